This is an optimization exercise on Yosys and OpenROAD, whose aim is small area, not a production implementation. RTL that was checked went through simulation tests only; none was proved equivalent to the original. The runs stand in the order in which they began. Some may have run side by side, so a run need not build on the results above it, and the first need not be the original design. Not every run is shown, and edits may drop behaviour that the tests do not exercise. Function not checked in runs 3 to 15 and 19 to 22: the RTL went through the layout flow alone. Power and IR drop assume default switching activity.

===== flow/design.v =====
module debounce_fsm
    # (
        parameter DEBOUNCE_COUNTER_WIDTH    = 24
    )
    (
        input   logic i_clock,
        input   logic i_reset,
        input   logic [DEBOUNCE_COUNTER_WIDTH-1 : 0] i_debounce_counter,
        input   logic i_bouncing_signal,
        output  logic o_debounced_signal
    );
    logic bouncing_signal_meta;
    logic bouncing_signal_stable;
    always_ff @(posedge i_clock) begin
        bouncing_signal_meta <= i_bouncing_signal;
        bouncing_signal_stable <= bouncing_signal_meta;
    end  
    typedef enum logic [1:0] {  IDLE,
                                EDGE_DETECTED,
                                DEBOUNCED_HIGH,
                                DEBOUNCED_LOW } fsm_state_t;
    fsm_state_t fsm_state;
    logic [DEBOUNCE_COUNTER_WIDTH-1 : 0] debounce_counter;
    always_ff @(posedge i_clock) begin
        if (i_reset) begin
            o_debounced_signal <= 1'b0;
            fsm_state <= IDLE;
        end else begin
            case (fsm_state)
                IDLE : begin
                    o_debounced_signal <= 1'b0;
                    debounce_counter <= 'b0;
                    fsm_state <= EDGE_DETECTED;
                end
                EDGE_DETECTED : begin
                    debounce_counter <= debounce_counter + 1;
                    if (debounce_counter == i_debounce_counter) begin
                        debounce_counter <= 'b0;
                        if (bouncing_signal_stable == 1'b1) begin
                            fsm_state <= DEBOUNCED_HIGH;
                        end else begin
                            fsm_state <= DEBOUNCED_LOW;
                        end
                    end
                end
                DEBOUNCED_HIGH : begin
                    o_debounced_signal <= 1'b1;
                    if (bouncing_signal_stable == 1'b0) begin
                        fsm_state <= EDGE_DETECTED;
                    end
                end
                DEBOUNCED_LOW : begin
                    o_debounced_signal <= 1'b0;
                    if (bouncing_signal_stable == 1'b1) begin
                        fsm_state <= EDGE_DETECTED;
                    end
                end
            endcase
        end
    end  
endmodule
module zed_debouncer
    # (
        parameter SWITCH_COUNT              = 8,
        parameter BUTTON_COUNT              = 5,
        parameter DEBOUNCE_COUNTER_WIDTH    = 24
    )
    (
        input   logic i_clock,
        input   logic i_reset,
        input   logic [DEBOUNCE_COUNTER_WIDTH-1 : 0] i_switch_debounce_counter,
        input   logic [DEBOUNCE_COUNTER_WIDTH-1 : 0] i_button_debounce_counter,
        input   logic i_sw0,
        input   logic i_sw1,
        input   logic i_sw2,
        input   logic i_sw3,
        input   logic i_sw4,
        input   logic i_sw5,
        input   logic i_sw6,
        input   logic i_sw7,
        input   logic i_btnu,
        input   logic i_btnd,
        input   logic i_btnl,
        input   logic i_btnr,
        input   logic i_btnc,
        output  logic o_sw0,
        output  logic o_sw1,
        output  logic o_sw2,
        output  logic o_sw3,
        output  logic o_sw4,
        output  logic o_sw5,
        output  logic o_sw6,
        output  logic o_sw7,
        output  logic o_btnu,
        output  logic o_btnd,
        output  logic o_btnl,
        output  logic o_btnr,
        output  logic o_btnc
    );
    logic [SWITCH_COUNT-1 : 0] bouncing_switch_array;
    logic [SWITCH_COUNT-1 : 0] debounced_switch_array;
    logic [BUTTON_COUNT-1 : 0] bouncing_button_array;
    logic [BUTTON_COUNT-1 : 0] debounced_button_array;
    assign bouncing_switch_array    = {i_sw7, i_sw6, i_sw5, i_sw4, i_sw3, i_sw2, i_sw1, i_sw0};
    assign {o_sw7, o_sw6, o_sw5, o_sw4, o_sw3, o_sw2, o_sw1, o_sw0} = debounced_switch_array;
    assign bouncing_button_array    = {i_btnu, i_btnd, i_btnl, i_btnr, i_btnc};
    assign {o_btnu, o_btnd, o_btnl, o_btnr, o_btnc} = debounced_button_array;
    genvar i;
    generate
        for (i = 0; i < SWITCH_COUNT; i++) begin : switch_debounce_fsm_gen
            debounce_fsm 
            # (
                .DEBOUNCE_COUNTER_WIDTH (DEBOUNCE_COUNTER_WIDTH)
            )
            switch_debounce_fsm_inst (
                .i_clock            (i_clock),
                .i_reset            (i_reset),
                .i_debounce_counter (i_switch_debounce_counter),
                .i_bouncing_signal  (bouncing_switch_array[i]),
                .o_debounced_signal (debounced_switch_array[i])
            );
        end 
    endgenerate
    genvar j;
    generate
        for (j = 0; j < BUTTON_COUNT; j++) begin : button_debounce_fsm_gen
            debounce_fsm 
            # (
                .DEBOUNCE_COUNTER_WIDTH (DEBOUNCE_COUNTER_WIDTH)
            )
            button_debounce_fsm_inst (
                .i_clock            (i_clock),
                .i_reset            (i_reset),
                .i_debounce_counter (i_button_debounce_counter),
                .i_bouncing_signal  (bouncing_button_array[j]),
                .o_debounced_signal (debounced_button_array[j])
            );
        end 
    endgenerate
endmodule

===== flow/run.sh =====
#!/bin/bash
# synth_recipe.tcl (not shown) runs the flow's synth.tcl, then flattens the netlist and writes it again
# the make line also repeats each setting of config.mk as NAME=value (left out here)
make -C /OpenROAD-flow-scripts/flow DESIGN_CONFIG=/design/flow/config.mk WORK_HOME=/design/flow/orfs CLKGATE_MAP_FILE= SYNTH_SCRIPT=/design/flow/synth_recipe.tcl finish

===== flow/config.mk =====
export PLATFORM = sky130hd
export DESIGN_NAME = zed_debouncer
export DESIGN_NICKNAME = zed_debouncer
export VERILOG_FILES = /design/flow/design.v
export SDC_FILE = /design/flow/constraint.sdc
export NUM_CORES = 4
export LEC_CHECK = 0
export CAP_MARGIN = 20
export CORE_MARGIN = 2
export CORE_UTILIZATION = 40
export SLEW_MARGIN = 20

===== flow/constraint.sdc =====
create_clock -name core_clock -period 5.0 [get_ports {i_clock}]
set_input_delay 1.0000 -clock core_clock [delete_from_list [all_inputs] [get_ports {i_clock}]]
set_output_delay 1.0000 -clock core_clock [all_outputs]
set_load 0.01 [all_outputs]

==> results.cfg, run 1 <==
[timing]
hold_viol_final = 0
holdWs_ns = 0.326
period_needed_ns = 3.62
drv_slew = 0
worst_slack_ns = 1.38
setup_tns_ns = 0
finalClockSkew_ns = 0.0259
clock.fmax_mhz = 277
slew_headroom_pct = 31.4
rsz0062_at_grt = no
min_period_over_period_pct = 72.3
setup_viol = 0
worst-slew-pin-transition_ns = 1.03

[setup_path]
path_cells = clkdlybuf4s50_1 -> xnor2_1 -> nand4_1 -> nor4_1 -> nand3_1 -> nand2_1 -> nor2_1
worst-setup-path-type = primary input to flop
cp_num_buf_inv = 1
cpPeakStageDelay_ns = 0.96
critPathCaptureType = flop
cp.arrival_ns = 3.92
cp_max_fo = 23
start_kind = primary input
cpLargestDelayFamily = simple AND/OR/NAND/NOR gates
required_ns = 5.30
r2r_cells = 5
cp_slowest_cell = clkdlybuf4s50_1
r2r_slack_ns = 2.40

[synth]
synth-seq-area-share_pct = 46.6
synth_edf_count = 312
yosys-top-cells-area = edfxtp_1 41%, xnor2_1 13%, xor2_1 10%, nor2_1 7.0%, dfxtp_1 5.7%
ys.flop_type = edfxtp_1
yosysTopAreaCellShare_pct = 40.9
postSynthCellCount = 2277
synth-seq-cells = 377
synth_top_area_cell = edfxtp_1
synth_async_sr_flop_share_pct = 0
synth_area_per_cell_sq_um = 10.1
synth.distinct_cells = 53
yosys_warnings = 1
syn_area_sq_mm = 0.0229

[grt]
grt_max_degree = 53
grt_overflow_total = 0
antenna_found_initial = 0
grt_util_all_layers_pct = 18.8
grt_pass1_wl_mm = 88.2
grt_pass1_vias = 15800

[detailed_routing]
top_layer = met4
vias = 16300
wl_per_cell_um = 18.3
drt_iter0_drc = 1360
wl_met3_mm = 3.55
wl_met2_mm = 26.0
drc = 0
drt-met1-wl_mm = 25.3
dr.pass1.iters = 6
ant_nets = 0
wirelength_mm = 56.6
drt-vias-per-instance = 5.28

[placed_design]
port_buffers = 75
pre_cts_slack_ns = 0.821
place_hpwl_mm = 38.0
dpl_cell_area_sq_mm = 0.0242
dp.cells = 3007
gp_congestion = 0.861

[outcome]
outcome = complete, no violations

[cells_and_area]
num_antenna_cells = 0
fillers = 5226
stdcell_area_sq_mm = 0.0258
drive_gt1_share_pct = 5.22
mostFrequentLayoutCells = 416 x nor2_1, 331 x xnor2_1, 312 x edfxtp_1
nets = 2427
syn_to_final_growth_pct = 12.7
final_common_cell = nor2_1
stdcell_count = 3093

[worst_hold_path]
hold_path_depth = 0
min_path_type = flop to flop

[cts]
postCtsResizedCells = 0
cts_sinks = 377
cts_max_level = 2
clock_latency_ns = 0.59
root_buffer = clkbuf_16
cts_setup_buffers = 0
cts_buffers = 46
cts_tree = done
postCtsHoldBufs = 0
clk_pin_slew_ns = 0.06
cts_buffer_depth = 3

[die]
die-area_sq_mm = 0.0592
die-height_um = 243
coreArea_sq_mm = 0.0565
chipWidth_um = 243
initial_core_util_pct = 40.5
num_rows = 87
ioPinCount = 76

[job]
max-cap-violations = 0

[power]
vdd_drop_max_uv = 238
leakagePower_nw = 8.71
p_per_area_mw_per_mm2 = 351
[worst register-to-register path, stage by stage (launching register included)]
cell,delay (ns)
edfxtp_1,0.49
xor2_1,0.20
nor4_1,0.67
nand3_1,0.18
nand2_1,0.64
nor2_1,0.13
[cell type report]
class	instances	area, sq um	area share (%)
well taps	756	946	3.67
multi-input cells	1741	11600	45.1
flip-flops and latches	377	10700	41.4
inverters	53	199	0.771
repair buffers	80	796	3.08
clock buffers	72	1410	5.48
clock inverters	14	144	0.558
[synth_stat cells (3+ instances only)]
library cell,count
nor2_1,429
xnor2_1,331
edfxtp_1,312
xor2_1,267
nand2_1,125
nand3_1,118
nand4_1,104
and3_1,67
dfxtp_1,65
ha_1,65
buf_2,54
inv_1,53
clkbuf_1,47
nor4_1,40
nor3_1,37
mux2i_1,26
o21ai_0,18
and4_1,17
a311oi_1,13
o21a_1,13
a21o_1,9
and2_1,8
nor2b_1,7
nor2_2,5
nor3_2,4
clkbuf_2,3
[metal layers]
metal / track usage [%] / up-vias
met5: 0 / -
met4: 6.39 / 0
met3: 3.24 / 110
met2: 30.2 / 475
met1: 25.5 / 7910
li1: - / 7849
[where the power goes]
group	switching, W	total (W)	internal, W
clock network	0.00138	0.00343	0.00205
registers	0.000440	0.00427	0.00383
logic	0.000762	0.00135	0.000591
total	0.00258	0.00905	0.00647
[logic make-up after synthesis]
kind of cell             Yosys count  share of synthesized area, %
XOR/XNOR                         598                          22.9
multiplexers                      28                          1.24
AND/OR/NAND/NOR                  993                          21.0
adder cells (fa/ha/maj)           65                          3.55
flip-flops                       377                          46.6
buffers and inverters            159                          2.94
AO/OA/AOI/OAI                     57                          1.73
[through the flow]
step | total power, W | utilization, %
floorplan | 0.00523 | -
global placement | 0.00563 | 42.8
detailed placement | 0.00567 | 42.9
CTS | 0.00914 | 45.7
global route | 0.00945 | 45.7
finish | 0.00905 | 45.7
[worst max path at each step]
stage / cells past startpoint / slack [ns] / endpoint / start
final: 7 / 1.38 / flop / i_switch_debounce_counter[2]
after global routing: 7 / 1.19 / flop / i_switch_debounce_counter[2]
after CTS: 7 / 1.44 / flop / i_switch_debounce_counter[2]
after detailed placement: 7 / 0.82 / flop / i_switch_debounce_counter[2]
after global placement: 7 / 0.85 / flop / i_switch_debounce_counter[9]
after floorplan: 4 / 1.98 / flop / i_reset
==> run 2: changes to the inputs <==
--- a/flow/design.v
+++ b/flow/design.v
@@ -9,55 +9,36 @@
         input   logic i_bouncing_signal,
         output  logic o_debounced_signal
     );
-    logic bouncing_signal_meta;
-    logic bouncing_signal_stable;
+    localparam W = DEBOUNCE_COUNTER_WIDTH;
+    logic meta;
+    logic stable;
+    logic level;
+    logic waiting;
+    logic [W-1 : 0] count_n;
+    logic [W : 0]   carry;
+    logic [W-1 : 0] count_n_inc;
+    always_comb begin
+        carry[0] = 1'b1;
+        for (int i = 0; i < W; i++) begin
+            count_n_inc[i] = count_n[i] ^ carry[i];
+            carry[i+1]     = count_n[i] & carry[i];
+        end
+    end
     always_ff @(posedge i_clock) begin
-        bouncing_signal_meta <= i_bouncing_signal;
-        bouncing_signal_stable <= bouncing_signal_meta;
-    end  
-    typedef enum logic [1:0] {  IDLE,
-                                EDGE_DETECTED,
-                                DEBOUNCED_HIGH,
-                                DEBOUNCED_LOW } fsm_state_t;
-    fsm_state_t fsm_state;
-    logic [DEBOUNCE_COUNTER_WIDTH-1 : 0] debounce_counter;
-    always_ff @(posedge i_clock) begin
+        meta    <= i_bouncing_signal;
+        stable  <= meta | i_reset;
+        level   <= stable & ~i_reset;
+        count_n <= waiting ? count_n_inc : ~i_debounce_counter;
         if (i_reset) begin
+            waiting            <= 1'b0;
             o_debounced_signal <= 1'b0;
-            fsm_state <= IDLE;
+        end else if (waiting) begin
+            waiting            <= ~carry[W];
         end else begin
-            case (fsm_state)
-                IDLE : begin
-                    o_debounced_signal <= 1'b0;
-                    debounce_counter <= 'b0;
-                    fsm_state <= EDGE_DETECTED;
-                end
-                EDGE_DETECTED : begin
-                    debounce_counter <= debounce_counter + 1;
-                    if (debounce_counter == i_debounce_counter) begin
-                        debounce_counter <= 'b0;
-                        if (bouncing_signal_stable == 1'b1) begin
-                            fsm_state <= DEBOUNCED_HIGH;
-                        end else begin
-                            fsm_state <= DEBOUNCED_LOW;
-                        end
-                    end
-                end
-                DEBOUNCED_HIGH : begin
-                    o_debounced_signal <= 1'b1;
-                    if (bouncing_signal_stable == 1'b0) begin
-                        fsm_state <= EDGE_DETECTED;
-                    end
-                end
-                DEBOUNCED_LOW : begin
-                    o_debounced_signal <= 1'b0;
-                    if (bouncing_signal_stable == 1'b1) begin
-                        fsm_state <= EDGE_DETECTED;
-                    end
-                end
-            endcase
+            waiting            <= stable ^ level;
+            o_debounced_signal <= level;
         end
-    end  
+    end
 endmodule
 module zed_debouncer
     # (
==> results.cfg, run 2 <==
[die]
chipWidth_um = 201
initial_core_util_pct = 40.3
coreArea_sq_mm = 0.0384
num_rows = 72
ioPinCount = 76
die-height_um = 201
die-area_sq_mm = 0.0402

[setup_path]
start_kind = flop
worst-setup-path-type = flop to flop
required_ns = 5.49
cp_max_fo = 2
critPathCaptureType = flop
cp.arrival_ns = 5.35

[synth]
synth_common_cells = 377 x dfxtp_1, 299 x ha_1, 217 x nand2_1
synth_area_per_cell_sq_um = 10.7
yosys-top-cells-area = dfxtp_1 49%, ha_1 24%, mux2i_1 7.0%, o21ai_0 6.9%, nand2_1 5.3%
synthAdderAreaFrac_pct = 24.2
synth_xor_area_share_pct = 0.736
yosysTopAreaCellShare_pct = 48.8
postSynthCellCount = 1441
synth_async_sr_flop_share_pct = 0
synth.most_common_cell = dfxtp_1
synth_edf_count = 0
synth.distinct_cells = 17
synth_top_area_cell = dfxtp_1
yosys.area_share.simple_pct = 6.63
ys.flop_type = dfxtp_1
synth_mux_area_share_pct = 6.99
synth-seq-cells = 377
syn_area_sq_mm = 0.0155
synth-seq-area-share_pct = 48.8
synth_top_family_by_area = adder cells
synth_compound_area_share_pct = 8.08
yosys_warnings = 1

[cts]
cts_max_level = 2
clk_pin_slew_ns = 0.06
cts_buffer_depth = 3
clock_latency_ns = 0.55
postCtsHoldBufs = 0
cts_tree = done
cts_sinks = 377
cts_setup_buffers = 0
root_buffer = clkbuf_16
cts_buffers = 41

[grt]
grt_util_all_layers_pct = 13.9
grt_pass1_vias = 9144
antenna_found_initial = 0
grt_max_degree = 53
grt_overflow_total = 0
grt_pass1_wl_mm = 45.3

[outcome]
outcome = complete, no violations

[cells_and_area]
num_antenna_cells = 0
largestRegisters = switch_debounce_fsm_gen.switch_debounce_fsm_inst.count_n x192, button_debounce_fsm_gen.button_debounce_fsm_inst.count_n x120
largest_reg_flops = 192
final_common_cell = dfxtp_1
mostFrequentLayoutCells = 365 x dfxtp_1, 217 x nand2_1, 207 x o21ai_0
drive_gt1_share_pct = 16.0
nets = 1872
syn_to_final_growth_pct = 19.3
regMostFlops = switch_debounce_fsm_gen.switch_debounce_fsm_inst.count_n
fillers = 3569

[detailed_routing]
dr.pass1.iters = 4
ant_nets = 0
drt_iter0_drc = 313
wl_per_cell_um = 13.3
vias = 9496
drc = 0
wirelength_mm = 27.3
drt-vias-per-instance = 4.62

[power]
leakagePower_nw = 8.38
p_per_area_mw_per_mm2 = 398
vdd_drop_max_uv = 228
p_total_w = 0.00735

[placed_design]
port_buffers = 75
place_hpwl_mm = 18.4
gp_congestion = 0.701

[job]
max-cap-violations = 0

[timing]
holdWs_ns = 0.402
worst-slew-pin-transition_ns = 0.714
period_needed_ns = 4.86
drv_slew = 0
min_period_over_period_pct = 97.2
clock.fmax_mhz = 206
finalClockSkew_ns = 0.0219
hold_viol_final = 0
slew_headroom_pct = 52.4
setup_viol = 0

[worst_hold_path]
min_path_type = flop to flop
==> run 2: cell count changes after synthesis, moves of 118 or more <==
cell,change
dfxtp_1,+312
edfxtp_1,-312
ha_1,+234
nand3_1,-118
nor2_1,-416
o21ai_0,+196
xnor2_1,-331
xor2_1,-254
==> run 2: critical path, cell delays in order, from the launching register on <==
cell and delay (ns):
dfxtp_2 0.32, ha_1 0.20, ha_2 0.18, ha_1 0.19
ha_1 0.20, ha_2 0.18, ha_2 0.17, ha_2 0.18
ha_2 0.18, ha_1 0.19, ha_2 0.19, ha_4 0.17
ha_4 0.15, ha_2 0.17, ha_2 0.18, ha_2 0.18
ha_2 0.17, ha_1 0.19, ha_2 0.18, ha_2 0.18
ha_1 0.19, ha_1 0.20, ha_2 0.18, ha_2 0.19
a21oi_2 0.17, o21a_1 0.14
==> run 2: logic make-up (layout without fill, tap and decap cells) <==
logic type               count (synthesis)  in the layout
flip-flops                             377            377
adder cells (fa/ha/maj)                299            299
AND/OR/NAND/NOR                        256            256
AO/OA/AOI/OAI                          243            243
buffers and inverters                  145            240
multiplexers                           108            108
XOR/XNOR                                13             13
==> run 2: path summary, 6_finish.rpt <==
check                           from  cells past startpoint   end  slack, ns
worst max-delay path            flop                     25  flop       0.14
worst min register to register  flop                      1  flop       0.40
worst min-delay path            flop                      1  flop       0.40
worst max register to register  flop                     25  flop       0.14
==> run 2: where the power goes <==
group	internal [W]	switching, W
registers	0.00340	0.000144
logic	0.000381	0.000428
clock network	0.00183	0.00116
==> run 2: per-layer routing <==
layer / GRT usage (%) / up-vias / wire length, um
met3: 3.10 / 36 / 1290
met1: 18.1 / 4325 / 13300
met4: 4.58 / 0 / 520
met5: 0 / - / 0
li1: - / 5021 / -
met2: 22.9 / 114 / 12200
==> run 2: what timing repair did <==
| action | in CTS | in global routing |
|---|---|---|
| endpoints found under the setup margin | 29 | 27 |
| endpoints found under the hold margin | 0 | 0 |
| gates resized for setup | 86 | 100 |
| pin swaps | 7 | 14 |
==> run 2: per-stage QoR <==
step / std cells / setup TNS, ns / utilization, % / instance area [sq um] / worst slack, ns
detailed placement: 1985 / -3.53 / 43.2 / 16600 / -0.308
global placement: 1985 / -2.70 / 43.2 / 16600 / -0.246
finish: 2054 / 0 / 48.1 / 18500 / 0.138
floorplan: 1441 / 0 / - / 15500 / 0.0542
global route: 2054 / -0.0217 / 48.1 / 18500 / -0.0142
CTS: 2054 / 0 / 47.3 / 18200 / 0.00706
==> run 2: cell type report <==
type	count	area [sq um]	area share (%)
Multi-Input combinational cell	919	7730	41.9
Inverter	82	308	1.67
Timing Repair Buffer	89	851	4.61
Clock inverter	11	146	0.793
Clock buffer	58	1210	6.56
Tap cell	518	648	3.51
Sequential cell	377	7560	41.0
==> run 3: changes to the inputs <==
--- a/flow/design.v
+++ b/flow/design.v
@@ -17,11 +17,15 @@
     logic [W-1 : 0] count_n;
     logic [W : 0]   carry;
     logic [W-1 : 0] count_n_inc;
+    localparam H = W / 2;
     always_comb begin
         carry[0] = 1'b1;
         for (int i = 0; i < W; i++) begin
             count_n_inc[i] = count_n[i] ^ carry[i];
-            carry[i+1]     = count_n[i] & carry[i];
+            if (i == H - 1)
+                carry[i+1] = &count_n[H-1 : 0];
+            else
+                carry[i+1] = count_n[i] & carry[i];
         end
     end
     always_ff @(posedge i_clock) begin
==> results.cfg, run 3 <==
[detailed_routing]
drt-vias-per-instance = 4.74
drc = 0
wl_per_cell_um = 14.3
ant_nets = 0
wirelength_mm = 30.0
vias = 9935
drt_iter0_drc = 418
dr.pass1.iters = 5

[timing]
hold_viol_final = 0
clock.fmax_mhz = 292
drv_slew = 0
finalClockSkew_ns = 0.0262
worst_slack_ns = 1.58
period_needed_ns = 3.42
slew_headroom_pct = 56.8
worst-slew-pin-transition_ns = 0.649
rsz0062_at_grt = no
setup_tns_ns = 0
setup_viol = 0
min_period_over_period_pct = 68.5

[cts]
clock_latency_ns = 0.56
cts_max_level = 2
postCtsResizedCells = 0
root_buffer = clkbuf_16
postCtsHoldBufs = 0
cts_buffer_depth = 3
clk_pin_slew_ns = 0.06
cts_buffers = 42
cts_tree = done
cts_setup_buffers = 0
cts_sinks = 377

[grt]
grt_pass1_vias = 9864
grt_pass1_wl_mm = 49.8
antenna_found_initial = 1
grt_util_all_layers_pct = 15.2
grt_overflow_total = 0
grt_max_degree = 53

[synth]
synth_edf_count = 0
synth_area_per_cell_sq_um = 10.7
synth-seq-cells = 377
yosys_warnings = 1
synth-seq-area-share_pct = 47.8
syn_area_sq_mm = 0.0158
synth.distinct_cells = 23
postSynthCellCount = 1481
yosys-top-cells-area = dfxtp_1 48%, ha_1 23%, mux2i_1 7.8%, o21ai_0 6.2%, nand2_1 4.8%
yosysTopAreaCellShare_pct = 47.8
ys.flop_type = dfxtp_1
synth.most_common_cell = dfxtp_1
synth_async_sr_flop_share_pct = 0
synth_common_cells = 377 x dfxtp_1, 286 x ha_1, 202 x nand2_1
synth_top_area_cell = dfxtp_1

[power]
p_per_area_mw_per_mm2 = 409
leakagePower_nw = 8.68
vdd_drop_max_uv = 217

[setup_path]
required_ns = 5.39
cp.arrival_ns = 3.82
r2r_cells = 17
worst-setup-path-type = flop to flop
r2r_slack_ns = 1.58
start_kind = flop
cp_max_fo = 2
critPathCaptureType = flop

[placed_design]
place_hpwl_mm = 20.2
port_buffers = 75
gp_congestion = 0.705
pre_cts_slack_ns = 1.56

[cells_and_area]
drive_gt1_share_pct = 5.44
regMostFlops = switch_debounce_fsm_gen.switch_debounce_fsm_inst.count_n
num_antenna_cells = 0
nets = 1899
final_common_cell = dfxtp_1
largestRegisters = switch_debounce_fsm_gen.switch_debounce_fsm_inst.count_n x192, button_debounce_fsm_gen.button_debounce_fsm_inst.count_n x120
syn_to_final_growth_pct = 15.5
mostFrequentLayoutCells = 377 x dfxtp_1, 286 x ha_1, 202 x nand2_1
largest_reg_flops = 192

[worst_hold_path]
hold_path_depth = 1
min_path_type = flop to flop

[outcome]
outcome = complete, no violations

[die]
coreArea_sq_mm = 0.0388
chipWidth_um = 203
die-height_um = 203
die-area_sq_mm = 0.0411
num_rows = 72
initial_core_util_pct = 40.7
ioPinCount = 76

[job]
max-cap-violations = 0
## run 3: cell types whose count changed after synthesis, sizes merged, moves of 6 or more
| cell | before | now |
|---|---|---|
| nor3 | 0 | 13 |
| clkbuf | 2 | 8 |
| ha | 299 | 286 |
| nand4 | 0 | 26 |
| o21ai | 217 | 202 |
| nand3 | 0 | 13 |
| mux2i | 108 | 123 |
| nand2 | 217 | 202 |
| xnor2 | 0 | 13 |
## run 3: cell families after synthesis
logic type	synth area share, %
muxes	7.80
buffers and inverters	4.84
DFF	47.8
and+or+nand+nor	8.00
adders and majority gates	22.7
xor gates and xnor gates	1.44
AOI/OAI and AO/OA	7.46
## run 3: layout make-up
class	count	area [sq um]
inverters	84	315
clock inverters	15	138
clock buffers	59	1260
multi-input cells	956	7480
fillers	3580	20600
well taps	518	648
repair buffers	89	851
flip-flops and latches	377	7550
## run 3: critical path: stages, from the launching register on
cell and delay (ns):
dfxtp_1 0.31, ha_1 0.22, nand4_1 0.09, nor3_1 0.06, ha_1 0.20, ha_1 0.19
ha_1 0.19, ha_1 0.20, ha_1 0.20, ha_1 0.19, ha_1 0.20, ha_1 0.20
ha_1 0.20, ha_1 0.20, ha_1 0.20, ha_1 0.28, nand2_1 0.06, o21ai_0 0.07
## run 3: power by group
group | internal (W) | leakage [nW] | switching, W
clock network | 0.00185 | 0.693 | 0.00122
registers | 0.00339 | 3.17 | 0.000171
logic | 0.000377 | 4.81 | 0.000441
## run 3: per-stage QoR
step,cells,utilization (%),instance area (sq um),total power (W),hold WS [ns]
final,2098,47.0,18200,0.00745,0.404
after global routing,2098,47.0,18200,0.00787,0.418
after CTS,2098,47.0,18200,0.00757,0.406
after detailed placement,2024,43.4,16800,0.00446,0.392
after global placement,2024,43.4,16800,0.00441,0.386
after floorplan,1481,-,15800,0.00421,0.383
## run 3: layer usage
metal,routed length [um],up-vias,track usage [%],share of wire [%]
li1,-,5217,-,-
met1,14900,4531,19.9,50
met2,13100,134,24.9,44
met3,1210,53,3.27,4.0
met4,763,0,4.85,2.5
met5,0,-,0,0
## run 3: worst max-delay path by stage
stage                     startpoint    to  cells after the start
after global placement          flop  flop                     17
after global routing            flop  flop                     17
after detailed placement        flop  flop                     17
after floorplan                 flop  flop                     17
after CTS                       flop  flop                     17
final                           flop  flop                     17
==> run 4: changes to the inputs <==
--- a/flow/config.mk
+++ b/flow/config.mk
@@ -8,4 +8,8 @@
 export CAP_MARGIN = 20
 export CORE_MARGIN = 2
 export CORE_UTILIZATION = 40
+export CTS_BUF_LIST = sky130_fd_sc_hd__clkbuf_8 sky130_fd_sc_hd__clkbuf_16
+export CTS_CLUSTER_DIAMETER = 60
+export CTS_CLUSTER_SIZE = 20
 export SLEW_MARGIN = 20
+export SYNTH_HIERARCHICAL = 1
==> results.cfg, run 4 <==
[cts]
root_buffer = clkbuf_16
cts_sinks = 377
cts_buffer_depth = 3
cts_buffers = 30
postCtsResizedCells = 0
clock_latency_ns = 0.57
cts_max_level = 1
postCtsHoldBufs = 0
cts_setup_buffers = 0
clk_pin_slew_ns = 0.07
cts_tree = done

[setup_path]
required_ns = 5.44
cp_slowest_cell = dfxtp_1
cp_max_fo = 2
path_cells = ha_1 -> nand3_1 -> nor3_1 -> ha_1 -> ha_1 -> ha_1 -> ha_1 -> ha_1 -> ha_1 -> ha_1 -> ha_1 -> ha_1 -> ha_1 -> ha_1 -> ha_1 -> nand2_1 -> o21ai_0
cp_common_cell = ha_1
cpPeakStageDelay_ns = 0.31
r2r_cells = 17
cp.arrival_ns = 3.64
critPathCaptureType = flop
r2r_slack_ns = 1.80
worst-setup-path-type = flop to flop
start_kind = flop

[synth]
yosysTopAreaCellShare_pct = 47.7
syn_area_sq_mm = 0.0158
yosys-top-cells-area = dfxtp_1 48%, ha_1 23%, o21ai_0 7.8%, nand2_1 6.5%, buf_12 3.3%
synth.distinct_cells = 22
synth_area_per_cell_sq_um = 10.7
synth_common_cells = 377 x dfxtp_1, 286 x ha_1, 273 x nand2_1
ys.flop_type = dfxtp_1
synth.most_common_cell = dfxtp_1
postSynthCellCount = 1482
synth_async_sr_flop_share_pct = 0
synth-seq-cells = 377
synth-seq-area-share_pct = 47.7
yosys_warnings = 7
synth_top_area_cell = dfxtp_1
synth_edf_count = 0

[detailed_routing]
drc = 0
dr.pass1.iters = 4
wirelength_mm = 28.9
drt-vias-per-instance = 4.76
ant_nets = 0
drt_iter0_drc = 415
vias = 9904
wl_per_cell_um = 13.9

[die]
num_rows = 72
die-area_sq_mm = 0.0411
chipWidth_um = 203
coreArea_sq_mm = 0.0388
ioPinCount = 76
initial_core_util_pct = 40.7
die-height_um = 203

[cells_and_area]
fillers = 3644
largestRegisters = switch_debounce_fsm_gen.switch_debounce_fsm_inst.count_n x192, button_debounce_fsm_gen.button_debounce_fsm_inst.count_n x120
final_common_cell = dfxtp_1
syn_to_final_growth_pct = 11.2
regMostFlops = switch_debounce_fsm_gen.switch_debounce_fsm_inst.count_n
nets = 1887
drive_gt1_share_pct = 6.02
largest_reg_flops = 192
num_antenna_cells = 0
mostFrequentLayoutCells = 377 x dfxtp_1, 286 x ha_1, 273 x nand2_1

[grt]
grt_util_all_layers_pct = 14.4
grt_overflow_total = 0
grt_pass1_wl_mm = 47.9
grt_max_degree = 49
antenna_found_initial = 0
grt_pass1_vias = 9436

[timing]
rsz0062_at_grt = no
finalClockSkew_ns = 0.0141
worst_slack_ns = 1.80
worst-slew-pin-transition_ns = 0.801
clock.fmax_mhz = 312
setup_tns_ns = 0
period_needed_ns = 3.20
setup_viol = 0
slew_headroom_pct = 46.5
hold_viol_final = 0
drv_slew = 0
min_period_over_period_pct = 64.1

[outcome]
outcome = complete, no violations

[placed_design]
pre_cts_slack_ns = 1.78
gp_congestion = 0.743
place_hpwl_mm = 19.8
port_buffers = 75

[job]
max-cap-violations = 0

[power]
p_per_area_mw_per_mm2 = 388
vdd_drop_max_uv = 267
leakagePower_nw = 8.05

[worst_hold_path]
min_path_type = flop to flop
hold_path_depth = 1
run 4: worst max path at each step:
stage               cells after the start   end
floorplan                              17  flop
global placement                       17  flop
detailed placement                     17  flop
CTS                                    17  flop
global route                           17  flop
finish                                 17  flop
run 4: power by group:
part	switching [W]	internal [W]	total, W	leakage [nW]
Clock	0.00118	0.00133	0.00250	0.527
Combinational	0.000423	0.000343	0.000766	4.35
Sequential	0.000168	0.00338	0.00355	3.17
run 4: critical path, delay by kind of cell (launching register included):
kind            cells  cell delay, ns
fa+ha+maj          13            2.50
flops               1            0.31
simple gates        3            0.19
compound gates      1            0.08
run 4: layout make-up:
class                      instances  area, sq um  share of cell area, %
clock buffer                      34          817                   4.65
clock inverter                    21          235                   1.34
inverter                          13         48.8                  0.278
multi-input combinational       1027         7430                   42.3
sequential                       377         7550                   42.9
tap                              518          648                   3.69
timing repair buffer              89          851                   4.84
run 4: layer usage:
layer,part of all wire [%],GRT usage [%]
met1,50,19.4
met2,45,24.3
met3,3.6,2.46
met4,1.6,2.97
met5,0,0
run 4: logic make-up after synthesis:
family / after synthesis / share of synthesized area (%)
simple gates: 364 / 9.67
mux: 52 / 3.29
buf+inv: 78 / 5.25
flops: 377 / 47.7
compound gates: 299 / 9.98
fa+ha+maj: 286 / 22.6
xor+xnor: 26 / 1.44
run 4: stage by stage:
step	area, sq um	utilization [%]	cells	hold slack (ns)	total power (W)
floorplan	15800	-	1482	0.389	0.00422
global placement	16500	42.6	2024	0.396	0.00436
detailed placement	16500	42.6	2024	0.399	0.00440
CTS	17600	45.3	2079	0.403	0.00693
global route	17600	45.3	2079	0.407	0.00723
finish	17600	45.3	2079	0.402	0.00682
==> run 5: changes to the inputs <==
--- a/flow/config.mk
+++ b/flow/config.mk
@@ -8,8 +8,8 @@
 export CAP_MARGIN = 20
 export CORE_MARGIN = 2
 export CORE_UTILIZATION = 40
-export CTS_BUF_LIST = sky130_fd_sc_hd__clkbuf_8 sky130_fd_sc_hd__clkbuf_16
-export CTS_CLUSTER_DIAMETER = 60
-export CTS_CLUSTER_SIZE = 20
+export CTS_BUF_LIST = sky130_fd_sc_hd__clkbuf_4 sky130_fd_sc_hd__clkbuf_8
+export CTS_CLUSTER_DIAMETER = 50
+export CTS_CLUSTER_SIZE = 12
 export SLEW_MARGIN = 20
 export SYNTH_HIERARCHICAL = 1
==> results.cfg, run 5 <==
[outcome]
outcome = complete, no violations

[grt]
antenna_found_initial = 0
grt_pass1_vias = 9561
grt_overflow_total = 0
grt_util_all_layers_pct = 14.8
grt_max_degree = 49
grt_pass1_wl_mm = 48.4

[detailed_routing]
drc = 0
drt_iter0_drc = 346
drt-vias-per-instance = 4.76
dr.pass1.iters = 4
ant_nets = 0
wl_per_cell_um = 14.0
vias = 9980
wirelength_mm = 29.3

[cts]
cts_buffer_depth = 3
root_buffer = clkbuf_8
cts_tree = done
cts_buffers = 43
cts_setup_buffers = 0
clk_pin_slew_ns = 0.08
cts_max_level = 2
postCtsHoldBufs = 0
cts_sinks = 377
clock_latency_ns = 0.62
postCtsResizedCells = 0

[synth]
ys.flop_type = dfxtp_1
yosysTopAreaCellShare_pct = 47.7
synth-seq-cells = 377
synth_area_per_cell_sq_um = 10.7
synth.distinct_cells = 22
postSynthCellCount = 1482
yosys-top-cells-area = dfxtp_1 48%, ha_1 23%, o21ai_0 7.8%, nand2_1 6.5%, buf_12 3.3%
synth_async_sr_flop_share_pct = 0
synth_edf_count = 0
synth_common_cells = 377 x dfxtp_1, 286 x ha_1, 273 x nand2_1
synth_top_area_cell = dfxtp_1
synth-seq-area-share_pct = 47.7
synth.most_common_cell = dfxtp_1
yosys_warnings = 7
syn_area_sq_mm = 0.0158

[die]
initial_core_util_pct = 40.7
die-height_um = 203
coreArea_sq_mm = 0.0388
num_rows = 72
chipWidth_um = 203
ioPinCount = 76
die-area_sq_mm = 0.0411

[timing]
hold_viol_final = 0
clock.fmax_mhz = 310
finalClockSkew_ns = 0.0315
slew_headroom_pct = 46.1
setup_viol = 0
period_needed_ns = 3.23
setup_tns_ns = 0
rsz0062_at_grt = no
worst-slew-pin-transition_ns = 0.806
min_period_over_period_pct = 64.5
drv_slew = 0

[cells_and_area]
largest_reg_flops = 192
multi_input_area_sq_mm = 0.00743
largestRegisters = switch_debounce_fsm_gen.switch_debounce_fsm_inst.count_n x192, button_debounce_fsm_gen.button_debounce_fsm_inst.count_n x120
fillers = 3649
final_common_cell = dfxtp_1
syn_to_final_growth_pct = 10.9
seqCellArea_sq_mm = 0.00755
num_antenna_cells = 0
nets = 1900
mostFrequentLayoutCells = 377 x dfxtp_1, 286 x ha_1, 273 x nand2_1
regMostFlops = switch_debounce_fsm_gen.switch_debounce_fsm_inst.count_n
drive_gt1_share_pct = 7.16

[setup_path]
cp.arrival_ns = 3.70
cp_max_fo = 2
critPathCaptureType = flop
required_ns = 5.47
r2r_cells = 17
start_kind = flop
worst-setup-path-type = flop to flop

[job]
max-cap-violations = 0

[power]
leakagePower_nw = 8.03
p_total_w = 0.00675
vdd_drop_max_uv = 199
p_per_area_mw_per_mm2 = 385

[worst_hold_path]
hold_path_depth = 1
min_path_type = flop to flop

[placed_design]
place_hpwl_mm = 19.8
gp_congestion = 0.743
port_buffers = 75
-- run 5: where the power goes --
part,switching (W),total [W],internal (W)
logic,0.000422,0.000765,0.000343
registers,0.000168,0.00355,0.00338
clock network,0.00113,0.00243,0.00130
-- run 5: area by class of cell --
type | count | area share [%]
multi-input combinational | 1027 | 42.4
sequential | 377 | 43.1
clock inverter | 18 | 1.67
clock buffer | 54 | 4.03
timing repair buffer | 89 | 4.85
tap | 518 | 3.70
inverter | 13 | 0.278
-- run 5: cells by family (layout without fill, tap and decap cells) --
group | after synthesis | after routing | synth area share, %
flops | 377 | 377 | 47.7
simple gates | 364 | 364 | 9.67
compound gates | 299 | 299 | 9.98
fa+ha+maj | 286 | 286 | 22.6
buf+inv | 78 | 174 | 5.25
mux | 52 | 52 | 3.29
xor+xnor | 26 | 26 | 1.44
-- run 5: worst paths after layout --
check / from / end / slack (ns)
hold / removal: flop / flop / 0.40
hold reg to reg: flop / flop / 0.40
setup reg to reg: flop / flop / 1.77
setup / recovery: flop / flop / 1.77
-- run 5: layer usage --
metal	vias to the layer above	global-route usage (%)	wire, um	share of wire, %
met4	0	5.21	661	2.3
met2	122	24.2	13100	45
met1	4544	19.5	14400	49
met3	45	2.87	1130	3.8
li1	5269	-	-	-
met5	-	0	0	0
-- run 5: metrics by stage --
| step | util, % | hold WS, ns | area (sq um) | instances | worst slack, ns |
|---|---|---|---|---|---|
| after CTS | 45.1 | 0.399 | 17500 | 2096 | 1.74 |
| after detailed placement | 42.6 | 0.399 | 16500 | 2024 | 1.78 |
| after global routing | 45.1 | 0.408 | 17500 | 2096 | 1.57 |
| after global placement | 42.6 | 0.396 | 16500 | 2024 | 1.81 |
| after floorplan | - | 0.389 | 15800 | 1482 | 2.03 |
| final | 45.1 | 0.398 | 17500 | 2096 | 1.77 |
-- run 5: critical path: stages, from the launching register on --
cell	delay, ns
dfxtp_1	0.32
ha_1	0.19
nand3_1	0.09
nor3_1	0.08
ha_1	0.19
ha_1	0.18
ha_1	0.18
ha_1	0.19
ha_1	0.18
ha_1	0.18
ha_1	0.18
ha_1	0.18
ha_1	0.18
ha_1	0.18
ha_1	0.18
ha_1	0.27
nand2_1	0.06
o21ai_0	0.08
==> run 6: changes to the inputs <==
==> flow/config.mk (replaced) <==
export PLATFORM = sky130hd
export DESIGN_NAME = zed_debouncer
export DESIGN_NICKNAME = zed_debouncer
export VERILOG_FILES = /design/flow/design.v
export SDC_FILE = /design/flow/constraint.sdc
export NUM_CORES = 4
export LEC_CHECK = 0
export CAP_MARGIN = 20
export CORE_MARGIN = 2
export CORE_UTILIZATION = 65
export CTS_BUF_LIST = sky130_fd_sc_hd__clkbuf_8 sky130_fd_sc_hd__clkbuf_16
export CTS_CLUSTER_DIAMETER = 80
export CTS_CLUSTER_SIZE = 24
export PLACE_DENSITY = 0.75
export SLEW_MARGIN = 20
export SYNTH_HIERARCHICAL = 1
==> results.cfg, run 6 <==
[cts]
cts_tree = done
clk_pin_slew_ns = 0.09
postCtsHoldBufs = 0
cts_sinks = 377
cts_buffers = 19
postCtsResizedCells = 0
clock_latency_ns = 0.52
cts_max_level = 1
root_buffer = clkbuf_16
cts_buffer_depth = 3
cts_setup_buffers = 0

[synth]
synth_common_cells = 377 x dfxtp_1, 286 x ha_1, 273 x nand2_1
ys.flop_type = dfxtp_1
synth.distinct_cells = 22
synth_area_per_cell_sq_um = 10.7
yosys.area_share.simple_pct = 9.67
synth_top_area_cell = dfxtp_1
synth_mux_area_share_pct = 3.29
syn_area_sq_mm = 0.0158
yosys_warnings = 7
synth-seq-area-share_pct = 47.7
synth_edf_count = 0
postSynthCellCount = 1482
synth_async_sr_flop_share_pct = 0
yosys-top-cells-area = dfxtp_1 48%, ha_1 23%, o21ai_0 7.8%, nand2_1 6.5%, buf_12 3.3%
yosysTopAreaCellShare_pct = 47.7
synth_compound_area_share_pct = 9.98
synthAdderAreaFrac_pct = 22.6
synth-seq-cells = 377
synth_top_family_by_area = adder cells
synth.most_common_cell = dfxtp_1
synth_xor_area_share_pct = 1.44

[timing]
slew_headroom_pct = 59.2
worst_slack_ns = 1.77
setup_tns_ns = 0
min_period_over_period_pct = 64.7
drv_slew = 0
rsz0062_at_grt = no
finalClockSkew_ns = 0.0127
period_needed_ns = 3.23
worst-slew-pin-transition_ns = 0.610
setup_viol = 0
clock.fmax_mhz = 309
hold_viol_final = 0

[setup_path]
cp.arrival_ns = 3.70
critPathCaptureType = flop
start_kind = flop
r2r_slack_ns = 1.77
worst-setup-path-type = flop to flop
r2r_cells = 17
required_ns = 5.47
cp_max_fo = 2

[placed_design]
port_buffers = 75
dpl_cell_area_sq_mm = 0.0163
place_hpwl_mm = 18.9
pre_cts_slack_ns = 1.77
gp_congestion = 0.774

[power]
p_total_w = 0.00593
vdd_drop_max_uv = 257
leakagePower_nw = 7.76
p_per_area_mw_per_mm2 = 354

[detailed_routing]
vias = 9769
ant_nets = 0
drc = 0
drt_iter0_drc = 536
wl_per_cell_um = 14.6
dr.pass1.iters = 5
wirelength_mm = 27.0
drt-vias-per-instance = 5.28

[die]
num_rows = 57
initial_core_util_pct = 65.6
chipWidth_um = 160
ioPinCount = 76
coreArea_sq_mm = 0.0241
die-height_um = 160
die-area_sq_mm = 0.0256

[cells_and_area]
multi_input_area_sq_mm = 0.00743
num_antenna_cells = 0
mostFrequentLayoutCells = 377 x dfxtp_1, 286 x ha_1, 273 x nand2_1
regMostFlops = switch_debounce_fsm_gen.switch_debounce_fsm_inst.count_n
drive_gt1_share_pct = 4.06
stdcell_area_sq_mm = 0.0168
largestRegisters = switch_debounce_fsm_gen.switch_debounce_fsm_inst.count_n x192, button_debounce_fsm_gen.button_debounce_fsm_inst.count_n x120
fillers = 1954
syn_to_final_growth_pct = 6.13
seqCellArea_sq_mm = 0.00755
nets = 1876
final_common_cell = dfxtp_1
largest_reg_flops = 192

[outcome]
outcome = complete, no violations

[grt]
grt_util_all_layers_pct = 22.0
antenna_found_initial = 0
grt_pass1_vias = 9366
grt_overflow_total = 0
busiest_layer = met2
grt_use_met1_pct = 31.5
grt_pass1_wl_mm = 46.2
grtUsageMet3_pct = 2.60
grt_max_degree = 53
use_met2_pct = 36.2

[job]
max-cap-violations = 0

[worst_hold_path]
min_path_type = flop to flop
run 6: cell types whose count changed in the layout (fill, tap and decap cells not counted), moves of 2 or more:
cell / change
clkbuf_8: -48
bufinv_16: -7
clkbuf_16: +19
clkbuf_4: -6
clkinvlp_4: -2
clkinv_2: -5
run 6: metal layers:
layer	part of all wire [%]	up-vias	routed length, um
li1	-	5208	-
met1	51	4428	13700
met2	45	109	12100
met3	3.1	24	842
met4	1.4	0	374
met5	0	-	0
run 6: logic make-up after synthesis:
logic type      after synthesis
simple gates                364
buf+inv                      78
mux                          52
flops                       377
fa+ha+maj                   286
xor+xnor                     26
compound gates              299
run 6: final cells by class:
class	count	area share, %
flip-flops and latches	377	45.0
multi-input cells	1027	44.3
repair buffers	89	5.07
clock buffers	19	2.83
well taps	324	2.42
inverters	13	0.291
clock inverters	2	0.104
run 6: worst min path at each step:
stage,slack (ns),cells past startpoint,from,to
floorplan,0.39,1,flop,flop
global placement,0.39,1,flop,flop
detailed placement,0.39,1,flop,flop
CTS,0.42,1,flop,flop
global route,0.43,1,flop,flop
finish,0.41,1,flop,flop
run 6: metrics by stage:
step	utilization, %	std cells	hold slack (ns)
after CTS	69.6	1851	0.416
after detailed placement	67.6	1830	0.394
after global routing	69.6	1851	0.432
final	69.6	1851	0.414
after floorplan	-	1482	0.389
after global placement	67.6	1830	0.394
run 6: where the power goes:
group / total (W) / internal (W) / leakage, nW / switching (W)
sequential: 0.00356 / 0.00338 / 3.17 / 0.000175
combinational: 0.000764 / 0.000346 / 4.35 / 0.000418
clock: 0.00161 / 0.000692 / 0.243 / 0.000918
total: 0.00593 / 0.00442 / 7.76 / 0.00151
run 6: worst max-delay path, stage by stage, from the launching register on:
cell and delay, ns:
dfxtp_1 0.32, ha_1 0.20, nand3_1 0.08, nor3_1 0.08
ha_1 0.19, ha_1 0.18, ha_1 0.18, ha_1 0.20
ha_1 0.19, ha_1 0.18, ha_1 0.18, ha_1 0.18
ha_1 0.18, ha_1 0.18, ha_1 0.18, ha_1 0.18
a21oi_1 0.16, o21a_1 0.15
==> run 7: changes to the inputs <==
==> flow/config.mk (replaced) <==
export PLATFORM = sky130hd
export DESIGN_NAME = zed_debouncer
export DESIGN_NICKNAME = zed_debouncer
export VERILOG_FILES = /design/flow/design.v
export SDC_FILE = /design/flow/constraint.sdc
export NUM_CORES = 4
export LEC_CHECK = 0
export CAP_MARGIN = 20
export CORE_MARGIN = 2
export CORE_UTILIZATION = 40
export CTS_BUF_LIST = sky130_fd_sc_hd__clkbuf_16
export CTS_CLUSTER_DIAMETER = 80
export CTS_CLUSTER_SIZE = 30
export SLEW_MARGIN = 20
export SYNTH_HIERARCHICAL = 1
==> results.cfg, run 7 <==
[outcome]
outcome = complete, no violations

[cts]
postCtsHoldBufs = 0
clock_latency_ns = 0.55
root_buffer = clkbuf_16
cts_buffers = 22
clk_pin_slew_ns = 0.11
postCtsResizedCells = 0
cts_sinks = 377
cts_max_level = 1
cts_setup_buffers = 0
cts_buffer_depth = 3
cts_tree = done

[setup_path]
r2r_slack_ns = 1.79
cp_num_buf_inv = 0
path_cells = ha_1 -> nand3_1 -> nor3_1 -> ha_1 -> ha_1 -> ha_1 -> ha_1 -> ha_1 -> ha_1 -> ha_1 -> ha_1 -> ha_1 -> ha_1 -> ha_1 -> ha_1 -> nand2_1 -> o21ai_0
r2r_cells = 17
required_ns = 5.42
crit_cells = 17
cp_common_cell = ha_1
cp.arrival_ns = 3.64
cp_slowest_cell = dfxtp_1
critPathCaptureType = flop
worst-setup-path-type = flop to flop
cpLargestDelayFamily = adder cells
cp_max_fo = 2
start_kind = flop
cpPeakStageDelay_ns = 0.32

[synth]
postSynthCellCount = 1482
synth.most_common_cell = dfxtp_1
synth_area_per_cell_sq_um = 10.7
syn_area_sq_mm = 0.0158
synth_top_area_cell = dfxtp_1
synth_edf_count = 0
synth_async_sr_flop_share_pct = 0
synth-seq-area-share_pct = 47.7
synth-seq-cells = 377
yosysTopAreaCellShare_pct = 47.7
yosys-top-cells-area = dfxtp_1 48%, ha_1 23%, o21ai_0 7.8%, nand2_1 6.5%, buf_12 3.3%
ys.flop_type = dfxtp_1
yosys_warnings = 7
synth_common_cells = 377 x dfxtp_1, 286 x ha_1, 273 x nand2_1
synth.distinct_cells = 22

[detailed_routing]
drc = 0
drt-met1-wl_mm = 14.2
dr.pass1.iters = 5
wirelength_mm = 28.7
drt-vias-per-instance = 4.79
vias = 9874
ant_nets = 0
wl_per_cell_um = 13.9
drt_iter0_drc = 356
wl_met2_mm = 12.9
top_layer = met4
wl_met3_mm = 1.08

[worst_hold_path]
min_path_type = flop to flop

[job]
max-cap-violations = 0

[die]
initial_core_util_pct = 40.7
ioPinCount = 76
chipWidth_um = 203
die-height_um = 203
die-area_sq_mm = 0.0411
coreArea_sq_mm = 0.0388
num_rows = 72

[power]
vdd_drop_max_uv = 195
p_per_area_mw_per_mm2 = 371
leakagePower_nw = 7.91
p_total_w = 0.00642

[timing]
clock.fmax_mhz = 311
drv_slew = 0
finalClockSkew_ns = 0.0301
min_period_over_period_pct = 64.3
setup_viol = 0
worst-slew-pin-transition_ns = 0.796
hold_viol_final = 0
setup_tns_ns = 0
slew_headroom_pct = 46.7
period_needed_ns = 3.21
rsz0062_at_grt = no

[cells_and_area]
num_antenna_cells = 0
mostFrequentLayoutCells = 377 x dfxtp_1, 286 x ha_1, 273 x nand2_1
largest_reg_flops = 192
regMostFlops = switch_debounce_fsm_gen.switch_debounce_fsm_inst.count_n
drive_gt1_share_pct = 5.05
final_common_cell = dfxtp_1
syn_to_final_growth_pct = 9.61
stdcell_count = 2062
largestRegisters = switch_debounce_fsm_gen.switch_debounce_fsm_inst.count_n x192, button_debounce_fsm_gen.button_debounce_fsm_inst.count_n x120
nets = 1879

[grt]
grt_max_degree = 49
grt_util_all_layers_pct = 14.3
grt_overflow_total = 0
grt_pass1_wl_mm = 47.5
antenna_found_initial = 0
grt_pass1_vias = 9377

[placed_design]
port_buffers = 75
dp.cells = 2024
place_hpwl_mm = 19.8
gp_congestion = 0.743
[run 7: cell counts after synthesis]
No cell type changed its count.
[run 7: area by class of cell]
| type | count | area (sq um) |
|---|---|---|
| clock buffer | 23 | 576 |
| tap | 518 | 648 |
| clock inverter | 15 | 225 |
| timing repair buffer | 89 | 851 |
| inverter | 13 | 48.8 |
| multi-input combinational | 1027 | 7430 |
| sequential | 377 | 7550 |
| fill | 3653 | 21500 |
[run 7: worst register-to-register path, stage by stage (launching register included)]
cell	delay, ns
dfxtp_1	0.32
ha_1	0.21
nand3_1	0.08
nor3_1	0.05
ha_1	0.18
ha_1	0.18
ha_1	0.18
ha_1	0.18
ha_1	0.19
ha_1	0.18
ha_1	0.18
ha_1	0.18
ha_1	0.19
ha_1	0.19
ha_1	0.19
ha_1	0.27
nand2_1	0.06
o21ai_0	0.08
[run 7: kinds of logic after synthesis]
| family | after synthesis | share of synthesized area (%) |
|---|---|---|
| muxes | 52 | 3.29 |
| buffers and inverters | 78 | 5.25 |
| AOI/OAI and AO/OA | 299 | 9.98 |
| DFF | 377 | 47.7 |
| and+or+nand+nor | 364 | 9.67 |
| xor gates and xnor gates | 26 | 1.44 |
| adders and majority gates | 286 | 22.6 |
[run 7: layer usage]
| layer | global-route usage (%) | up-vias |
|---|---|---|
| met3 | 2.17 | 28 |
| met1 | 19.3 | 4520 |
| met4 | 2.84 | 0 |
| li1 | - | 5226 |
| met5 | 0 | - |
| met2 | 24.2 | 100 |
[run 7: worst min path at each step]
| stage | start | endpoint | slack (ns) | cells past startpoint |
|---|---|---|---|---|
| final | flop | flop | 0.38 | 1 |
| after detailed placement | flop | flop | 0.40 | 1 |
| after CTS | flop | flop | 0.38 | 1 |
| after global routing | flop | flop | 0.39 | 1 |
| after floorplan | flop | flop | 0.39 | 1 |
| after global placement | flop | flop | 0.40 | 1 |
[run 7: through the flow]
| stage | hold slack (ns) | setup WS (ns) | util, % | cell area (sq um) |
|---|---|---|---|---|
| after floorplan | 0.389 | 2.03 | - | 15800 |
| after global placement | 0.396 | 1.81 | 42.6 | 16500 |
| after detailed placement | 0.399 | 1.78 | 42.6 | 16500 |
| after CTS | 0.384 | 1.75 | 44.6 | 17300 |
| after global routing | 0.390 | 1.55 | 44.6 | 17300 |
| final | 0.382 | 1.79 | 44.6 | 17300 |
[run 7: report_power, final]
part | switching [W] | internal (W)
registers | 0.000168 | 0.00338
clock network | 0.00117 | 0.000938
logic | 0.000422 | 0.000343
==> run 8: changes to the inputs <==
--- a/flow/config.mk
+++ b/flow/config.mk
@@ -7,9 +7,10 @@
 export LEC_CHECK = 0
 export CAP_MARGIN = 20
 export CORE_MARGIN = 2
-export CORE_UTILIZATION = 40
-export CTS_BUF_LIST = sky130_fd_sc_hd__clkbuf_16
+export CORE_UTILIZATION = 80
+export CTS_BUF_LIST = sky130_fd_sc_hd__clkbuf_8 sky130_fd_sc_hd__clkbuf_16
 export CTS_CLUSTER_DIAMETER = 80
-export CTS_CLUSTER_SIZE = 30
+export CTS_CLUSTER_SIZE = 24
+export PLACE_DENSITY = 0.85
 export SLEW_MARGIN = 20
 export SYNTH_HIERARCHICAL = 1
==> results.cfg, run 8 <==
[grt]
grt_overflow_total = 0
grt_max_degree = 53
grt_pass1_wl_mm = 48.0
antenna_found_initial = 0
grt_pass1_vias = 9901
grt_util_all_layers_pct = 29.3

[cells_and_area]
multi_input_area_sq_mm = 0.00743
nets = 1875
largestRegisters = switch_debounce_fsm_gen.switch_debounce_fsm_inst.count_n x192, button_debounce_fsm_gen.button_debounce_fsm_inst.count_n x120
seqCellArea_sq_mm = 0.00755
fillers = 1096
post-route-util_pct = 86.0
final_common_cell = dfxtp_1
drive_gt1_share_pct = 3.93
num_antenna_cells = 0
largest_reg_flops = 192
syn_to_final_growth_pct = 5.56
regMostFlops = switch_debounce_fsm_gen.switch_debounce_fsm_inst.count_n
mostFrequentLayoutCells = 377 x dfxtp_1, 286 x ha_1, 273 x nand2_1

[die]
initial_core_util_pct = 81.5
coreArea_sq_mm = 0.0194
chipWidth_um = 145
ioPinCount = 76
die-height_um = 145
num_rows = 51
die-area_sq_mm = 0.0209

[cts]
clock_latency_ns = 0.52
postCtsResizedCells = 0
cts_sinks = 377
cts_setup_buffers = 0
cts_buffers = 19
cts_tree = done
cts_max_level = 1
root_buffer = clkbuf_16
cts_buffer_depth = 3
clk_pin_slew_ns = 0.09
postCtsHoldBufs = 0

[synth]
yosysTopAreaCellShare_pct = 47.7
synth.most_common_cell = dfxtp_1
synth-seq-area-share_pct = 47.7
synth_top_family_by_area = adder cells
synth_area_per_cell_sq_um = 10.7
syn_area_sq_mm = 0.0158
yosys.area_share.simple_pct = 9.67
synth_common_cells = 377 x dfxtp_1, 286 x ha_1, 273 x nand2_1
synthAdderAreaFrac_pct = 22.6
yosys-top-cells-area = dfxtp_1 48%, ha_1 23%, o21ai_0 7.8%, nand2_1 6.5%, buf_12 3.3%
synth.distinct_cells = 22
synth_mux_area_share_pct = 3.29
synth_top_area_cell = dfxtp_1
ys.flop_type = dfxtp_1
synth-seq-cells = 377
synth_xor_area_share_pct = 1.44
synth_edf_count = 0
yosys_warnings = 7
synth_compound_area_share_pct = 9.98
postSynthCellCount = 1482
synth_async_sr_flop_share_pct = 0

[power]
vdd_drop_max_uv = 374
p_total_w = 0.00596
p_per_area_mw_per_mm2 = 357
leakagePower_nw = 7.75

[timing]
setup_viol = 0
rsz0062_at_grt = no
min_period_over_period_pct = 66.3
worst-slew-pin-transition_ns = 1.05
slew_headroom_pct = 30.0
finalClockSkew_ns = 0.00987
drv_slew = 0
clock.fmax_mhz = 302
period_needed_ns = 3.31
hold_viol_final = 0
setup_tns_ns = 0

[job]
max-cap-violations = 0

[detailed_routing]
drt-vias-per-instance = 5.74
dr.pass1.iters = 5
wirelength_mm = 30.2
drt_iter0_drc = 565
drc = 0
wl_per_cell_um = 16.9
vias = 10300
ant_nets = 0

[placed_design]
port_buffers = 75
gp_congestion = 0.792
place_hpwl_mm = 20.4

[outcome]
outcome = complete, no violations

[setup_path]
cp_slowest_cell = dfxtp_1
worst-setup-path-type = flop to flop
cp.arrival_ns = 3.77
required_ns = 5.45
cp_common_cell = ha_1
start_kind = flop
cpLargestDelayFamily = adder cells
cp_num_buf_inv = 0
cp_max_fo = 2
critPathCaptureType = flop
cpPeakStageDelay_ns = 0.33
path_cells = ha_1 -> nand3_1 -> nor3_1 -> ha_1 -> ha_1 -> ha_1 -> ha_1 -> ha_1 -> ha_1 -> ha_1 -> ha_1 -> ha_1 -> ha_1 -> ha_1 -> ha_1 -> a21oi_1 -> o21a_1

[worst_hold_path]
min_path_type = flop to flop
[run 8: cell types whose count changed in the layout (fill, tap and decap cells not counted), sizes merged]
cell	change
inv	-10
clkbuf	-4
clkinv	-4
buf	-1
[run 8: cell type report]
| cell class | instances | share of cell area [%] |
|---|---|---|
| Multi-Input combinational cell | 1027 | 44.5 |
| Clock buffer | 19 | 2.85 |
| Tap cell | 265 | 1.99 |
| Inverter | 13 | 0.292 |
| Clock inverter | 1 | 0.0525 |
| Timing Repair Buffer | 88 | 5.05 |
| Sequential cell | 377 | 45.2 |
[run 8: final timing paths]
check	end	slack, ns	from	cells after the start
setup / recovery	flop	1.69	flop	17
hold / removal	flop	0.42	flop	1
setup reg to reg	flop	1.69	flop	17
hold reg to reg	flop	0.42	flop	1
[run 8: metrics by stage]
step / area (sq um) / worst slack (ns) / std cells / hold slack, ns
after detailed placement: 16200 / 1.74 / 1770 / 0.396
final: 16700 / 1.69 / 1790 / 0.416
after floorplan: 15800 / 2.03 / 1482 / 0.389
after global placement: 16200 / 1.83 / 1770 / 0.391
after global routing: 16700 / 1.49 / 1790 / 0.441
after CTS: 16700 / 1.66 / 1790 / 0.414
[run 8: per-layer routing]
layer	routed length, um	global-route usage [%]
met1	13400	37.2
met2	14900	52.2
met3	983	3.38
met4	845	9.40
met5	0	0
[run 8: cells by family after synthesis]
| logic type | count (synthesis) |
|---|---|
| compound gates | 299 |
| xor+xnor | 26 |
| fa+ha+maj | 286 |
| buf+inv | 78 |
| flops | 377 |
| mux | 52 |
| simple gates | 364 |
[run 8: report_power, final]
group / total [W] / switching (W) / internal (W) / leakage, nW
logic: 0.000807 / 0.000455 / 0.000352 / 4.34
clock network: 0.00159 / 0.000902 / 0.000688 / 0.239
registers: 0.00356 / 0.000178 / 0.00338 / 3.17
total: 0.00596 / 0.00154 / 0.00442 / 7.75
==> run 9: changes to the inputs <==
==> flow/flow/run.sh (new file) <==
#!/bin/bash
# Layout flow: the standard ORFS flow with smaller port buffers and a
# clock tree built without dummy loads. Each tool's output goes to its own
# log file in the work folder.
set -euo pipefail
cat >> config.mk <<'EOC'
export BUFFER_PORTS_ARGS = -buffer_cell sky130_fd_sc_hd__buf_1
export CTS_ARGS = -sink_clustering_enable -repair_clock_nets -sink_clustering_size 24 -sink_clustering_max_diameter 80 -buf_list {sky130_fd_sc_hd__clkbuf_8 sky130_fd_sc_hd__clkbuf_16} -dont_use_dummy_load
EOC
bash standard.sh synth > synth.log 2>&1
bash standard.sh floorplan > floorplan.log 2>&1
bash standard.sh place > place.log 2>&1
bash standard.sh cts > cts.log 2>&1
bash standard.sh route > route.log 2>&1
bash standard.sh finish > finish.log 2>&1
==> flow/standard.sh (new file) <==
#!/bin/bash
# synth_recipe.tcl (not shown) runs the flow's synth.tcl, then flattens the netlist and writes it again
# the make line also repeats each setting of config.mk as NAME=value (left out here)
make -C /OpenROAD-flow-scripts/flow DESIGN_CONFIG=/design/flow/config.mk WORK_HOME=/design/flow/orfs CLKGATE_MAP_FILE= SYNTH_SCRIPT=/design/flow/synth_recipe.tcl "${@:-finish}"
==> flow/config.mk (replaced) <==
export PLATFORM = sky130hd
export DESIGN_NAME = zed_debouncer
export DESIGN_NICKNAME = zed_debouncer
export VERILOG_FILES = /design/flow/design.v
export SDC_FILE = /design/flow/constraint.sdc
export NUM_CORES = 4
export LEC_CHECK = 0
export CAP_MARGIN = 20
export CORE_MARGIN = 2
export CORE_UTILIZATION = 65
export PLACE_DENSITY = 0.75
export SLEW_MARGIN = 20
export SYNTH_HIERARCHICAL = 1
export BUFFER_PORTS_ARGS = -buffer_cell sky130_fd_sc_hd__buf_1
export CTS_ARGS = -sink_clustering_enable -repair_clock_nets -sink_clustering_size 24 -sink_clustering_max_diameter 80 -buf_list {sky130_fd_sc_hd__clkbuf_8 sky130_fd_sc_hd__clkbuf_16} -dont_use_dummy_load
removed: flow/run.sh
==> results.cfg, run 9 <==
[outcome]
outcome = complete, no violations

[setup_path]
cp_slowest_cell = dfxtp_1
r2r_slack_ns = 1.75
r2r_cells = 17
cp.arrival_ns = 3.63
worst-setup-path-type = flop to flop
cp_max_fo = 2
required_ns = 5.38
cpPeakStageDelay_ns = 0.32
path_cells = ha_1 -> nand3_1 -> nor3_1 -> ha_1 -> ha_1 -> ha_1 -> ha_1 -> ha_1 -> ha_1 -> ha_1 -> ha_1 -> ha_1 -> ha_1 -> ha_1 -> ha_1 -> nand2_1 -> o21ai_0
start_kind = flop
critPathCaptureType = flop
cp_common_cell = ha_1

[cts]
cts_max_level = 1
postCtsResizedCells = 0
cts_setup_buffers = 0
cts_sinks = 377
clk_pin_slew_ns = 0.09
cts_buffers = 19
cts_buffer_depth = 3
cts_tree = done
clock_latency_ns = 0.51
postCtsHoldBufs = 0
root_buffer = clkbuf_16

[synth]
synth.distinct_cells = 22
synth_xor_area_share_pct = 1.44
synth_top_family_by_area = adder cells
postSynthCellCount = 1482
syn_area_sq_mm = 0.0158
synth-seq-cells = 377
ys.flop_type = dfxtp_1
synth.most_common_cell = dfxtp_1
synth_edf_count = 0
synth_mux_area_share_pct = 3.29
synthAdderAreaFrac_pct = 22.6
yosys_warnings = 7
synth_async_sr_flop_share_pct = 0
synth_common_cells = 377 x dfxtp_1, 286 x ha_1, 273 x nand2_1
yosys-top-cells-area = dfxtp_1 48%, ha_1 23%, o21ai_0 7.8%, nand2_1 6.5%, buf_12 3.3%
synth_top_area_cell = dfxtp_1
yosys.area_share.simple_pct = 9.67
synth-seq-area-share_pct = 47.7
synth_compound_area_share_pct = 9.98
yosysTopAreaCellShare_pct = 47.7
synth_area_per_cell_sq_um = 10.7

[die]
initial_core_util_pct = 65.6
ioPinCount = 76
num_rows = 57
chipWidth_um = 160
die-area_sq_mm = 0.0256
die-height_um = 160
coreArea_sq_mm = 0.0241

[cells_and_area]
mostFrequentLayoutCells = 377 x dfxtp_1, 286 x ha_1, 273 x nand2_1
syn_to_final_growth_pct = 3.09
stdcell_area_sq_mm = 0.0163
drive_gt1_share_pct = 3.93
largest_reg_flops = 192
final_common_cell = dfxtp_1
largestRegisters = switch_debounce_fsm_gen.switch_debounce_fsm_inst.count_n x192, button_debounce_fsm_gen.button_debounce_fsm_inst.count_n x120
stdcell_count = 1849
regMostFlops = switch_debounce_fsm_gen.switch_debounce_fsm_inst.count_n
num_antenna_cells = 0
fillers = 1919
nets = 1876

[timing]
period_needed_ns = 3.25
worst-slew-pin-transition_ns = 0.807
setup_viol = 0
clock.fmax_mhz = 307
worst_slack_ns = 1.75
hold_viol_final = 0
slew_headroom_pct = 46.2
rsz0062_at_grt = no
holdWs_ns = 0.413
setup_tns_ns = 0
finalClockSkew_ns = 0.0214
drv_slew = 0
min_period_over_period_pct = 65.1

[grt]
grt_pass1_wl_mm = 45.2
grtUsageMet3_pct = 2.49
busiest_layer = met2
grt_pass1_vias = 9137
grt_overflow_total = 0
grt_util_all_layers_pct = 21.7
antenna_found_initial = 0
grt_use_met1_pct = 30.5
grt_max_degree = 53
use_met2_pct = 36.3

[detailed_routing]
vias = 9823
wl_per_cell_um = 14.8
wirelength_mm = 27.4
ant_nets = 0
drt-vias-per-instance = 5.31
drt_iter0_drc = 618
drc = 0
dr.pass1.iters = 5

[power]
power.share.clock_pct = 26.9
swShare_pct = 25.4
pwr-share-comb_pct = 12.5
leakagePower_nw = 7.56
internal_power_w = 0.00437
p_per_area_mw_per_mm2 = 360
p_seq_share_pct = 60.7
vdd_drop_max_uv = 248
p_switching_w = 0.00149

[placed_design]
dpl_cell_area_sq_mm = 0.0158
dp.cells = 1830
gp_congestion = 0.777
place_hpwl_mm = 18.7
pre_cts_slack_ns = 1.77
port_buffers = 75

[job]
max-cap-violations = 0

[worst_hold_path]
hold_path_depth = 1
min_path_type = flop to flop
[run 9: critical path, delay by kind of cell, from the launching register on]
family / cells / cell delay [ns]
adders and majority gates: 13 / 2.46
DFF: 1 / 0.32
and+or+nand+nor: 3 / 0.25
AOI/OAI and AO/OA: 1 / 0.10
[run 9: layout make-up]
cell class / instances / area, sq um / share of cell area, %
repair buffers: 89 / 388 / 2.38
inverters: 13 / 48.8 / 0.299
multi-input cells: 1027 / 7430 / 45.6
well taps: 324 / 405 / 2.49
clock buffers: 19 / 475 / 2.92
flip-flops and latches: 377 / 7550 / 46.3
[run 9: metal layers]
metal / share of wire, % / up-vias
met5: 0 / -
met4: 1.2 / 0
met3: 3.3 / 27
met2: 45 / 111
met1: 50 / 4478
li1: - / 5207
[run 9: worst max path at each step]
stage / to / from / depth (start not counted) / slack (ns)
finish: flop / flop / 17 / 1.75
global route: flop / flop / 17 / 1.56
CTS: flop / flop / 17 / 1.74
detailed placement: flop / flop / 17 / 1.77
global placement: flop / flop / 17 / 1.80
floorplan: flop / flop / 17 / 2.03
[run 9: power by group through the flow]
stage	clock network [W]	registers, W	logic, W
2_1_floorplan	0	0.00358	0.000639
3_3_place_gp	0	0.00361	0.000690
3_5_place_dp	0	0.00363	0.000731
4_1_cts	0.00162	0.00356	0.000741
5_1_grt	0.00174	0.00360	0.000871
6_report	0.00158	0.00356	0.000730
[run 9: metrics by stage]
| stage | util [%] | total power, W |
|---|---|---|
| final | 67.6 | 0.00586 |
| after global routing | 67.6 | 0.00621 |
| after global placement | 65.6 | 0.00430 |
| after CTS | 67.6 | 0.00592 |
| after detailed placement | 65.6 | 0.00436 |
| after floorplan | - | 0.00422 |
[run 9: cells by family after synthesis]
| group | Yosys count |
|---|---|
| DFF | 377 |
| and+or+nand+nor | 364 |
| muxes | 52 |
| adders and majority gates | 286 |
| xor gates and xnor gates | 26 |
| AOI/OAI and AO/OA | 299 |
| buffers and inverters | 78 |
==> run 10: changes to the inputs <==
--- a/flow/flow/run.sh
+++ b/flow/flow/run.sh
@@ -5,7 +5,7 @@
 set -euo pipefail
 cat >> config.mk <<'EOC'
 export BUFFER_PORTS_ARGS = -buffer_cell sky130_fd_sc_hd__buf_1
-export CTS_ARGS = -sink_clustering_enable -repair_clock_nets -sink_clustering_size 24 -sink_clustering_max_diameter 80 -buf_list {sky130_fd_sc_hd__clkbuf_8 sky130_fd_sc_hd__clkbuf_16} -dont_use_dummy_load
+export CTS_ARGS = -sink_clustering_enable -repair_clock_nets -sink_clustering_size 20 -sink_clustering_max_diameter 60 -buf_list {sky130_fd_sc_hd__clkbuf_8} -dont_use_dummy_load
 EOC
 bash standard.sh synth > synth.log 2>&1
 bash standard.sh floorplan > floorplan.log 2>&1
--- a/flow/config.mk
+++ b/flow/config.mk
@@ -12,4 +12,4 @@
 export SLEW_MARGIN = 20
 export SYNTH_HIERARCHICAL = 1
 export BUFFER_PORTS_ARGS = -buffer_cell sky130_fd_sc_hd__buf_1
-export CTS_ARGS = -sink_clustering_enable -repair_clock_nets -sink_clustering_size 24 -sink_clustering_max_diameter 80 -buf_list {sky130_fd_sc_hd__clkbuf_8 sky130_fd_sc_hd__clkbuf_16} -dont_use_dummy_load
+export CTS_ARGS = -sink_clustering_enable -repair_clock_nets -sink_clustering_size 20 -sink_clustering_max_diameter 60 -buf_list {sky130_fd_sc_hd__clkbuf_8} -dont_use_dummy_load
==> results.cfg, run 10 <==
[die]
num_rows = 57
chipWidth_um = 160
ioPinCount = 76
coreArea_sq_mm = 0.0241
die-height_um = 160
initial_core_util_pct = 65.6
die-area_sq_mm = 0.0256

[cells_and_area]
mostFrequentLayoutCells = 377 x dfxtp_1, 286 x ha_1, 273 x nand2_1
num_antenna_cells = 0
largestRegisters = switch_debounce_fsm_gen.switch_debounce_fsm_inst.count_n x192, button_debounce_fsm_gen.button_debounce_fsm_inst.count_n x120
syn_to_final_growth_pct = 2.60
regMostFlops = switch_debounce_fsm_gen.switch_debounce_fsm_inst.count_n
stdcell_area_sq_mm = 0.0162
nets = 1886
post-route-util_pct = 67.3
largest_reg_flops = 192
final_common_cell = dfxtp_1
drive_gt1_share_pct = 4.56

[synth]
synth_common_cells = 377 x dfxtp_1, 286 x ha_1, 273 x nand2_1
synth_area_per_cell_sq_um = 10.7
syn_area_sq_mm = 0.0158
yosys-top-cells-area = dfxtp_1 48%, ha_1 23%, o21ai_0 7.8%, nand2_1 6.5%, buf_12 3.3%
synth-seq-area-share_pct = 47.7
synth.distinct_cells = 22
synth_edf_count = 0
ys.flop_type = dfxtp_1
synth_top_area_cell = dfxtp_1
postSynthCellCount = 1482
yosys_warnings = 7
yosysTopAreaCellShare_pct = 47.7
synth.most_common_cell = dfxtp_1
synth-seq-cells = 377
synth_async_sr_flop_share_pct = 0

[cts]
postCtsHoldBufs = 0
cts_tree = done
postCtsResizedCells = 0
cts_max_level = 1
cts_buffer_depth = 3
clock_latency_ns = 0.59
cts_buffers = 29
cts_setup_buffers = 0
root_buffer = clkbuf_8
clk_pin_slew_ns = 0.12
cts_sinks = 377

[worst_hold_path]
hold_path_depth = 1
min_path_type = flop to flop

[setup_path]
r2r_slack_ns = 1.74
start_kind = flop
required_ns = 5.44
r2r_cells = 17
cp_max_fo = 2
critPathCaptureType = flop
worst-setup-path-type = flop to flop
cp.arrival_ns = 3.70

[timing]
hold_viol_final = 0
holdWs_ns = 0.388
rsz0062_at_grt = no
setup_tns_ns = 0
setup_viol = 0
clock.fmax_mhz = 307
worst-slew-pin-transition_ns = 0.794
drv_slew = 0
slew_headroom_pct = 47.1
finalClockSkew_ns = 0.0519
min_period_over_period_pct = 65.1
period_needed_ns = 3.26

[detailed_routing]
drt_iter0_drc = 640
wirelength_mm = 27.2
drt-vias-per-instance = 5.28
dr.pass1.iters = 4
drc = 0
wl_per_cell_um = 14.6
drt-met1-wl_mm = 13.7
vias = 9814
wl_met3_um = 940
top_layer = met4
wl_met2_mm = 12.2
ant_nets = 0

[power]
vdd_drop_max_uv = 268
swShare_pct = 26.0
leakagePower_nw = 7.53
p_per_area_mw_per_mm2 = 351
power.share.clock_pct = 24.7
p_seq_share_pct = 62.5
internal_power_w = 0.00421
pwr-share-comb_pct = 12.8
p_switching_w = 0.00148

[grt]
grt_overflow_total = 0
grt_util_all_layers_pct = 21.5
antenna_found_initial = 0
grt_pass1_vias = 9096
grt_max_degree = 53
grt_pass1_wl_mm = 44.7

[placed_design]
dpl_cell_area_sq_mm = 0.0158
place_hpwl_mm = 18.7
port_buffers = 75
gp_congestion = 0.777

[job]
max-cap-violations = 0

[outcome]
outcome = complete, no violations
run 10: routing by layer:
| metal | vias up | GRT usage, % |
|---|---|---|
| li1 | 5220 | - |
| met1 | 4435 | 30.3 |
| met2 | 125 | 35.6 |
| met3 | 34 | 2.73 |
| met4 | 0 | 4.46 |
| met5 | - | 0 |
run 10: layout make-up:
type                       count  area, sq um
clock buffer                  29          399
timing repair buffer          89          388
inverter                      13         48.8
sequential                   377         7550
tap                          324          405
fill                        1942         7880
multi-input combinational   1027         7430
run 10: critical path, cell delays in order, from the launching register on:
cell	delay, ns
dfxtp_1	0.32
ha_1	0.21
nand3_1	0.09
nor3_1	0.08
ha_1	0.20
ha_1	0.20
ha_1	0.18
ha_1	0.18
ha_1	0.18
ha_1	0.18
ha_1	0.18
ha_1	0.18
ha_1	0.18
ha_1	0.18
ha_1	0.18
ha_1	0.26
nand2_1	0.06
o21ai_0	0.07
run 10: logic make-up after synthesis:
group,synth area share [%]
flops,47.7
buf+inv,5.25
compound gates,9.98
fa+ha+maj,22.6
simple gates,9.67
xor+xnor,1.44
mux,3.29
run 10: how the worst max path moves through the flow:
| stage | endpoint | depth (start not counted) | startpoint | slack (ns) |
|---|---|---|---|---|
| 3_5_place_dp | flop | 17 | flop | 1.77 |
| 5_1_grt | flop | 17 | flop | 1.50 |
| 6_report | flop | 17 | flop | 1.74 |
| 3_3_place_gp | flop | 17 | flop | 1.80 |
| 2_1_floorplan | flop | 17 | flop | 2.03 |
| 4_1_cts | flop | 17 | flop | 1.71 |
run 10: power by group through the flow:
stage / Sequential (W) / Combinational [W] / Clock [W]
floorplan: 0.00358 / 0.000639 / 0
global placement: 0.00361 / 0.000690 / 0
detailed placement: 0.00363 / 0.000731 / 0
CTS: 0.00356 / 0.000738 / 0.00146
global route: 0.00360 / 0.000868 / 0.00158
finish: 0.00355 / 0.000726 / 0.00141
run 10: metrics by stage:
step | worst slack (ns) | cells | power (W)
2_1_floorplan | 2.03 | 1482 | 0.00422
3_3_place_gp | 1.80 | 1830 | 0.00430
3_5_place_dp | 1.77 | 1830 | 0.00436
4_1_cts | 1.71 | 1859 | 0.00576
5_1_grt | 1.50 | 1859 | 0.00605
6_report | 1.74 | 1859 | 0.00569
==> run 11: changes to the inputs <==
--- a/flow/flow/run.sh
+++ b/flow/flow/run.sh
@@ -5,7 +5,7 @@
 set -euo pipefail
 cat >> config.mk <<'EOC'
 export BUFFER_PORTS_ARGS = -buffer_cell sky130_fd_sc_hd__buf_1
-export CTS_ARGS = -sink_clustering_enable -repair_clock_nets -sink_clustering_size 20 -sink_clustering_max_diameter 60 -buf_list {sky130_fd_sc_hd__clkbuf_8} -dont_use_dummy_load
+export CTS_ARGS = -sink_clustering_enable -repair_clock_nets -sink_clustering_size 30 -sink_clustering_max_diameter 80 -buf_list {sky130_fd_sc_hd__clkbuf_8 sky130_fd_sc_hd__clkbuf_16} -dont_use_dummy_load
 EOC
 bash standard.sh synth > synth.log 2>&1
 bash standard.sh floorplan > floorplan.log 2>&1
--- a/flow/config.mk
+++ b/flow/config.mk
@@ -12,4 +12,4 @@
 export SLEW_MARGIN = 20
 export SYNTH_HIERARCHICAL = 1
 export BUFFER_PORTS_ARGS = -buffer_cell sky130_fd_sc_hd__buf_1
-export CTS_ARGS = -sink_clustering_enable -repair_clock_nets -sink_clustering_size 20 -sink_clustering_max_diameter 60 -buf_list {sky130_fd_sc_hd__clkbuf_8} -dont_use_dummy_load
+export CTS_ARGS = -sink_clustering_enable -repair_clock_nets -sink_clustering_size 30 -sink_clustering_max_diameter 80 -buf_list {sky130_fd_sc_hd__clkbuf_8 sky130_fd_sc_hd__clkbuf_16} -dont_use_dummy_load
==> results.cfg, run 11 <==
[timing]
holdWs_ns = 0.419
slew_headroom_pct = 46.6
clock.fmax_mhz = 307
rsz0062_at_grt = no
hold_viol_final = 0
min_period_over_period_pct = 65.2
setup_tns_ns = 0
drv_slew = 0
setup_viol = 0
period_needed_ns = 3.26
finalClockSkew_ns = 0.0322
worst-slew-pin-transition_ns = 0.801

[synth]
syn_area_sq_mm = 0.0158
synth_common_cells = 377 x dfxtp_1, 286 x ha_1, 273 x nand2_1
synth_area_per_cell_sq_um = 10.7
synth.distinct_cells = 22
ys.flop_type = dfxtp_1
synth.most_common_cell = dfxtp_1
synth_edf_count = 0
synth_async_sr_flop_share_pct = 0
synth-seq-cells = 377
yosys-top-cells-area = dfxtp_1 48%, ha_1 23%, o21ai_0 7.8%, nand2_1 6.5%, buf_12 3.3%
yosysTopAreaCellShare_pct = 47.7
yosys_warnings = 7
postSynthCellCount = 1482
synth_top_area_cell = dfxtp_1
synth-seq-area-share_pct = 47.7

[cells_and_area]
num_antenna_cells = 0
syn_to_final_growth_pct = 2.61
largestRegisters = switch_debounce_fsm_gen.switch_debounce_fsm_inst.count_n x192, button_debounce_fsm_gen.button_debounce_fsm_inst.count_n x120
drive_gt1_share_pct = 3.75
largest_reg_flops = 192
regMostFlops = switch_debounce_fsm_gen.switch_debounce_fsm_inst.count_n
mostFrequentLayoutCells = 377 x dfxtp_1, 286 x ha_1, 273 x nand2_1
final_common_cell = dfxtp_1
nets = 1873

[detailed_routing]
dr.pass1.iters = 5
drt-vias-per-instance = 5.30
vias = 9793
drt_iter0_drc = 622
wirelength_mm = 27.3
wl_per_cell_um = 14.8
drc = 0
ant_nets = 0

[power]
p_seq_share_pct = 62.0
p_per_area_mw_per_mm2 = 353
p_switching_w = 0.00146
pwr-share-comb_pct = 12.7
power.share.clock_pct = 25.3
swShare_pct = 25.5
vdd_drop_max_uv = 198
internal_power_w = 0.00427
leakagePower_nw = 7.52

[cts]
cts_sinks = 377
cts_tree = done
clk_pin_slew_ns = 0.11
cts_max_level = 1
clock_latency_ns = 0.51
postCtsResizedCells = 0
postCtsHoldBufs = 0
cts_setup_buffers = 0
cts_buffer_depth = 3
root_buffer = clkbuf_16
cts_buffers = 16

[grt]
antenna_found_initial = 0
grt_util_all_layers_pct = 21.5
busiest_layer = met2
grt_pass1_wl_mm = 44.7
grtUsageMet3_pct = 2.29
grt_max_degree = 53
use_met2_pct = 36.0
grt_use_met1_pct = 30.3
grt_overflow_total = 0
grt_pass1_vias = 9066

[die]
die-area_sq_mm = 0.0256
ioPinCount = 76
coreArea_sq_mm = 0.0241
initial_core_util_pct = 65.6
num_rows = 57
chipWidth_um = 160
die-height_um = 160

[setup_path]
start_kind = flop
worst-setup-path-type = flop to flop
critPathCaptureType = flop
required_ns = 5.46
r2r_slack_ns = 1.74
cp.arrival_ns = 3.72
r2r_cells = 17
cp_max_fo = 2

[job]
max-cap-violations = 0

[placed_design]
gp_congestion = 0.777
port_buffers = 75
place_hpwl_mm = 18.7

[outcome]
outcome = complete, no violations

[worst_hold_path]
min_path_type = flop to flop
run 11: cell counts after synthesis:
No cell type changed its count.
run 11: critical path: stages, from the launching register on:
cell	delay, ns
dfxtp_1	0.33
ha_1	0.20
nand3_1	0.09
nor3_1	0.06
ha_1	0.19
ha_1	0.20
ha_1	0.19
ha_1	0.21
ha_1	0.19
ha_1	0.18
ha_1	0.18
ha_1	0.18
ha_1	0.18
ha_1	0.18
ha_1	0.18
ha_1	0.19
a21oi_1	0.16
o21a_1	0.13
run 11: cell families after synthesis:
logic type,synth area share (%)
buffers and inverters,5.25
DFF,47.7
AOI/OAI and AO/OA,9.98
xor gates and xnor gates,1.44
adders and majority gates,22.6
muxes,3.29
and+or+nand+nor,9.67
run 11: power by group through the flow:
stage	logic [W]	registers [W]	clock network, W
2_1_floorplan	0.000639	0.00358	0
3_3_place_gp	0.000690	0.00361	0
3_5_place_dp	0.000731	0.00363	0
4_1_cts	0.000740	0.00356	0.00149
5_1_grt	0.000871	0.00360	0.00160
6_report	0.000729	0.00356	0.00145
run 11: area by class of cell:
type / count / area (sq um)
clock buffer: 16 / 400
fill: 1934 / 7880
inverter: 13 / 48.8
multi-input combinational: 1027 / 7430
sequential: 377 / 7550
tap: 324 / 405
timing repair buffer: 89 / 388
run 11: worst min path at each step:
stage                     startpoint  slack, ns    to  depth (start not counted)
final                           flop       0.42  flop                          1
after global routing            flop       0.43  flop                          1
after CTS                       flop       0.42  flop                          1
after detailed placement        flop       0.39  flop                          1
after global placement          flop       0.39  flop                          1
after floorplan                 flop       0.39  flop                          1
run 11: layer usage:
| metal | vias to the layer above | share of wire (%) |
|---|---|---|
| met4 | 0 | 1.6 |
| met3 | 30 | 3.1 |
| met5 | - | 0 |
| met1 | 4451 | 50 |
| met2 | 118 | 45 |
| li1 | 5194 | - |
run 11: metrics by stage:
step	std cells	cell area [sq um]	power [W]	util, %	setup WS, ns
final	1846	16200	0.00573	67.3	1.74
after global routing	1846	16200	0.00607	67.3	1.53
after CTS	1846	16200	0.00579	67.3	1.73
after detailed placement	1830	15800	0.00436	65.6	1.77
after global placement	1830	15800	0.00430	65.6	1.80
after floorplan	1482	15800	0.00422	-	2.03
==> run 12: changes to the inputs <==
--- a/flow/flow/run.sh
+++ b/flow/flow/run.sh
@@ -5,7 +5,7 @@
 set -euo pipefail
 cat >> config.mk <<'EOC'
 export BUFFER_PORTS_ARGS = -buffer_cell sky130_fd_sc_hd__buf_1
-export CTS_ARGS = -sink_clustering_enable -repair_clock_nets -sink_clustering_size 30 -sink_clustering_max_diameter 80 -buf_list {sky130_fd_sc_hd__clkbuf_8 sky130_fd_sc_hd__clkbuf_16} -dont_use_dummy_load
+export CTS_ARGS = -sink_clustering_enable -repair_clock_nets -sink_clustering_size 16 -sink_clustering_max_diameter 50 -buf_list {sky130_fd_sc_hd__clkbuf_4 sky130_fd_sc_hd__clkbuf_8} -dont_use_dummy_load
 EOC
 bash standard.sh synth > synth.log 2>&1
 bash standard.sh floorplan > floorplan.log 2>&1
--- a/flow/config.mk
+++ b/flow/config.mk
@@ -12,4 +12,4 @@
 export SLEW_MARGIN = 20
 export SYNTH_HIERARCHICAL = 1
 export BUFFER_PORTS_ARGS = -buffer_cell sky130_fd_sc_hd__buf_1
-export CTS_ARGS = -sink_clustering_enable -repair_clock_nets -sink_clustering_size 30 -sink_clustering_max_diameter 80 -buf_list {sky130_fd_sc_hd__clkbuf_8 sky130_fd_sc_hd__clkbuf_16} -dont_use_dummy_load
+export CTS_ARGS = -sink_clustering_enable -repair_clock_nets -sink_clustering_size 16 -sink_clustering_max_diameter 50 -buf_list {sky130_fd_sc_hd__clkbuf_4 sky130_fd_sc_hd__clkbuf_8} -dont_use_dummy_load
==> results.cfg, run 12 <==
[detailed_routing]
wl_per_cell_um = 14.6
ant_nets = 0
wirelength_mm = 27.2
drt_iter0_drc = 615
drt-vias-per-instance = 5.28
vias = 9855
dr.pass1.iters = 4
drc = 0

[synth]
yosysTopAreaCellShare_pct = 47.7
synth.distinct_cells = 22
synth_common_cells = 377 x dfxtp_1, 286 x ha_1, 273 x nand2_1
synth_compound_area_share_pct = 9.98
yosys-top-cells-area = dfxtp_1 48%, ha_1 23%, o21ai_0 7.8%, nand2_1 6.5%, buf_12 3.3%
synth.most_common_cell = dfxtp_1
synth-seq-area-share_pct = 47.7
synth_edf_count = 0
synth_top_area_cell = dfxtp_1
ys.flop_type = dfxtp_1
synth_xor_area_share_pct = 1.44
synth_top_family_by_area = adder cells
yosys_warnings = 7
synth_mux_area_share_pct = 3.29
synth_async_sr_flop_share_pct = 0
synth-seq-cells = 377
synth_area_per_cell_sq_um = 10.7
syn_area_sq_mm = 0.0158
postSynthCellCount = 1482
synthAdderAreaFrac_pct = 22.6
yosys.area_share.simple_pct = 9.67

[timing]
clock.fmax_mhz = 309
hold_viol_final = 0
setup_tns_ns = 0
worst-slew-pin-transition_ns = 0.782
finalClockSkew_ns = 0.0561
setup_viol = 0
slew_headroom_pct = 47.8
holdWs_ns = 0.405
rsz0062_at_grt = no
worst_slack_ns = 1.76
drv_slew = 0
min_period_over_period_pct = 64.8
period_needed_ns = 3.24

[power]
vdd_drop_max_uv = 230
leakagePower_nw = 7.58
p_seq_share_pct = 60.8
p_switching_w = 0.00151
power.share.clock_pct = 26.7
internal_power_w = 0.00433
p_per_area_mw_per_mm2 = 358
p_total_w = 0.00584
pwr-share-comb_pct = 12.4
swShare_pct = 25.8

[setup_path]
cp_slowest_cell = dfxtp_1
path_cells = ha_1 -> nand3_1 -> nor3_1 -> ha_1 -> ha_1 -> ha_1 -> ha_1 -> ha_1 -> ha_1 -> ha_1 -> ha_1 -> ha_1 -> ha_1 -> ha_1 -> ha_1 -> nand2_1 -> o21ai_0
critPathCaptureType = flop
cp.arrival_ns = 3.61
worst-setup-path-type = flop to flop
cp_max_fo = 2
start_kind = flop
required_ns = 5.37
cpPeakStageDelay_ns = 0.31
r2r_slack_ns = 1.76
cp_common_cell = ha_1
r2r_cells = 17

[worst_hold_path]
hold_path_depth = 1
min_path_type = flop to flop

[cts]
postCtsResizedCells = 0
clk_pin_slew_ns = 0.09
postCtsHoldBufs = 0
clock_latency_ns = 0.53
cts_sinks = 377
cts_buffers = 36
cts_setup_buffers = 0
root_buffer = clkbuf_8
cts_buffer_depth = 3
cts_tree = done
cts_max_level = 2

[placed_design]
gp_congestion = 0.777
dp.cells = 1830
place_hpwl_mm = 18.7
pre_cts_slack_ns = 1.77
port_buffers = 75

[cells_and_area]
nets = 1893
regMostFlops = switch_debounce_fsm_gen.switch_debounce_fsm_inst.count_n
stdcell_count = 1866
drive_gt1_share_pct = 4.99
fillers = 1931
seqCellArea_sq_mm = 0.00755
final_common_cell = dfxtp_1
mostFrequentLayoutCells = 377 x dfxtp_1, 286 x ha_1, 273 x nand2_1
multi_input_area_sq_mm = 0.00743
syn_to_final_growth_pct = 3.21
num_antenna_cells = 0
largest_reg_flops = 192
largestRegisters = switch_debounce_fsm_gen.switch_debounce_fsm_inst.count_n x192, button_debounce_fsm_gen.button_debounce_fsm_inst.count_n x120

[die]
coreArea_sq_mm = 0.0241
die-height_um = 160
ioPinCount = 76
initial_core_util_pct = 65.6
die-area_sq_mm = 0.0256
num_rows = 57
chipWidth_um = 160

[job]
max-cap-violations = 0

[grt]
grt_util_all_layers_pct = 21.6
grt_pass1_vias = 9139
antenna_found_initial = 0
grt_overflow_total = 0
grt_pass1_wl_mm = 44.9
grt_max_degree = 53

[outcome]
outcome = complete, no violations
[run 12: cell count changes in the layout (fill, tap and decap cells not counted)]
cell and change:
clkbuf_8 +36, clkbuf_16 -16
[run 12: per-stage QoR]
stage	util (%)	area, sq um
5_1_grt	67.7	16300
4_1_cts	67.7	16300
2_1_floorplan	-	15800
6_report	67.7	16300
3_3_place_gp	65.6	15800
3_5_place_dp	65.6	15800
[run 12: cells by family after synthesis]
family,Yosys count
AOI/OAI and AO/OA,299
xor gates and xnor gates,26
adders and majority gates,286
buffers and inverters,78
DFF,377
muxes,52
and+or+nand+nor,364
[run 12: power by group through the flow]
stage	clock, W	combinational (W)	sequential [W]
after floorplan	0	0.000639	0.00358
after global placement	0	0.000690	0.00361
after detailed placement	0	0.000731	0.00363
after CTS	0.00162	0.000738	0.00356
after global routing	0.00173	0.000868	0.00360
final	0.00156	0.000727	0.00355
[run 12: cell type report]
class / count / area share [%]
flip-flops and latches: 377 / 46.3
clock buffers: 36 / 3.04
multi-input cells: 1027 / 45.6
inverters: 13 / 0.299
repair buffers: 89 / 2.38
well taps: 324 / 2.48
[run 12: worst max-delay path: cells and delay by family (launching register included)]
family,cells,cell delay (ns)
adders and majority gates,13,2.49
AOI/OAI and AO/OA,1,0.07
DFF,1,0.31
and+or+nand+nor,3,0.23
[run 12: how the worst max path moves through the flow]
stage	startpoint	to	slack, ns
floorplan	flop	flop	2.03
global placement	flop	flop	1.80
detailed placement	flop	flop	1.77
CTS	flop	flop	1.74
global route	flop	flop	1.53
finish	flop	flop	1.76
[run 12: routing by layer]
layer | wire length, um | part of all wire, % | up-vias | global-route usage, %
met1 | 13600 | 50 | 4457 | 30.1
li1 | - | - | 5233 | -
met3 | 998 | 3.7 | 32 | 2.88
met5 | 0 | 0 | - | 0
met4 | 400 | 1.5 | 0 | 5.32
met2 | 12200 | 45 | 133 | 35.6
==> run 13: changes to the inputs <==
--- a/flow/flow/run.sh
+++ b/flow/flow/run.sh
@@ -5,7 +5,7 @@
 set -euo pipefail
 cat >> config.mk <<'EOC'
 export BUFFER_PORTS_ARGS = -buffer_cell sky130_fd_sc_hd__buf_1
-export CTS_ARGS = -sink_clustering_enable -repair_clock_nets -sink_clustering_size 16 -sink_clustering_max_diameter 50 -buf_list {sky130_fd_sc_hd__clkbuf_4 sky130_fd_sc_hd__clkbuf_8} -dont_use_dummy_load
+export CTS_ARGS = -sink_clustering_enable -repair_clock_nets -sink_clustering_size 35 -sink_clustering_max_diameter 70 -buf_list {sky130_fd_sc_hd__clkbuf_16} -dont_use_dummy_load
 EOC
 bash standard.sh synth > synth.log 2>&1
 bash standard.sh floorplan > floorplan.log 2>&1
--- a/flow/config.mk
+++ b/flow/config.mk
@@ -12,4 +12,4 @@
 export SLEW_MARGIN = 20
 export SYNTH_HIERARCHICAL = 1
 export BUFFER_PORTS_ARGS = -buffer_cell sky130_fd_sc_hd__buf_1
-export CTS_ARGS = -sink_clustering_enable -repair_clock_nets -sink_clustering_size 16 -sink_clustering_max_diameter 50 -buf_list {sky130_fd_sc_hd__clkbuf_4 sky130_fd_sc_hd__clkbuf_8} -dont_use_dummy_load
+export CTS_ARGS = -sink_clustering_enable -repair_clock_nets -sink_clustering_size 35 -sink_clustering_max_diameter 70 -buf_list {sky130_fd_sc_hd__clkbuf_16} -dont_use_dummy_load
==> results.cfg, run 13 <==
[worst_hold_path]
hold_path_depth = 1
min_path_type = flop to flop

[power]
p_seq_share_pct = 61.0
p_total_w = 0.00582
p_switching_w = 0.00149
pwr-share-comb_pct = 12.5
power.share.clock_pct = 26.5
p_per_area_mw_per_mm2 = 358
swShare_pct = 25.5
leakagePower_nw = 7.54
vdd_drop_max_uv = 282
internal_power_w = 0.00434

[synth]
yosys_warnings = 7
synth.distinct_cells = 22
synth.most_common_cell = dfxtp_1
yosys-top-cells-area = dfxtp_1 48%, ha_1 23%, o21ai_0 7.8%, nand2_1 6.5%, buf_12 3.3%
ys.flop_type = dfxtp_1
synth_async_sr_flop_share_pct = 0
synth_top_area_cell = dfxtp_1
postSynthCellCount = 1482
yosysTopAreaCellShare_pct = 47.7
synth_area_per_cell_sq_um = 10.7
syn_area_sq_mm = 0.0158
synth-seq-cells = 377
synth_edf_count = 0
synth_common_cells = 377 x dfxtp_1, 286 x ha_1, 273 x nand2_1
synth-seq-area-share_pct = 47.7

[grt]
grt_pass1_wl_mm = 44.8
grt_overflow_total = 0
antenna_found_initial = 0
grt_pass1_vias = 9047
grt_util_all_layers_pct = 21.5
grt_max_degree = 53

[cells_and_area]
drive_gt1_share_pct = 3.87
largest_reg_flops = 192
nets = 1875
stdcell_count = 1848
num_antenna_cells = 0
fillers = 1930
regMostFlops = switch_debounce_fsm_gen.switch_debounce_fsm_inst.count_n
post-route-util_pct = 67.5
syn_to_final_growth_pct = 2.93
mostFrequentLayoutCells = 377 x dfxtp_1, 286 x ha_1, 273 x nand2_1
largestRegisters = switch_debounce_fsm_gen.switch_debounce_fsm_inst.count_n x192, button_debounce_fsm_gen.button_debounce_fsm_inst.count_n x120
final_common_cell = dfxtp_1

[setup_path]
r2r_cells = 17
cp_common_cell = ha_1
path_cells = ha_1 -> nand3_1 -> nor3_1 -> ha_1 -> ha_1 -> ha_1 -> ha_1 -> ha_1 -> ha_1 -> ha_1 -> ha_1 -> ha_1 -> ha_1 -> ha_1 -> ha_1 -> nand2_1 -> o21ai_0
start_kind = flop
cpPeakStageDelay_ns = 0.33
r2r_slack_ns = 1.71
worst-setup-path-type = flop to flop
cpLargestDelayFamily = adder cells
critPathCaptureType = flop
required_ns = 5.36
cp_max_fo = 2
cp_num_buf_inv = 0
cp.arrival_ns = 3.65
cp_slowest_cell = dfxtp_1

[cts]
cts_buffer_depth = 3
cts_max_level = 1
postCtsResizedCells = 0
cts_sinks = 377
cts_tree = done
postCtsHoldBufs = 0
root_buffer = clkbuf_16
clock_latency_ns = 0.54
cts_buffers = 18
cts_setup_buffers = 0
clk_pin_slew_ns = 0.13

[timing]
finalClockSkew_ns = 0.0857
worst-slew-pin-transition_ns = 0.791
drv_slew = 0
clock.fmax_mhz = 304
setup_tns_ns = 0
period_needed_ns = 3.29
slew_headroom_pct = 47.3
setup_viol = 0
hold_viol_final = 0
rsz0062_at_grt = no
min_period_over_period_pct = 65.7

[detailed_routing]
drt-vias-per-instance = 5.33
dr.pass1.iters = 4
wl_per_cell_um = 14.8
drt_iter0_drc = 702
wirelength_mm = 27.3
vias = 9857
ant_nets = 0
drc = 0

[placed_design]
place_hpwl_mm = 18.7
port_buffers = 75
dp.cells = 1830
gp_congestion = 0.777

[die]
chipWidth_um = 160
num_rows = 57
initial_core_util_pct = 65.6
die-area_sq_mm = 0.0256
coreArea_sq_mm = 0.0241
die-height_um = 160
ioPinCount = 76

[job]
max-cap-violations = 0

[outcome]
outcome = complete, no violations
run 13: logic make-up (layout without fill, tap and decap cells):
family	Yosys count	count (layout)	share of synthesized area, %
AOI/OAI and AO/OA	299	299	9.98
xor gates and xnor gates	26	26	1.44
adders and majority gates	286	286	22.6
buffers and inverters	78	120	5.25
DFF	377	377	47.7
muxes	52	52	3.29
and+or+nand+nor	364	364	9.67
run 13: per-layer routing:
metal	vias up	wire length [um]	track usage [%]
met4	0	383	4.38
met3	29	780	2.05
met1	4514	13900	30.5
met5	-	0	0
li1	5200	-	-
met2	114	12200	36.0
run 13: how the worst max path moves through the flow:
stage | startpoint | slack, ns | end | cells past startpoint
3_3_place_gp | flop | 1.80 | flop | 17
4_1_cts | flop | 1.70 | flop | 17
2_1_floorplan | flop | 2.03 | flop | 17
6_report | flop | 1.71 | flop | 17
5_1_grt | flop | 1.54 | flop | 17
3_5_place_dp | flop | 1.77 | flop | 17
run 13: final cells by class:
| type | count | area, sq um | share of cell area, % |
|---|---|---|---|
| well taps | 324 | 405 | 2.49 |
| clock buffers | 18 | 450 | 2.77 |
| flip-flops and latches | 377 | 7550 | 46.4 |
| repair buffers | 89 | 388 | 2.38 |
| inverters | 13 | 48.8 | 0.300 |
| multi-input cells | 1027 | 7430 | 45.7 |
run 13: power groups by stage:
| stage | Combinational [W] | Clock, W | Sequential [W] |
|---|---|---|---|
| CTS | 0.000741 | 0.00158 | 0.00356 |
| global placement | 0.000690 | 0 | 0.00361 |
| global route | 0.000870 | 0.00169 | 0.00360 |
| floorplan | 0.000639 | 0 | 0.00358 |
| finish | 0.000729 | 0.00154 | 0.00355 |
| detailed placement | 0.000731 | 0 | 0.00363 |
run 13: per-stage QoR:
stage	hold WS [ns]	cell area [sq um]	worst slack [ns]
after global routing	0.426	16300	1.54
final	0.409	16300	1.71
after floorplan	0.389	15800	2.03
after detailed placement	0.393	15800	1.77
after CTS	0.410	16300	1.70
after global placement	0.394	15800	1.80
==> run 14: changes to the inputs <==
--- a/flow/flow/run.sh
+++ b/flow/flow/run.sh
@@ -5,7 +5,7 @@
 set -euo pipefail
 cat >> config.mk <<'EOC'
 export BUFFER_PORTS_ARGS = -buffer_cell sky130_fd_sc_hd__buf_1
-export CTS_ARGS = -sink_clustering_enable -repair_clock_nets -sink_clustering_size 35 -sink_clustering_max_diameter 70 -buf_list {sky130_fd_sc_hd__clkbuf_16} -dont_use_dummy_load
+export CTS_ARGS = -sink_clustering_enable -repair_clock_nets -sink_clustering_size 26 -sink_clustering_max_diameter 50 -buf_list {sky130_fd_sc_hd__clkbuf_8} -dont_use_dummy_load
 EOC
 bash standard.sh synth > synth.log 2>&1
 bash standard.sh floorplan > floorplan.log 2>&1
--- a/flow/config.mk
+++ b/flow/config.mk
@@ -12,4 +12,4 @@
 export SLEW_MARGIN = 20
 export SYNTH_HIERARCHICAL = 1
 export BUFFER_PORTS_ARGS = -buffer_cell sky130_fd_sc_hd__buf_1
-export CTS_ARGS = -sink_clustering_enable -repair_clock_nets -sink_clustering_size 35 -sink_clustering_max_diameter 70 -buf_list {sky130_fd_sc_hd__clkbuf_16} -dont_use_dummy_load
+export CTS_ARGS = -sink_clustering_enable -repair_clock_nets -sink_clustering_size 26 -sink_clustering_max_diameter 50 -buf_list {sky130_fd_sc_hd__clkbuf_8} -dont_use_dummy_load
==> results.cfg, run 14 <==
[synth]
synth_common_cells = 377 x dfxtp_1, 286 x ha_1, 273 x nand2_1
yosys_warnings = 7
synth_async_sr_flop_share_pct = 0
yosys-top-cells-area = dfxtp_1 48%, ha_1 23%, o21ai_0 7.8%, nand2_1 6.5%, buf_12 3.3%
synth.distinct_cells = 22
ys.flop_type = dfxtp_1
postSynthCellCount = 1482
synth_edf_count = 0
yosysTopAreaCellShare_pct = 47.7
synth-seq-cells = 377
synth_area_per_cell_sq_um = 10.7
synth_top_area_cell = dfxtp_1
synth-seq-area-share_pct = 47.7
syn_area_sq_mm = 0.0158
synth.most_common_cell = dfxtp_1

[timing]
rsz0062_at_grt = no
period_needed_ns = 3.23
min_period_over_period_pct = 64.6
finalClockSkew_ns = 0.0421
holdWs_ns = 0.392
setup_viol = 0
worst-slew-pin-transition_ns = 0.790
setup_tns_ns = 0
hold_viol_final = 0
drv_slew = 0
slew_headroom_pct = 47.3
clock.fmax_mhz = 310

[cts]
postCtsHoldBufs = 0
cts_sinks = 377
cts_tree = done
cts_buffer_depth = 3
cts_buffers = 36
clk_pin_slew_ns = 0.11
postCtsResizedCells = 0
clock_latency_ns = 0.54
cts_max_level = 2
root_buffer = clkbuf_8
cts_setup_buffers = 0

[die]
die-area_sq_mm = 0.0256
die-height_um = 160
initial_core_util_pct = 65.6
chipWidth_um = 160
num_rows = 57
ioPinCount = 76
coreArea_sq_mm = 0.0241

[detailed_routing]
wirelength_mm = 27.4
vias = 9851
drc = 0
drt_iter0_drc = 647
wl_per_cell_um = 14.7
dr.pass1.iters = 4
drt-vias-per-instance = 5.28
ant_nets = 0

[job]
max-cap-violations = 0

[cells_and_area]
stdcell_area_sq_mm = 0.0163
num_antenna_cells = 0
largestRegisters = switch_debounce_fsm_gen.switch_debounce_fsm_inst.count_n x192, button_debounce_fsm_gen.button_debounce_fsm_inst.count_n x120
syn_to_final_growth_pct = 3.21
stdcell_count = 1866
mostFrequentLayoutCells = 377 x dfxtp_1, 286 x ha_1, 273 x nand2_1
largest_reg_flops = 192
fillers = 1936
final_common_cell = dfxtp_1
regMostFlops = switch_debounce_fsm_gen.switch_debounce_fsm_inst.count_n
nets = 1893
drive_gt1_share_pct = 4.99

[grt]
grt_util_all_layers_pct = 21.7
antenna_found_initial = 0
grt_overflow_total = 0
grt_pass1_wl_mm = 45.0
grt_pass1_vias = 9130
grt_max_degree = 53

[setup_path]
worst-setup-path-type = flop to flop
required_ns = 5.41
r2r_cells = 17
cp_max_fo = 2
critPathCaptureType = flop
cp.arrival_ns = 3.64
start_kind = flop
r2r_slack_ns = 1.77

[placed_design]
dpl_cell_area_sq_mm = 0.0158
place_hpwl_mm = 18.7
gp_congestion = 0.777
dp.cells = 1830
port_buffers = 75

[power]
vdd_drop_max_uv = 233
p_per_area_mw_per_mm2 = 359
leakagePower_nw = 7.58

[worst_hold_path]
min_path_type = flop to flop
hold_path_depth = 1

[outcome]
outcome = complete, no violations
run 14: cell counts after synthesis:
Identical to the previous run, type by type.
run 14: critical path: stages (launching register included):
cell     delay (ns)
dfxtp_1        0.33
ha_1           0.19
nand3_1        0.08
nor3_1         0.08
ha_1           0.20
ha_1           0.18
ha_1           0.18
ha_1           0.18
ha_1           0.19
ha_1           0.18
ha_1           0.19
ha_1           0.18
ha_1           0.18
ha_1           0.18
ha_1           0.18
ha_1           0.27
nand2_1        0.06
o21ai_0        0.08
run 14: how the worst max path moves through the flow:
stage,startpoint,end,cells after the start
floorplan,flop,flop,17
global placement,flop,flop,17
detailed placement,flop,flop,17
CTS,flop,flop,17
global route,flop,flop,17
finish,flop,flop,17
run 14: routing by layer:
metal	GRT usage, %	up-vias	part of all wire [%]
met5	0	-	0
met2	35.7	106	45
met3	2.86	39	2.8
met4	6.18	0	1.8
met1	30.3	4475	50
li1	-	5231	-
run 14: layout make-up:
cell class / instances / area (sq um) / share of cell area [%]
well taps: 324 / 405 / 2.48
multi-input cells: 1027 / 7430 / 45.6
flip-flops and latches: 377 / 7550 / 46.3
clock buffers: 36 / 495 / 3.04
repair buffers: 89 / 388 / 2.38
inverters: 13 / 48.8 / 0.299
run 14: power by group:
group          switching (W)  internal [W]  total, W
Clock               0.000923      0.000645   0.00157
Sequential          0.000171       0.00338   0.00356
Combinational       0.000423      0.000304  0.000727
Total                0.00152       0.00433   0.00585
run 14: stage by stage:
stage | total power, W | util, % | setup slack [ns]
6_report | 0.00585 | 67.7 | 1.77
4_1_cts | 0.00592 | 67.7 | 1.74
5_1_grt | 0.00621 | 67.7 | 1.54
2_1_floorplan | 0.00422 | - | 2.03
3_3_place_gp | 0.00430 | 65.6 | 1.80
3_5_place_dp | 0.00436 | 65.6 | 1.77
run 14: cells by family after synthesis:
logic type | Yosys count | synth area share, %
AOI/OAI and AO/OA | 299 | 9.98
xor gates and xnor gates | 26 | 1.44
adders and majority gates | 286 | 22.6
buffers and inverters | 78 | 5.25
DFF | 377 | 47.7
muxes | 52 | 3.29
and+or+nand+nor | 364 | 9.67
==> run 15: changes to the inputs <==
--- a/flow/design.v
+++ b/flow/design.v
@@ -17,7 +17,7 @@
     logic [W-1 : 0] count_n;
     logic [W : 0]   carry;
     logic [W-1 : 0] count_n_inc;
-    localparam H = W / 2;
+    localparam H = 8;
     always_comb begin
         carry[0] = 1'b1;
         for (int i = 0; i < W; i++) begin
--- a/flow/flow/run.sh
+++ b/flow/flow/run.sh
@@ -5,7 +5,7 @@
 set -euo pipefail
 cat >> config.mk <<'EOC'
 export BUFFER_PORTS_ARGS = -buffer_cell sky130_fd_sc_hd__buf_1
-export CTS_ARGS = -sink_clustering_enable -repair_clock_nets -sink_clustering_size 26 -sink_clustering_max_diameter 50 -buf_list {sky130_fd_sc_hd__clkbuf_8} -dont_use_dummy_load
+export CTS_ARGS = -sink_clustering_enable -repair_clock_nets -sink_clustering_size 30 -sink_clustering_max_diameter 80 -buf_list {sky130_fd_sc_hd__clkbuf_8 sky130_fd_sc_hd__clkbuf_16} -dont_use_dummy_load
 EOC
 bash standard.sh synth > synth.log 2>&1
 bash standard.sh floorplan > floorplan.log 2>&1
--- a/flow/config.mk
+++ b/flow/config.mk
@@ -12,4 +12,4 @@
 export SLEW_MARGIN = 20
 export SYNTH_HIERARCHICAL = 1
 export BUFFER_PORTS_ARGS = -buffer_cell sky130_fd_sc_hd__buf_1
-export CTS_ARGS = -sink_clustering_enable -repair_clock_nets -sink_clustering_size 26 -sink_clustering_max_diameter 50 -buf_list {sky130_fd_sc_hd__clkbuf_8} -dont_use_dummy_load
+export CTS_ARGS = -sink_clustering_enable -repair_clock_nets -sink_clustering_size 30 -sink_clustering_max_diameter 80 -buf_list {sky130_fd_sc_hd__clkbuf_8 sky130_fd_sc_hd__clkbuf_16} -dont_use_dummy_load
==> results.cfg, run 15 <==
[cells_and_area]
final_common_cell = dfxtp_1
regMostFlops = switch_debounce_fsm_gen.switch_debounce_fsm_inst.count_n
drive_gt1_share_pct = 3.78
fillers = 1896
largestRegisters = switch_debounce_fsm_gen.switch_debounce_fsm_inst.count_n x192, button_debounce_fsm_gen.button_debounce_fsm_inst.count_n x120
nets = 1860
largest_reg_flops = 192
num_antenna_cells = 0
mostFrequentLayoutCells = 377 x dfxtp_1, 286 x ha_1, 273 x nand2_1
syn_to_final_growth_pct = 2.59
post-route-util_pct = 68.3

[detailed_routing]
ant_nets = 0
wirelength_mm = 24.6
drt_iter0_drc = 470
wl_per_cell_um = 13.5
dr.pass1.iters = 5
vias = 9495
drc = 0
drt-vias-per-instance = 5.19

[timing]
finalClockSkew_ns = 0.0207
worst_slack_ns = 1.06
slew_headroom_pct = 55.0
period_needed_ns = 3.94
setup_tns_ns = 0
holdWs_ns = 0.414
hold_viol_final = 0
setup_viol = 0
drv_slew = 0
worst-slew-pin-transition_ns = 0.675
clock.fmax_mhz = 254
rsz0062_at_grt = no
min_period_over_period_pct = 78.8

[setup_path]
path_cells = ha_1 -> nand4_1 -> nor2_1 -> ha_1 -> ha_1 -> ha_1 -> ha_1 -> ha_1 -> ha_1 -> ha_1 -> ha_1 -> ha_1 -> ha_1 -> ha_1 -> ha_1 -> ha_1 -> ha_1 -> ha_1 -> ha_1 -> nand2_1 -> o21ai_0
critPathCaptureType = flop
start_kind = flop
cp_max_fo = 2
cp_slowest_cell = dfxtp_1
required_ns = 5.39
cp_common_cell = ha_1
cp.arrival_ns = 4.33
worst-setup-path-type = flop to flop
cpPeakStageDelay_ns = 0.32

[grt]
grt_util_all_layers_pct = 19.7
grt_pass1_wl_mm = 41.9
grt_pass1_vias = 8858
grt_max_degree = 53
grt_overflow_total = 0
antenna_found_initial = 0

[synth]
synth_async_sr_flop_share_pct = 0
synth.most_common_cell = dfxtp_1
yosys-top-cells-area = dfxtp_1 48%, ha_1 23%, o21ai_0 7.9%, nand2_1 6.5%, buf_12 3.3%
synth_common_cells = 377 x dfxtp_1, 286 x ha_1, 273 x nand2_1
synth_top_area_cell = dfxtp_1
yosys_warnings = 7
synth.distinct_cells = 21
ys.flop_type = dfxtp_1
yosysTopAreaCellShare_pct = 48.0
syn_area_sq_mm = 0.0157
synth_area_per_cell_sq_um = 10.7
postSynthCellCount = 1469
synth_edf_count = 0
synth-seq-cells = 377
synth-seq-area-share_pct = 48.0

[power]
p_total_w = 0.00570
vdd_drop_max_uv = 259
leakagePower_nw = 7.52
p_per_area_mw_per_mm2 = 354

[cts]
cts_buffers = 16
cts_buffer_depth = 3
clk_pin_slew_ns = 0.11
postCtsResizedCells = 0
cts_tree = done
cts_setup_buffers = 0
postCtsHoldBufs = 0
cts_sinks = 377
cts_max_level = 1
root_buffer = clkbuf_16
clock_latency_ns = 0.51

[job]
max-cap-violations = 0

[die]
initial_core_util_pct = 66.5
ioPinCount = 76
die-area_sq_mm = 0.0254
num_rows = 56
coreArea_sq_mm = 0.0236
chipWidth_um = 159
die-height_um = 159

[placed_design]
gp_congestion = 0.740
pre_cts_slack_ns = 1.06
place_hpwl_mm = 17.2
port_buffers = 75

[worst_hold_path]
min_path_type = flop to flop

[outcome]
outcome = complete, no violations
==> run 15: logic make-up after synthesis <==
kind of cell / Yosys count / synth area share (%)
flops: 377 / 48.0
simple gates: 351 / 9.11
compound gates: 299 / 10.0
fa+ha+maj: 286 / 22.8
buf+inv: 78 / 5.28
mux: 52 / 3.31
xor+xnor: 26 / 1.45
==> run 15: layer usage <==
metal / global-route usage (%) / part of all wire (%) / wire length (um)
met1: 27.1 / 51 / 12500
met5: 0 / 0 / 0
met2: 33.7 / 46 / 11200
met3: 2.14 / 2.4 / 590
met4: 4.01 / 1.3 / 309
==> run 15: critical path: cells and delay by family (launching register included) <==
family,cells,cell delay [ns]
flops,1,0.32
simple gates,3,0.20
compound gates,1,0.07
fa+ha+maj,17,3.22
==> run 15: power breakdown <==
| group | switching (W) | internal [W] |
|---|---|---|
| sequential | 0.000150 | 0.00338 |
| clock | 0.000866 | 0.000582 |
| combinational | 0.000416 | 0.000302 |
==> run 15: area by class of cell <==
type | count | area, sq um | area share (%)
sequential | 377 | 7550 | 46.8
tap | 319 | 399 | 2.48
multi-input combinational | 1014 | 7340 | 45.5
timing repair buffer | 89 | 388 | 2.41
clock buffer | 16 | 400 | 2.48
inverter | 13 | 48.8 | 0.303
==> run 15: per-stage QoR <==
step | area (sq um) | std cells
6_report | 16100 | 1828
3_3_place_gp | 15700 | 1812
4_1_cts | 16100 | 1828
3_5_place_dp | 15700 | 1812
2_1_floorplan | 15700 | 1469
5_1_grt | 16100 | 1828
==> run 15: worst paths after layout <==
check / from / end / slack [ns] / cells after the start
worst max-delay path: flop / flop / 1.06 / 21
worst min-delay path: flop / flop / 0.41 / 1
worst max register to register: flop / flop / 1.06 / 21
worst min register to register: flop / flop / 0.41 / 1
==> run 16: changes to the inputs <==
--- a/flow/design.v
+++ b/flow/design.v
@@ -17,7 +17,7 @@
     logic [W-1 : 0] count_n;
     logic [W : 0]   carry;
     logic [W-1 : 0] count_n_inc;
-    localparam H = 8;
+    localparam H = 4;
     always_comb begin
         carry[0] = 1'b1;
         for (int i = 0; i < W; i++) begin
--- a/flow/flow/run.sh
+++ b/flow/flow/run.sh
@@ -5,7 +5,7 @@
 set -euo pipefail
 cat >> config.mk <<'EOC'
 export BUFFER_PORTS_ARGS = -buffer_cell sky130_fd_sc_hd__buf_1
-export CTS_ARGS = -sink_clustering_enable -repair_clock_nets -sink_clustering_size 30 -sink_clustering_max_diameter 80 -buf_list {sky130_fd_sc_hd__clkbuf_8 sky130_fd_sc_hd__clkbuf_16} -dont_use_dummy_load
+export CTS_ARGS = -sink_clustering_enable -repair_clock_nets -sink_clustering_size 40 -sink_clustering_max_diameter 60 -buf_list {sky130_fd_sc_hd__clkbuf_16} -dont_use_dummy_load
 EOC
 bash standard.sh synth > synth.log 2>&1
 bash standard.sh floorplan > floorplan.log 2>&1
--- a/flow/config.mk
+++ b/flow/config.mk
@@ -12,4 +12,4 @@
 export SLEW_MARGIN = 20
 export SYNTH_HIERARCHICAL = 1
 export BUFFER_PORTS_ARGS = -buffer_cell sky130_fd_sc_hd__buf_1
-export CTS_ARGS = -sink_clustering_enable -repair_clock_nets -sink_clustering_size 30 -sink_clustering_max_diameter 80 -buf_list {sky130_fd_sc_hd__clkbuf_8 sky130_fd_sc_hd__clkbuf_16} -dont_use_dummy_load
+export CTS_ARGS = -sink_clustering_enable -repair_clock_nets -sink_clustering_size 40 -sink_clustering_max_diameter 60 -buf_list {sky130_fd_sc_hd__clkbuf_16} -dont_use_dummy_load
==> results.cfg, run 16 <==
[synth]
synth_edf_count = 0
synth.most_common_cell = dfxtp_1
postSynthCellCount = 1443
synth_async_sr_flop_share_pct = 0
synth-seq-cells = 377
synth_top_family_by_area = adder cells
synth_top_area_cell = dfxtp_1
synth.distinct_cells = 18
synth-seq-area-share_pct = 49.9
ys.flop_type = dfxtp_1
synth_xor_area_share_pct = 1.51
synth_mux_area_share_pct = 2.58
yosys.area_share.simple_pct = 9.03
yosys-top-cells-area = dfxtp_1 50%, ha_1 24%, o21ai_0 7.7%, nand2_1 7.1%, mux2i_1 2.6%
syn_area_sq_mm = 0.0151
synth_compound_area_share_pct = 10.5
yosys_warnings = 7
yosysTopAreaCellShare_pct = 49.9
synth_area_per_cell_sq_um = 10.5
synth_common_cells = 377 x dfxtp_1, 286 x ha_1, 286 x nand2_1
synthAdderAreaFrac_pct = 23.7

[worst_hold_path]
hold_path_depth = 1
min_path_type = flop to flop

[cts]
root_buffer = clkbuf_16
postCtsHoldBufs = 0
cts_buffer_depth = 3
cts_buffers = 25
clk_pin_slew_ns = 0.10
clock_latency_ns = 0.54
cts_sinks = 377
cts_tree = done
cts_setup_buffers = 0
cts_max_level = 1

[setup_path]
r2r_slack_ns = 0.19
cp_common_cell = ha_1
cp.arrival_ns = 5.27
required_ns = 5.46
critPathCaptureType = flop
cp_max_fo = 2
start_kind = flop
cpPeakStageDelay_ns = 0.32
cp_slowest_cell = dfxtp_1
worst-setup-path-type = flop to flop
path_cells = ha_1 -> and3_1 -> ha_1 -> ha_1 -> ha_1 -> ha_1 -> ha_1 -> ha_1 -> ha_1 -> ha_1 -> ha_1 -> ha_1 -> ha_1 -> ha_1 -> ha_1 -> ha_1 -> ha_1 -> ha_1 -> ha_1 -> ha_1 -> ha_1 -> ha_1 -> a21oi_1 -> o21a_1
r2r_cells = 24

[job]
max-cap-violations = 0

[die]
ioPinCount = 76
coreArea_sq_mm = 0.0227
initial_core_util_pct = 66.6
num_rows = 55
die-height_um = 157
chipWidth_um = 157
die-area_sq_mm = 0.0245

[power]
p_per_area_mw_per_mm2 = 375
internal_power_w = 0.00457
leakagePower_nw = 7.56
swShare_pct = 24.3
power.share.clock_pct = 29.8
vdd_drop_max_uv = 369
pwr-share-comb_pct = 11.6
p_switching_w = 0.00147
p_seq_share_pct = 58.6

[grt]
grt_overflow_total = 0
grt_pass1_wl_mm = 41.4
grt_max_degree = 53
antenna_found_initial = 0
grt_pass1_vias = 8665
grt_util_all_layers_pct = 20.8

[placed_design]
dpl_cell_area_sq_mm = 0.0154
gp_congestion = 0.713
place_hpwl_mm = 17.1
port_buffers = 75

[cells_and_area]
seqCellArea_sq_mm = 0.00755
fillers = 1689
final_common_cell = dfxtp_1
multi_input_area_sq_mm = 0.00720
syn_to_final_growth_pct = 6.49
largest_reg_flops = 192
regMostFlops = switch_debounce_fsm_gen.switch_debounce_fsm_inst.count_n
mostFrequentLayoutCells = 377 x dfxtp_1, 286 x nand2_1, 275 x ha_1
nets = 1842
num_antenna_cells = 0
post-route-util_pct = 70.9
largestRegisters = switch_debounce_fsm_gen.switch_debounce_fsm_inst.count_n x192, button_debounce_fsm_gen.button_debounce_fsm_inst.count_n x120
drive_gt1_share_pct = 4.49
stdcell_area_sq_mm = 0.0161

[detailed_routing]
drc = 0
dr.pass1.iters = 5
wirelength_mm = 25.0
drt_iter0_drc = 498
wl_per_cell_um = 14.1
drt-vias-per-instance = 5.35
vias = 9495
ant_nets = 0

[timing]
period_needed_ns = 4.81
drv_slew = 0
hold_viol_final = 0
setup_tns_ns = 0
clock.fmax_mhz = 208
slew_headroom_pct = 35.0
worst-slew-pin-transition_ns = 0.975
min_period_over_period_pct = 96.2
setup_viol = 0
rsz0062_at_grt = no
finalClockSkew_ns = 0.0393

[outcome]
outcome = complete, no violations
## run 16: layer usage
metal,vias to the layer above,wire length [um],GRT usage [%],share of wire (%)
met5,-,0,0,0
met4,0,243,3.58,0.97
met3,23,1030,3.13,4.1
met2,137,11100,34.6,45
met1,4291,12600,29.1,50
li1,5044,-,-,-
## run 16: worst max path at each step
stage                     start    to  slack, ns  depth (start not counted)
after floorplan            flop  flop       0.65                         24
after global placement     flop  flop       0.25                         24
after detailed placement   flop  flop       0.20                         24
after CTS                  flop  flop       0.14                         24
after global routing       flop  flop     0.0005                         24
final                      flop  flop       0.19                         24
## run 16: stage by stage
stage | hold WS, ns | instances | total power, W | worst slack, ns
finish | 0.371 | 1776 | 0.00604 | 0.189
global route | 0.376 | 1776 | 0.00638 | 0.000498
CTS | 0.372 | 1776 | 0.00611 | 0.138
detailed placement | 0.394 | 1751 | 0.00431 | 0.197
global placement | 0.391 | 1751 | 0.00425 | 0.252
floorplan | 0.389 | 1443 | 0.00413 | 0.652
## run 16: cell type report
cell class                      count  area share, %
Timing Repair Buffer               88           2.36
Clock buffer                       25           3.88
Sequential cell                   377           46.9
Tap cell                          285           2.21
Multi-Input combinational cell   1001           44.7
## run 16: timing repair
item	CTS	global route
hold endpoints to repair	0	0
gates resized for setup	0	15
setup endpoints to repair	0	14
## run 16: power groups by stage
stage	registers, W	logic (W)	clock network, W
floorplan	0.00356	0.000565	0
global placement	0.00359	0.000658	0
detailed placement	0.00361	0.000698	0
CTS	0.00354	0.000709	0.00186
global route	0.00357	0.000840	0.00197
finish	0.00354	0.000701	0.00180
## run 16: cell families after synthesis
group | Yosys count
simple gates | 338
mux | 39
xor+xnor | 26
compound gates | 312
buf+inv | 65
flops | 377
fa+ha+maj | 286
## run 16: worst max-delay path, delay by kind of cell, from the launching register on
kind            cells  cell delay [ns]
fa+ha+maj          21             3.96
flops               1             0.32
simple gates        1             0.16
compound gates      2             0.29
==> run 17: changes to the inputs <==
--- a/flow/flow/run.sh
+++ b/flow/flow/run.sh
@@ -5,7 +5,7 @@
 set -euo pipefail
 cat >> config.mk <<'EOC'
 export BUFFER_PORTS_ARGS = -buffer_cell sky130_fd_sc_hd__buf_1
-export CTS_ARGS = -sink_clustering_enable -repair_clock_nets -sink_clustering_size 40 -sink_clustering_max_diameter 60 -buf_list {sky130_fd_sc_hd__clkbuf_16} -dont_use_dummy_load
+export CTS_ARGS = -sink_clustering_enable -repair_clock_nets -sink_clustering_size 30 -sink_clustering_max_diameter 80 -buf_list {sky130_fd_sc_hd__clkbuf_8 sky130_fd_sc_hd__clkbuf_16} -dont_use_dummy_load
 EOC
 bash standard.sh synth > synth.log 2>&1
 bash standard.sh floorplan > floorplan.log 2>&1
==> flow/config.mk (replaced) <==
export PLATFORM = sky130hd
export DESIGN_NAME = zed_debouncer
export DESIGN_NICKNAME = zed_debouncer
export VERILOG_FILES = /design/flow/design.v
export SDC_FILE = /design/flow/constraint.sdc
export NUM_CORES = 4
export LEC_CHECK = 0
export CAP_MARGIN = 20
export CORE_MARGIN = 2
export CORE_UTILIZATION = 75
export PLACE_DENSITY = 0.9
export SLEW_MARGIN = 20
export SYNTH_HIERARCHICAL = 1
export BUFFER_PORTS_ARGS = -buffer_cell sky130_fd_sc_hd__buf_1
export CTS_ARGS = -sink_clustering_enable -repair_clock_nets -sink_clustering_size 30 -sink_clustering_max_diameter 80 -buf_list {sky130_fd_sc_hd__clkbuf_8 sky130_fd_sc_hd__clkbuf_16} -dont_use_dummy_load
==> results.cfg, run 17 <==
[cells_and_area]
syn_to_final_growth_pct = 5.06
largestRegisters = switch_debounce_fsm_gen.switch_debounce_fsm_inst.count_n x192, button_debounce_fsm_gen.button_debounce_fsm_inst.count_n x120
stdcell_count = 1747
num_antenna_cells = 0
multi_input_area_sq_mm = 0.00723
mostFrequentLayoutCells = 375 x dfxtp_1, 286 x nand2_1, 270 x ha_1
final_common_cell = dfxtp_1
seqCellArea_sq_mm = 0.00755
fillers = 1164
post-route-util_pct = 80.9
largest_reg_flops = 192
nets = 1833
drive_gt1_share_pct = 4.72
regMostFlops = switch_debounce_fsm_gen.switch_debounce_fsm_inst.count_n

[grt]
grt_util_all_layers_pct = 25.5
grt_pass1_vias = 9824
busiest_layer = met2
grt_max_degree = 53
use_met2_pct = 45.1
grt_use_met1_pct = 33.0
grt_overflow_total = 0
antenna_found_initial = 1
grtUsageMet3_pct = 3.31
grt_pass1_wl_mm = 45.2

[setup_path]
cp_max_fo = 2
worst-setup-path-type = flop to flop
start_kind = flop
critPathCaptureType = flop
required_ns = 5.39
cp.arrival_ns = 5.23

[timing]
setup_viol = 0
drv_slew = 0
min_period_over_period_pct = 96.8
hold_viol_final = 0
slew_headroom_pct = 25.5
worst-slew-pin-transition_ns = 1.12
clock.fmax_mhz = 207
finalClockSkew_ns = 0.0251
period_needed_ns = 4.84

[synth]
synth_top_area_cell = dfxtp_1
synth-seq-area-share_pct = 49.9
syn_area_sq_mm = 0.0151
synth-seq-cells = 377
ys.flop_type = dfxtp_1
synth_area_per_cell_sq_um = 10.5
synth.most_common_cell = dfxtp_1
yosys-top-cells-area = dfxtp_1 50%, ha_1 24%, o21ai_0 7.7%, nand2_1 7.1%, mux2i_1 2.6%
postSynthCellCount = 1443
synth_common_cells = 377 x dfxtp_1, 286 x ha_1, 286 x nand2_1
yosysTopAreaCellShare_pct = 49.9
synth_edf_count = 0
synth_async_sr_flop_share_pct = 0
synth.distinct_cells = 18
yosys_warnings = 7

[die]
num_rows = 51
initial_core_util_pct = 77.0
die-height_um = 146
ioPinCount = 76
coreArea_sq_mm = 0.0197
chipWidth_um = 146
die-area_sq_mm = 0.0213

[cts]
cts_sinks = 377
cts_tree = done
cts_setup_buffers = 0
cts_max_level = 1
clk_pin_slew_ns = 0.11
cts_buffers = 16
clock_latency_ns = 0.51
root_buffer = clkbuf_16
cts_buffer_depth = 3

[detailed_routing]
ant_nets = 0
drc = 0
wl_per_cell_um = 15.5
drt_iter0_drc = 670
drt-vias-per-instance = 5.71
dr.pass1.iters = 5
wirelength_mm = 27.1
vias = 9981

[placed_design]
port_buffers = 75
place_hpwl_mm = 18.6
gp_congestion = 0.764
dp.cells = 1731

[power]
vdd_drop_max_uv = 304
p_total_w = 0.00572
leakagePower_nw = 7.44
p_per_area_mw_per_mm2 = 360

[worst_hold_path]
min_path_type = flop to flop

[outcome]
outcome = complete, no violations

[job]
max-cap-violations = 0
==> run 17: cells by family (layout without fill, tap and decap cells) <==
group	after synthesis	in the layout	synth area share, %
xor gates and xnor gates	26	26	1.51
and+or+nand+nor	338	338	9.03
buffers and inverters	65	104	2.80
adders and majority gates	286	286	23.7
muxes	39	39	2.58
AOI/OAI and AO/OA	312	312	10.5
DFF	377	377	49.9
==> run 17: worst max-delay path, stage by stage (launching register included) <==
cell and delay [ns]:
dfxtp_1 0.33, ha_1 0.18, and3_1 0.17, ha_1 0.20, ha_1 0.22, ha_1 0.19, ha_1 0.18, ha_1 0.18
ha_1 0.18, ha_1 0.18, ha_1 0.18, ha_1 0.18, ha_1 0.19, ha_1 0.19, ha_1 0.18, ha_1 0.18
ha_1 0.18, ha_1 0.18, ha_1 0.18, ha_2 0.20, ha_1 0.21, ha_1 0.21, ha_1 0.28, nand2_1 0.10
o21ai_1 0.08
==> run 17: path summary, 6_finish.rpt <==
check	endpoint	slack (ns)	depth (start not counted)
min	flop	0.42	1
min reg2reg	flop	0.42	1
max	flop	0.16	24
max reg2reg	flop	0.16	24
==> run 17: per-layer routing <==
layer / routed length, um / share of wire [%] / vias to the layer above
met2: 13200 / 49 / 193
met3: 1090 / 4.0 / 45
met5: 13 / 0.048 / -
li1: - / - / 5021
met1: 12200 / 45 / 4720
met4: 586 / 2.2 / 2
==> run 17: cell type report <==
type,instances,share of cell area (%)
multi-input cells,1001,45.5
well taps,265,2.09
clock buffers,16,2.52
repair buffers,88,2.39
flip-flops and latches,377,47.5
==> run 17: repair_timing <==
action                     4_1_cts  5_1_grt
gates resized for setup          0       27
hold buffers                     0        0
setup endpoints to repair        0       19
==> run 17: metrics by stage <==
stage	TNS (ns)	worst slack, ns	cell area [sq um]	hold slack, ns
2_1_floorplan	0	0.652	15100	0.389
3_3_place_gp	0	0.284	15400	0.391
3_5_place_dp	0	0.157	15400	0.392
4_1_cts	0	0.0854	15800	0.418
5_1_grt	-0.0349	-0.0151	15900	0.437
6_report	0	0.158	15900	0.417
==> run 17: where the power goes <==
group,total (W),internal (W),switching [W]
Combinational,0.000734,0.000309,0.000425
Sequential,0.00355,0.00339,0.000163
Clock,0.00144,0.000581,0.000858
Total,0.00572,0.00428,0.00145
==> run 18: changes to the inputs <==
--- a/flow/config.mk
+++ b/flow/config.mk
@@ -7,8 +7,8 @@
 export LEC_CHECK = 0
 export CAP_MARGIN = 20
 export CORE_MARGIN = 2
-export CORE_UTILIZATION = 75
-export PLACE_DENSITY = 0.9
+export CORE_UTILIZATION = 65
+export PLACE_DENSITY = 0.75
 export SLEW_MARGIN = 20
 export SYNTH_HIERARCHICAL = 1
 export BUFFER_PORTS_ARGS = -buffer_cell sky130_fd_sc_hd__buf_1
==> results.cfg, run 18 <==
[outcome]
outcome = complete, no violations

[cells_and_area]
drive_gt1_share_pct = 4.12
syn_to_final_growth_pct = 5.04
final_common_cell = dfxtp_1
largest_reg_flops = 192
mostFrequentLayoutCells = 374 x dfxtp_1, 286 x nand2_1, 276 x ha_1
num_antenna_cells = 0
regMostFlops = switch_debounce_fsm_gen.switch_debounce_fsm_inst.count_n
nets = 1833
largestRegisters = switch_debounce_fsm_gen.switch_debounce_fsm_inst.count_n x192, button_debounce_fsm_gen.button_debounce_fsm_inst.count_n x120

[placed_design]
place_hpwl_mm = 17.1
port_buffers = 75
gp_congestion = 0.713

[detailed_routing]
dr.pass1.iters = 5
drt-vias-per-instance = 5.34
ant_nets = 0
vias = 9429
wirelength_mm = 24.8
drt_iter0_drc = 575
drc = 0
wl_per_cell_um = 14.0

[synth]
synth-seq-cells = 377
yosys_warnings = 7
synth_edf_count = 0
synth.most_common_cell = dfxtp_1
synth_mux_area_share_pct = 2.58
postSynthCellCount = 1443
yosysTopAreaCellShare_pct = 49.9
synth_common_cells = 377 x dfxtp_1, 286 x ha_1, 286 x nand2_1
syn_area_sq_mm = 0.0151
synth.distinct_cells = 18
synth-seq-area-share_pct = 49.9
synth_area_per_cell_sq_um = 10.5
yosys.area_share.simple_pct = 9.03
synth_async_sr_flop_share_pct = 0
synth_top_family_by_area = adder cells
synth_xor_area_share_pct = 1.51
ys.flop_type = dfxtp_1
synth_top_area_cell = dfxtp_1
yosys-top-cells-area = dfxtp_1 50%, ha_1 24%, o21ai_0 7.7%, nand2_1 7.1%, mux2i_1 2.6%
synthAdderAreaFrac_pct = 23.7
synth_compound_area_share_pct = 10.5

[setup_path]
required_ns = 5.38
path_cells = ha_1 -> and3_1 -> ha_1 -> ha_1 -> ha_1 -> ha_1 -> ha_1 -> ha_1 -> ha_1 -> ha_1 -> ha_1 -> ha_1 -> ha_1 -> ha_1 -> ha_1 -> ha_1 -> ha_1 -> ha_1 -> ha_1 -> ha_2 -> ha_1 -> ha_1 -> nand2_1 -> o21ai_1
critPathCaptureType = flop
start_kind = flop
cpLargestDelayFamily = adder cells
cp_max_fo = 2
cp.arrival_ns = 5.17
cp_num_buf_inv = 0
r2r_slack_ns = 0.20
cp_slowest_cell = dfxtp_1
cp_common_cell = ha_1
cpPeakStageDelay_ns = 0.32
worst-setup-path-type = flop to flop

[power]
p_per_area_mw_per_mm2 = 358
vdd_drop_max_uv = 276
leakagePower_nw = 7.45
p_total_w = 0.00568

[timing]
min_period_over_period_pct = 95.9
finalClockSkew_ns = 0.0318
setup_tns_ns = 0
holdWs_ns = 0.414
worst-slew-pin-transition_ns = 0.995
slew_headroom_pct = 33.7
hold_viol_final = 0
period_needed_ns = 4.80
drv_slew = 0
clock.fmax_mhz = 208
setup_viol = 0

[grt]
use_met2_pct = 34.1
grt_overflow_total = 0
grt_pass1_wl_mm = 40.8
grtUsageMet3_pct = 2.94
grt_use_met1_pct = 28.9
grt_util_all_layers_pct = 20.5
grt_max_degree = 53
antenna_found_initial = 0
busiest_layer = met2
grt_pass1_vias = 8585

[cts]
clk_pin_slew_ns = 0.10
cts_buffers = 16
clock_latency_ns = 0.51
cts_sinks = 377
cts_tree = done
cts_max_level = 1
cts_buffer_depth = 3
root_buffer = clkbuf_16

[die]
initial_core_util_pct = 66.6
ioPinCount = 76
chipWidth_um = 157
die-area_sq_mm = 0.0245
coreArea_sq_mm = 0.0227
die-height_um = 157
num_rows = 55

[worst_hold_path]
min_path_type = flop to flop

[job]
max-cap-violations = 0
-- run 18: cell counts after synthesis --
Identical to the previous run, type by type.
-- run 18: worst register-to-register path, stage by stage (launching register included) --
cell and delay [ns]:
dfxtp_1 0.32, ha_1 0.20, and3_1 0.15, ha_1 0.21, ha_1 0.20, ha_1 0.18
ha_1 0.18, ha_1 0.22, ha_1 0.19, ha_1 0.17, ha_1 0.18, ha_1 0.18
ha_1 0.18, ha_1 0.18, ha_1 0.19, ha_1 0.18, ha_1 0.18, ha_1 0.18
ha_1 0.18, ha_1 0.19, ha_2 0.21, ha_1 0.22, ha_1 0.27, nand2_1 0.06
o21ai_1 0.06
-- run 18: power by group --
group / total, W / internal [W] / switching (W)
Sequential: 0.00354 / 0.00339 / 0.000150
Combinational: 0.000700 / 0.000302 / 0.000398
Clock: 0.00145 / 0.000581 / 0.000865
-- run 18: worst paths after layout --
kind / startpoint / to / cells after the start
min reg2reg: flop / flop / 1
max reg2reg: flop / flop / 24
min: flop / flop / 1
max: flop / flop / 24
-- run 18: layer usage --
| metal | wire [um] | up-vias |
|---|---|---|
| li1 | - | 5017 |
| met1 | 12500 | 4272 |
| met2 | 11100 | 119 |
| met3 | 883 | 21 |
| met4 | 352 | 0 |
| met5 | 0 | - |
-- run 18: what timing repair did --
action	4_1_cts	5_1_grt
setup endpoints to repair	0	13
setup buffers	0	0
resized for setup	0	18
hold buffers	0	0
-- run 18: final cells by class --
cell class	instances	area, sq um
Clock buffer	16	400
Fill cell	1713	6820
Multi-Input combinational cell	1001	7200
Sequential cell	377	7550
Tap cell	285	357
Timing Repair Buffer	88	380
-- run 18: kinds of logic after synthesis --
| kind of cell | after synthesis |
|---|---|
| buffers and inverters | 65 |
| flip-flops | 377 |
| AO/OA/AOI/OAI | 312 |
| XOR/XNOR | 26 |
| AND/OR/NAND/NOR | 338 |
| adder cells (fa/ha/maj) | 286 |
| multiplexers | 39 |
-- run 18: stage by stage --
stage	cells	area, sq um	setup WS, ns	utilization [%]
floorplan	1443	15100	0.652	-
global placement	1751	15400	0.252	68.0
detailed placement	1751	15400	0.197	68.0
CTS	1767	15800	0.152	69.8
global route	1767	15900	-0.00601	70.0
finish	1767	15900	0.204	70.0
==> run 19: changes to the inputs <==
--- a/flow/design.v
+++ b/flow/design.v
@@ -7,7 +7,9 @@
         input   logic i_reset,
         input   logic [DEBOUNCE_COUNTER_WIDTH-1 : 0] i_debounce_counter,
         input   logic i_bouncing_signal,
-        output  logic o_debounced_signal
+        output  logic o_debounced_signal,
+        output  logic o_waiting,
+        output  logic o_done
     );
     localparam W = DEBOUNCE_COUNTER_WIDTH;
     logic meta;
@@ -28,6 +30,8 @@
                 carry[i+1] = count_n[i] & carry[i];
         end
     end
+    assign o_waiting = waiting;
+    assign o_done    = waiting & carry[W];
     always_ff @(posedge i_clock) begin
         meta    <= i_bouncing_signal;
         stable  <= meta | i_reset;
@@ -41,6 +45,69 @@
         end else begin
             waiting            <= stable ^ level;
             o_debounced_signal <= level;
+        end
+    end
+endmodule
+module debounce_lfsr
+    # (
+        parameter LFSR_WIDTH    = 25,
+        parameter LFSR_TAP      = 21
+    )
+    (
+        input   logic i_clock,
+        input   logic i_reset,
+        input   logic i_first,
+        input   logic i_first_done,
+        input   logic [LFSR_WIDTH-1 : 0] i_seed_n,
+        input   logic i_bouncing_signal,
+        output  logic o_debounced_signal
+    );
+    localparam L = LFSR_WIDTH;
+    logic meta;
+    logic stable;
+    logic level;
+    logic waiting;
+    logic [L-1 : 0] state;
+    logic           done;
+    assign done = i_first ? i_first_done : &state;
+    always_ff @(posedge i_clock) begin
+        meta   <= i_bouncing_signal;
+        stable <= meta | i_reset;
+        level  <= stable & ~i_reset;
+        state  <= waiting ? {state[L-2 : 0], state[L-1] ^ state[LFSR_TAP]} : ~i_seed_n;
+        if (i_reset) begin
+            waiting            <= 1'b0;
+            o_debounced_signal <= 1'b0;
+        end else if (waiting) begin
+            waiting            <= ~done;
+        end else begin
+            waiting            <= stable ^ level;
+            o_debounced_signal <= level;
+        end
+    end
+endmodule
+module debounce_seed
+    # (
+        parameter LFSR_WIDTH    = 25,
+        parameter LFSR_TAP      = 21
+    )
+    (
+        input   logic i_clock,
+        input   logic i_reset,
+        input   logic i_waiting,
+        input   logic i_done,
+        output  logic o_first,
+        output  logic [LFSR_WIDTH-1 : 0] o_seed_n
+    );
+    localparam L = LFSR_WIDTH;
+    always_ff @(posedge i_clock) begin
+        if (i_reset) begin
+            o_first  <= 1'b1;
+            o_seed_n <= '0;
+        end else if (o_first & i_done) begin
+            o_first  <= 1'b0;
+        end else if (o_first & i_waiting) begin
+            o_seed_n <= {~(o_seed_n[0] ^ o_seed_n[LFSR_TAP+1]), o_seed_n[L-1 : 1]};
         end
     end
 endmodule
@@ -90,36 +157,104 @@
     assign {o_sw7, o_sw6, o_sw5, o_sw4, o_sw3, o_sw2, o_sw1, o_sw0} = debounced_switch_array;
     assign bouncing_button_array    = {i_btnu, i_btnd, i_btnl, i_btnr, i_btnc};
     assign {o_btnu, o_btnd, o_btnl, o_btnr, o_btnc} = debounced_button_array;
+    localparam LFSR_WIDTH = 25;
+    localparam LFSR_TAP   = 21;
+    logic                    switch_waiting;
+    logic                    switch_done;
+    logic                    switch_first;
+    logic [LFSR_WIDTH-1 : 0] switch_seed_n;
+    logic                    button_waiting;
+    logic                    button_done;
+    logic                    button_first;
+    logic [LFSR_WIDTH-1 : 0] button_seed_n;
+    debounce_fsm
+    # (
+        .DEBOUNCE_COUNTER_WIDTH (DEBOUNCE_COUNTER_WIDTH)
+    )
+    switch_debounce_fsm_inst (
+        .i_clock            (i_clock),
+        .i_reset            (i_reset),
+        .i_debounce_counter (i_switch_debounce_counter),
+        .i_bouncing_signal  (bouncing_switch_array[0]),
+        .o_debounced_signal (debounced_switch_array[0]),
+        .o_waiting          (switch_waiting),
+        .o_done             (switch_done)
+    );
+    debounce_seed
+    # (
+        .LFSR_WIDTH (LFSR_WIDTH),
+        .LFSR_TAP   (LFSR_TAP)
+    )
+    switch_seed_inst (
+        .i_clock    (i_clock),
+        .i_reset    (i_reset),
+        .i_waiting  (switch_waiting),
+        .i_done     (switch_done),
+        .o_first    (switch_first),
+        .o_seed_n   (switch_seed_n)
+    );
     genvar i;
     generate
-        for (i = 0; i < SWITCH_COUNT; i++) begin : switch_debounce_fsm_gen
-            debounce_fsm 
+        for (i = 1; i < SWITCH_COUNT; i++) begin : switch_debounce_lfsr_gen
+            debounce_lfsr
             # (
-                .DEBOUNCE_COUNTER_WIDTH (DEBOUNCE_COUNTER_WIDTH)
+                .LFSR_WIDTH (LFSR_WIDTH),
+                .LFSR_TAP   (LFSR_TAP)
             )
-            switch_debounce_fsm_inst (
+            switch_debounce_lfsr_inst (
                 .i_clock            (i_clock),
                 .i_reset            (i_reset),
-                .i_debounce_counter (i_switch_debounce_counter),
+                .i_first            (switch_first),
+                .i_first_done       (switch_done),
+                .i_seed_n           (switch_seed_n),
                 .i_bouncing_signal  (bouncing_switch_array[i]),
                 .o_debounced_signal (debounced_switch_array[i])
             );
-        end 
+        end
     endgenerate
+    debounce_fsm
+    # (
+        .DEBOUNCE_COUNTER_WIDTH (DEBOUNCE_COUNTER_WIDTH)
+    )
+    button_debounce_fsm_inst (
+        .i_clock            (i_clock),
+        .i_reset            (i_reset),
+        .i_debounce_counter (i_button_debounce_counter),
+        .i_bouncing_signal  (bouncing_button_array[0]),
+        .o_debounced_signal (debounced_button_array[0]),
+        .o_waiting          (button_waiting),
+        .o_done             (button_done)
+    );
+    debounce_seed
+    # (
+        .LFSR_WIDTH (LFSR_WIDTH),
+        .LFSR_TAP   (LFSR_TAP)
+    )
+    button_seed_inst (
+        .i_clock    (i_clock),
+        .i_reset    (i_reset),
+        .i_waiting  (button_waiting),
+        .i_done     (button_done),
+        .o_first    (button_first),
+        .o_seed_n   (button_seed_n)
+    );
     genvar j;
     generate
-        for (j = 0; j < BUTTON_COUNT; j++) begin : button_debounce_fsm_gen
-            debounce_fsm 
+        for (j = 1; j < BUTTON_COUNT; j++) begin : button_debounce_lfsr_gen
+            debounce_lfsr
             # (
-                .DEBOUNCE_COUNTER_WIDTH (DEBOUNCE_COUNTER_WIDTH)
+                .LFSR_WIDTH (LFSR_WIDTH),
+                .LFSR_TAP   (LFSR_TAP)
             )
-            button_debounce_fsm_inst (
+            button_debounce_lfsr_inst (
                 .i_clock            (i_clock),
                 .i_reset            (i_reset),
-                .i_debounce_counter (i_button_debounce_counter),
+                .i_first            (button_first),
+                .i_first_done       (button_done),
+                .i_seed_n           (button_seed_n),
                 .i_bouncing_signal  (bouncing_button_array[j]),
                 .o_debounced_signal (debounced_button_array[j])
             );
-        end 
+        end
     endgenerate
 endmodule
--- a/flow/config.mk
+++ b/flow/config.mk
@@ -10,6 +10,5 @@
 export CORE_UTILIZATION = 65
 export PLACE_DENSITY = 0.75
 export SLEW_MARGIN = 20
-export SYNTH_HIERARCHICAL = 1
 export BUFFER_PORTS_ARGS = -buffer_cell sky130_fd_sc_hd__buf_1
 export CTS_ARGS = -sink_clustering_enable -repair_clock_nets -sink_clustering_size 30 -sink_clustering_max_diameter 80 -buf_list {sky130_fd_sc_hd__clkbuf_8 sky130_fd_sc_hd__clkbuf_16} -dont_use_dummy_load
==> results.cfg, run 19 <==
[outcome]
outcome = complete, no violations

[placed_design]
dpl_cell_area_sq_mm = 0.0152
pre_cts_slack_ns = -0.123
place_hpwl_mm = 19.1
gp_congestion = 0.798
port_buffers = 75

[cts]
cts_tree = done
root_buffer = clkbuf_16
cts_sinks = 440
cts_buffer_depth = 3
clk_pin_slew_ns = 0.11
clock_latency_ns = 0.52
cts_max_level = 1
cts_buffers = 18

[timing]
setup_viol = 0
holdWs_ns = 0.415
min_period_over_period_pct = 96.8
setup_tns_ns = 0
slew_headroom_pct = 50.9
finalClockSkew_ns = 0.0241
clock.fmax_mhz = 207
period_needed_ns = 4.84
hold_viol_final = 0
worst-slew-pin-transition_ns = 0.736
rsz0062_at_grt = no
drv_slew = 0
worst_slack_ns = 0.159

[setup_path]
cpLargestDelayFamily = adder cells
cp_max_fo = 6
cp_common_cell = ha_2
reg2reg_from = switch_debounce_fsm_inst.count_n[0]
required_ns = 5.44
cp.arrival_ns = 5.28
startpoint = switch_debounce_fsm_inst.count_n[0]
cp_num_buf_inv = 2
critPathCaptureType = flop
worst-setup-path-type = flop to flop
start_kind = flop
cpPeakStageDelay_ns = 0.35
cp_slowest_cell = dfxtp_2

[synth]
synth_async_sr_flop_share_pct = 0
ys.flop_type = dfxtp_1
synth.distinct_cells = 27
yosys_warnings = 3
yosysTopAreaCellShare_pct = 59.6
synth-seq-area-share_pct = 59.6
synth.most_common_cell = dfxtp_1
yosys-top-cells-area = dfxtp_1 60%, o21ai_0 10%, nand2_1 10%, ha_1 3.7%, nand4_1 2.8%
synth_edf_count = 0
syn_area_sq_mm = 0.0148
synth_top_area_cell = dfxtp_1
postSynthCellCount = 1572
synth_common_cells = 440 x dfxtp_1, 408 x nand2_1, 308 x o21ai_0
synth-seq-cells = 440
synth_area_per_cell_sq_um = 9.39

[cells_and_area]
nets = 1714
num_antenna_cells = 0
mostFrequentLayoutCells = 437 x dfxtp_1, 404 x nand2_1, 308 x o21ai_0
drive_gt1_share_pct = 8.54
final_common_cell = dfxtp_1
syn_to_final_growth_pct = 9.55
stdcell_area_sq_mm = 0.0162
largestRegisters = switch_debounce_lfsr_gen.switch_debounce_lfsr_inst.state x175, button_debounce_lfsr_gen.button_debounce_lfsr_inst.state x100
largest_reg_flops = 175
regMostFlops = switch_debounce_lfsr_gen.switch_debounce_lfsr_inst.state

[job]
max-cap-violations = 0

[die]
num_rows = 55
chipWidth_um = 155
coreArea_sq_mm = 0.0225
ioPinCount = 76
die-height_um = 155
initial_core_util_pct = 65.6
die-area_sq_mm = 0.0239

[detailed_routing]
ant_nets = 0
wl_per_cell_um = 15.8
drt_iter0_drc = 841
wirelength_mm = 29.8
drc = 0
dr.pass1.iters = 7
vias = 10500
drt-vias-per-instance = 5.55

[grt]
grt_util_all_layers_pct = 24.4
grt_pass1_vias = 9544
antenna_found_initial = 0
grt_pass1_wl_mm = 47.7
grt_overflow_total = 0
grt_max_degree = 63

[worst_hold_path]
min_path_type = flop to flop

[power]
p_seq_share_pct = 63.3
p_per_area_mw_per_mm2 = 397
power.share.clock_pct = 25.6
internal_power_w = 0.00484
leakagePower_nw = 6.26
vdd_drop_max_uv = 339
pwr-share-comb_pct = 11.1
p_switching_w = 0.00158
swShare_pct = 24.7
## run 19: cell count changes in the layout (fill, tap and decap cells not counted), moves of 7 or more
cell,delta
dfxtp_1,+63
nand2_1,+118
a21oi_1,+32
o21ai_1,-52
ha_1,-269
buf_4,+9
o21ai_0,+74
o21a_1,-13
a211oi_1,+13
ha_2,+22
buf_12,+7
nand4_1,+66
nor4_1,+20
and3_1,-12
## run 19: layout make-up
| type | instances | area, sq um |
|---|---|---|
| Clock buffer | 18 | 450 |
| Tap cell | 285 | 357 |
| Sequential cell | 440 | 8810 |
| Timing Repair Buffer | 116 | 852 |
| Fill cell | 1686 | 6320 |
| Multi-Input combinational cell | 1031 | 5710 |
## run 19: power groups by stage
| stage | Sequential, W | Clock (W) | Combinational, W |
|---|---|---|---|
| finish | 0.00407 | 0.00164 | 0.000712 |
| global route | 0.00411 | 0.00179 | 0.000824 |
| CTS | 0.00406 | 0.00168 | 0.000694 |
| detailed placement | 0.00414 | 0 | 0.000634 |
| global placement | 0.00413 | 0 | 0.000614 |
| floorplan | 0.00408 | 0 | 0.000519 |
## run 19: cells by family after synthesis
kind of cell	share of synthesized area, %
simple gates	16.1
flops	59.6
compound gates	13.0
buf+inv	3.24
fa+ha+maj	3.73
mux	2.64
xor+xnor	1.66
## run 19: path summary, 6_finish.rpt
kind                              endpoint  slack, ns  cells past startpoint
max          switch_seed_inst.o_seed_n[21]       0.16                     27
min                                   flop       0.42                      1
max reg2reg  switch_seed_inst.o_seed_n[21]       0.16                     27
min reg2reg                           flop       0.42                      1
## run 19: timing repair
action                     in CTS  in global routing
gates resized for setup        37                 38
setup endpoints to repair      61                 61
hold buffers                    0                  0
gates cloned                    6                  3
pin swaps                       6                  8
setup buffers                   8                  4
## run 19: metal layers
layer | vias up | share of wire [%] | global-route usage (%)
met2 | 195 | 45 | 39.1
met1 | 4888 | 48 | 35.9
li1 | 5383 | - | -
met5 | - | 0 | 0
met4 | 0 | 1.4 | 3.88
met3 | 26 | 4.7 | 3.42
## run 19: stage by stage
stage,power (W),utilization [%],std cells
2_1_floorplan,0.00460,-,1572
3_3_place_gp,0.00474,67.4,1853
3_5_place_dp,0.00477,67.4,1853
4_1_cts,0.00644,71.0,1885
5_1_grt,0.00672,71.9,1890
6_report,0.00643,71.9,1890
==> run 20: changes to the inputs <==
--- a/flow/flow/run.sh
+++ b/flow/flow/run.sh
@@ -5,7 +5,7 @@
 set -euo pipefail
 cat >> config.mk <<'EOC'
 export BUFFER_PORTS_ARGS = -buffer_cell sky130_fd_sc_hd__buf_1
-export CTS_ARGS = -sink_clustering_enable -repair_clock_nets -sink_clustering_size 30 -sink_clustering_max_diameter 80 -buf_list {sky130_fd_sc_hd__clkbuf_8 sky130_fd_sc_hd__clkbuf_16} -dont_use_dummy_load
+export CTS_ARGS = -sink_clustering_enable -repair_clock_nets -sink_clustering_size 12 -sink_clustering_max_diameter 40 -buf_list {sky130_fd_sc_hd__clkbuf_4} -dont_use_dummy_load
 EOC
 bash standard.sh synth > synth.log 2>&1
 bash standard.sh floorplan > floorplan.log 2>&1
--- a/flow/config.mk
+++ b/flow/config.mk
@@ -11,4 +11,4 @@
 export PLACE_DENSITY = 0.75
 export SLEW_MARGIN = 20
 export BUFFER_PORTS_ARGS = -buffer_cell sky130_fd_sc_hd__buf_1
-export CTS_ARGS = -sink_clustering_enable -repair_clock_nets -sink_clustering_size 30 -sink_clustering_max_diameter 80 -buf_list {sky130_fd_sc_hd__clkbuf_8 sky130_fd_sc_hd__clkbuf_16} -dont_use_dummy_load
+export CTS_ARGS = -sink_clustering_enable -repair_clock_nets -sink_clustering_size 12 -sink_clustering_max_diameter 40 -buf_list {sky130_fd_sc_hd__clkbuf_4} -dont_use_dummy_load
==> results.cfg, run 20 <==
[outcome]
outcome = complete, no violations

[setup_path]
cp_num_buf_inv = 1
cpPeakStageDelay_ns = 0.33
start_kind = flop
required_ns = 5.53
cp.arrival_ns = 5.36
cp_slowest_cell = dfxtp_2
critPathCaptureType = flop
cp_max_fo = 8
cp_common_cell = ha_2
worst-setup-path-type = flop to flop
cpLargestDelayFamily = adder cells

[cells_and_area]
largest_reg_flops = 175
nets = 1733
multi_input_area_sq_mm = 0.00568
mostFrequentLayoutCells = 438 x dfxtp_1, 408 x nand2_1, 308 x o21ai_0
syn_to_final_growth_pct = 7.51
final_common_cell = dfxtp_1
seqCellArea_sq_mm = 0.00881
drive_gt1_share_pct = 8.93
stdcell_count = 1910
largestRegisters = switch_debounce_lfsr_gen.switch_debounce_lfsr_inst.state x175, button_debounce_lfsr_gen.button_debounce_lfsr_inst.state x100
regMostFlops = switch_debounce_lfsr_gen.switch_debounce_lfsr_inst.state
fillers = 1734

[grt]
grt_util_all_layers_pct = 24.1
grt_pass1_wl_mm = 47.2
antenna_found_initial = 1
grt_pass1_vias = 9677
grt_overflow_total = 0
grt_max_degree = 63

[timing]
holdWs_ns = 0.392
drv_slew = 0
period_needed_ns = 4.83
worst_slack_ns = 0.173
setup_viol = 0
hold_viol_final = 0
worst-slew-pin-transition_ns = 0.746
min_period_over_period_pct = 96.5
finalClockSkew_ns = 0.0775
clock.fmax_mhz = 207
slew_headroom_pct = 50.3

[cts]
root_buffer = clkbuf_4
cts_sinks = 440
cts_buffer_depth = 3
clk_pin_slew_ns = 0.11
cts_buffers = 48
cts_max_level = 2
clock_latency_ns = 0.69
cts_tree = done

[worst_hold_path]
min_path_type = primary input to flop

[synth]
postSynthCellCount = 1572
synth_area_per_cell_sq_um = 9.39
synth_common_cells = 440 x dfxtp_1, 408 x nand2_1, 308 x o21ai_0
synth_async_sr_flop_share_pct = 0
synth_edf_count = 0
synth.most_common_cell = dfxtp_1
yosysTopAreaCellShare_pct = 59.6
syn_area_sq_mm = 0.0148
synth-seq-area-share_pct = 59.6
synth.distinct_cells = 27
yosys_warnings = 3
ys.flop_type = dfxtp_1
yosys-top-cells-area = dfxtp_1 60%, o21ai_0 10%, nand2_1 10%, ha_1 3.7%, nand4_1 2.8%
synth-seq-cells = 440
synth_top_area_cell = dfxtp_1

[placed_design]
place_hpwl_mm = 19.1
pre_cts_slack_ns = -0.123
port_buffers = 75
dp.cells = 1853
gp_congestion = 0.798

[job]
max-cap-violations = 0

[die]
initial_core_util_pct = 65.6
die-area_sq_mm = 0.0239
die-height_um = 155
num_rows = 55
chipWidth_um = 155
coreArea_sq_mm = 0.0225
ioPinCount = 76

[detailed_routing]
drt_iter0_drc = 701
drc = 0
vias = 10600
wirelength_mm = 29.0
drt-vias-per-instance = 5.57
dr.pass1.iters = 5
wl_per_cell_um = 15.2
ant_nets = 0

[power]
p_per_area_mw_per_mm2 = 390
leakagePower_nw = 6.16
vdd_drop_max_uv = 259
-- run 20: cell counts after synthesis --
No cell type changed its count.
-- run 20: final timing paths --
kind,startpoint,to,slack [ns],cells past startpoint
max,switch_debounce_fsm_inst.count_n[0],flop,0.17,26
min,i_btnd,flop,0.39,1
max reg2reg,switch_debounce_fsm_inst.count_n[0],flop,0.17,26
min reg2reg,flop,flop,0.41,1
-- run 20: through the flow --
step,setup TNS [ns],cell area (sq um),utilization (%),power (W)
CTS,0,15700,69.8,0.00622
finish,0,15900,70.6,0.00620
detailed placement,-5.07,15200,67.4,0.00477
global route,-0.0438,15900,70.6,0.00653
global placement,-1.01,15200,67.4,0.00474
floorplan,0,14800,-,0.00460
-- run 20: cells by family (layout without fill, tap and decap cells) --
kind of cell	Yosys count	after routing	synth area share, %
AO/OA/AOI/OAI	373	373	13.0
buffers and inverters	101	153	3.24
XOR/XNOR	28	28	1.66
flip-flops	440	440	59.6
multiplexers	39	39	2.64
adder cells (fa/ha/maj)	44	44	3.73
other	0	1	0
AND/OR/NAND/NOR	547	547	16.1
-- run 20: area by class of cell --
cell class                 count  area share, %
antenna                        1         0.0158
clock buffer                  48           2.27
multi-input combinational   1031           35.8
sequential                   440           55.5
tap                          285           2.25
timing repair buffer         105           4.18
-- run 20: what timing repair did --
| item | CTS | global route |
|---|---|---|
| pin swaps | 4 | 7 |
| hold buffers | 0 | 0 |
| gates resized for setup | 28 | 29 |
| setup endpoints to repair | 61 | 61 |
| buffers inserted | 5 | 0 |
| gates cloned | 2 | 1 |
-- run 20: power breakdown --
part           internal, W  switching [W]  leakage, nW  total, W
Sequential         0.00387       0.000202         3.67   0.00407
Combinational     0.000292       0.000378         2.27  0.000670
Clock             0.000443        0.00101        0.221   0.00146
Total              0.00460        0.00159         6.16   0.00620
-- run 20: metal layers --
layer,share of wire [%],routed length (um),vias up,GRT usage [%]
met5,0,0,-,0
met4,1.5,435,0,5.82
met3,5.5,1600,45,4.62
met2,44,12800,231,37.3
met1,49,14200,4925,35.3
li1,-,-,5434,-
==> run 21: changes to the inputs <==
--- a/flow/design.v
+++ b/flow/design.v
@@ -1,6 +1,7 @@
 module debounce_fsm
     # (
-        parameter DEBOUNCE_COUNTER_WIDTH    = 24
+        parameter DEBOUNCE_COUNTER_WIDTH    = 24,
+        parameter FAST_DONE                 = 0
     )
     (
         input   logic i_clock,
@@ -30,8 +31,10 @@
                 carry[i+1] = count_n[i] & carry[i];
         end
     end
+    logic done;
+    assign done      = FAST_DONE ? &count_n : carry[W];
     assign o_waiting = waiting;
-    assign o_done    = waiting & carry[W];
+    assign o_done    = waiting & done;
     always_ff @(posedge i_clock) begin
         meta    <= i_bouncing_signal;
         stable  <= meta | i_reset;
@@ -41,7 +44,7 @@
             waiting            <= 1'b0;
             o_debounced_signal <= 1'b0;
         end else if (waiting) begin
-            waiting            <= ~carry[W];
+            waiting            <= ~done;
         end else begin
             waiting            <= stable ^ level;
             o_debounced_signal <= level;
@@ -169,7 +172,8 @@
     logic [LFSR_WIDTH-1 : 0] button_seed_n;
     debounce_fsm
     # (
-        .DEBOUNCE_COUNTER_WIDTH (DEBOUNCE_COUNTER_WIDTH)
+        .DEBOUNCE_COUNTER_WIDTH (DEBOUNCE_COUNTER_WIDTH),
+        .FAST_DONE              (1)
     )
     switch_debounce_fsm_inst (
         .i_clock            (i_clock),
@@ -214,7 +218,8 @@
     endgenerate
     debounce_fsm
     # (
-        .DEBOUNCE_COUNTER_WIDTH (DEBOUNCE_COUNTER_WIDTH)
+        .DEBOUNCE_COUNTER_WIDTH (DEBOUNCE_COUNTER_WIDTH),
+        .FAST_DONE              (1)
     )
     button_debounce_fsm_inst (
         .i_clock            (i_clock),
==> results.cfg, run 21 <==
[synth]
yosys_warnings = 3
synth.most_common_cell = dfxtp_1
postSynthCellCount = 1562
synth-seq-cells = 440
synth_async_sr_flop_share_pct = 0
ys.flop_type = dfxtp_1
yosys-top-cells-area = dfxtp_1 58%, o21ai_0 10%, nand2_1 7.8%, mux2i_1 4.9%, ha_1 3.5%
synth_area_per_cell_sq_um = 9.65
synth.distinct_cells = 32
yosysTopAreaCellShare_pct = 58.4
synth_edf_count = 0
syn_area_sq_mm = 0.0151
synth_top_area_cell = dfxtp_1
synth_common_cells = 440 x dfxtp_1, 312 x nand2_1, 308 x o21ai_0
synth-seq-area-share_pct = 58.4

[setup_path]
cp_max_fo = 3
cpLargestDelayFamily = adder cells
worst-setup-path-type = flop to flop
critPathCaptureType = flop
r2r_cells = 25
cp_num_buf_inv = 1
cp_slowest_cell = dfxtp_1
crit_cells = 25
reg2reg_to = button_debounce_fsm_inst.count_n[23]
reg2reg_from = button_debounce_fsm_inst.count_n[0]
cp.arrival_ns = 5.11
cpPeakStageDelay_ns = 0.33
r2r_slack_ns = 0.46
required_ns = 5.57
cp_common_cell = ha_1
start_kind = flop

[timing]
drv_slew = 0
worst_slack_ns = 0.458
min_period_over_period_pct = 90.8
setup_tns_ns = 0
finalClockSkew_ns = 0.0509
slew_headroom_pct = 47.5
setup_viol = 0
clock.fmax_mhz = 220
period_needed_ns = 4.54
worst-slew-pin-transition_ns = 0.786
rsz0062_at_grt = no
holdWs_ns = 0.364
hold_viol_final = 0

[placed_design]
pre_cts_slack_ns = 0.450
gp_congestion = 0.762
port_buffers = 75
place_hpwl_mm = 20.5

[power]
leakagePower_nw = 6.46
vdd_drop_max_uv = 231
p_per_area_mw_per_mm2 = 401

[cells_and_area]
largestRegisters = switch_debounce_lfsr_gen.switch_debounce_lfsr_inst.state x175, button_debounce_lfsr_gen.button_debounce_lfsr_inst.state x100
fillers = 1834
largest_reg_flops = 175
mostFrequentLayoutCells = 440 x dfxtp_1, 312 x nand2_1, 308 x o21ai_0
nets = 1712
post-route-util_pct = 69.5
drive_gt1_share_pct = 5.30
regMostFlops = switch_debounce_lfsr_gen.switch_debounce_lfsr_inst.state
final_common_cell = dfxtp_1
syn_to_final_growth_pct = 4.72

[cts]
cts_tree = done
postCtsResizedCells = 0
cts_setup_buffers = 0
root_buffer = clkbuf_4
cts_sinks = 440
cts_buffers = 49
cts_max_level = 2
cts_buffer_depth = 3
clk_pin_slew_ns = 0.11
postCtsHoldBufs = 0
clock_latency_ns = 0.71

[job]
max-cap-violations = 0

[grt]
grt_util_all_layers_pct = 25.3
antenna_found_initial = 1
grt_pass1_wl_mm = 49.5
grt_overflow_total = 0
grt_pass1_vias = 9988
grt_max_degree = 66

[die]
die-area_sq_mm = 0.0244
coreArea_sq_mm = 0.0227
num_rows = 55
chipWidth_um = 156
die-height_um = 156
ioPinCount = 76
initial_core_util_pct = 66.4

[detailed_routing]
wl_per_cell_um = 16.2
drt_iter0_drc = 647
wirelength_mm = 30.6
dr.pass1.iters = 6
drt-vias-per-instance = 5.64
drc = 0
ant_nets = 0
vias = 10700

[worst_hold_path]
hold_path_depth = 1
min_path_type = flop to flop

[outcome]
outcome = complete, no violations
[run 21: worst register-to-register path: stages (launching register included)]
cell and delay (ns):
dfxtp_1 0.33, ha_1 0.21, nand3_1 0.13, inv_1 0.06, ha_1 0.18, ha_1 0.18
ha_1 0.17, ha_1 0.19, ha_1 0.19, ha_1 0.19, ha_1 0.18, ha_1 0.18
ha_1 0.18, ha_1 0.18, ha_1 0.18, ha_1 0.18, ha_1 0.18, ha_1 0.18
ha_1 0.18, ha_1 0.18, ha_1 0.17, ha_1 0.18, ha_1 0.18, xor2_1 0.14
nor2_1 0.09, a21oi_1 0.04
[run 21: logic make-up (layout without fill, tap and decap cells)]
family,count (synthesis),after routing,share of synthesized area (%)
flops,440,440,58.4
xor+xnor,30,30,1.74
compound gates,342,342,12.1
buf+inv,102,145,2.94
mux,74,74,4.91
simple gates,532,532,16.3
fa+ha+maj,42,42,3.49
other cells,0,1,0
[run 21: power breakdown]
group	total [W]	leakage, nW	switching, W	internal (W)
Clock	0.00148	0.225	0.00103	0.000452
Combinational	0.000708	2.57	0.000401	0.000307
Sequential	0.00414	3.67	0.000240	0.00390
[run 21: worst max-delay path by stage]
stage                                              from                              endpoint  slack [ns]
floorplan           switch_debounce_fsm_inst.count_n[0]  switch_debounce_fsm_inst.count_n[23]        0.72
global placement    switch_debounce_fsm_inst.count_n[0]  switch_debounce_fsm_inst.count_n[23]        0.55
detailed placement  button_debounce_fsm_inst.count_n[0]  button_debounce_fsm_inst.count_n[23]        0.45
CTS                 button_debounce_fsm_inst.count_n[0]  button_debounce_fsm_inst.count_n[23]        0.42
global route        button_debounce_fsm_inst.count_n[0]  button_debounce_fsm_inst.count_n[23]        0.17
finish              button_debounce_fsm_inst.count_n[0]  button_debounce_fsm_inst.count_n[23]        0.46
[run 21: metrics by stage]
stage | total power (W) | cells | instance area, sq um
2_1_floorplan | 0.00473 | 1562 | 15100
3_3_place_gp | 0.00490 | 1841 | 15400
3_5_place_dp | 0.00493 | 1841 | 15400
4_1_cts | 0.00638 | 1890 | 15800
5_1_grt | 0.00668 | 1891 | 15800
6_report | 0.00633 | 1891 | 15800
[run 21: area by class of cell]
class                   instances  area [sq um]  area share [%]
flip-flops and latches        440          8810            55.8
multi-input cells            1020          5820            36.9
inverters                       4          15.0          0.0951
clock buffers                  49           368            2.33
well taps                     285           357            2.26
diodes                          1          2.50          0.0159
repair buffers                 92           413            2.62
[run 21: per-layer routing]
metal  share of wire (%)  wire, um  vias to the layer above  GRT usage [%]
met5                   0         0                        -              0
met4                 2.6       810                        0           8.52
met3                 4.4      1350                       63           3.96
met2                  48     14800                      238           43.3
met1                  45     13700                     4934           32.9
li1                    -         -                     5432              -
==> run 22: changes to the inputs <==
--- a/flow/design.v
+++ b/flow/design.v
@@ -166,10 +166,6 @@
     logic                    switch_done;
     logic                    switch_first;
     logic [LFSR_WIDTH-1 : 0] switch_seed_n;
-    logic                    button_waiting;
-    logic                    button_done;
-    logic                    button_first;
-    logic [LFSR_WIDTH-1 : 0] button_seed_n;
     debounce_fsm
     # (
         .DEBOUNCE_COUNTER_WIDTH (DEBOUNCE_COUNTER_WIDTH),
@@ -216,49 +212,21 @@
             );
         end
     endgenerate
-    debounce_fsm
-    # (
-        .DEBOUNCE_COUNTER_WIDTH (DEBOUNCE_COUNTER_WIDTH),
-        .FAST_DONE              (1)
-    )
-    button_debounce_fsm_inst (
-        .i_clock            (i_clock),
-        .i_reset            (i_reset),
-        .i_debounce_counter (i_button_debounce_counter),
-        .i_bouncing_signal  (bouncing_button_array[0]),
-        .o_debounced_signal (debounced_button_array[0]),
-        .o_waiting          (button_waiting),
-        .o_done             (button_done)
-    );
-    debounce_seed
-    # (
-        .LFSR_WIDTH (LFSR_WIDTH),
-        .LFSR_TAP   (LFSR_TAP)
-    )
-    button_seed_inst (
-        .i_clock    (i_clock),
-        .i_reset    (i_reset),
-        .i_waiting  (button_waiting),
-        .i_done     (button_done),
-        .o_first    (button_first),
-        .o_seed_n   (button_seed_n)
-    );
     genvar j;
     generate
-        for (j = 1; j < BUTTON_COUNT; j++) begin : button_debounce_lfsr_gen
-            debounce_lfsr
+        for (j = 0; j < BUTTON_COUNT; j++) begin : button_debounce_fsm_gen
+            debounce_fsm
             # (
-                .LFSR_WIDTH (LFSR_WIDTH),
-                .LFSR_TAP   (LFSR_TAP)
+                .DEBOUNCE_COUNTER_WIDTH (DEBOUNCE_COUNTER_WIDTH)
             )
-            button_debounce_lfsr_inst (
+            button_debounce_fsm_inst (
                 .i_clock            (i_clock),
                 .i_reset            (i_reset),
-                .i_first            (button_first),
-                .i_first_done       (button_done),
-                .i_seed_n           (button_seed_n),
+                .i_debounce_counter (i_button_debounce_counter),
                 .i_bouncing_signal  (bouncing_button_array[j]),
-                .o_debounced_signal (debounced_button_array[j])
+                .o_debounced_signal (debounced_button_array[j]),
+                .o_waiting          (),
+                .o_done             ()
             );
         end
     endgenerate
==> results.cfg, run 22 <==
[detailed_routing]
vias = 10800
drt_iter0_drc = 733
dr.pass1.iters = 5
wl_per_cell_um = 15.7
drc = 0
drt-vias-per-instance = 5.55
ant_nets = 0
wirelength_mm = 30.6

[setup_path]
cp.arrival_ns = 5.33
path_cells = ha_1 -> and3_1 -> ha_1 -> ha_1 -> ha_1 -> ha_1 -> ha_1 -> ha_1 -> ha_1 -> ha_1 -> ha_1 -> ha_1 -> ha_1 -> ha_1 -> ha_1 -> ha_1 -> ha_1 -> ha_1 -> ha_1 -> ha_1 -> ha_1 -> ha_1 -> nand2_1 -> o21ai_0
cp_slowest_cell = dfxtp_1
crit_cells = 24
cpLargestDelayFamily = adder cells
critPathCaptureType = flop
worst-setup-path-type = flop to flop
cp_max_fo = 2
required_ns = 5.57
cp_num_buf_inv = 0
cp_common_cell = ha_1
cpPeakStageDelay_ns = 0.33
r2r_cells = 24
start_kind = flop

[placed_design]
place_hpwl_mm = 20.0
dp.cells = 1906
pre_cts_slack_ns = 0.175
port_buffers = 75
dpl_cell_area_sq_mm = 0.0159
gp_congestion = 0.774

[synth]
ys.flop_type = dfxtp_1
synth.distinct_cells = 37
synth_area_per_cell_sq_um = 9.67
synth_common_cells = 410 x dfxtp_1, 262 x o21ai_0, 257 x nand2_1
yosys_warnings = 4
synth_async_sr_flop_share_pct = 0
synth_edf_count = 0
postSynthCellCount = 1596
synth-seq-cells = 410
yosys-top-cells-area = dfxtp_1 53%, ha_1 11%, o21ai_0 8.5%, nand2_1 6.3%, mux2i_1 5.0%
synth-seq-area-share_pct = 53.2
syn_area_sq_mm = 0.0154
synth.most_common_cell = dfxtp_1
synth_top_area_cell = dfxtp_1
yosysTopAreaCellShare_pct = 53.2

[cells_and_area]
fillers = 1953
multi_input_area_sq_mm = 0.00667
regMostFlops = switch_debounce_lfsr_gen.switch_debounce_lfsr_inst.state
drive_gt1_share_pct = 5.33
largest_reg_flops = 175
nets = 1829
stdcell_count = 1953
syn_to_final_growth_pct = 5.03
final_common_cell = dfxtp_1
largestRegisters = switch_debounce_lfsr_gen.switch_debounce_lfsr_inst.state x175, button_debounce_fsm_gen.button_debounce_fsm_inst.count_n x120, switch_seed_inst.o_seed_n x25
mostFrequentLayoutCells = 407 x dfxtp_1, 261 x o21ai_0, 257 x nand2_1
seqCellArea_sq_mm = 0.00821
stdcell_area_sq_mm = 0.0162

[grt]
grt_overflow_total = 0
antenna_found_initial = 1
grt_pass1_vias = 9947
grt_pass1_wl_mm = 49.3
grt_max_degree = 71
grt_util_all_layers_pct = 25.0

[die]
coreArea_sq_mm = 0.0234
die-height_um = 158
initial_core_util_pct = 65.9
num_rows = 56
ioPinCount = 76
chipWidth_um = 158
die-area_sq_mm = 0.0250

[timing]
finalClockSkew_ns = 0.0945
drv_slew = 0
setup_tns_ns = 0
setup_viol = 0
hold_viol_final = 0
clock.fmax_mhz = 210
worst_slack_ns = 0.241
worst-slew-pin-transition_ns = 0.920
slew_headroom_pct = 38.7
min_period_over_period_pct = 95.2
rsz0062_at_grt = no
period_needed_ns = 4.76
holdWs_ns = 0.389

[cts]
cts_sinks = 410
clock_latency_ns = 0.70
cts_buffers = 46
cts_max_level = 2
cts_setup_buffers = 0
cts_buffer_depth = 3
root_buffer = clkbuf_4
clk_pin_slew_ns = 0.12
cts_tree = done
postCtsHoldBufs = 0

[worst_hold_path]
hold_path_depth = 1
min_path_type = primary input to flop

[power]
leakagePower_nw = 7.01
pwr-share-comb_pct = 11.4
swShare_pct = 26.4
power.share.clock_pct = 23.4
p_seq_share_pct = 65.2
vdd_drop_max_uv = 268
p_per_area_mw_per_mm2 = 367
internal_power_w = 0.00438
p_switching_w = 0.00157

[job]
max-cap-violations = 0

[outcome]
outcome = complete, no violations
## run 22: cell types whose count changed after synthesis, moves of 10 or more
| cell | before | now |
|---|---|---|
| inv_1 | 4 | 46 |
| nand2_1 | 312 | 257 |
| ha_1 | 42 | 131 |
| nand2b_1 | 52 | 24 |
| nor3_1 | 11 | 1 |
| dfxtp_1 | 440 | 410 |
| nor2_1 | 32 | 64 |
| o21ai_0 | 308 | 262 |
| o311ai_0 | 0 | 14 |
| a21oi_1 | 4 | 22 |
| nand4_1 | 74 | 63 |
## run 22: layout make-up
type                       count  share of cell area [%]
sequential                   410                    50.7
antenna                        1                  0.0154
multi-input combinational   1040                    41.2
timing repair buffer          91                    2.49
clock buffer                  46                    2.13
tap                          319                    2.46
inverter                      46                    1.07
## run 22: worst paths after layout
check / start / endpoint / slack, ns
worst min-delay path: i_btnr / flop / 0.39
worst max-delay path: flop / flop / 0.24
worst min register to register: flop / flop / 0.40
worst max register to register: flop / flop / 0.24
## run 22: metal layers
metal | routed length [um] | share of wire, % | global-route usage, %
met3 | 1440 | 4.7 | 4.24
met1 | 13600 | 45 | 32.4
met5 | 0 | 0 | 0
met4 | 720 | 2.4 | 7.55
met2 | 14800 | 48 | 42.9
## run 22: cells by family after synthesis
logic type	count (synthesis)	synth area share, %
DFF	410	53.2
xor gates and xnor gates	28	1.59
muxes	77	4.99
AOI/OAI and AO/OA	325	11.4
buffers and inverters	146	3.60
and+or+nand+nor	479	14.6
adders and majority gates	131	10.6
## run 22: worst reg2reg max path: stages, from the launching register on
cell	delay, ns
dfxtp_1	0.33
ha_1	0.20
and3_1	0.19
ha_1	0.18
ha_1	0.18
ha_1	0.18
ha_1	0.18
ha_1	0.18
ha_1	0.18
ha_1	0.20
ha_1	0.19
ha_1	0.18
ha_1	0.17
ha_1	0.18
ha_1	0.18
ha_1	0.18
ha_1	0.21
ha_1	0.19
ha_1	0.17
ha_1	0.19
ha_1	0.18
ha_1	0.18
ha_1	0.28
nand2_1	0.07
o21ai_0	0.09
## run 22: power groups by stage
| stage | logic [W] | clock network, W | registers (W) |
|---|---|---|---|
| 5_1_grt | 0.000800 | 0.00157 | 0.00392 |
| 2_1_floorplan | 0.000561 | 0 | 0.00387 |
| 3_5_place_dp | 0.000684 | 0 | 0.00395 |
| 4_1_cts | 0.000687 | 0.00144 | 0.00388 |
| 6_report | 0.000676 | 0.00139 | 0.00388 |
| 3_3_place_gp | 0.000652 | 0 | 0.00394 |
## run 22: repair_timing
action	4_1_cts	5_1_grt
endpoints found under the setup margin	0	2
endpoints found under the hold margin	0	0
resized for setup	0	4
## run 22: metrics by stage
step / util [%] / power [W]
4_1_cts: 69.2 / 0.00600
6_report: 69.3 / 0.00595
5_1_grt: 69.3 / 0.00628
2_1_floorplan: - / 0.00443
3_5_place_dp: 67.7 / 0.00463
3_3_place_gp: 67.7 / 0.00459
==> run 23: changes to the inputs <==
==> flow/design.v: back to that of run 16 <==
--- a/flow/config.mk
+++ b/flow/config.mk
@@ -5,10 +5,11 @@
 export SDC_FILE = /design/flow/constraint.sdc
 export NUM_CORES = 4
 export LEC_CHECK = 0
-export CAP_MARGIN = 20
+export CAP_MARGIN = 0
 export CORE_MARGIN = 2
 export CORE_UTILIZATION = 65
 export PLACE_DENSITY = 0.75
-export SLEW_MARGIN = 20
+export SLEW_MARGIN = 0
+export SYNTH_HIERARCHICAL = 1
 export BUFFER_PORTS_ARGS = -buffer_cell sky130_fd_sc_hd__buf_1
 export CTS_ARGS = -sink_clustering_enable -repair_clock_nets -sink_clustering_size 12 -sink_clustering_max_diameter 40 -buf_list {sky130_fd_sc_hd__clkbuf_4} -dont_use_dummy_load
==> results.cfg, run 23 <==
[synth]
synth.distinct_cells = 18
yosys_warnings = 7
synth_area_per_cell_sq_um = 10.5
postSynthCellCount = 1443
synth_xor_area_share_pct = 1.51
synth_compound_area_share_pct = 10.5
synth_mux_area_share_pct = 2.58
synth.most_common_cell = dfxtp_1
synthAdderAreaFrac_pct = 23.7
synth-seq-area-share_pct = 49.9
yosysTopAreaCellShare_pct = 49.9
synth_common_cells = 377 x dfxtp_1, 286 x ha_1, 286 x nand2_1
synth_top_family_by_area = adder cells
synth_edf_count = 0
syn_area_sq_mm = 0.0151
synth_async_sr_flop_share_pct = 0
synth_top_area_cell = dfxtp_1
ys.flop_type = dfxtp_1
yosys.area_share.simple_pct = 9.03
synth-seq-cells = 377
yosys-top-cells-area = dfxtp_1 50%, ha_1 24%, o21ai_0 7.7%, nand2_1 7.1%, mux2i_1 2.6%

[detailed_routing]
drt_iter0_drc = 440
drt-vias-per-instance = 5.32
ant_nets = 0
drc = 0
dr.pass1.iters = 5
wirelength_mm = 24.7
vias = 9569
wl_per_cell_um = 13.7

[setup_path]
cp.arrival_ns = 5.38
cp_slowest_cell = dfxtp_1
cp_common_cell = ha_1
r2r_cells = 24
critPathCaptureType = flop
r2r_slack_ns = 0.22
start_kind = flop
cp_max_fo = 2
worst-setup-path-type = flop to flop
required_ns = 5.60
path_cells = ha_1 -> and3_1 -> ha_1 -> ha_1 -> ha_1 -> ha_1 -> ha_1 -> ha_1 -> ha_1 -> ha_1 -> ha_1 -> ha_1 -> ha_1 -> ha_1 -> ha_1 -> ha_1 -> ha_1 -> ha_1 -> ha_1 -> ha_2 -> ha_1 -> ha_1 -> a21oi_1 -> o21a_1
cpPeakStageDelay_ns = 0.32

[job]
max-cap-violations = 0

[cells_and_area]
regMostFlops = switch_debounce_fsm_gen.switch_debounce_fsm_inst.count_n
multi_input_area_sq_mm = 0.00720
largestRegisters = switch_debounce_fsm_gen.switch_debounce_fsm_inst.count_n x192, button_debounce_fsm_gen.button_debounce_fsm_inst.count_n x120
seqCellArea_sq_mm = 0.00755
final_common_cell = dfxtp_1
drive_gt1_share_pct = 6.02
stdcell_area_sq_mm = 0.0158
syn_to_final_growth_pct = 4.64
fillers = 1745
mostFrequentLayoutCells = 373 x dfxtp_1, 286 x nand2_1, 275 x ha_1
largest_reg_flops = 192
nets = 1862

[cts]
root_buffer = clkbuf_4
clk_pin_slew_ns = 0.11
cts_buffer_depth = 3
cts_buffers = 45
postCtsResizedCells = 0
cts_sinks = 377
cts_tree = done
clock_latency_ns = 0.68
cts_max_level = 2
postCtsHoldBufs = 0
cts_setup_buffers = 0

[grt]
grt_max_degree = 53
grt_pass1_vias = 8725
grt_pass1_wl_mm = 41.1
grt_util_all_layers_pct = 20.7
antenna_found_initial = 1
grt_overflow_total = 0

[timing]
drv_slew = 0
clock.fmax_mhz = 209
slew_headroom_pct = 34.2
worst-slew-pin-transition_ns = 0.986
setup_viol = 0
min_period_over_period_pct = 95.6
finalClockSkew_ns = 0.0837
period_needed_ns = 4.78
rsz0062_at_grt = yes
hold_viol_final = 0

[placed_design]
port_buffers = 75
dpl_cell_area_sq_mm = 0.0154
gp_congestion = 0.713
place_hpwl_mm = 17.1

[worst_hold_path]
hold_path_depth = 1
min_path_type = flop to flop

[die]
num_rows = 55
die-height_um = 157
ioPinCount = 76
coreArea_sq_mm = 0.0227
die-area_sq_mm = 0.0245
chipWidth_um = 157
initial_core_util_pct = 66.6

[power]
leakagePower_nw = 7.46
vdd_drop_max_uv = 258
p_total_w = 0.00553
p_per_area_mw_per_mm2 = 349

[outcome]
outcome = complete, no violations
## run 23: per-stage QoR
step,instances,worst slack (ns),util [%],TNS [ns],hold WS (ns)
after floorplan,1443,0.652,-,0,0.389
after global placement,1751,0.252,68.0,0,0.391
after detailed placement,1751,0.197,68.0,0,0.394
after CTS,1796,0.161,69.5,0,0.355
after global routing,1797,-0.0297,69.7,-0.0570,0.332
final,1797,0.220,69.7,0,0.378
## run 23: where the power goes
| part | switching, W | leakage [nW] | total [W] | internal [W] |
|---|---|---|---|---|
| registers | 0.000149 | 3.17 | 0.00354 | 0.00339 |
| clock network | 0.000881 | 0.207 | 0.00130 | 0.000416 |
| logic | 0.000394 | 4.08 | 0.000696 | 0.000301 |
## run 23: routing by layer
metal | global-route usage [%] | vias to the layer above | part of all wire, %
met2 | 33.7 | 144 | 44
met1 | 28.4 | 4306 | 51
li1 | - | 5091 | -
met5 | 0 | - | 0
met4 | 5.29 | 0 | 1.4
met3 | 4.24 | 28 | 4.2
## run 23: worst max-delay path: cells and delay by family (launching register included)
| family | cells | cell delay, ns |
|---|---|---|
| compound gates | 2 | 0.28 |
| fa+ha+maj | 21 | 3.95 |
| flops | 1 | 0.32 |
| simple gates | 1 | 0.15 |
## run 23: kinds of logic after synthesis
group	after synthesis
XOR/XNOR	26
flip-flops	377
adder cells (fa/ha/maj)	286
AO/OA/AOI/OAI	312
multiplexers	39
AND/OR/NAND/NOR	338
buffers and inverters	65
## run 23: final cells by class
type                       count  share of cell area [%]
sequential                   377                    47.7
antenna                        1                  0.0158
multi-input combinational   1001                    45.5
tap                          285                    2.25
clock buffer                  45                    2.13
timing repair buffer          88                    2.40
## run 23: worst min-delay path by stage
stage | slack, ns | to
floorplan | 0.39 | flop
global placement | 0.39 | flop
detailed placement | 0.39 | flop
CTS | 0.35 | flop
global route | 0.33 | flop
finish | 0.38 | flop
==> run 24: changes to the inputs <==
--- a/flow/config.mk
+++ b/flow/config.mk
@@ -5,11 +5,11 @@
 export SDC_FILE = /design/flow/constraint.sdc
 export NUM_CORES = 4
 export LEC_CHECK = 0
-export CAP_MARGIN = 0
+export CAP_MARGIN = 20
 export CORE_MARGIN = 2
 export CORE_UTILIZATION = 65
 export PLACE_DENSITY = 0.75
-export SLEW_MARGIN = 0
+export SLEW_MARGIN = 20
 export SYNTH_HIERARCHICAL = 1
 export BUFFER_PORTS_ARGS = -buffer_cell sky130_fd_sc_hd__buf_1
 export CTS_ARGS = -sink_clustering_enable -repair_clock_nets -sink_clustering_size 12 -sink_clustering_max_diameter 40 -buf_list {sky130_fd_sc_hd__clkbuf_4} -dont_use_dummy_load
==> results.cfg, run 24 <==
[outcome]
outcome = complete, no violations

[timing]
worst-slew-pin-transition_ns = 0.986
setup_tns_ns = 0
holdWs_ns = 0.378
drv_slew = 0
setup_viol = 0
clock.fmax_mhz = 209
period_needed_ns = 4.78
finalClockSkew_ns = 0.0837
hold_viol_final = 0
min_period_over_period_pct = 95.6
slew_headroom_pct = 34.2
rsz0062_at_grt = yes

[die]
num_rows = 55
coreArea_sq_mm = 0.0227
ioPinCount = 76
initial_core_util_pct = 66.6
die-area_sq_mm = 0.0245
die-height_um = 157
chipWidth_um = 157

[grt]
grt_overflow_total = 0
antenna_found_initial = 1
use_met2_pct = 33.7
grt_max_degree = 53
grtUsageMet3_pct = 4.24
busiest_layer = met2
grt_use_met1_pct = 28.4
grt_pass1_vias = 8725
grt_pass1_wl_mm = 41.1
grt_util_all_layers_pct = 20.7

[power]
leakagePower_nw = 7.46
vdd_drop_max_uv = 258
p_per_area_mw_per_mm2 = 349

[cts]
cts_buffer_depth = 3
cts_sinks = 377
clk_pin_slew_ns = 0.11
cts_setup_buffers = 0
cts_max_level = 2
postCtsHoldBufs = 0
cts_buffers = 45
cts_tree = done
clock_latency_ns = 0.68
root_buffer = clkbuf_4

[setup_path]
r2r_slack_ns = 0.22
r2r_cells = 24
critPathCaptureType = flop
cp.arrival_ns = 5.38
worst-setup-path-type = flop to flop
start_kind = flop
cp_max_fo = 2
required_ns = 5.60

[worst_hold_path]
hold_path_depth = 1
min_path_type = flop to flop

[placed_design]
gp_congestion = 0.713
dp.cells = 1751
port_buffers = 75
place_hpwl_mm = 17.1

[cells_and_area]
nets = 1862
largestRegisters = switch_debounce_fsm_gen.switch_debounce_fsm_inst.count_n x192, button_debounce_fsm_gen.button_debounce_fsm_inst.count_n x120
stdcell_count = 1797
final_common_cell = dfxtp_1
regMostFlops = switch_debounce_fsm_gen.switch_debounce_fsm_inst.count_n
mostFrequentLayoutCells = 373 x dfxtp_1, 286 x nand2_1, 275 x ha_1
largest_reg_flops = 192
syn_to_final_growth_pct = 4.64
drive_gt1_share_pct = 6.02

[synth]
ys.flop_type = dfxtp_1
synth_top_area_cell = dfxtp_1
synth_edf_count = 0
synth-seq-area-share_pct = 49.9
synth.most_common_cell = dfxtp_1
synth.distinct_cells = 18
synth-seq-cells = 377
yosysTopAreaCellShare_pct = 49.9
syn_area_sq_mm = 0.0151
synth_area_per_cell_sq_um = 10.5
synth_common_cells = 377 x dfxtp_1, 286 x ha_1, 286 x nand2_1
yosys_warnings = 7
synth_async_sr_flop_share_pct = 0
postSynthCellCount = 1443
yosys-top-cells-area = dfxtp_1 50%, ha_1 24%, o21ai_0 7.7%, nand2_1 7.1%, mux2i_1 2.6%

[detailed_routing]
dr.pass1.iters = 5
wl_per_cell_um = 13.7
wirelength_mm = 24.7
vias = 9569
drt_iter0_drc = 440
drc = 0
drt-vias-per-instance = 5.32
ant_nets = 0

[job]
max-cap-violations = 0
## run 24: cell counts after synthesis
No cell type changed its count.
## run 24: where the power goes
group / internal (W) / total (W) / switching, W
Clock: 0.000416 / 0.00130 / 0.000881
Combinational: 0.000301 / 0.000696 / 0.000394
Sequential: 0.00339 / 0.00354 / 0.000149
Total: 0.00410 / 0.00553 / 0.00142
## run 24: worst max-delay path by stage
stage	start	to	cells after the start
2_1_floorplan	flop	flop	24
3_3_place_gp	flop	flop	24
3_5_place_dp	flop	flop	24
4_1_cts	flop	flop	24
5_1_grt	flop	flop	24
6_report	flop	flop	24
## run 24: worst max-delay path, cell delays in order, from the launching register on
cell and delay [ns]:
dfxtp_1 0.32, ha_1 0.20, and3_1 0.15, ha_1 0.21
ha_1 0.20, ha_1 0.18, ha_1 0.18, ha_1 0.22
ha_1 0.19, ha_1 0.17, ha_1 0.18, ha_1 0.18
ha_1 0.17, ha_1 0.17, ha_1 0.19, ha_1 0.18
ha_1 0.18, ha_1 0.18, ha_1 0.18, ha_1 0.19
ha_2 0.21, ha_1 0.21, ha_1 0.18, a21oi_1 0.14
o21a_1 0.14
## run 24: cells by family (layout without fill, tap and decap cells)
logic type | after synthesis | count (layout) | synth area share, %
fa+ha+maj | 286 | 286 | 23.7
other cells | 0 | 1 | 0
buf+inv | 65 | 133 | 2.80
simple gates | 338 | 338 | 9.03
compound gates | 312 | 312 | 10.5
xor+xnor | 26 | 26 | 1.51
mux | 39 | 39 | 2.58
flops | 377 | 377 | 49.9
## run 24: metal layers
metal	vias to the layer above	part of all wire [%]
li1	5091	-
met1	4306	51
met2	144	44
met3	28	4.2
met4	0	1.4
met5	-	0
## run 24: repair_timing
item / CTS / global route
endpoints found under the setup margin: 0 / 14
endpoints found under the hold margin: 0 / 0
resized for setup: 0 / 19
## run 24: metrics by stage
stage                     instance area [sq um]  worst slack, ns  util [%]  total power, W
after floorplan                           15100            0.652         -         0.00413
after global placement                    15400            0.252      68.0         0.00425
after detailed placement                  15400            0.197      68.0         0.00431
after CTS                                 15800            0.161      69.5         0.00561
after global routing                      15800          -0.0297      69.7         0.00589
final                                     15800            0.220      69.7         0.00553
## run 24: cell type report
class	count	area (sq um)
Sequential cell	377	7550
Multi-Input combinational cell	1001	7200
Fill cell	1745	6880
Timing Repair Buffer	88	380
Tap cell	285	357
Clock buffer	45	338
Antenna cell	1	2.50
==> run 25: changes to the inputs <==
--- a/flow/flow/run.sh
+++ b/flow/flow/run.sh
@@ -5,7 +5,7 @@
 set -euo pipefail
 cat >> config.mk <<'EOC'
 export BUFFER_PORTS_ARGS = -buffer_cell sky130_fd_sc_hd__buf_1
-export CTS_ARGS = -sink_clustering_enable -repair_clock_nets -sink_clustering_size 12 -sink_clustering_max_diameter 40 -buf_list {sky130_fd_sc_hd__clkbuf_4} -dont_use_dummy_load
+export CTS_ARGS = -sink_clustering_enable -repair_clock_nets -buf_list {sky130_fd_sc_hd__clkbuf_4} -dont_use_dummy_load
 EOC
 bash standard.sh synth > synth.log 2>&1
 bash standard.sh floorplan > floorplan.log 2>&1
--- a/flow/config.mk
+++ b/flow/config.mk
@@ -12,4 +12,4 @@
 export SLEW_MARGIN = 20
 export SYNTH_HIERARCHICAL = 1
 export BUFFER_PORTS_ARGS = -buffer_cell sky130_fd_sc_hd__buf_1
-export CTS_ARGS = -sink_clustering_enable -repair_clock_nets -sink_clustering_size 12 -sink_clustering_max_diameter 40 -buf_list {sky130_fd_sc_hd__clkbuf_4} -dont_use_dummy_load
+export CTS_ARGS = -sink_clustering_enable -repair_clock_nets -buf_list {sky130_fd_sc_hd__clkbuf_4} -dont_use_dummy_load
==> results.cfg, run 25 <==
[cts]
cts_max_level = 3
cts_buffer_depth = 3
root_buffer = clkbuf_4
clk_pin_slew_ns = 0.06
cts_tree = done
cts_setup_buffers = 0
cts_buffers = 95
clock_latency_ns = 0.69
postCtsHoldBufs = 0
cts_sinks = 377

[cells_and_area]
nets = 1912
post-route-util_pct = 71.3
fillers = 1710
syn_to_final_growth_pct = 7.01
multi_input_area_sq_mm = 0.00719
final_common_cell = dfxtp_1
regMostFlops = switch_debounce_fsm_gen.switch_debounce_fsm_inst.count_n
largest_reg_flops = 192
mostFrequentLayoutCells = 377 x dfxtp_1, 286 x nand2_1, 278 x ha_1
seqCellArea_sq_mm = 0.00755
largestRegisters = switch_debounce_fsm_gen.switch_debounce_fsm_inst.count_n x192, button_debounce_fsm_gen.button_debounce_fsm_inst.count_n x120
drive_gt1_share_pct = 8.52

[outcome]
outcome = complete, no violations

[synth]
yosys-top-cells-area = dfxtp_1 50%, ha_1 24%, o21ai_0 7.7%, nand2_1 7.1%, mux2i_1 2.6%
synth_common_cells = 377 x dfxtp_1, 286 x ha_1, 286 x nand2_1
synth-seq-area-share_pct = 49.9
yosysTopAreaCellShare_pct = 49.9
synth_async_sr_flop_share_pct = 0
synth-seq-cells = 377
synth_edf_count = 0
synth.distinct_cells = 18
synth.most_common_cell = dfxtp_1
postSynthCellCount = 1443
yosys_warnings = 7
synth_top_area_cell = dfxtp_1
ys.flop_type = dfxtp_1
synth_area_per_cell_sq_um = 10.5
syn_area_sq_mm = 0.0151

[timing]
setup_viol = 0
worst_slack_ns = 0.180
finalClockSkew_ns = 0.0331
min_period_over_period_pct = 96.4
clock.fmax_mhz = 207
period_needed_ns = 4.82
slew_headroom_pct = 35.2
worst-slew-pin-transition_ns = 0.972
hold_viol_final = 0
drv_slew = 0
setup_tns_ns = 0

[die]
die-height_um = 157
chipWidth_um = 157
ioPinCount = 76
num_rows = 55
coreArea_sq_mm = 0.0227
initial_core_util_pct = 66.6
die-area_sq_mm = 0.0245

[grt]
grtUsageMet3_pct = 5.01
grt_max_degree = 53
grt_pass1_vias = 9204
antenna_found_initial = 2
use_met2_pct = 34.9
grt_util_all_layers_pct = 21.5
busiest_layer = met2
grt_pass1_wl_mm = 42.2
grt_overflow_total = 0
grt_use_met1_pct = 27.9

[detailed_routing]
drt-vias-per-instance = 5.32
wirelength_mm = 25.3
drt_iter0_drc = 485
wl_per_cell_um = 13.7
drc = 0
ant_nets = 0
dr.pass1.iters = 5
vias = 9832

[power]
vdd_drop_max_uv = 251
p_per_area_mw_per_mm2 = 377
p_total_w = 0.00610
leakagePower_nw = 7.70

[setup_path]
cp_num_buf_inv = 0
cp_common_cell = ha_1
cpPeakStageDelay_ns = 0.30
cpLargestDelayFamily = adder cells
required_ns = 5.63
cp_slowest_cell = dfxtp_1
cp.arrival_ns = 5.45
worst-setup-path-type = flop to flop
path_cells = ha_1 -> and3_1 -> ha_1 -> ha_1 -> ha_1 -> ha_1 -> ha_1 -> ha_1 -> ha_1 -> ha_1 -> ha_1 -> ha_1 -> ha_1 -> ha_1 -> ha_1 -> ha_1 -> ha_1 -> ha_1 -> ha_1 -> ha_1 -> ha_1 -> ha_1 -> a21oi_2 -> o21a_1
cp_max_fo = 2
critPathCaptureType = flop
start_kind = flop

[worst_hold_path]
min_path_type = flop to flop

[placed_design]
place_hpwl_mm = 17.1
pre_cts_slack_ns = 0.197
port_buffers = 75
gp_congestion = 0.713

[job]
max-cap-violations = 0
## run 25: routing by layer
layer	up-vias	share of wire (%)
li1	5200	-
met1	4423	49
met2	171	45
met3	36	4.6
met4	2	1.7
met5	-	0.032
## run 25: repair_timing
action                                 4_1_cts  5_1_grt
endpoints found under the hold margin        0        0
resized for setup                            0       11
setup endpoints to repair                    0       11
## run 25: cell families after synthesis
| group | synth area share, % |
|---|---|
| buffers and inverters | 2.80 |
| AO/OA/AOI/OAI | 10.5 |
| adder cells (fa/ha/maj) | 23.7 |
| flip-flops | 49.9 |
| XOR/XNOR | 1.51 |
| multiplexers | 2.58 |
| AND/OR/NAND/NOR | 9.03 |
## run 25: path summary, 6_finish.rpt
path / from / end / slack (ns) / depth (start not counted)
worst max-delay path: flop / flop / 0.18 / 24
worst min-delay path: flop / flop / 0.39 / 1
worst max register to register: flop / flop / 0.18 / 24
worst min register to register: flop / flop / 0.39 / 1
## run 25: power by group
part           leakage (nW)  total [W]  switching [W]  internal, W
clock                 0.437    0.00186        0.00100     0.000858
sequential             3.17    0.00354       0.000150      0.00339
combinational          4.09   0.000698       0.000396     0.000301
## run 25: cell type report
class	instances	share of cell area, %
clock buffer	95	4.41
antenna	1	0.0155
multi-input combinational	1001	44.4
tap	285	2.20
timing repair buffer	88	2.35
sequential	377	46.6
## run 25: metrics by stage
step	hold slack [ns]	instances	cell area, sq um
floorplan	0.389	1443	15100
global placement	0.391	1751	15400
detailed placement	0.394	1751	15400
CTS	0.340	1846	16200
global route	0.356	1847	16200
finish	0.394	1847	16200
==> run 26: changes to the inputs <==
--- a/flow/flow/run.sh
+++ b/flow/flow/run.sh
@@ -4,8 +4,9 @@
 # log file in the work folder.
 set -euo pipefail
 cat >> config.mk <<'EOC'
+export REMOVE_ABC_BUFFERS = 1
 export BUFFER_PORTS_ARGS = -buffer_cell sky130_fd_sc_hd__buf_1
-export CTS_ARGS = -sink_clustering_enable -repair_clock_nets -buf_list {sky130_fd_sc_hd__clkbuf_4} -dont_use_dummy_load
+export CTS_ARGS = -sink_clustering_enable -repair_clock_nets -sink_clustering_size 12 -sink_clustering_max_diameter 40 -buf_list {sky130_fd_sc_hd__clkbuf_4} -dont_use_dummy_load
 EOC
 bash standard.sh synth > synth.log 2>&1
 bash standard.sh floorplan > floorplan.log 2>&1
--- a/flow/config.mk
+++ b/flow/config.mk
@@ -8,8 +8,10 @@
 export CAP_MARGIN = 20
 export CORE_MARGIN = 2
 export CORE_UTILIZATION = 65
+export GPL_TIMING_DRIVEN = 0
 export PLACE_DENSITY = 0.75
 export SLEW_MARGIN = 20
 export SYNTH_HIERARCHICAL = 1
+export REMOVE_ABC_BUFFERS = 1
 export BUFFER_PORTS_ARGS = -buffer_cell sky130_fd_sc_hd__buf_1
-export CTS_ARGS = -sink_clustering_enable -repair_clock_nets -buf_list {sky130_fd_sc_hd__clkbuf_4} -dont_use_dummy_load
+export CTS_ARGS = -sink_clustering_enable -repair_clock_nets -sink_clustering_size 12 -sink_clustering_max_diameter 40 -buf_list {sky130_fd_sc_hd__clkbuf_4} -dont_use_dummy_load
==> results.cfg, run 26 <==
[outcome]
outcome = complete, no violations

[detailed_routing]
ant_nets = 0
wl_per_cell_um = 12.5
dr.pass1.iters = 5
drt_iter0_drc = 377
wirelength_mm = 22.5
drt-vias-per-instance = 5.17
vias = 9263
drc = 0

[timing]
period_needed_ns = 4.80
rsz0062_at_grt = no
finalClockSkew_ns = 0.0726
worst-slew-pin-transition_ns = 0.802
holdWs_ns = 0.387
hold_viol_final = 0
drv_slew = 0
min_period_over_period_pct = 95.9
setup_tns_ns = 0
clock.fmax_mhz = 208
setup_viol = 0
slew_headroom_pct = 46.5

[grt]
antenna_found_initial = 1
grt_pass1_wl_mm = 37.3
grt_util_all_layers_pct = 18.6
grt_overflow_total = 0
grt_pass1_vias = 8239
grt_max_degree = 50

[placed_design]
place_hpwl_mm = 16.1
gp_congestion = 0.715
port_buffers = 75

[synth]
yosys-top-cells-area = dfxtp_1 50%, ha_1 24%, o21ai_0 7.7%, nand2_1 7.1%, mux2i_1 2.6%
postSynthCellCount = 1443
yosys_warnings = 7
ys.flop_type = dfxtp_1
syn_area_sq_mm = 0.0151
yosysTopAreaCellShare_pct = 49.9
synth_common_cells = 377 x dfxtp_1, 286 x ha_1, 286 x nand2_1
yosys.area_share.simple_pct = 9.03
synth-seq-cells = 377
synth-seq-area-share_pct = 49.9
synth_top_family_by_area = adder cells
synth_async_sr_flop_share_pct = 0
synth.most_common_cell = dfxtp_1
synth.distinct_cells = 18
synth_top_area_cell = dfxtp_1
synth_mux_area_share_pct = 2.58
synth_xor_area_share_pct = 1.51
synth_area_per_cell_sq_um = 10.5
synth_edf_count = 0
synth_compound_area_share_pct = 10.5
synthAdderAreaFrac_pct = 23.7

[cts]
clk_pin_slew_ns = 0.12
cts_sinks = 377
cts_buffers = 45
cts_buffer_depth = 3
root_buffer = clkbuf_4
postCtsHoldBufs = 0
clock_latency_ns = 0.67
cts_tree = done
cts_setup_buffers = 0
cts_max_level = 2

[setup_path]
cpPeakStageDelay_ns = 0.33
cp_max_fo = 2
path_cells = ha_1 -> and3_1 -> ha_1 -> ha_1 -> ha_1 -> ha_1 -> ha_1 -> ha_1 -> ha_1 -> ha_1 -> ha_1 -> ha_1 -> ha_1 -> ha_1 -> ha_1 -> ha_1 -> ha_1 -> ha_1 -> ha_1 -> ha_1 -> ha_1 -> ha_1 -> nand2_1 -> o21ai_1
critPathCaptureType = flop
cp_common_cell = ha_1
cp.arrival_ns = 5.33
cp_slowest_cell = dfxtp_1
required_ns = 5.54
worst-setup-path-type = flop to flop
start_kind = flop

[cells_and_area]
regMostFlops = switch_debounce_fsm_gen.switch_debounce_fsm_inst.count_n
drive_gt1_share_pct = 5.78
nets = 1857
mostFrequentLayoutCells = 363 x dfxtp_1, 286 x nand2_1, 284 x ha_1
syn_to_final_growth_pct = 5.19
fillers = 1774
final_common_cell = dfxtp_1
largest_reg_flops = 192
largestRegisters = switch_debounce_fsm_gen.switch_debounce_fsm_inst.count_n x192, button_debounce_fsm_gen.button_debounce_fsm_inst.count_n x120

[die]
die-height_um = 157
coreArea_sq_mm = 0.0227
num_rows = 55
ioPinCount = 76
die-area_sq_mm = 0.0245
initial_core_util_pct = 66.6
chipWidth_um = 157

[power]
p_per_area_mw_per_mm2 = 348
vdd_drop_max_uv = 243
leakagePower_nw = 7.50

[worst_hold_path]
min_path_type = flop to flop

[job]
max-cap-violations = 0
## run 26: cells by family (layout without fill, tap and decap cells)
logic type	after synthesis	after routing
compound gates	312	312
xor+xnor	26	26
fa+ha+maj	286	286
buf+inv	65	128
flops	377	377
mux	39	39
other cells	0	1
simple gates	338	338
## run 26: area by class of cell
class / instances / area (sq um) / area share, %
clock buffer: 45 / 338 / 2.12
sequential: 377 / 7560 / 47.5
multi-input combinational: 1001 / 7180 / 45.1
antenna: 1 / 2.50 / 0.0157
timing repair buffer: 83 / 473 / 2.97
tap: 285 / 357 / 2.24
## run 26: metrics by stage
| step | power [W] | area [sq um] | cells | setup slack [ns] | util, % |
|---|---|---|---|---|---|
| 3_5_place_dp | 0.00431 | 15500 | 1746 | 0.200 | 68.5 |
| 3_3_place_gp | 0.00422 | 15300 | 1738 | 0.202 | 67.6 |
| 4_1_cts | 0.00561 | 15900 | 1791 | 0.163 | 70.0 |
| 2_1_floorplan | 0.00408 | 14700 | 1378 | 0.591 | - |
| 6_report | 0.00553 | 15900 | 1792 | 0.203 | 70.1 |
| 5_1_grt | 0.00589 | 15900 | 1792 | 0.0139 | 70.1 |
## run 26: critical path, delay by kind of cell, from the launching register on
kind	cells	cell delay (ns)
adder cells (fa/ha/maj)	21	4.08
flip-flops	1	0.33
AND/OR/NAND/NOR	2	0.21
AO/OA/AOI/OAI	1	0.05
## run 26: path summary, 6_finish.rpt
path,to,startpoint,cells past startpoint,slack (ns)
max,flop,flop,24,0.20
min,flop,flop,1,0.39
max reg2reg,flop,flop,24,0.20
min reg2reg,flop,flop,1,0.39
## run 26: report_power, final
group,switching [W],leakage [nW],internal (W)
Sequential,0.000210,3.18,0.00339
Clock,0.000882,0.207,0.000416
Combinational,0.000319,4.12,0.000314
Total,0.00141,7.50,0.00412
## run 26: routing by layer
metal / up-vias / part of all wire [%] / global-route usage, %
met5: - / 0 / 0
met4: 0 / 1.7 / 5.90
met3: 31 / 3.8 / 3.46
met2: 118 / 44 / 30.8
met1: 4036 / 50 / 24.6
li1: 5078 / - / -
## run 26: timing repair
item,in CTS,in global routing
gates resized for setup,0,7
endpoints found under the hold margin,0,0
setup endpoints to repair,0,5
==> run 27: changes to the inputs <==
--- a/flow/flow/run.sh
+++ b/flow/flow/run.sh
@@ -4,9 +4,8 @@
 # log file in the work folder.
 set -euo pipefail
 cat >> config.mk <<'EOC'
-export REMOVE_ABC_BUFFERS = 1
 export BUFFER_PORTS_ARGS = -buffer_cell sky130_fd_sc_hd__buf_1
-export CTS_ARGS = -sink_clustering_enable -repair_clock_nets -sink_clustering_size 12 -sink_clustering_max_diameter 40 -buf_list {sky130_fd_sc_hd__clkbuf_4} -dont_use_dummy_load
+export CTS_ARGS = -sink_clustering_enable -repair_clock_nets -sink_clustering_size 12 -sink_clustering_max_diameter 50 -buf_list {sky130_fd_sc_hd__clkbuf_4} -dont_use_dummy_load
 EOC
 bash standard.sh synth > synth.log 2>&1
 bash standard.sh floorplan > floorplan.log 2>&1
==> flow/config.mk (replaced) <==
export PLATFORM = sky130hd
export DESIGN_NAME = zed_debouncer
export DESIGN_NICKNAME = zed_debouncer
export VERILOG_FILES = /design/flow/design.v
export SDC_FILE = /design/flow/constraint.sdc
export NUM_CORES = 4
export LEC_CHECK = 0
export CAP_MARGIN = 20
export CORE_MARGIN = 2
export CORE_UTILIZATION = 65
export PLACE_DENSITY = 0.75
export SLEW_MARGIN = 20
export SYNTH_HIERARCHICAL = 1
export BUFFER_PORTS_ARGS = -buffer_cell sky130_fd_sc_hd__buf_1
export CTS_ARGS = -sink_clustering_enable -repair_clock_nets -sink_clustering_size 12 -sink_clustering_max_diameter 50 -buf_list {sky130_fd_sc_hd__clkbuf_4} -dont_use_dummy_load
==> results.cfg, run 27 <==
[detailed_routing]
dr.pass1.iters = 5
drt_iter0_drc = 479
wl_per_cell_um = 13.7
ant_nets = 0
wl_met3_mm = 1.00
wl_met2_mm = 10.8
top_layer = met4
drc = 0
wirelength_mm = 24.6
drt-vias-per-instance = 5.34
vias = 9552
drt-met1-wl_mm = 12.4

[power]
vdd_drop_max_uv = 259
p_switching_w = 0.00141
power.share.clock_pct = 22.4
p_per_area_mw_per_mm2 = 346
leakagePower_nw = 7.44
internal_power_w = 0.00404
pwr-share-comb_pct = 12.7
swShare_pct = 25.9
p_seq_share_pct = 64.8

[cts]
clk_pin_slew_ns = 0.12
cts_max_level = 2
cts_buffer_depth = 3
root_buffer = clkbuf_4
cts_tree = done
cts_buffers = 38
clock_latency_ns = 0.65
cts_sinks = 377
cts_setup_buffers = 0
postCtsHoldBufs = 0

[timing]
min_period_over_period_pct = 95.8
setup_viol = 0
hold_viol_final = 0
holdWs_ns = 0.420
drv_slew = 0
finalClockSkew_ns = 0.0574
clock.fmax_mhz = 209
worst-slew-pin-transition_ns = 0.992
period_needed_ns = 4.79
slew_headroom_pct = 33.9
setup_tns_ns = 0

[setup_path]
worst-setup-path-type = flop to flop
start_kind = flop
critPathCaptureType = flop
r2r_cells = 24
cp.arrival_ns = 5.37
cp_max_fo = 2
required_ns = 5.58

[synth]
synth_area_per_cell_sq_um = 10.5
synth-seq-cells = 377
ys.flop_type = dfxtp_1
synth.distinct_cells = 18
syn_area_sq_mm = 0.0151
yosysTopAreaCellShare_pct = 49.9
yosys-top-cells-area = dfxtp_1 50%, ha_1 24%, o21ai_0 7.7%, nand2_1 7.1%, mux2i_1 2.6%
synth_common_cells = 377 x dfxtp_1, 286 x ha_1, 286 x nand2_1
yosys_warnings = 7
synth.most_common_cell = dfxtp_1
synth_edf_count = 0
postSynthCellCount = 1443
synth_async_sr_flop_share_pct = 0
synth-seq-area-share_pct = 49.9
synth_top_area_cell = dfxtp_1

[die]
chipWidth_um = 157
die-area_sq_mm = 0.0245
initial_core_util_pct = 66.6
ioPinCount = 76
num_rows = 55
die-height_um = 157
coreArea_sq_mm = 0.0227

[grt]
grt_util_all_layers_pct = 20.7
grt_pass1_vias = 8678
grt_pass1_wl_mm = 41.0
grt_overflow_total = 0
antenna_found_initial = 1
grt_max_degree = 53

[cells_and_area]
syn_to_final_growth_pct = 4.19
drive_gt1_share_pct = 5.19
stdcell_area_sq_mm = 0.0158
final_common_cell = dfxtp_1
multi_input_area_sq_mm = 0.00719
largestRegisters = switch_debounce_fsm_gen.switch_debounce_fsm_inst.count_n x192, button_debounce_fsm_gen.button_debounce_fsm_inst.count_n x120
regMostFlops = switch_debounce_fsm_gen.switch_debounce_fsm_inst.count_n
largest_reg_flops = 192
post-route-util_pct = 69.4
fillers = 1751
nets = 1855
stdcell_count = 1790
seqCellArea_sq_mm = 0.00755
mostFrequentLayoutCells = 374 x dfxtp_1, 286 x nand2_1, 279 x ha_1

[outcome]
outcome = complete, no violations

[job]
max-cap-violations = 0

[placed_design]
dp.cells = 1751
dpl_cell_area_sq_mm = 0.0154
gp_congestion = 0.713
port_buffers = 75
place_hpwl_mm = 17.1

[worst_hold_path]
hold_path_depth = 1
min_path_type = flop to flop
run 27: cell types whose count changed in the layout (fill, tap and decap cells not counted):
cell / change
buf_4: +13
ha_1: -5
dfxtp_1: +11
buf_12: -4
dfxtp_2: -11
buf_16: -4
clkbuf_4: -7
and3_4: -1
and3_1: +1
ha_2: +5
buf_2: -1
clkbuf_2: +1
run 27: stage by stage:
| step | setup WS [ns] | total power, W |
|---|---|---|
| after floorplan | 0.652 | 0.00413 |
| after global placement | 0.252 | 0.00425 |
| after detailed placement | 0.197 | 0.00431 |
| after CTS | 0.158 | 0.00553 |
| after global routing | -0.00172 | 0.00580 |
| final | 0.209 | 0.00545 |
run 27: critical path: stages, from the launching register on:
cell and delay, ns:
dfxtp_1 0.33, ha_1 0.19, and3_1 0.15, ha_1 0.20, ha_1 0.19, ha_1 0.18
ha_1 0.18, ha_1 0.19, ha_1 0.18, ha_1 0.18, ha_1 0.18, ha_1 0.18
ha_1 0.18, ha_1 0.18, ha_1 0.20, ha_1 0.19, ha_1 0.19, ha_1 0.19
ha_1 0.20, ha_1 0.19, ha_1 0.19, ha_1 0.21, ha_1 0.20, a21oi_1 0.15
o21a_1 0.15
run 27: path summary, 6_finish.rpt:
check / start / endpoint / slack, ns
hold / removal: flop / flop / 0.42
hold reg to reg: flop / flop / 0.42
setup reg to reg: flop / flop / 0.21
setup / recovery: flop / flop / 0.21
run 27: cell families after synthesis:
family	share of synthesized area (%)
adders and majority gates	23.7
AOI/OAI and AO/OA	10.5
muxes	2.58
DFF	49.9
buffers and inverters	2.80
xor gates and xnor gates	1.51
and+or+nand+nor	9.03
run 27: layout make-up:
class                      instances  area share (%)
antenna                            1          0.0159
clock buffer                      38            1.81
multi-input combinational       1001            45.6
sequential                       377            47.9
tap                              285            2.26
timing repair buffer              88            2.41
run 27: power groups by stage:
stage / clock network [W] / logic, W / registers [W]
after floorplan: 0 / 0.000565 / 0.00356
after global placement: 0 / 0.000658 / 0.00359
after detailed placement: 0 / 0.000698 / 0.00361
after CTS: 0.00129 / 0.000704 / 0.00354
after global routing: 0.00140 / 0.000834 / 0.00357
final: 0.00122 / 0.000695 / 0.00353
run 27: what timing repair did:
item	in CTS	in global routing
setup endpoints to repair	0	10
gates resized for setup	0	13
endpoints found under the hold margin	0	0
run 27: layer usage:
metal	GRT usage [%]	up-vias
li1	-	5070
met1	28.6	4301
met2	33.8	149
met3	3.60	32
met4	5.16	0
met5	0	-
==> run 28: changes to the inputs <==
--- a/flow/flow/run.sh
+++ b/flow/flow/run.sh
@@ -5,7 +5,7 @@
 set -euo pipefail
 cat >> config.mk <<'EOC'
 export BUFFER_PORTS_ARGS = -buffer_cell sky130_fd_sc_hd__buf_1
-export CTS_ARGS = -sink_clustering_enable -repair_clock_nets -sink_clustering_size 12 -sink_clustering_max_diameter 50 -buf_list {sky130_fd_sc_hd__clkbuf_4} -dont_use_dummy_load
+export CTS_ARGS = -sink_clustering_enable -repair_clock_nets -sink_clustering_size 12 -sink_clustering_max_diameter 40 -buf_list {sky130_fd_sc_hd__clkbuf_4} -dont_use_dummy_load
 EOC
 bash standard.sh synth > synth.log 2>&1
 bash standard.sh floorplan > floorplan.log 2>&1
==> flow/config.mk (replaced) <==
export PLATFORM = sky130hd
export DESIGN_NAME = zed_debouncer
export DESIGN_NICKNAME = zed_debouncer
export VERILOG_FILES = /design/flow/design.v
export SDC_FILE = /design/flow/constraint.sdc
export NUM_CORES = 4
export LEC_CHECK = 0
export CAP_MARGIN = 20
export CORE_MARGIN = 2
export CORE_UTILIZATION = 75
export PLACE_DENSITY = 0.9
export SLEW_MARGIN = 20
export SYNTH_HIERARCHICAL = 1
export BUFFER_PORTS_ARGS = -buffer_cell sky130_fd_sc_hd__buf_1
export CTS_ARGS = -sink_clustering_enable -repair_clock_nets -sink_clustering_size 12 -sink_clustering_max_diameter 40 -buf_list {sky130_fd_sc_hd__clkbuf_4} -dont_use_dummy_load
==> results.cfg, run 28 <==
[grt]
grt_overflow_total = 0
antenna_found_initial = 1
grt_pass1_wl_mm = 44.5
grt_pass1_vias = 9752
grt_max_degree = 53
grt_util_all_layers_pct = 25.2

[setup_path]
start_kind = flop
cp_slowest_cell = dfxtp_1
cp.arrival_ns = 5.33
worst-setup-path-type = flop to flop
path_cells = ha_1 -> and3_1 -> ha_1 -> ha_1 -> ha_1 -> ha_1 -> ha_1 -> ha_1 -> ha_1 -> ha_1 -> ha_1 -> ha_1 -> ha_1 -> ha_1 -> ha_1 -> ha_1 -> ha_1 -> ha_1 -> ha_1 -> ha_1 -> ha_1 -> ha_1 -> nand2_1 -> o21ai_1
cpPeakStageDelay_ns = 0.32
critPathCaptureType = flop
cp_common_cell = ha_1
cp_max_fo = 2
required_ns = 5.52

[detailed_routing]
wl_met2_mm = 12.6
ant_nets = 0
wirelength_mm = 26.5
drc = 0
drt-vias-per-instance = 5.64
drt_iter0_drc = 591
dr.pass1.iters = 5
wl_met3_mm = 1.27
drt-met1-wl_mm = 12.0
wl_per_cell_um = 14.9
vias = 10000
top_layer = met4

[cts]
root_buffer = clkbuf_4
clk_pin_slew_ns = 0.11
cts_buffer_depth = 3
cts_sinks = 377
cts_buffers = 41
clock_latency_ns = 0.70
cts_tree = done
cts_setup_buffers = 0
cts_max_level = 2

[power]
p_per_area_mw_per_mm2 = 351
p_total_w = 0.00554
p_seq_share_pct = 64.0
vdd_drop_max_uv = 276
internal_power_w = 0.00407
p_switching_w = 0.00146
pwr-share-comb_pct = 13.0
leakagePower_nw = 7.45
power.share.clock_pct = 23.0
swShare_pct = 26.5

[synth]
synth_edf_count = 0
synth.distinct_cells = 18
postSynthCellCount = 1443
synth_common_cells = 377 x dfxtp_1, 286 x ha_1, 286 x nand2_1
synth-seq-cells = 377
synth_top_area_cell = dfxtp_1
yosys_warnings = 7
synth-seq-area-share_pct = 49.9
syn_area_sq_mm = 0.0151
synth_area_per_cell_sq_um = 10.5
yosys-top-cells-area = dfxtp_1 50%, ha_1 24%, o21ai_0 7.7%, nand2_1 7.1%, mux2i_1 2.6%
ys.flop_type = dfxtp_1
synth_async_sr_flop_share_pct = 0
yosysTopAreaCellShare_pct = 49.9
synth.most_common_cell = dfxtp_1

[timing]
setup_viol = 0
holdWs_ns = 0.381
hold_viol_final = 0
clock.fmax_mhz = 208
drv_slew = 0
finalClockSkew_ns = 0.113
slew_headroom_pct = 31.9
worst-slew-pin-transition_ns = 1.02
min_period_over_period_pct = 96.1
period_needed_ns = 4.81

[cells_and_area]
stdcell_area_sq_mm = 0.0158
nets = 1858
drive_gt1_share_pct = 5.24
largest_reg_flops = 192
multi_input_area_sq_mm = 0.00719
mostFrequentLayoutCells = 376 x dfxtp_1, 286 x nand2_1, 280 x ha_1
post-route-util_pct = 80.2
syn_to_final_growth_pct = 4.19
final_common_cell = dfxtp_1
regMostFlops = switch_debounce_fsm_gen.switch_debounce_fsm_inst.count_n
fillers = 1218
largestRegisters = switch_debounce_fsm_gen.switch_debounce_fsm_inst.count_n x192, button_debounce_fsm_gen.button_debounce_fsm_inst.count_n x120
seqCellArea_sq_mm = 0.00755

[die]
chipWidth_um = 146
initial_core_util_pct = 77.0
die-area_sq_mm = 0.0213
coreArea_sq_mm = 0.0197
ioPinCount = 76
num_rows = 51
die-height_um = 146

[placed_design]
dpl_cell_area_sq_mm = 0.0154
port_buffers = 75
gp_congestion = 0.764
place_hpwl_mm = 18.6

[outcome]
outcome = complete, no violations

[job]
max-cap-violations = 0

[worst_hold_path]
min_path_type = primary input to flop
-- run 28: cell counts after synthesis --
Identical to the previous run, type by type.
-- run 28: worst max-delay path: cells and delay by family, from the launching register on --
| family | cells | cell delay [ns] |
|---|---|---|
| adders and majority gates | 21 | 4.08 |
| DFF | 1 | 0.32 |
| and+or+nand+nor | 2 | 0.22 |
| AOI/OAI and AO/OA | 1 | 0.06 |
-- run 28: power by group through the flow --
stage               Sequential [W]  Clock, W  Combinational (W)
floorplan                  0.00356         0           0.000565
global placement           0.00359         0           0.000650
detailed placement         0.00362         0           0.000715
CTS                        0.00355   0.00130           0.000725
global route               0.00358   0.00141           0.000856
finish                     0.00354   0.00127           0.000720
-- run 28: cells by family (layout without fill, tap and decap cells) --
| family | Yosys count | in the layout | share of synthesized area, % |
|---|---|---|---|
| AOI/OAI and AO/OA | 312 | 312 | 10.5 |
| xor gates and xnor gates | 26 | 26 | 1.51 |
| adders and majority gates | 286 | 286 | 23.7 |
| buffers and inverters | 65 | 129 | 2.80 |
| DFF | 377 | 377 | 49.9 |
| muxes | 39 | 39 | 2.58 |
| other | 0 | 2 | 0 |
| and+or+nand+nor | 338 | 338 | 9.03 |
-- run 28: final cells by class --
| class | instances | area share, % |
|---|---|---|
| antenna | 2 | 0.0318 |
| clock buffer | 41 | 1.95 |
| multi-input combinational | 1001 | 45.6 |
| sequential | 377 | 47.9 |
| tap | 265 | 2.10 |
| timing repair buffer | 88 | 2.41 |
-- run 28: timing repair --
action	CTS	global route
endpoints found under the setup margin	0	8
resized for setup	0	11
hold buffers	0	0
-- run 28: final timing paths --
check	endpoint	depth (start not counted)	slack [ns]	start
worst min register to register	flop	1	0.40	flop
worst max-delay path	flop	24	0.19	flop
worst max register to register	flop	24	0.19	flop
worst min-delay path	flop	1	0.38	i_sw3
-- run 28: per-stage QoR --
step / cells / TNS, ns / setup WS, ns
4_1_cts: 1772 / 0 / 0.113
3_5_place_dp: 1731 / 0 / 0.157
5_1_grt: 1773 / -0.000219 / -0.000219
6_report: 1774 / 0 / 0.195
3_3_place_gp: 1731 / 0 / 0.284
2_1_floorplan: 1443 / 0 / 0.652
-- run 28: layer usage --
| metal | global-route usage, % | vias to the layer above |
|---|---|---|
| met5 | 0.682 | - |
| met4 | 8.11 | 0 |
| met3 | 3.81 | 53 |
| met2 | 43.6 | 194 |
| met1 | 32.6 | 4674 |
| li1 | - | 5081 |

## port drivers added, routing unchanged
The results above use ideal ports. As a check the final layouts listed here were re-extracted and re-timed, cells and wires unchanged. Step 1 sets driving cells, clkbuf_16 on the clock port and buf_2 on the other inputs (assumed; they add their load-dependent delay and slew). Step 2 times the ports against the registers' clock, not the clock port: input delays grow and output delays shrink by t, the midpoint of the rising clock arrivals with the driver on. Slacks: ideal / step 1 / step 2; pairs: ideal / step 1.
run	shift t [ns]	setup WS [ns]	hold slack, ns	worst setup path after step 2
run 1	0.634	1.384 / 1.417 / 0.783	0.326 / 0.326 / 0.326	input to register
run 2	0.589	0.138 / 0.138 / 0.138	0.402 / 0.402 / 0.402	register to register
run 3	0.595	1.576 / 1.577 / 1.577	0.404 / 0.404 / 0.404	register to register
run 4	0.617	1.796 / 1.796 / 1.796	0.402 / 0.402 / 0.402	register to register
run 5	0.656	1.773 / 1.773 / 1.773	0.398 / 0.398 / 0.398	register to register
run 6	0.567	1.767 / 1.767 / 1.767	0.414 / 0.414 / 0.414	register to register
run 7	0.589	1.787 / 1.787 / 1.787	0.382 / 0.382 / 0.382	register to register
run 8	0.557	1.686 / 1.686 / 1.686	0.416 / 0.416 / 0.416	register to register
run 9	0.548	1.746 / 1.746 / 1.746	0.413 / 0.413 / 0.413	register to register
run 10	0.611	1.744 / 1.744 / 1.744	0.388 / 0.388 / 0.388	register to register
run 11	0.544	1.741 / 1.741 / 1.741	0.419 / 0.419 / 0.419	register to register
run 12	0.546	1.760 / 1.760 / 1.760	0.405 / 0.405 / 0.405	register to register
run 13	0.549	1.715 / 1.715 / 1.715	0.409 / 0.409 / 0.409	register to register
run 14	0.564	1.769 / 1.769 / 1.769	0.392 / 0.392 / 0.392	register to register
run 15	0.548	1.059 / 1.059 / 1.059	0.414 / 0.414 / 0.414	register to register
run 16	0.564	0.189 / 0.189 / 0.189	0.371 / 0.371 / 0.371	register to register
run 17	0.546	0.158 / 0.158 / 0.158	0.416 / 0.416 / 0.416	register to register
run 18	0.544	0.204 / 0.203 / 0.203	0.414 / 0.414 / 0.414	register to register
run 19	0.560	0.159 / 0.159 / 0.159	0.415 / 0.415 / 0.415	register to register
run 20	0.697	0.173 / 0.173 / 0.173	0.392 / 0.388 / 0.415	register to register
run 21	0.717	0.458 / 0.458 / 0.458	0.364 / 0.359 / 0.364	register to register
run 22	0.701	0.241 / 0.241 / 0.241	0.389 / 0.366 / 0.395	register to register
run 23	0.676	0.220 / 0.220 / 0.220	0.378 / 0.378 / 0.378	register to register
run 24	0.676	0.220 / 0.220 / 0.220	0.378 / 0.378 / 0.378	register to register
run 25	0.722	0.180 / 0.180 / 0.180	0.394 / 0.385 / 0.394	register to register
run 26	0.679	0.203 / 0.203 / 0.203	0.387 / 0.384 / 0.387	register to register
run 27	0.663	0.209 / 0.209 / 0.209	0.420 / 0.420 / 0.420	register to register
run 28	0.686	0.195 / 0.195 / 0.195	0.381 / 0.361 / 0.402	register to register
After both steps setup and hold are still met in every run listed. The setup slack of run 1, which loses most, moves by +0.033 ns with the drivers and by -0.601 ns with both steps.
